This design comes from an exercise in tuning for small area on the open sky130 flow, not from production work.
RTL that was checked went through simulation tests only; none was proved equivalent to the original.
Runs are listed by start time; runs that overlapped did not see each other's results, and the first one shown may already differ from the original design.
Some runs may be left out. An edit can pass the tests and still lose a function that they never use.
The RTL of runs 5, 6, 9 to 11 and 19 was laid out without a check of its function.
In runs 16 to 21 the design's own scripts or RTL, not TritonCTS, make the clock network.
The clock port is modelled as an ideal driver, which makes a skipped or thinned clock tree look cheaper than it is; a real chip needs a root buffer or a tree.
Power is estimated from default activity; no workload was simulated.

[flow/design.v]
module i2s (
	input master_enable, 
	input sdin, 
	output reg [31:0] dout_l, dout_r, 
	output reg sdout, 
	input [31:0] din_l, din_r, 
	input bclk_i, lrclk_i, 
	output bclk_o, lrclk_o, 
	input [19:0] bdiv, 
	input [7:0] lrdiv, 
	output reg [2:0] cst, nst, 
	input rstn, clk
);
reg bclk;
reg [19:0] bcnt;
always @(negedge rstn or posedge clk) begin
	if(!rstn) begin
		bcnt <= 20'd0;
		bclk <= 1'b0;
	end
	else begin
		if(master_enable) begin
			if(bcnt == 20'd0) begin
				bcnt <= bdiv;
				bclk <= ~bclk;
			end
			else bcnt <= bcnt - 20'd1;
		end
		else bclk <= bclk_i;
	end
end
assign bclk_o = bclk;
reg bclk_d;
always @(negedge rstn or posedge clk) begin
	if(!rstn) bclk_d <= 1'b0;
	else bclk_d <= bclk;
end
wire bclk_01 = ~bclk_d & bclk;
wire bclk_10 = bclk_d & ~bclk;
reg lrclk;
reg [7:0] lrcnt;
always @(negedge rstn or posedge clk) begin
	if(!rstn) begin
		lrcnt <= 8'd0;
		lrclk <= 1'b0;
	end
	else begin
		if(master_enable) begin
			if(bclk_10) begin
				if(lrcnt == 8'd0) begin
					lrcnt <= lrdiv;
					lrclk <= ~lrclk;
				end
				else lrcnt <= lrcnt - 8'd1;
			end
		end
		else lrclk <= lrclk_i;
	end
end
assign lrclk_o = lrclk;
reg lrclk_d;
always @(negedge rstn or posedge clk) begin
	if(!rstn) lrclk_d <= 1'b0;
	else lrclk_d <= lrclk;
end
wire lrclk_01 = ~lrclk_d & lrclk;
wire lrclk_10 = lrclk_d & ~lrclk;
localparam
	start_l = 3'd5, channel_l = 3'd4, idle_l = 3'd3, 
	start_r = 3'd2, channel_r = 3'd1, idle_r = 3'd0;
reg [4:0] channel_cnt;
always @(negedge rstn or posedge clk) begin
	if(!rstn) cst <= idle_r;
	else cst <= nst;
end
always @(*) begin
	case(cst)
		idle_l: nst = lrclk_01 ? start_r : cst;
		start_r: nst = bclk_10 ? channel_r : cst;
		channel_r: nst = bclk_10 & (channel_cnt == 5'd0) ? idle_r : cst;
		idle_r: nst = lrclk_10 ? start_l : cst;
		start_l: nst = bclk_10 ? channel_l : cst;
		channel_l: nst = bclk_10 & (channel_cnt == 5'd0) ? idle_l : cst;
		default: nst = cst;
	endcase
end
always @(negedge rstn or posedge clk) begin
	if(!rstn) channel_cnt <= 5'd0;
	else if(bclk_10) 
		channel_cnt <= ((cst == channel_l) | (cst == channel_r)) ? channel_cnt - 5'd1 : 5'd31;
end
reg [31:0] bin_l, bin_r;
always @(negedge rstn or posedge clk) begin
	if(!rstn) begin
		bin_l <= 32'd0;
		bin_r <= 32'd0;
	end
	else begin
		case(cst) 
			idle_l: bin_l <= din_l;
			idle_r: bin_r <= din_r;
			default: {bin_l, bin_r} <= {bin_l, bin_r};
		endcase
	end
end
always @(negedge rstn or posedge clk) begin
	if(!rstn) sdout <= 1'b0;
	else begin
		case(cst)
			channel_l: sdout <= bin_l[channel_cnt];
			channel_r: sdout <= bin_r[channel_cnt];
			default: sdout <= sdout;
		endcase
	end
end
reg [31:0] bout_l, bout_r;
always @(negedge rstn or posedge clk) begin
	if(!rstn) begin
		bout_l <= 32'd0;
		bout_r <= 32'd0;
	end
	else begin
		case(nst)
			channel_l: bout_l[channel_cnt] <= sdin;
			channel_r: bout_r[channel_cnt] <= sdin;
			default: {bout_l, bout_r} <= {bout_l, bout_r};
		endcase
	end
end
always @(negedge rstn or posedge clk) begin
	if(!rstn) begin
		dout_l <= 32'd0;
		dout_r <= 32'd0;
	end
	else begin
		case(cst) 
			idle_l: dout_l <= bout_l;
			idle_r: dout_r <= bout_r;
			default: {dout_l, dout_r} <= {dout_l, dout_r};
		endcase
	end
end
endmodule
[flow/run.sh]
#!/bin/bash
# synth_recipe.tcl (not shown) runs the flow's synth.tcl, then flattens the netlist and writes it again
# the make line also repeats each setting of config.mk as NAME=value (left out here)
make -C /OpenROAD-flow-scripts/flow DESIGN_CONFIG=/design/flow/config.mk WORK_HOME=/design/flow/orfs CLKGATE_MAP_FILE= SYNTH_SCRIPT=/design/flow/synth_recipe.tcl finish
[flow/config.mk]
export PLATFORM = sky130hd
export DESIGN_NAME = i2s
export DESIGN_NICKNAME = i2s
export VERILOG_FILES = /design/flow/design.v
export SDC_FILE = /design/flow/constraint.sdc
export NUM_CORES = 4
export LEC_CHECK = 0
export CAP_MARGIN = 20
export CORE_MARGIN = 2
export CORE_UTILIZATION = 40
export SLEW_MARGIN = 20
[flow/constraint.sdc]
create_clock -name core_clock -period 6.0 [get_ports {clk}]
set_input_delay 1.2000 -clock core_clock [delete_from_list [all_inputs] [get_ports {clk}]]
set_output_delay 1.2000 -clock core_clock [all_outputs]
set_load 0.01 [all_outputs]
==> impl_results.md, run 1 <==
* Hold Path Stages at 2
* CTS max path bufs at 3
* Pwr dens at 490.0 mW/mm2
* Clock sink total at 233
* Post-Syn Nets at 1,111
* DR vias/cell at 5.261
* Post-synthesis mux area share at 12.38%
* Post-synthesis register bit count at 233
* Xor-xnor portion of the synthesized cell area at 0.5054%
* Slew @ Worst Pin at 0.9672 ns
* CP Cell Sequence: buf_4, inv_1, ha_1, and2_1, ha_1, mux4_2, mux2_2, nand2_1, clkdlybuf4s50_1
* Path depth of the worst reg2reg path at 10
* Async SR Flop Fraction at 100.0%
* Top delay family on crit path: buffers and inverters
* Vias in the first global route at 7,585
* Initial Utilization at 40.36%
* Hold Path Class: reg2reg
* P&R area growth vs syn at 27.23%
* Final wirelength at 25,270 um
* First-pass GRT wire length at 40,660 um
* Final #Nets at 1,260
* Ys Warns at 1
* Minimum clock period at 4.749 ns
* TritonCTS clock tree: yes
* R2R Path End: bout_r[4]
* Number of synthesized flops with an enable pin at 0
* Startpoint types: flip-flop
* Largest family of logic cells by synthesized area: simple AND/OR/NAND/NOR gates
* Count of cell types in the netlist at 50
* Compound-cell area share of the yosys netlist at 12.14%
* Kind of critical path: reg2out
* Setup Buffers After CTS at 0
* Die area at 0.02730 mm2
* PostCTS Resize Cnt at 0
* H-tree depth at 1
* Drt first pass iters at 5
* Commonest non-fill, non-tap cell in the layout: nand2_1
* Hold-fix buffers, CTS at 0
* Proportion of layout cells with a drive suffix above 1 at 13.04%
* FMAX at 210.6 MHz
* Remaining DRCs at 0
* Clock transition at path regs at 0.06 ns
* Detailed placement HPWL at 17,140 um
* Fin. Hold Viols at 0
* VDD IR max at 0.2205 mV
* Max-slew headroom at 35.52%
* Top-level I/O count at 171
* CP max stage delay at 0.60 ns
* Most frequent cells in the layout: 235 x nand2_1, 233 x dfrtp_1, 169 x clkdlybuf4s50_1, 108 x o21ai_0, 85 x mux2_2
* GRT Util Overall at 18.79%
* R2R setup slack at 2.48 ns
* DR vias at 7,897
* Simple-Gate Fraction of Synth Area at 14.74%
* Later-pin clock latency in the skew report at 0.52 ns
* Crit path buffers/inverters at 3
* Crit path top cell by count: ha_1
* Leakage at 5.610 nW
* GP Congestion at 0.8263
* Crit path max-delay cell type: clkdlybuf4s50_1
* RSZ-0062 raised after global routing: false
* Critical path endpoint category: output port
* TNS Setup at 0 ns
* Mapped Cells at 1,003
* Cell area after synthesis at 0.01040 mm2
* Sequential share of the synthesized area at 56.08%
* Worst EP required at 4.80 ns
* Worst Path Arrival at 3.55 ns
* Setup violators final at 0
* Clk root buf: clkbuf_16
* Initial DRC count at 573
* Initial antenna violation count at 1
* Hold Slack at 0.4599 ns
* WL/cell at 16.84 um
* R2r startpoint: channel_cnt[0]
* Num CTS Buffers at 26
* Port bufs at 170
* Final Skew at 0.01282 ns
* Total congestion overflow at 0
* Min-delay src: bout_r[29]
* Syn Area/Cell at 10.37 um2
* Die H at 165.2 um
* Crit path max fanout at 27
* Site Rows at 59
* Adder-cell share of the synthesized area at 1.203%
* Die width at 165.2 um
* Synth Flop Type: dfrtp_1
* Tcrit/Tclk final at 79.15%
* Largest net degree at the start of global routing at 123
* Max Cap Viol at 0
* Core Box Area at 0.02576 mm2
* Worst Hold Endpoint: dout_r[29]
* Outcome: timing/DRC/antenna clean
* Ant diodes at 0
* Antenna Nets Post-Route at 0
* Max-slew violation count at 0
[kinds of logic after synthesis]
logic type	Yosys count
DFF	233
buffers and inverters	73
adders and majority gates	10
xor gates and xnor gates	6
AOI/OAI and AO/OA	220
and+or+nand+nor	358
muxes	103
[sequential cells by signal, indices dropped and copies added (netlist names), 3 cells and up]
register	cells
cst	3
lrcnt	8
bcnt	20
bin_l	32
dout_l	32
bout_l	32
channel_cnt	5
bin_r	32
dout_r	32
bout_r	32
[power by group]
group / switching (W) / internal (W) / total, W
combinational: 0.00116 / 0.00107 / 0.00223
sequential: 0.000431 / 0.00223 / 0.00266
clock: 0.000603 / 0.000990 / 0.00159
total: 0.00219 / 0.00429 / 0.00648
[layer usage]
metal | vias up | track usage (%) | wire [um]
met5 | - | 0 | 12
met4 | 2 | 4.545 | 514
met3 | 44 | 4.046 | 1660
met2 | 214 | 28.45 | 11210
met1 | 3814 | 27.61 | 11870
li1 | 3823 | - | -
[synth_stat cells (12+ instances only)]
| cell | count | area share [%] |
|---|---|---|
| mux2_2 | 85 | 9.2 |
| nor3_1 | 19 | 0.91 |
| o21ai_0 | 108 | 5.2 |
| nand3_1 | 20 | 0.96 |
| o31ai_1 | 28 | 2.0 |
| nor2_1 | 35 | 1.3 |
| inv_1 | 17 | 0.61 |
| a21oi_1 | 45 | 2.2 |
| clkbuf_1 | 42 | 1.5 |
| dfrtp_1 | 233 | 56 |
| mux4_2 | 12 | 2.6 |
| nand2_1 | 235 | 8.5 |
[per-stage QoR]
step	std cells	area, um2	setup slack, ns	util, %	total power (W)
detailed placement	1459	12370	1.786	48.01	0.004934
global placement	1459	12370	1.813	48.01	0.004879
floorplan	1003	10400	2.547	-	0.003935
finish	1501	13230	1.251	51.35	0.006482
CTS	1501	13220	1.244	51.32	0.006552
global route	1501	13230	1.103	51.35	0.006957
[area by class of cell]
cell class | count | area (um2)
fillers | 2320 | 12530
multi-input cells | 697 | 4290
repair buffers | 177 | 1772
well taps | 335 | 419.2
flip-flops and latches | 233 | 5831
clock inverters | 5 | 100.1
inverters | 17 | 63.81
clock buffers | 37 | 753.2
[worst max-delay path by stage]
stage               slack (ns)      startpoint     end  cells after the start
floorplan                 2.55  channel_cnt[0]  nst[0]                      8
global placement          1.81  channel_cnt[0]  nst[0]                      9
detailed placement        1.79  channel_cnt[0]  nst[0]                      9
CTS                       1.24  channel_cnt[0]  nst[0]                      9
global route              1.10  channel_cnt[0]  nst[0]                      9
finish                    1.25  channel_cnt[0]  nst[0]                      9
[worst min-delay path: cells and delay by family, from the launching register on]
family	cells	cell delay [ns]
DFF	1	0.33
and+or+nand+nor	2	0.10
==> run 2: changes to the inputs <==
==> flow/design.v (replaced) <==
module i2s (
	input master_enable, 
	input sdin, 
	output reg [31:0] dout_l, dout_r, 
	output reg sdout, 
	input [31:0] din_l, din_r, 
	input bclk_i, lrclk_i, 
	output bclk_o, lrclk_o, 
	input [19:0] bdiv, 
	input [7:0] lrdiv, 
	output reg [2:0] cst, nst, 
	input rstn, clk
);
reg bclk;
reg [19:0] bcnt;
wire [20:0] bb;
assign bb[0] = master_enable;
genvar gi;
generate for (gi = 0; gi < 20; gi = gi + 1) begin : g_bb
	assign bb[gi+1] = bb[gi] & ~bcnt[gi];
end endgenerate
wire bload = bb[20];
wire [19:0] bcnt_nx = (bcnt ^ bb[19:0]) & (bdiv | {20{~bload}});
always @(negedge rstn or posedge clk) begin
	if(!rstn) begin
		bcnt <= 20'd0;
		bclk <= 1'b0;
	end
	else begin
		bcnt <= bcnt_nx;
		bclk <= master_enable ? (bclk ^ bload) : bclk_i;
	end
end
assign bclk_o = bclk;
reg bclk_d;
always @(negedge rstn or posedge clk) begin
	if(!rstn) bclk_d <= 1'b0;
	else bclk_d <= bclk;
end
wire bclk_10 = bclk_d & ~bclk;
reg lrclk;
reg [7:0] lrcnt;
wire [8:0] lb;
assign lb[0] = master_enable & bclk_10;
generate for (gi = 0; gi < 8; gi = gi + 1) begin : g_lb
	assign lb[gi+1] = lb[gi] & ~lrcnt[gi];
end endgenerate
wire lload = lb[8];
wire [7:0] lrcnt_nx = (lrcnt ^ lb[7:0]) & (lrdiv | {8{~lload}});
always @(negedge rstn or posedge clk) begin
	if(!rstn) begin
		lrcnt <= 8'd0;
		lrclk <= 1'b0;
	end
	else begin
		lrcnt <= lrcnt_nx;
		lrclk <= master_enable ? (lrclk ^ lload) : lrclk_i;
	end
end
assign lrclk_o = lrclk;
reg lrclk_d;
always @(negedge rstn or posedge clk) begin
	if(!rstn) lrclk_d <= 1'b0;
	else lrclk_d <= lrclk;
end
wire lrclk_01 = ~lrclk_d & lrclk;
wire lrclk_10 = lrclk_d & ~lrclk;
localparam
	start_l = 3'd5, channel_l = 3'd4, idle_l = 3'd3, 
	start_r = 3'd2, channel_r = 3'd1, idle_r = 3'd0;
reg [4:0] ncnt;
wire in_chan = (cst == channel_l) | (cst == channel_r);
wire last = &ncnt;
always @(negedge rstn or posedge clk) begin
	if(!rstn) cst <= idle_r;
	else cst <= nst;
end
always @(*) begin
	case(cst)
		idle_l: nst = lrclk_01 ? start_r : cst;
		start_r: nst = bclk_10 ? channel_r : cst;
		channel_r: nst = bclk_10 & last ? idle_r : cst;
		idle_r: nst = lrclk_10 ? start_l : cst;
		start_l: nst = bclk_10 ? channel_l : cst;
		channel_l: nst = bclk_10 & last ? idle_l : cst;
		default: nst = cst;
	endcase
end
always @(negedge rstn or posedge clk) begin
	if(!rstn) ncnt <= 5'd0;
	else if(bclk_10 & in_chan) ncnt <= ncnt + 5'd1;
end
reg [31:0] bin_l, bin_r;
reg bin_l_v;
always @(posedge clk) begin
	if(cst == idle_l) bin_l <= din_l;
	if(cst == idle_r) bin_r <= din_r;
end
always @(negedge rstn or posedge clk) begin
	if(!rstn) bin_l_v <= 1'b0;
	else if(cst == idle_l) bin_l_v <= 1'b1;
end
wire [4:0] idx = ~ncnt;
always @(negedge rstn or posedge clk) begin
	if(!rstn) sdout <= 1'b0;
	else begin
		case(cst)
			channel_l: sdout <= bin_l[idx] & bin_l_v;
			channel_r: sdout <= bin_r[idx];
			default: sdout <= sdout;
		endcase
	end
end
reg [30:0] sr;
reg sr0;
always @(posedge clk) begin
	if(bclk_10 & in_chan & ~last) sr <= {sr[29:0], sdin};
	if(last & ~bclk_10) sr0 <= sdin;
end
always @(negedge rstn or posedge clk) begin
	if(!rstn) begin
		dout_l <= 32'd0;
		dout_r <= 32'd0;
	end
	else begin
		if(cst == idle_l) dout_l <= {sr, sr0};
		if((cst == idle_r) & bin_l_v) dout_r <= {sr, sr0};
	end
end
endmodule
==> impl_results.md, run 2 <==
* Outcome: timing/DRC/antenna clean
* Leakage at 4.642 nW (-17%)
* Kind of critical path: in2reg
* TritonCTS clock tree: yes
* Mapped Cells at 548 (-45%)
* Commonest non-fill, non-tap cell in the layout: clkdlybuf4s50_1
* Slew @ Worst Pin at 0.8027 ns (-0.1646 ns)
* Number of synthesized flops with an enable pin at 96 (+96)
* R2r startpoint: bcnt[0]
* Cell area after synthesis at 0.007921 mm2 (-24%)
* PostCTS Resize Cnt at 0 (unchanged)
* DR vias/cell at 4.687 (-11%)
* VDD IR max at 0.2012 mV (-8.8%)
* Vias in the first global route at 4,911 (-35%)
* Site Rows at 51 (-14%)
* Most frequent cells after synthesis: 106 x dfrtp_1, 100 x nand2_1, 96 x edfxtp_1, 60 x nor2_1, 34 x mux2_2
* GRT Util Overall at 15.31% (-3.5 points)
* Count of cell types in the netlist at 41 (-18%)
* Synth area leaders: edfxtp_1 36%, dfrtp_1 33%, mux2_2 4.8%
* P&R area growth vs syn at 33.80%
* Initial antenna violation count at 0 (-1)
* GP Congestion at 0.7829 (-5.3%)
* Num CTS Buffers at 22 (-15%)
* Post-Syn Nets at 674 (-39%)
* Tcrit/Tclk final at 86.81% (+7.7 points)
* TNS Setup at 0 ns (unchanged)
* Final Skew at 0.01868 ns (+0.005857 ns)
* Async SR Flop Fraction at 52.48% (-48 points)
* Max-slew headroom at 46.49% (+11 points)
* Cell with the most instances after synthesis: dfrtp_1
* Remaining DRCs at 0 (unchanged)
* Worst Slack Setup Final at 0.7914 ns (-0.4598 ns)
* H-tree depth at 1 (unchanged)
* Fin. Hold Viols at 0 (unchanged)
* WL/cell at 15.66 um (-7.0%)
* Clk root buf: clkbuf_16
* Largest net degree at the start of global routing at 65 (-47%)
* Die width at 144.7 um (-12%)
* Critical path startpoint: master_enable
* Max-slew violation count at 0 (unchanged)
* Max Cap Viol at 0 (unchanged)
* Antenna Nets Post-Route at 0 (unchanged)
* Critical path endpoint category: flip-flop
* Hold-fix buffers, CTS at 0 (unchanged)
* Sequential share of the synthesized area at 69.88% (+14 points)
* Proportion of layout cells with a drive suffix above 1 at 11.26% (-1.8 points)
* FMAX at 192.0 MHz (-8.8%)
* Clock transition at path regs at 0.06 ns (about the same)
* Startpoint types: input port
* Ant diodes at 0 (unchanged)
* Post-synth top area share at 36.39% (-20 points)
* Fillcell total at 1,634 (-30%)
* CTS max path bufs at 3 (unchanged)
* DR vias at 4,739 (-40%)
* Pre-CTS WS at 0.2524 ns (-1.534 ns)
* Die area at 0.02095 mm2 (-23%)
* Clock sink total at 202 (-13%)
* Post-synthesis register bit count at 202 (-13%)
* Minimum clock period at 5.209 ns (+0.4598 ns)
* Syn Area/Cell at 14.46 um2 (+39%)
* Later-pin clock latency in the skew report at 0.50 ns (-0.02 ns)
* Core Box Area at 0.01946 mm2 (-24%)
* Hold Path Class: reg2reg
* Port bufs at 170 (unchanged)
* Initial DRC count at 180 (-69%)
* First-pass GRT wire length at 25,050 um (-38%)
* Final wirelength at 15,840 um (-37%)
* Min-delay src: dout_l[29]
* Total congestion overflow at 0 (unchanged)
* Setup violators final at 0 (unchanged)
* Synth Flop Type: dfrtp_1
* Drt first pass iters at 4 (-1)
* Worst Path Arrival at 5.62 ns (+2.07 ns)
* Most frequent cells in the layout: 169 x clkdlybuf4s50_1, 106 x dfrtp_1, 100 x nand2_1, 96 x edfxtp_1, 60 x nor2_1
* Die H at 144.7 um (-12%)
* Pwr dens at 334.2 mW/mm2 (-32%)
* Ys Warns at 1 (unchanged)
* RSZ-0062 raised after global routing: false
* Final #Nets at 856 (-32%)
* Setup Buffers After CTS at 0 (unchanged)
* Area leader, netlist: edfxtp_1
* Initial Utilization at 40.70% (+0.34 points)
* Detailed placement HPWL at 10,870 um (-37%)
* Crit path max fanout at 11 (-59%)
* Worst EP required at 6.41 ns (+1.61 ns)
* Top-level I/O count at 171 (unchanged)
==> run 2: area by class of cell <==
class	instances	area, um2	area share (%)
inverter	31	116.4	1.098
clock inverter	10	86.33	0.8145
timing repair buffer	180	1774	16.74
tap	265	331.6	3.128
clock buffer	30	600.6	5.666
multi-input combinational	293	2155	20.33
sequential	202	5535	52.23
==> run 2: power breakdown <==
group / switching, W / internal, W
Clock: 0.000521 / 0.000746
Sequential: 0.000122 / 0.00162
Combinational: 0.000238 / 0.000290
Total: 0.000881 / 0.00266
==> run 2: final timing paths <==
path                               to  slack, ns  depth (start not counted)
hold reg to reg            dout_l[29]       0.47                          2
max in group asynchronous  dout_r[11]       4.14                          2
setup reg to reg              bcnt[3]       1.63                         24
min in group asynchronous    lrcnt[7]       0.78                          1
hold / removal             dout_l[29]       0.47                          2
setup / recovery              bcnt[3]       0.79                         24
==> run 2: kinds of logic after synthesis <==
logic type | Yosys count | share of synthesized area (%)
AO/OA/AOI/OAI | 18 | 1.469
XOR/XNOR | 6 | 0.6634
adder cells (fa/ha/maj) | 28 | 4.423
buffers and inverters | 53 | 3.064
flip-flops | 202 | 69.88
multiplexers | 58 | 11.03
AND/OR/NAND/NOR | 183 | 9.477
==> run 2: per-stage QoR <==
step | hold slack, ns | util (%) | std cells | instance area (um2) | power, W
after floorplan | 0.4346 | - | 548 | 7921 | 0.002103
final | 0.4721 | 54.46 | 1011 | 10600 | 0.003542
after global placement | 0.4394 | 50.93 | 971 | 9912 | 0.002301
after CTS | 0.4689 | 54.46 | 1011 | 10600 | 0.003601
after detailed placement | 0.4383 | 50.93 | 971 | 9912 | 0.002320
after global routing | 0.4847 | 54.46 | 1011 | 10600 | 0.003726
==> run 2: worst max-delay path, cell delays in order <==
cell and delay, ns:
clkdlybuf4s50_1 0.44, ha_1 0.22, ha_1 0.18, ha_1 0.19, ha_1 0.19, ha_1 0.18, ha_1 0.18, ha_1 0.18
ha_1 0.18, ha_1 0.18, ha_1 0.18, ha_1 0.18, ha_1 0.19, ha_1 0.19, ha_1 0.19, ha_1 0.19
ha_1 0.18, ha_1 0.18, ha_1 0.18, ha_1 0.18, nand2b_1 0.12, buf_4 0.19, nor2_1 0.05, nor2_1 0.09
==> run 2: metal layers <==
layer	up-vias	track usage, %	share of wire, %
li1	2260	-	-
met2	144	25.92	49
met5	-	0	0
met1	2313	20.72	44
met4	0	3.577	1.6
met3	22	2.797	5.5
==> run 3: changes to the inputs <==
==> flow/flow/run.sh (new file) <==
#!/bin/bash
# Standard ORFS layout with smaller port buffers and a clock tree of small
# clock buffers without dummy loads.
set -euo pipefail
export BUFFER_PORTS_ARGS="-buffer_cell sky130_fd_sc_hd__buf_1"
export CTS_ARGS="-sink_clustering_enable -repair_clock_nets -dont_use_dummy_load -buf_list {sky130_fd_sc_hd__clkbuf_2 sky130_fd_sc_hd__clkbuf_4}"
bash standard.sh > flow_standard.log 2>&1
==> flow/standard.sh (new file) <==
#!/bin/bash
# synth_recipe.tcl (not shown) runs the flow's synth.tcl, then flattens the netlist and writes it again
# the make line also repeats each setting of config.mk as NAME=value (left out here)
make -C /OpenROAD-flow-scripts/flow DESIGN_CONFIG=/design/flow/config.mk WORK_HOME=/design/flow/orfs CLKGATE_MAP_FILE= SYNTH_SCRIPT=/design/flow/synth_recipe.tcl "${@:-finish}"
--- a/flow/config.mk
+++ b/flow/config.mk
@@ -6,6 +6,7 @@
 export NUM_CORES = 4
 export LEC_CHECK = 0
+export ABC_AREA = 1
 export CAP_MARGIN = 20
 export CORE_MARGIN = 2
-export CORE_UTILIZATION = 40
+export CORE_UTILIZATION = 55
 export SLEW_MARGIN = 20
removed: flow/run.sh
==> impl_results.md, run 3 <==
* Outcome: timing/DRC/antenna clean
* TNS Setup at 0 ns (unchanged)
* Sequential share of the synthesized area at 67.25% (-2.6 points)
* Proportion of layout cells with a drive suffix above 1 at 9.934% (-1.3 points)
* Area leader, netlist: edfxtp_1
* Crit path buffers/inverters at 4 (+2)
* Core Box Area at 0.01459 mm2 (-25%)
* Die area at 0.01596 mm2 (-24%)
* R2r startpoint: bcnt[0]
* Max Cap Viol at 0 (unchanged)
* Most frequent cells after synthesis: 166 x nand2_1, 106 x dfrtp_1, 104 x inv_1, 96 x edfxtp_1, 43 x nand3_1
* WL/cell at 14.69 um (-6.2%)
* Site Rows at 44 (-14%)
* Worst EP required at 6.54 ns (+0.13 ns)
* Ys Warns at 1 (unchanged)
* Hold-fix buffers, CTS at 0 (unchanged)
* Clock sink total at 202 (unchanged)
* Synth Flop Type: dfrtp_1
* Top-level I/O count at 171 (unchanged)
* First-pass GRT wire length at 26,630 um (+6.3%)
* Min-delay src: sr[11]
* Initial DRC count at 307 (+71%)
* DR vias at 5,563 (+17%)
* Total congestion overflow at 0 (unchanged)
* Initial Utilization at 56.42% (+16 points)
* Critical path endpoint category: flip-flop
* Die width at 126.3 um (-13%)
* DR vias/cell at 5.057 (+7.9%)
* Number of synthesized flops with an enable pin at 96 (unchanged)
* Max Used Layer: met4
* Async SR Flop Fraction at 52.48% (unchanged)
* Clock transition at path regs at 0.06 ns (about the same)
* PostCTS Resize Cnt at 0 (unchanged)
* Vias in the first global route at 5,661 (+15%)
* Top delay family on crit path: adder cells
* Critical path startpoint: master_enable
* Post-Syn Nets at 841 (+25%)
* Max-slew violation count at 0 (unchanged)
* RSZ-0062 raised after global routing: false
* Clk root buf: clkbuf_4
* Post-DP Area at 0.008932 mm2 (-9.9%)
* Final #Nets at 1,044 (+22%)
* Hold Slack at 0.4326 ns (-0.03950 ns)
* H-tree depth at 2 (+1)
* Worst Path Arrival at 5.37 ns (-0.25 ns)
* Final Skew at 0.03478 ns (+0.01610 ns)
* Post-synth top area share at 35.03% (-1.4 points)
* Setup Buffers After CTS at 0 (unchanged)
* TritonCTS clock tree: yes
* CTS max path bufs at 3 (unchanged)
* GRT Util Overall at 20.92% (+5.6 points)
* Crit path top cell by count: ha_1
* Die H at 126.3 um (-13%)
* Synth area leaders: edfxtp_1 35%, dfrtp_1 32%, nand2_1 7.6%
* Met2 routed WL at 7172 um (-7.7%)
* Leakage at 4.208 nW (-9.3%)
* Crit path max-delay cell type: or2_2
* Crit path max fanout at 12 (+1)
* GP Congestion at 0.7833 (about the same)
* Slew @ Worst Pin at 1.030 ns (+0.2277 ns)
* Power Total at 0.003261 W (-7.9%)
* Detailed placement HPWL at 10,710 um (-1.5%)
* Cell with the most instances after synthesis: nand2_1
* Later-pin clock latency in the skew report at 0.63 ns (+0.13 ns)
* Drt first pass iters at 5 (+1)
* Most frequent cells in the layout: 169 x buf_1, 166 x nand2_1, 106 x dfrtp_1, 104 x inv_1, 96 x edfxtp_1
* Port bufs at 170 (unchanged)
* Mapped Cells at 715 (+30%)
* Fin. Hold Viols at 0 (unchanged)
* Fillcell total at 1,221 (-25%)
* Startpoint types: input port
* Post-route cell area at 0.009335 mm2 (-12%)
* Antenna Nets Post-Route at 0 (unchanged)
* Ant diodes at 0 (unchanged)
* Num CTS Buffers at 53 (+140%)
* Largest net degree at the start of global routing at 66 (+1.5%)
* CP max stage delay at 0.22 ns (-0.22 ns)
* Final wirelength at 16,160 um (+2.1%)
* Kind of critical path: in2reg
* Syn Area/Cell at 11.51 um2 (-20%)
* Minimum clock period at 4.829 ns (-0.3798 ns)
* Count of cell types in the netlist at 28 (-32%)
* Initial antenna violation count at 0 (unchanged)
* Met3 wire len at 1389 um (+59%)
* Post-synthesis register bit count at 202 (unchanged)
* Tcrit/Tclk final at 80.48% (-6.3 points)
* Max-slew headroom at 31.14% (-15 points)
* VDD IR max at 0.1933 mV (-3.9%)
* Setup violators final at 0 (unchanged)
* Pwr dens at 349.3 mW/mm2 (+4.5%)
* FMAX at 207.1 MHz (+7.9%)
* Hold Path Class: reg2reg
* Met1 WL at 7274 um (+5.0%)
* Cell area after synthesis at 0.008230 mm2 (+3.9%)
* P&R area growth vs syn at 13.42%
* Remaining DRCs at 0 (unchanged)
* Commonest non-fill, non-tap cell in the layout: buf_1
## run 3: changes by cell type in the layout (fill, tap and decap cells not counted), sizes merged, moves of 35 or more
cell / delta
clkdlybuf4s50: -169
buf: +164
inv: +78
o21ai: +69
nand2: +67
nor2: -42
nand3: +40
mux2: -35
## run 3: path summary, 6_finish.rpt
path	endpoint	cells after the start	slack [ns]
max	bcnt[1]	25	1.17
min in group asynchronous	ncnt[4]	1	0.59
min reg2reg	sr[12]	0	0.43
min	sr[12]	0	0.43
max in group asynchronous	dout_r[11]	2	4.17
max reg2reg	bcnt[1]	25	1.52
## run 3: metal layers
| metal | up-vias | global-route usage [%] |
|---|---|---|
| met4 | 0 | 7.822 |
| met1 | 2579 | 29.06 |
| li1 | 2742 | - |
| met5 | - | 0 |
| met3 | 29 | 6.622 |
| met2 | 213 | 31.34 |
## run 3: cell families (layout without fill, tap and decap cells)
| family | count (synthesis) | count (layout) | share of synthesized area (%) |
|---|---|---|---|
| simple gates | 236 | 236 | 12.12 |
| xor+xnor | 5 | 5 | 0.5321 |
| flops | 202 | 202 | 67.25 |
| buf+inv | 137 | 338 | 7.677 |
| compound gates | 107 | 107 | 8.164 |
| fa+ha+maj | 28 | 28 | 4.257 |
## run 3: per-stage QoR
step	setup WS [ns]	instances	util [%]
floorplan	0.8783	715	-
global placement	0.6213	1047	61.23
detailed placement	0.5314	1047	61.23
CTS	1.184	1100	63.95
global route	0.9837	1100	63.99
finish	1.171	1100	63.99
## run 3: worst reg2reg max path: stages, from the launching register on
cell	delay [ns]
dfrtp_1	0.32
inv_1	0.04
ha_1	0.17
ha_1	0.18
ha_1	0.18
ha_1	0.18
ha_1	0.18
ha_1	0.18
ha_1	0.18
ha_1	0.18
ha_1	0.18
ha_1	0.18
ha_1	0.19
ha_1	0.18
ha_1	0.18
ha_1	0.18
ha_1	0.18
ha_1	0.18
ha_1	0.18
ha_1	0.18
ha_1	0.18
inv_1	0.06
or2_2	0.22
buf_4	0.22
o21bai_1	0.08
inv_1	0.05
## run 3: report_power, final
group          internal, W  switching (W)  total [W]
registers          0.00165      0.0000935    0.00174
clock network     0.000398       0.000461   0.000859
logic             0.000206       0.000454   0.000659
## run 3: layout make-up
class	count	area, um2	share of cell area, %
tap	184	230.2	2.466
timing repair buffer	176	686.9	7.358
inverter	109	411.6	4.410
multi-input combinational	376	2073	22.21
clock buffer	53	397.9	4.262
sequential	202	5535	59.30
==> run 4: changes to the inputs <==
--- a/flow/config.mk
+++ b/flow/config.mk
@@ -6,7 +6,6 @@
 export NUM_CORES = 4
 export LEC_CHECK = 0
-export ABC_AREA = 1
 export CAP_MARGIN = 20
 export CORE_MARGIN = 2
-export CORE_UTILIZATION = 55
+export CORE_UTILIZATION = 60
 export SLEW_MARGIN = 20
==> impl_results.md, run 4 <==
* H-tree depth at 2 (unchanged)
* Count of cell types in the netlist at 41 (+46%)
* Sequential share of the synthesized area at 69.88% (+2.6 points)
* Setup Buffers After CTS at 0 (unchanged)
* GP Congestion at 0.7654 (-2.3%)
* RSZ-0062 raised after global routing: false
* DR vias/cell at 5.175 (+2.3%)
* P&R area growth vs syn at 14.77%
* Later-pin clock latency in the skew report at 0.63 ns (about the same)
* Area leader, netlist: edfxtp_1
* Mapped Cells at 548 (-23%)
* Hold Path Class: reg2reg
* Slew @ Worst Pin at 0.9720 ns (-0.05839 ns)
* Top-level I/O count at 171 (unchanged)
* Initial Utilization at 62.01% (+5.6 points)
* Crit path max fanout at 9 (-3)
* Drt first pass iters at 5 (unchanged)
* Fillcell total at 940 (-23%)
* Clk root buf: clkbuf_4
* Proportion of layout cells with a drive suffix above 1 at 13.15% (+3.2 points)
* Num CTS Buffers at 49 (-7.5%)
* Startpoint types: input port
* CTS max path bufs at 3 (unchanged)
* Antenna Nets Post-Route at 0 (unchanged)
* Port bufs at 170 (unchanged)
* Total congestion overflow at 0 (unchanged)
* Ys Warns at 1 (unchanged)
* Most frequent cells after synthesis: 106 x dfrtp_1, 100 x nand2_1, 96 x edfxtp_1, 60 x nor2_1, 34 x mux2_2
* Initial antenna violation count at 0 (unchanged)
* Cell area after synthesis at 0.007921 mm2 (-3.8%)
* TritonCTS clock tree: yes
* Number of synthesized flops with an enable pin at 96 (unchanged)
* Most frequent cells in the layout: 169 x buf_1, 106 x dfrtp_1, 100 x nand2_1, 96 x edfxtp_1, 60 x nor2_1
* Tcrit/Tclk final at 81.28% (+0.80 points)
* WL/cell at 15.69 um (+6.8%)
* Worst EP required at 6.49 ns (-0.05 ns)
* PostCTS Resize Cnt at 0 (unchanged)
* Critical path endpoint category: flip-flop
* Sequential cell area at 0.005535 mm2 (unchanged)
* Core Box Area at 0.01277 mm2 (-12%)
* Worst Slack Setup Final at 1.123 ns (-0.04784 ns)
* Remaining DRCs at 0 (unchanged)
* Clock transition at path regs at 0.06 ns (about the same)
* Area of the multi-input gates at 0.002155 mm2 (+3.9%)
* Syn Area/Cell at 14.46 um2 (+26%)
* GRT Util Overall at 21.62% (+0.70 points)
* Final #Nets at 881 (-16%)
* Synth Flop Type: dfrtp_1
* FMAX at 205.1 MHz (-0.98%)
* Largest net degree at the start of global routing at 65 (-1.5%)
* First-pass GRT wire length at 24,010 um (-9.8%)
* Vias in the first global route at 5,098 (-9.9%)
* Setup violators final at 0 (unchanged)
* Ant diodes at 0 (unchanged)
* Max-slew headroom at 35.20% (+4.1 points)
* Post-Syn Nets at 674 (-20%)
* Max Cap Viol at 0 (unchanged)
* TNS Setup at 0 ns (unchanged)
* Worst Path Arrival at 5.37 ns (about the same)
* Die width at 118.9 um (-5.9%)
* Commonest non-fill, non-tap cell in the layout: buf_1
* Site Rows at 41 (-6.8%)
* Die H at 118.9 um (-5.9%)
* Hold-fix buffers, CTS at 0 (unchanged)
* VDD IR max at 0.2210 mV (+14%)
* Synth area leaders: edfxtp_1 36%, dfrtp_1 33%, mux2_2 4.8%
* Kind of critical path: in2reg
* Post-synth top area share at 36.39% (+1.4 points)
* Die area at 0.01414 mm2 (-11%)
* Detailed placement HPWL at 9729 um (-9.1%)
* Final wirelength at 14,510 um (-10%)
* Max-slew violation count at 0 (unchanged)
* Async SR Flop Fraction at 52.48% (unchanged)
* Pwr dens at 332.0 mW/mm2 (-5.0%)
* Initial DRC count at 275 (-10%)
* Cell with the most instances after synthesis: dfrtp_1
* Minimum clock period at 4.877 ns (+0.04784 ns)
* Outcome: timing/DRC/antenna clean
* Clock sink total at 202 (unchanged)
* Final Skew at 0.04478 ns (+0.009999 ns)
* Pre-CTS WS at 0.4816 ns (-0.04978 ns)
* Leakage at 4.094 nW (-2.7%)
* Post-synthesis register bit count at 202 (unchanged)
* DR vias at 4,787 (-14%)
* Fin. Hold Viols at 0 (unchanged)
## run 4: changes by cell type in the layout (fill, tap and decap cells not counted), moves of 34 or more
cell / delta
nand2_1: -66
nor2_1: +45
o21ai_0: -36
inv_1: -74
mux2_2: +34
nand3_1: -40
## run 4: kinds of logic after synthesis
kind of cell             share of synthesized area, %
flip-flops                                      69.88
AND/OR/NAND/NOR                                 9.477
multiplexers                                    11.03
buffers and inverters                           3.064
adder cells (fa/ha/maj)                         4.423
AO/OA/AOI/OAI                                   1.469
XOR/XNOR                                       0.6634
## run 4: metrics by stage
stage	instance area (um2)	cells	utilization [%]	power [W]	hold WS, ns
after floorplan	7921	548	-	0.002103	0.4346
after global placement	8723	876	68.29	0.002222	0.4439
after detailed placement	8723	876	68.29	0.002247	0.4461
after CTS	9091	925	71.17	0.003068	0.4407
after global routing	9091	925	71.17	0.003205	0.4781
final	9091	925	71.17	0.003018	0.4580
## run 4: worst max-delay path: stages
cell and delay [ns]:
buf_1 0.13, ha_1 0.22, ha_1 0.18, ha_1 0.18
ha_1 0.18, ha_1 0.19, ha_1 0.19, ha_1 0.19
ha_1 0.19, ha_1 0.19, ha_1 0.19, ha_1 0.19
ha_1 0.19, ha_1 0.18, ha_1 0.19, ha_1 0.18
ha_1 0.18, ha_1 0.18, ha_1 0.18, ha_1 0.19
nand2b_1 0.10, buf_4 0.16, xor2_1 0.15, a21oi_1 0.08
## run 4: final cells by class
cell class	instances	share of cell area [%]
Sequential cell	202	60.89
Multi-Input combinational cell	293	23.70
Timing Repair Buffer	178	7.721
Inverter	31	1.280
Tap cell	172	2.367
Clock buffer	49	4.046
## run 4: final timing paths
| check | startpoint | to | slack, ns | depth (start not counted) |
|---|---|---|---|---|
| worst min-delay path | sr[5] | sr[6] | 0.46 | 0 |
| worst max register to register | bcnt[0] | bclk | 1.53 | 24 |
| worst min register to register | sr[5] | sr[6] | 0.46 | 0 |
| max in group asynchronous | rstn | dout_l[26] | 4.14 | 2 |
| min in group asynchronous | rstn | ncnt[1] | 0.62 | 1 |
| worst max-delay path | master_enable | bclk | 1.12 | 24 |
## run 4: routing by layer
metal | vias up | share of wire (%) | wire length (um) | track usage, %
met3 | 24 | 6.0 | 874 | 5.316
li1 | 2306 | - | - | -
met4 | 0 | 2.2 | 313 | 8.705
met5 | - | 0 | 0 | 0
met1 | 2290 | 43 | 6216 | 27.80
met2 | 167 | 49 | 7106 | 35.63
## run 4: power by group
group	leakage, nW	internal, W	switching [W]
sequential	2.22	0.00162	0.000155
combinational	1.65	0.000224	0.000204
clock	0.225	0.000370	0.000441
total	4.09	0.00222	0.000800
==> run 5: changes to the inputs <==
--- a/flow/design.v
+++ b/flow/design.v
@@ -101,11 +101,15 @@
 	else if(cst == idle_l) bin_l_v <= 1'b1;
 end
-wire [4:0] idx = ~ncnt;
+wire [31:0] bin_l_rev, bin_r_rev;
+generate for (gi = 0; gi < 32; gi = gi + 1) begin : g_rev
+	assign bin_l_rev[gi] = bin_l[31-gi];
+	assign bin_r_rev[gi] = bin_r[31-gi];
+end endgenerate
 always @(negedge rstn or posedge clk) begin
 	if(!rstn) sdout <= 1'b0;
 	else begin
 		case(cst)
-			channel_l: sdout <= bin_l[idx] & bin_l_v;
-			channel_r: sdout <= bin_r[idx];
+			channel_l: sdout <= bin_l_rev[ncnt] & bin_l_v;
+			channel_r: sdout <= bin_r_rev[ncnt];
 			default: sdout <= sdout;
 		endcase
==> impl_results.md, run 5 <==
* Hold-fix buffers, CTS at 0 (unchanged)
* Ant diodes at 0 (unchanged)
* Initial DRC count at 190 (-31%)
* GP Congestion at 0.7788 (+1.8%)
* Die area at 0.01414 mm2 (about the same)
* Setup Buffers After CTS at 0 (unchanged)
* Crit path buffers/inverters at 2 (unchanged)
* Hold Path Class: reg2reg
* Setup violators final at 0 (unchanged)
* Count of cell types in the netlist at 37 (-9.8%)
* Post-Syn Nets at 677 (+0.45%)
* Clock sink total at 202 (unchanged)
* Antenna Nets Post-Route at 0 (unchanged)
* Sequential share of the synthesized area at 69.85% (about the same)
* CP Cell Sequence: buf_1, ha_1, ha_1, ha_1, ha_1, ha_1, ha_1, ha_1, ha_1, ha_1, ha_1, ha_1, ha_1, ha_1, ha_1, ha_1, ha_1, ha_1, ha_1, ha_1, nand2b_1, buf_4, nor2_1, nor2_1
* Die width at 118.9 um (about the same)
* Async SR Flop Fraction at 52.48% (unchanged)
* Post-synth top area share at 36.38% (about the same)
* Startpoint types: input port
* Total congestion overflow at 0 (unchanged)
* Crit path max-delay cell type: nand2b_1
* VDD IR max at 0.2336 mV (+5.7%)
* Max-slew violation count at 0 (unchanged)
* Cell area after synthesis at 0.007925 mm2 (about the same)
* Leakage at 4.098 nW (about the same)
* Ys Warns at 1 (unchanged)
* Top-level I/O count at 171 (unchanged)
* CP max stage delay at 0.39 ns (+0.17 ns)
* Detailed placement HPWL at 9661 um (-0.70%)
* DR vias at 4,872 (+1.8%)
* DR vias/cell at 5.244 (+1.3%)
* Initial antenna violation count at 0 (unchanged)
* Crit path max fanout at 14 (+5)
* Mapped Cells at 551 (+0.55%)
* Kind of critical path: in2reg
* H-tree depth at 2 (unchanged)
* TNS Setup at 0 ns (unchanged)
* Synth Flop Type: dfrtp_1
* Fin. Hold Viols at 0 (unchanged)
* Die H at 118.9 um (about the same)
* First-pass GRT wire length at 23,740 um (-1.1%)
* Clock transition at path regs at 0.06 ns (about the same)
* Proportion of layout cells with a drive suffix above 1 at 13.21% (+0.063 points)
* Area leader, netlist: edfxtp_1
* Crit path top cell by count: ha_1
* Util after Layout at 71.30% (+0.13 points)
* Number of synthesized flops with an enable pin at 96 (unchanged)
* Critical path endpoint category: flip-flop
* Tcrit/Tclk final at 84.04% (+2.8 points)
* Vias in the first global route at 5,034 (-1.3%)
* Pwr dens at 330.2 mW/mm2 (-0.53%)
* Post-synthesis register bit count at 202 (unchanged)
* Slew @ Worst Pin at 1.019 ns (+0.04736 ns)
* Most frequent cells in the layout: 169 x buf_1, 106 x dfrtp_1, 103 x nand2_1, 96 x edfxtp_1, 61 x nor2_1
* Port bufs at 170 (unchanged)
* RSZ-0062 raised after global routing: false
* Clk root buf: clkbuf_4
* WL/cell at 15.28 um (-2.6%)
* Final wirelength at 14,200 um (-2.1%)
* Num CTS Buffers at 51 (+4.1%)
* Largest net degree at the start of global routing at 58 (-11%)
* Most frequent cells after synthesis: 106 x dfrtp_1, 103 x nand2_1, 96 x edfxtp_1, 61 x nor2_1, 36 x mux2_2
* Worst EP required at 6.55 ns (+0.06 ns)
* Syn Area/Cell at 14.38 um2 (-0.50%)
* Commonest non-fill, non-tap cell in the layout: buf_1
* Max Cap Viol at 0 (unchanged)
* Drt first pass iters at 4 (-1)
* Max-slew headroom at 32.04% (-3.2 points)
* Final #Nets at 885 (+0.45%)
* Site Rows at 41 (unchanged)
* Area of the multi-input gates at 0.002163 mm2 (+0.41%)
* Cell with the most instances after synthesis: dfrtp_1
* Remaining DRCs at 0 (unchanged)
* P&R area growth vs syn at 14.92%
* GRT Util Overall at 21.51% (-0.11 points)
* Initial Utilization at 62.04% (about the same)
* TritonCTS clock tree: yes
* FMAX at 198.3 MHz (-3.3%)
* Worst Path Arrival at 5.59 ns (+0.22 ns)
* PostCTS Resize Cnt at 0 (unchanged)
* Minimum clock period at 5.042 ns (+0.1654 ns)
* Outcome: timing/DRC/antenna clean
* Synth area leaders: edfxtp_1 36%, dfrtp_1 33%, mux2_2 5.1%
* Later-pin clock latency in the skew report at 0.61 ns (-0.02 ns)
* Top delay family on crit path: adder cells
* Final Skew at 0.02347 ns (-0.02131 ns)
* Core Box Area at 0.01277 mm2 (unchanged)
* CTS max path bufs at 3 (unchanged)
* Fillcell total at 928 (-1.3%)
* Sequential cell area at 0.005535 mm2 (unchanged)
[run 5: cell count changes after synthesis, moves of 2 or more]
cell     before  now
nand2_1     100  103
o21ai_0       2    4
buf_4         3    0
buf_1         0    4
buf_6         1    3
nand3_1       3    0
buf_2         6    4
nor3_1        1    3
mux2_2       34   36
[run 5: where the power goes]
group	internal [W]	leakage, nW	switching, W
Sequential	0.00161	2.22	0.000141
Combinational	0.000228	1.64	0.000192
Clock	0.000384	0.235	0.000448
[run 5: area by class of cell]
cell class,instances,area share (%)
Multi-Input combinational cell,296,23.75
Inverter,31,1.278
Timing Repair Buffer,177,7.625
Sequential cell,202,60.78
Clock buffer,51,4.204
Tap cell,172,2.363
[run 5: final timing paths]
path                       slack [ns]         end           from  cells past startpoint
min in group asynchronous        0.66    bcnt[14]           rstn                      1
hold reg to reg                  0.47       sr[9]          sr[8]                      0
hold / removal                   0.47       sr[9]          sr[8]                      0
setup / recovery                 0.96    bcnt[14]  master_enable                     24
setup reg to reg                 1.38    bcnt[14]        bcnt[0]                     24
max in group asynchronous        4.13  dout_r[24]           rstn                      2
[run 5: logic make-up (layout without fill, tap and decap cells)]
kind of cell               Yosys count  after routing  share of synthesized area, %
AOI/OAI and AO/OA                   18             18                         1.405
xor gates and xnor gates             5              5                        0.5525
adders and majority gates           28             28                         4.421
buffers and inverters               53            259                         2.984
DFF                                202            202                         69.85
muxes                               59             59                         11.23
and+or+nand+nor                    186            186                         9.567
[run 5: per-stage QoR]
stage | setup slack (ns) | power [W] | hold slack [ns] | instance area [um2] | instances
floorplan | 0.9163 | 0.002077 | 0.4346 | 7925 | 551
global route | 0.7034 | 0.003195 | 0.4859 | 9107 | 929
finish | 0.9579 | 0.003007 | 0.4659 | 9107 | 929
global placement | 0.4192 | 0.002197 | 0.4429 | 8725 | 878
CTS | 0.9598 | 0.003067 | 0.4680 | 9107 | 929
detailed placement | 0.2775 | 0.002216 | 0.4583 | 8725 | 878
[run 5: metal layers]
layer / GRT usage [%] / up-vias / part of all wire, %
met3: 5.699 / 25 / 5.5
li1: - / 2321 / -
met1: 26.02 / 2367 / 41
met4: 9.524 / 0 / 2.1
met5: 0 / - / 0
met2: 36.46 / 159 / 51
[run 5: worst register-to-register path: stages (launching register included)]
cell	delay, ns
dfrtp_1	0.32
inv_1	0.04
ha_1	0.18
ha_1	0.18
ha_1	0.18
ha_1	0.17
ha_1	0.17
ha_1	0.18
ha_1	0.18
ha_1	0.17
ha_1	0.18
ha_1	0.18
ha_1	0.18
ha_1	0.18
ha_1	0.18
ha_1	0.18
ha_1	0.18
ha_1	0.18
ha_1	0.18
ha_1	0.19
ha_1	0.19
nand2b_1	0.39
buf_4	0.25
nor2_1	0.05
nor2_1	0.08
==> run 6: changes to the inputs <==
==> flow/flow/run.sh (replaced) <==
#!/bin/bash
set -euo pipefail
export BUFFER_PORTS_ARGS="-buffer_cell sky130_fd_sc_hd__buf_1"
export CTS_ARGS="-sink_clustering_enable -repair_clock_nets -dont_use_dummy_load -sink_clustering_size 16 -sink_clustering_max_diameter 50 -buf_list {sky130_fd_sc_hd__clkbuf_4 sky130_fd_sc_hd__clkbuf_8}"
bash standard.sh > flow_standard.log 2>&1
==> impl_results.md, run 6 <==
* Clock sink total at 202 (unchanged)
* Top-level I/O count at 171 (unchanged)
* Final #Nets at 852 (-3.7%)
* Pwr dens at 316.6 mW/mm2 (-4.1%)
* Critical path startpoint: master_enable
* Post-synthesis mux area share at 11.23% (unchanged)
* Outcome: timing/DRC/antenna clean
* Kind of critical path: in2reg
* Top delay family on crit path: adder cells
* Clk root buf: clkbuf_8
* Xor-xnor portion of the synthesized cell area at 0.5526% (unchanged)
* Num CTS Buffers at 18 (-65%)
* Worst EP required at 6.42 ns (-0.13 ns)
* Synth Flop Type: dfrtp_1
* Critical path endpoint category: flip-flop
* Max-slew headroom at 32.39% (+0.35 points)
* Post-synth top area share at 36.38% (unchanged)
* Initial antenna violation count at 0 (unchanged)
* Sequential share of the synthesized area at 69.85% (unchanged)
* Vias in the first global route at 4,715 (-6.3%)
* Adder-cell share of the synthesized area at 4.421% (unchanged)
* Die area at 0.01414 mm2 (unchanged)
* Remaining DRCs at 0 (unchanged)
* Die H at 118.9 um (unchanged)
* WL/cell at 15.53 um (+1.6%)
* Power Total at 0.002841 W (-5.5%)
* Site Rows at 41 (unchanged)
* CTS max path bufs at 3 (unchanged)
* P&R area growth vs syn at 13.21%
* Max-slew violation count at 0 (unchanged)
* Compound-cell area share of the yosys netlist at 1.405% (unchanged)
* TNS Setup at 0 ns (unchanged)
* Area of the multi-input gates at 0.002163 mm2 (unchanged)
* Post-route cell area at 0.008972 mm2 (-1.5%)
* Cell with the most instances after synthesis: dfrtp_1
* Largest net degree at the start of global routing at 58 (unchanged)
* Most frequent cells in the layout: 169 x buf_1, 106 x dfrtp_1, 103 x nand2_1, 96 x edfxtp_1, 61 x nor2_1
* Detailed placement HPWL at 9661 um (unchanged)
* Clock transition at path regs at 0.09 ns (+0.03 ns)
* Port bufs at 170 (unchanged)
* DR vias/cell at 5.198 (-0.89%)
* H-tree depth at 1 (-1)
* Path depth of the worst reg2reg path at 24 (unchanged)
* DR vias at 4,657 (-4.4%)
* Hold Path Class: reg2reg
* TritonCTS clock tree: yes
* Most frequent cells after synthesis: 106 x dfrtp_1, 103 x nand2_1, 96 x edfxtp_1, 61 x nor2_1, 36 x mux2_2
* Synth area leaders: edfxtp_1 36%, dfrtp_1 33%, mux2_2 5.1%
* R2R setup slack at 1.38 ns (about the same)
* R2r startpoint: bcnt[0]
* Post-Syn Nets at 677 (unchanged)
* GP Congestion at 0.7788 (unchanged)
* Mapped Cells at 551 (unchanged)
* Fin. Hold Viols at 0 (unchanged)
* Largest family of logic cells by synthesized area: multiplexers
* Tcrit/Tclk final at 86.15% (+2.1 points)
* Crit path max fanout at 14 (unchanged)
* GRT Util Overall at 20.56% (-0.95 points)
* Minimum clock period at 5.169 ns (+0.1271 ns)
* Initial DRC count at 229 (+21%)
* Sequential cell area at 0.005535 mm2 (unchanged)
* Hold Path Stages at 2 (+2)
* Drt first pass iters at 4 (unchanged)
* Simple-Gate Fraction of Synth Area at 9.567% (unchanged)
* Crit path buffers/inverters at 2 (unchanged)
* Worst Path Arrival at 5.59 ns (about the same)
* PostCTS Resize Cnt at 0 (unchanged)
* Syn Area/Cell at 14.38 um2 (unchanged)
* Crit path max-delay cell type: nand2b_1
* Count of cell types in the netlist at 37 (unchanged)
* R2R Path End: bcnt[14]
* Die width at 118.9 um (unchanged)
* First-pass GRT wire length at 23,170 um (-2.4%)
* Final Skew at 0.04109 ns (+0.01762 ns)
* RSZ-0062 raised after global routing: false
* VDD IR max at 0.2419 mV (+3.6%)
* Min-delay src: sr[30]
* CP max stage delay at 0.39 ns (about the same)
* Ys Warns at 1 (unchanged)
* Core Box Area at 0.01277 mm2 (unchanged)
* Initial Utilization at 62.04% (unchanged)
* CP Cell Sequence: buf_1, ha_1, ha_1, ha_1, ha_1, ha_1, ha_1, ha_1, ha_1, ha_1, ha_1, ha_1, ha_1, ha_1, ha_1, ha_1, ha_1, ha_1, ha_1, ha_1, nand2b_1, buf_4, nor2_1, nor2_1
* Total congestion overflow at 0 (unchanged)
* Leakage at 3.992 nW (-2.6%)
* Area leader, netlist: edfxtp_1
* Final wirelength at 13,920 um (-2.0%)
* Proportion of layout cells with a drive suffix above 1 at 9.254% (-4.0 points)
* Worst Hold Endpoint: dout_l[31]
* Cell area after synthesis at 0.007925 mm2 (unchanged)
* Crit path top cell by count: ha_1
* Slew @ Worst Pin at 1.014 ns (-0.005234 ns)
* Setup violators final at 0 (unchanged)
* Ant diodes at 0 (unchanged)
* Antenna Nets Post-Route at 0 (unchanged)
* Post-synthesis register bit count at 202 (unchanged)
* Number of synthesized flops with an enable pin at 96 (unchanged)
* Max Cap Viol at 0 (unchanged)
* Startpoint types: input port
* Async SR Flop Fraction at 52.48% (unchanged)
* Fillcell total at 933 (+0.54%)
* Later-pin clock latency in the skew report at 0.50 ns (-0.11 ns)
* Post-DP Area at 0.008725 mm2 (unchanged)
* FMAX at 193.5 MHz (-2.5%)
* Hold-fix buffers, CTS at 0 (unchanged)
* Setup Buffers After CTS at 0 (unchanged)
* Commonest non-fill, non-tap cell in the layout: buf_1
## run 6: cell counts after synthesis
No cell type changed its count.
## run 6: tightest hold or removal path: stages, from the launching register on
cell      delay (ns)
edfxtp_1        0.34
nand2_1         0.05
nand2_1         0.05
## run 6: stage by stage
| stage | instances | setup WS (ns) | hold WS (ns) | util [%] |
|---|---|---|---|---|
| 6_report | 896 | 0.8308 | 0.4603 | 70.24 |
| 5_1_grt | 896 | 0.5570 | 0.4721 | 70.24 |
| 4_1_cts | 896 | 0.7882 | 0.4621 | 70.24 |
| 3_5_place_dp | 878 | 0.2775 | 0.4583 | 68.30 |
| 3_3_place_gp | 878 | 0.4192 | 0.4429 | 68.30 |
| 2_1_floorplan | 551 | 0.9163 | 0.4346 | - |
## run 6: cell type report
class | instances | area share [%]
clock buffers | 18 | 2.761
multi-input cells | 296 | 24.11
flip-flops and latches | 202 | 61.69
repair buffers | 177 | 7.740
inverters | 31 | 1.297
well taps | 172 | 2.399
## run 6: how the worst max path moves through the flow
stage                     slack, ns  cells past startpoint       end
after floorplan                0.92                     22  bcnt[19]
after global placement         0.42                     24  bcnt[17]
after detailed placement       0.28                     24  bcnt[14]
after CTS                      0.79                     24  bcnt[14]
after global routing           0.56                     24  bcnt[14]
final                          0.83                     24  bcnt[14]
## run 6: power by group
group	internal (W)	switching (W)	total, W
Combinational	0.000228	0.000191	0.000419
Clock	0.000269	0.000400	0.000670
Sequential	0.00161	0.000142	0.00175
Total	0.00211	0.000733	0.00284
## run 6: layer usage
layer	part of all wire [%]	GRT usage [%]
met3	5.1	3.544
met1	42	27.20
met2	51	35.70
met5	0	0
met4	1.9	5.134
## run 6: cell families (layout without fill, tap and decap cells)
logic type / count (synthesis) / after routing
simple gates: 186 / 186
mux: 59 / 59
fa+ha+maj: 28 / 28
xor+xnor: 5 / 5
compound gates: 18 / 18
flops: 202 / 202
buf+inv: 53 / 226
==> run 7: changes to the inputs <==
--- a/flow/design.v
+++ b/flow/design.v
@@ -13,20 +13,20 @@
 );
 reg bclk;
-reg [19:0] bcnt;
+reg [19:0] nbc;
 wire [20:0] bb;
 assign bb[0] = master_enable;
 genvar gi;
 generate for (gi = 0; gi < 20; gi = gi + 1) begin : g_bb
-	assign bb[gi+1] = bb[gi] & ~bcnt[gi];
+	assign bb[gi+1] = bb[gi] & nbc[gi];
 end endgenerate
 wire bload = bb[20];
-wire [19:0] bcnt_nx = (bcnt ^ bb[19:0]) & (bdiv | {20{~bload}});
+wire [19:0] nbc_nx = (nbc ^ bb[19:0]) | (~bdiv & {20{bload}});
 always @(negedge rstn or posedge clk) begin
 	if(!rstn) begin
-		bcnt <= 20'd0;
+		nbc <= 20'hfffff;
 		bclk <= 1'b0;
 	end
 	else begin
-		bcnt <= bcnt_nx;
+		nbc <= nbc_nx;
 		bclk <= master_enable ? (bclk ^ bload) : bclk_i;
 	end
@@ -40,19 +40,19 @@
 wire bclk_10 = bclk_d & ~bclk;
 reg lrclk;
-reg [7:0] lrcnt;
+reg [7:0] nlc;
 wire [8:0] lb;
 assign lb[0] = master_enable & bclk_10;
 generate for (gi = 0; gi < 8; gi = gi + 1) begin : g_lb
-	assign lb[gi+1] = lb[gi] & ~lrcnt[gi];
+	assign lb[gi+1] = lb[gi] & nlc[gi];
 end endgenerate
 wire lload = lb[8];
-wire [7:0] lrcnt_nx = (lrcnt ^ lb[7:0]) & (lrdiv | {8{~lload}});
+wire [7:0] nlc_nx = (nlc ^ lb[7:0]) | (~lrdiv & {8{lload}});
 always @(negedge rstn or posedge clk) begin
 	if(!rstn) begin
-		lrcnt <= 8'd0;
+		nlc <= 8'hff;
 		lrclk <= 1'b0;
 	end
 	else begin
-		lrcnt <= lrcnt_nx;
+		nlc <= nlc_nx;
 		lrclk <= master_enable ? (lrclk ^ lload) : lrclk_i;
 	end
@@ -91,34 +91,35 @@
 	else if(bclk_10 & in_chan) ncnt <= ncnt + 5'd1;
 end
-reg [31:0] bin_l, bin_r;
-reg bin_l_v;
+reg [31:0] tl, tr;
+reg tl_v;
+reg sdin_d;
+wire rx_bit = last ? sdin_d : sdin;
+wire sh_l = bclk_10 & (cst == channel_l);
+wire sh_r = bclk_10 & (cst == channel_r);
 always @(posedge clk) begin
-	if(cst == idle_l) bin_l <= din_l;
-	if(cst == idle_r) bin_r <= din_r;
+	sdin_d <= sdin;
+	if(cst == idle_l) tl <= din_l;
+	else if(sh_l) tl <= {tl[30:0], rx_bit};
+	if(cst == idle_r) tr <= din_r;
+	else if(sh_r) tr <= {tr[30:0], rx_bit};
 end
 always @(negedge rstn or posedge clk) begin
-	if(!rstn) bin_l_v <= 1'b0;
-	else if(cst == idle_l) bin_l_v <= 1'b1;
+	if(!rstn) tl_v <= 1'b0;
+	else if(cst == idle_l) tl_v <= 1'b1;
 end
-wire [31:0] bin_l_rev, bin_r_rev;
-generate for (gi = 0; gi < 32; gi = gi + 1) begin : g_rev
-	assign bin_l_rev[gi] = bin_l[31-gi];
-	assign bin_r_rev[gi] = bin_r[31-gi];
-end endgenerate
 always @(negedge rstn or posedge clk) begin
 	if(!rstn) sdout <= 1'b0;
 	else begin
 		case(cst)
-			channel_l: sdout <= bin_l_rev[ncnt] & bin_l_v;
-			channel_r: sdout <= bin_r_rev[ncnt];
+			channel_l: sdout <= tl[31] & tl_v;
+			channel_r: sdout <= tr[31];
 			default: sdout <= sdout;
 		endcase
 	end
 end
-reg [30:0] sr;
-reg sr0;
-always @(posedge clk) begin
-	if(bclk_10 & in_chan & ~last) sr <= {sr[29:0], sdin};
-	if(last & ~bclk_10) sr0 <= sdin;
+reg fin;
+always @(negedge rstn or posedge clk) begin
+	if(!rstn) fin <= 1'b0;
+	else fin <= bclk_10 & in_chan & last;
 end
 always @(negedge rstn or posedge clk) begin
@@ -128,6 +129,6 @@
 	end
 	else begin
-		if(cst == idle_l) dout_l <= {sr, sr0};
-		if((cst == idle_r) & bin_l_v) dout_r <= {sr, sr0};
+		if(fin & (cst == idle_l)) dout_l <= tl;
+		if(fin & (cst == idle_r)) dout_r <= tr;
 	end
 end
==> impl_results.md, run 7 <==
* Initial antenna violation count at 0 (unchanged)
* Initial DRC count at 206 (-10%)
* H-tree depth at 4 (+3)
* GRT Util Overall at 21.10% (+0.54 points)
* Post-Syn Nets at 593 (-12%)
* PostCTS Resize Cnt at 0 (unchanged)
* Max-slew headroom at 37.29% (+4.9 points)
* Crit path max fanout at 21 (+7)
* Clock transition at path regs at 0.09 ns (about the same)
* Ys Warns at 1 (unchanged)
* Cell area after synthesis at 0.007312 mm2 (-7.7%)
* Die H at 114.4 um (-3.8%)
* Die area at 0.01309 mm2 (-7.5%)
* Number of synthesized flops with an enable pin at 64 (-33%)
* Mapped Cells at 465 (-16%)
* Path depth of the worst reg2reg path at 22 (-8.3%)
* Clk root buf: clkbuf_8
* Startpoint types: input port
* Critical path endpoint category: flip-flop
* Num CTS Buffers at 17 (-1)
* Port bufs at 170 (unchanged)
* Outcome: timing/DRC/antenna clean
* Sequential share of the synthesized area at 63.66% (-6.2 points)
* P&R area growth vs syn at 13.64%
* R2R Path End: bclk
* Hold Slack at 0.4732 ns (+0.01293 ns)
* Most frequent cells in the layout: 169 x buf_1, 124 x mux2_2, 79 x dfrtp_1, 64 x edfxtp_1, 32 x inv_1
* RSZ-0062 raised after global routing: false
* Max Cap Viol at 0 (unchanged)
* CP max stage delay at 0.43 ns (+0.04 ns)
* Synth area leaders: dfrtp_1 27%, edfxtp_1 26%, mux2_2 19%
* Cell with the most instances after synthesis: mux2_2
* Worst Path Arrival at 5.61 ns (+0.02 ns)
* Die width at 114.4 um (-3.8%)
* Crit path buffers/inverters at 1 (-1)
* Worst Hold Endpoint: ncnt[3]
* Syn Area/Cell at 15.72 um2 (+9.3%)
* Total congestion overflow at 0 (unchanged)
* Leakage at 3.835 nW (-3.9%)
* Detailed placement HPWL at 8786 um (-9.1%)
* Slew @ Worst Pin at 0.9357 ns (-0.07843 ns)
* Most frequent cells after synthesis: 124 x mux2_2, 79 x dfrtp_1, 64 x edfxtp_1, 32 x inv_1, 30 x ha_1
* Proportion of layout cells with a drive suffix above 1 at 28.93% (+20 points)
* Post-synthesis register bit count at 172 (-15%)
* Tcrit/Tclk final at 87.32% (+1.2 points)
* Minimum clock period at 5.239 ns (+0.06988 ns)
* CP Cell Sequence: buf_1, ha_1, ha_1, ha_1, ha_1, ha_1, ha_1, ha_1, ha_1, ha_1, ha_1, ha_1, ha_1, ha_1, ha_1, ha_1, ha_1, ha_1, ha_1, ha_1, ha_1, xnor2_1, a21oi_1
* Top-level I/O count at 171 (unchanged)
* Worst EP required at 6.37 ns (-0.05 ns)
* Later-pin clock latency in the skew report at 0.46 ns (-0.04 ns)
* Vias in the first global route at 4,326 (-8.3%)
* Core Box Area at 0.01196 mm2 (-6.4%)
* Ant diodes at 0 (unchanged)
* Clock sink total at 172 (-15%)
* Fin. Hold Viols at 0 (unchanged)
* Initial Utilization at 61.13% (-0.91 points)
* R2r startpoint: nbc[0]
* Min-delay src: ncnt[3]
* Remaining DRCs at 0 (unchanged)
* Count of cell types in the netlist at 44 (+19%)
* Crit path top cell by count: ha_1
* Commonest non-fill, non-tap cell in the layout: buf_1
* Setup violators final at 0 (unchanged)
* Kind of critical path: in2reg
* FMAX at 190.9 MHz (-1.3%)
* Crit path max-delay cell type: ha_1
* Hold Path Stages at 1 (-1)
* Pwr dens at 322.8 mW/mm2 (+2.0%)
* Max-slew violation count at 0 (unchanged)
* Hold-fix buffers, CTS at 0 (unchanged)
* TritonCTS clock tree: yes
* Site Rows at 40 (-2.4%)
* CTS max path bufs at 2 (-1)
* TNS Setup at 0 ns (unchanged)
* GP Congestion at 0.7339 (-5.8%)
* Antenna Nets Post-Route at 0 (unchanged)
* Util after Layout at 69.47% (-0.78 points)
* Largest net degree at the start of global routing at 56 (-3.4%)
* Setup Buffers After CTS at 0 (unchanged)
* Drt first pass iters at 4 (unchanged)
* Top delay family on crit path: adder cells
* R2R setup slack at 1.34 ns (-0.04 ns)
* Final #Nets at 766 (-10%)
* Post-synth top area share at 27.04% (-9.3 points)
* Final wirelength at 12,920 um (-7.2%)
* Final Skew at 0.02052 ns (-0.02057 ns)
* VDD IR max at 0.2839 mV (+17%)
* WL/cell at 16.50 um (+6.2%)
* DR vias/cell at 5.345 (+2.8%)
* Async SR Flop Fraction at 62.21% (+9.7 points)
* DR vias at 4,185 (-10%)
* First-pass GRT wire length at 20,990 um (-9.4%)
* Synth Flop Type: dfrtp_1
* Hold Path Class: reg2reg
* Area leader, netlist: dfrtp_1
[run 7: changes by cell type in the layout (fill, tap and decap cells not counted), moves of 14 or more]
cell / before / now
dfstp_2: 0 / 28
a21o_1: 1 / 28
mux2_2: 36 / 124
dfrtp_1: 106 / 79
nand2_1: 103 / 2
nor2_1: 61 / 7
mux4_1: 14 / 0
edfxtp_1: 96 / 64
[run 7: layout make-up]
type,instances,area (um2)
Multi-Input combinational cell,239,2430
Sequential cell,172,4654
Tap cell,147,183.9
Fill cell,908,3652
Inverter,32,120.1
Timing Repair Buffer,176,686.9
Clock buffer,17,234.0
[run 7: worst max-delay path by stage]
stage                  start      end  slack (ns)  cells after the start
3_5_place_dp   master_enable     bclk        0.25                     23
4_1_cts        master_enable     bclk        0.74                     23
2_1_floorplan  master_enable  nbc[18]        0.87                     22
5_1_grt        master_enable     bclk        0.42                     23
6_report       master_enable     bclk        0.76                     23
3_3_place_gp   master_enable     bclk        0.31                     23
[run 7: power by group]
part / total [W] / switching, W / internal, W / leakage (nW)
clock network: 0.000595 / 0.000345 / 0.000250 / 0.122
logic: 0.000493 / 0.000240 / 0.000253 / 1.74
registers: 0.00159 / 0.000111 / 0.00148 / 1.97
[run 7: metrics by stage]
step           setup slack, ns  cell area [um2]  total power [W]  instances
2_1_floorplan           0.8708             7312         0.001969        465
5_1_grt                 0.4181             8309         0.002829        783
3_5_place_dp            0.2517             8075         0.002116        766
6_report                0.7609             8309         0.002682        783
3_3_place_gp            0.3117             8075         0.002089        766
4_1_cts                 0.7371             8309         0.002712        783
[run 7: logic make-up (layout without fill, tap and decap cells)]
kind of cell               count (synthesis)  count (layout)  share of synthesized area, %
AOI/OAI and AO/OA                         42              42                         4.278
xor gates and xnor gates                   6               6                        0.7187
adders and majority gates                 30              30                         5.133
buffers and inverters                     54             225                         3.371
DFF                                      172             172                         63.66
muxes                                    130             130                         20.09
and+or+nand+nor                           31              31                         2.755
[run 7: per-layer routing]
layer | share of wire (%) | GRT usage (%)
met4 | 1.8 | 7.886
met2 | 50 | 34.99
met3 | 4.8 | 5.876
met5 | 0 | 0
met1 | 43 | 26.62
==> run 8: changes to the inputs <==
==> flow/flow/run.sh (replaced) <==
#!/bin/bash
set -euo pipefail
export BUFFER_PORTS_ARGS="-buffer_cell sky130_fd_sc_hd__buf_1"
export CTS_ARGS="-sink_clustering_enable -repair_clock_nets -dont_use_dummy_load -sink_clustering_size 20 -sink_clustering_max_diameter 60 -buf_list {sky130_fd_sc_hd__clkbuf_4 sky130_fd_sc_hd__clkbuf_8}"
bash standard.sh > flow_standard.log 2>&1
==> impl_results.md, run 8 <==
* DR vias at 4,185 (unchanged)
* R2R Path End: bclk
* Kind of critical path: in2reg
* Largest net degree at the start of global routing at 56 (unchanged)
* Worst Path Arrival at 5.61 ns (about the same)
* DR vias/cell at 5.345 (unchanged)
* Hold Path Class: reg2reg
* Cell with the most instances after synthesis: mux2_2
* Ys Warns at 1 (unchanged)
* Most Crowded Layer GR: met2
* Sequential share of the synthesized area at 63.66% (unchanged)
* Post-Syn Nets at 593 (unchanged)
* Max Cap Viol at 0 (unchanged)
* TritonCTS clock tree: yes
* Mapped Cells at 465 (unchanged)
* Max-slew violation count at 0 (unchanged)
* H-tree depth at 4 (unchanged)
* Worst EP required at 6.37 ns (about the same)
* WL/cell at 16.50 um (unchanged)
* GRT Util Overall at 21.10% (unchanged)
* Pre-CTS WS at 0.2517 ns (unchanged)
* CTS max path bufs at 2 (unchanged)
* Fin. Hold Viols at 0 (unchanged)
* FMAX at 190.9 MHz (unchanged)
* PostCTS Resize Cnt at 0 (unchanged)
* Hold Path Stages at 1 (unchanged)
* VDD IR max at 0.2839 mV (unchanged)
* Num CTS Buffers at 17 (unchanged)
* Setup violators final at 0 (unchanged)
* Worst Slack Setup Final at 0.7609 ns (unchanged)
* Fillcell total at 908 (unchanged)
* Setup Buffers After CTS at 0 (unchanged)
* Leakage at 3.835 nW (unchanged)
* Most frequent cells in the layout: 169 x buf_1, 124 x mux2_2, 79 x dfrtp_1, 64 x edfxtp_1, 32 x inv_1
* Initial DRC count at 206 (unchanged)
* Initial Utilization at 61.13% (unchanged)
* Hold-fix buffers, CTS at 0 (unchanged)
* Detailed placement HPWL at 8786 um (unchanged)
* Proportion of layout cells with a drive suffix above 1 at 28.93% (unchanged)
* Path depth of the worst reg2reg path at 22 (unchanged)
* Slew @ Worst Pin at 0.9357 ns (unchanged)
* Syn Area/Cell at 15.72 um2 (unchanged)
* Initial antenna violation count at 0 (unchanged)
* Critical path endpoint category: flip-flop
* Area leader, netlist: dfrtp_1
* Count of cell types in the netlist at 44 (unchanged)
* Drt first pass iters at 4 (unchanged)
* First-pass GRT wire length at 20,990 um (unchanged)
* Max-slew headroom at 37.29% (unchanged)
* Tcrit/Tclk final at 87.32% (unchanged)
* Later-pin clock latency in the skew report at 0.46 ns (about the same)
* Number of synthesized flops with an enable pin at 64 (unchanged)
* Worst Hold Endpoint: ncnt[3]
* Async SR Flop Fraction at 62.21% (unchanged)
* GP Congestion at 0.7339 (unchanged)
* Met1 Track Usage GR at 26.62% (unchanged)
* Startpoint types: input port
* Ant diodes at 0 (unchanged)
* Post-synthesis register bit count at 172 (unchanged)
* Die area at 0.01309 mm2 (unchanged)
* Crit path max fanout at 21 (unchanged)
* Total congestion overflow at 0 (unchanged)
* Final #Nets at 766 (unchanged)
* Minimum clock period at 5.239 ns (unchanged)
* Core Box Area at 0.01196 mm2 (unchanged)
* R2r startpoint: nbc[0]
* Post-synth top area share at 27.04% (unchanged)
* Final wirelength at 12,920 um (unchanged)
* Clock sink total at 172 (unchanged)
* Post-DP Area at 0.008075 mm2 (unchanged)
* R2R setup slack at 1.34 ns (about the same)
* GR Util met2 at 34.99% (unchanged)
* Die H at 114.4 um (unchanged)
* Antenna Nets Post-Route at 0 (unchanged)
* Port bufs at 170 (unchanged)
* Most frequent cells after synthesis: 124 x mux2_2, 79 x dfrtp_1, 64 x edfxtp_1, 32 x inv_1, 30 x ha_1
* P&R area growth vs syn at 13.64% (unchanged)
* RSZ-0062 raised after global routing: false
* Clk root buf: clkbuf_8
* Synth area leaders: dfrtp_1 27%, edfxtp_1 26%, mux2_2 19%
* Die width at 114.4 um (unchanged)
* GRT met3 Usage at 5.876% (unchanged)
* Synth Flop Type: dfrtp_1
* Site Rows at 40 (unchanged)
* Min-delay src: ncnt[3]
* Pwr dens at 322.8 mW/mm2 (unchanged)
* Clock transition at path regs at 0.09 ns (about the same)
* Top-level I/O count at 171 (unchanged)
* Commonest non-fill, non-tap cell in the layout: buf_1
* Post-route cell area at 0.008309 mm2 (unchanged)
* Final Skew at 0.02052 ns (unchanged)
* TNS Setup at 0 ns (unchanged)
* Outcome: timing/DRC/antenna clean
* Vias in the first global route at 4,326 (unchanged)
* Remaining DRCs at 0 (unchanged)
* Cell area after synthesis at 0.007312 mm2 (unchanged)
run 8: cell counts after synthesis:
No cell type changed its count.
run 8: critical path, cell delays in order:
cell,delay (ns)
buf_1,0.13
ha_1,0.22
ha_1,0.18
ha_1,0.18
ha_1,0.18
ha_1,0.18
ha_1,0.18
ha_1,0.18
ha_1,0.18
ha_1,0.18
ha_1,0.18
ha_1,0.18
ha_1,0.18
ha_1,0.18
ha_1,0.18
ha_1,0.19
ha_1,0.18
ha_1,0.18
ha_1,0.18
ha_1,0.18
ha_1,0.43
xnor2_1,0.22
a21oi_1,0.16
run 8: metrics by stage:
step                utilization (%)  hold WS [ns]  std cells  power [W]
floorplan                         -        0.4350        465   0.001969
global placement              67.51        0.4496        766   0.002089
detailed placement            67.51        0.4547        766   0.002116
CTS                           69.47        0.4751        783   0.002712
global route                  69.47        0.4944        783   0.002829
finish                        69.47        0.4732        783   0.002682
run 8: worst max path at each step:
stage / start / end / slack (ns)
detailed placement: master_enable / bclk / 0.25
global placement: master_enable / bclk / 0.31
global route: master_enable / bclk / 0.42
floorplan: master_enable / nbc[18] / 0.87
CTS: master_enable / bclk / 0.74
finish: master_enable / bclk / 0.76
run 8: cell type report:
class,instances,area (um2),area share [%]
well taps,147,183.9,2.214
clock buffers,17,234.0,2.816
repair buffers,176,686.9,8.267
inverters,32,120.1,1.446
multi-input cells,239,2430,29.24
flip-flops and latches,172,4654,56.02
run 8: report_power, final:
part / switching, W / internal, W
Combinational: 0.000240 / 0.000253
Sequential: 0.000111 / 0.00148
Clock: 0.000345 / 0.000250
run 8: logic make-up (layout without fill, tap and decap cells):
logic type | count (synthesis) | count (layout) | synth area share, %
compound gates | 42 | 42 | 4.278
xor+xnor | 6 | 6 | 0.7187
fa+ha+maj | 30 | 30 | 5.133
buf+inv | 54 | 225 | 3.371
flops | 172 | 172 | 63.66
mux | 130 | 130 | 20.09
simple gates | 31 | 31 | 2.755
run 8: metal layers:
layer  wire [um]  vias up
li1            -     2003
met1        5604     2059
met2        6461      106
met3         622       17
met4         228        0
met5           0        -
==> run 9: changes to the inputs <==
--- a/flow/design.v
+++ b/flow/design.v
@@ -13,20 +13,20 @@
 );
 reg bclk;
-reg [19:0] nbc;
-wire [20:0] bb;
-assign bb[0] = master_enable;
+reg [19:0] bcnt;
+wire [20:0] nb;
+assign nb[0] = ~master_enable;
 genvar gi;
-generate for (gi = 0; gi < 20; gi = gi + 1) begin : g_bb
-	assign bb[gi+1] = bb[gi] & nbc[gi];
+generate for (gi = 0; gi < 20; gi = gi + 1) begin : g_nb
+	assign nb[gi+1] = nb[gi] | bcnt[gi];
 end endgenerate
-wire bload = bb[20];
-wire [19:0] nbc_nx = (nbc ^ bb[19:0]) | (~bdiv & {20{bload}});
+wire bload = ~nb[20];
+wire [19:0] bcnt_nx = ~(bcnt ^ nb[19:0]) & (bdiv | {20{~bload}});
 always @(negedge rstn or posedge clk) begin
 	if(!rstn) begin
-		nbc <= 20'hfffff;
+		bcnt <= 20'd0;
 		bclk <= 1'b0;
 	end
 	else begin
-		nbc <= nbc_nx;
+		bcnt <= bcnt_nx;
 		bclk <= master_enable ? (bclk ^ bload) : bclk_i;
 	end
@@ -40,19 +40,19 @@
 wire bclk_10 = bclk_d & ~bclk;
 reg lrclk;
-reg [7:0] nlc;
-wire [8:0] lb;
-assign lb[0] = master_enable & bclk_10;
-generate for (gi = 0; gi < 8; gi = gi + 1) begin : g_lb
-	assign lb[gi+1] = lb[gi] & nlc[gi];
+reg [7:0] lrcnt;
+wire [8:0] nl;
+assign nl[0] = ~(master_enable & bclk_10);
+generate for (gi = 0; gi < 8; gi = gi + 1) begin : g_nl
+	assign nl[gi+1] = nl[gi] | lrcnt[gi];
 end endgenerate
-wire lload = lb[8];
-wire [7:0] nlc_nx = (nlc ^ lb[7:0]) | (~lrdiv & {8{lload}});
+wire lload = ~nl[8];
+wire [7:0] lrcnt_nx = ~(lrcnt ^ nl[7:0]) & (lrdiv | {8{~lload}});
 always @(negedge rstn or posedge clk) begin
 	if(!rstn) begin
-		nlc <= 8'hff;
+		lrcnt <= 8'd0;
 		lrclk <= 1'b0;
 	end
 	else begin
-		nlc <= nlc_nx;
+		lrcnt <= lrcnt_nx;
 		lrclk <= master_enable ? (lrclk ^ lload) : lrclk_i;
 	end
==> flow/flow/run.sh (replaced) <==
#!/bin/bash
# Standard ORFS layout (standard.sh) with these changes:
#  - synthesis: no half-adder extraction, and abc maps the logic for area
#    (flow/area.abc) instead of with ORFS's speed script;
#  - ports get the smallest buffer (buf_1);
#  - the clock tree uses small clock buffers in clusters of up to 16
#    flip-flops, without dummy loads.
set -euo pipefail
here=$(pwd)
export AREA_ABC_SCRIPT=$here/flow/area.abc
export BUFFER_PORTS_ARGS="-buffer_cell sky130_fd_sc_hd__buf_1"
export CTS_ARGS="-sink_clustering_enable -repair_clock_nets -dont_use_dummy_load -sink_clustering_size 16 -sink_clustering_max_diameter 50 -buf_list {sky130_fd_sc_hd__clkbuf_4 sky130_fd_sc_hd__clkbuf_8}"
sed "s|SYNTH_SCRIPT=[^ ]*|SYNTH_SCRIPT=$here/flow/synth.tcl|" standard.sh > own_standard.sh
grep -q "SYNTH_SCRIPT=$here/flow/synth.tcl" own_standard.sh
bash own_standard.sh ADDER_MAP_FILE= finish > flow_standard.log 2>&1
==> flow/flow/area.abc (new file) <==
strash
&get -n
&deepsyn -T 30
&put
dch -f
amap
topo
stime -c
==> flow/flow/synth.tcl (new file) <==
# The standard flow's synthesis script (synth_recipe.tcl) with one change: abc maps the
# logic with the script in $::env(AREA_ABC_SCRIPT) (area-oriented) instead of
# ORFS's. Registers are mapped before abc exactly as in the standard script.
proc synth {args} { yosys synth -nofsm -noshare {*}$args }
proc abc {args} {
  set i [lsearch -exact $args -script]
  if { $i >= 0 } { lset args [expr {$i+1}] $::env(AREA_ABC_SCRIPT) }
  yosys abc {*}$args
}
source $::env(SCRIPTS_DIR)/synth.tcl
# left out here: clear keep_hierarchy, flatten, clean up, hide names made inside functions, write 1_2_yosys.v
--- a/flow/config.mk
+++ b/flow/config.mk
@@ -6,4 +6,5 @@
 export NUM_CORES = 4
 export LEC_CHECK = 0
+export ABC_AREA = 1
 export CAP_MARGIN = 20
 export CORE_MARGIN = 2
==> impl_results.md, run 9 <==
* Outcome: timing/DRC/antenna clean
* Hold Path Class: reg2reg
* Synth Flop Type: dfrtp_1
* Commonest non-fill, non-tap cell in the layout: buf_1
* DR vias/cell at 5.661 (+5.9%)
* Most frequent cells in the layout: 169 x buf_1, 127 x o22a_1, 107 x dfrtp_1, 64 x edfxtp_1, 42 x nor2_1
* Ant diodes at 0 (unchanged)
* Die area at 0.01179 mm2 (-9.9%)
* Most frequent cells after synthesis: 127 x o22a_1, 107 x dfrtp_1, 64 x edfxtp_1, 48 x nor2_1, 32 x nand2_1
* Die width at 108.6 um (-5.1%)
* Minimum clock period at 5.704 ns (+0.4648 ns)
* Synth area leaders: dfrtp_1 41%, edfxtp_1 29%, o22a_1 17%
* Critical path startpoint: master_enable
* Kind of critical path: in2reg
* Vias in the first global route at 4,679 (+8.2%)
* Cell Count, Final, Fillers Out at 823 (+5.1%)
* P&R area growth vs syn at 19.09%
* Crit path max-delay cell type: or3_4
* Min-delay src: bclk
* Setup violators final at 0 (unchanged)
* VDD IR max at 0.1601 mV (-44%)
* Drt first pass iters at 5 (+1)
* Max-slew violation count at 0 (unchanged)
* Clk root buf: clkbuf_8
* Ys Warns at 1 (unchanged)
* Fin. Hold Viols at 0 (unchanged)
* Site Rows at 38 (-5.0%)
* Crit path max fanout at 5 (-76%)
* WL/cell at 16.68 um (+1.1%)
* Area leader, netlist: dfrtp_1
* Port bufs at 170 (unchanged)
* Post-Syn Nets at 573 (-3.4%)
* Total congestion overflow at 0 (unchanged)
* Count of cell types in the netlist at 23 (-48%)
* Placed cell count at 804 (+5.0%)
* Core Box Area at 0.01075 mm2 (-10%)
* GP Congestion at 0.7630 (+4.0%)
* Met2 routed WL at 6775 um (+4.9%)
* Num CTS Buffers at 17 (unchanged)
* RSZ-0062 raised after global routing: false
* FMAX at 175.3 MHz (-8.1%)
* CTS max path bufs at 2 (unchanged)
* Post-route cell area at 0.007812 mm2 (-6.0%)
* Die H at 108.6 um (-5.1%)
* Cell area after synthesis at 0.006560 mm2 (-10%)
* TritonCTS clock tree: yes
* Tcrit/Tclk final at 95.07% (+7.7 points)
* Later-pin clock latency in the skew report at 0.43 ns (-0.03 ns)
* CP Cell Sequence: buf_1, clkinv_1, or3_4, or2_1, or2_1, or2_1, or2_1, or2_1, or2_1, or2_0, or2_0, or2_1, or2_0, or2_0, or2_0, or2_0, or3_4, nor2_4, nand2_2, nor2_4, clkinv_4, o22ai_1, a21oi_1
* DR vias at 4,659 (+11%)
* Worst EP required at 6.29 ns (-0.08 ns)
* Pwr dens at 328.0 mW/mm2 (+1.6%)
* Crit path top cell by count: or2_1
* Setup Buffers After CTS at 0 (unchanged)
* Max-slew headroom at 33.62% (-3.7 points)
* Clock sink total at 172 (unchanged)
* First-pass GRT wire length at 22,350 um (+6.5%)
* R2r startpoint: bcnt[0]
* Max Cap Viol at 0 (unchanged)
* Mapped Cells at 475 (+2.2%)
* H-tree depth at 4 (unchanged)
* Final wirelength at 13,730 um (+6.3%)
* Final #Nets at 783 (+2.2%)
* CP max stage delay at 0.40 ns (-0.03 ns)
* Slew @ Worst Pin at 0.9895 ns (+0.05384 ns)
* Post-synthesis register bit count at 172 (unchanged)
* Leakage at 3.093 nW (-19%)
* Post-synth top area share at 40.82% (+14 points)
* Max Used Layer: met4
* Proportion of layout cells with a drive suffix above 1 at 7.174% (-22 points)
* Syn Area/Cell at 13.81 um2 (-12%)
* Met1 WL at 5794 um (+3.4%)
* Cell with the most instances after synthesis: o22a_1
* Final Skew at 0.02942 ns (+0.008900 ns)
* Critical path endpoint category: flip-flop
* Worst Path Arrival at 5.99 ns (+0.38 ns)
* Async SR Flop Fraction at 62.21% (unchanged)
* Post-DP Area at 0.007547 mm2 (-6.5%)
* Top delay family on crit path: simple AND/OR/NAND/NOR gates
* Initial DRC count at 233 (+13%)
* Met3 wire len at 931 um (+50%)
* Detailed placement HPWL at 9118 um (+3.8%)
* Initial antenna violation count at 0 (unchanged)
* Top-level I/O count at 171 (unchanged)
* Startpoint types: input port
* Antenna Nets Post-Route at 0 (unchanged)
* Remaining DRCs at 0 (unchanged)
* Clock transition at path regs at 0.06 ns (-0.03 ns)
* Sequential share of the synthesized area at 70.42% (+6.8 points)
* Number of synthesized flops with an enable pin at 64 (unchanged)
* Initial Utilization at 61.05% (-0.079 points)
* Crit path buffers/inverters at 3 (+2)
* Largest net degree at the start of global routing at 56 (unchanged)
* GRT Util Overall at 24.60% (+3.5 points)
[run 9: changes by cell type in the layout (fill, tap and decap cells not counted), sizes merged, moves of 30 or more]
| cell | before | now |
|---|---|---|
| o22a | 0 | 127 |
| nand2 | 2 | 32 |
| ha | 30 | 0 |
| inv | 32 | 1 |
| nor2 | 7 | 48 |
| mux2 | 128 | 0 |
[run 9: cells by family (layout without fill, tap and decap cells)]
group	after synthesis	after routing	synth area share, %
buf+inv	22	230	1.259
simple gates	107	107	7.114
compound gates	174	174	21.21
flops	172	172	70.42
[run 9: cell type report]
class / instances / area, um2
Sequential cell: 172 / 4619
Fill cell: 787 / 2933
Multi-Input combinational cell: 281 / 1901
Timing Repair Buffer: 189 / 784.5
Clock buffer: 17 / 234.0
Tap cell: 140 / 175.2
Inverter: 22 / 87.58
Timing Repair inverter: 2 / 11.26
[run 9: metal layers]
layer  track usage [%]  vias up
li1                  -     2238
met2             40.49      142
met5                 0        -
met3             6.269       16
met4             8.242        0
met1             32.12     2263
[run 9: what timing repair did]
action | in CTS | in global routing
hold buffers | 0 | 0
setup endpoints to repair | 0 | 19
gates resized for setup | 0 | 13
[run 9: stage by stage]
stage | setup TNS, ns | setup WS, ns | hold slack [ns] | power [W] | util, %
2_1_floorplan | 0 | 0.02511 | 0.4345 | 0.001836 | -
3_3_place_gp | -0.06757 | -0.06614 | 0.4256 | 0.001976 | 70.24
3_5_place_dp | -1.173 | -0.1391 | 0.4302 | 0.001998 | 70.24
4_1_cts | 0 | 0.2540 | 0.4464 | 0.002582 | 72.41
5_1_grt | 0 | 0.02332 | 0.4626 | 0.002701 | 72.71
6_report | 0 | 0.2961 | 0.4438 | 0.002562 | 72.71
[run 9: path summary, 6_finish.rpt]
path / cells after the start / to / slack (ns)
setup reg to reg: 21 / bclk / 0.90
hold / removal: 0 / bclk_d / 0.44
min in group asynchronous: 1 / dout_r[10] / 0.88
setup / recovery: 23 / bclk / 0.30
hold reg to reg: 0 / bclk_d / 0.44
max in group asynchronous: 2 / lrcnt[0] / 3.92
[run 9: worst reg2reg max path, stage by stage (launching register included)]
cell      delay [ns]
dfrtp_1         0.39
or3_4           0.38
or2_1           0.25
or2_1           0.24
or2_1           0.24
or2_1           0.24
or2_1           0.25
or2_1           0.24
or2_0           0.22
or2_0           0.22
or2_1           0.25
or2_0           0.23
or2_0           0.22
or2_0           0.22
or2_0           0.23
or3_4           0.39
nor2_4          0.12
nand2_2         0.08
nor2_4          0.22
clkinv_4        0.11
o22ai_1         0.16
a21oi_1         0.08
[run 9: where the power goes]
part	switching (W)	internal, W
clock	0.000341	0.000251
combinational	0.000247	0.000195
sequential	0.0000869	0.00144
==> run 10: changes to the inputs <==
--- a/flow/config.mk
+++ b/flow/config.mk
@@ -7,6 +7,6 @@
 export LEC_CHECK = 0
 export ABC_AREA = 1
-export CAP_MARGIN = 20
+export CAP_MARGIN = 0
 export CORE_MARGIN = 2
 export CORE_UTILIZATION = 60
-export SLEW_MARGIN = 20
+export SLEW_MARGIN = 0
==> impl_results.md, run 10 <==
* Vias in the first global route at 4,679 (unchanged)
* Sequential share of the synthesized area at 70.42% (unchanged)
* Critical path startpoint: master_enable
* Hold-fix buffers, CTS at 0 (unchanged)
* Setup violators final at 0 (unchanged)
* Drt first pass iters at 5 (unchanged)
* Clock transition at path regs at 0.06 ns (about the same)
* Min-delay src: bclk
* Worst Slack Setup Final at 0.2961 ns (unchanged)
* Placed cell count at 804 (unchanged)
* Clock share of power at 23.1% (about the same)
* Crit path max-delay cell type: or3_4
* Max Cap Viol at 0 (unchanged)
* CP max stage delay at 0.40 ns (about the same)
* Worst EP required at 6.29 ns (about the same)
* Clock sink total at 172 (unchanged)
* Max-slew violation count at 0 (unchanged)
* Die area at 0.01179 mm2 (unchanged)
* Worst Path Arrival at 5.99 ns (about the same)
* Later-pin clock latency in the skew report at 0.43 ns (about the same)
* Commonest non-fill, non-tap cell in the layout: buf_1
* Post-synth top area share at 40.82% (unchanged)
* Remaining DRCs at 0 (unchanged)
* Cell Count, Final, Fillers Out at 823 (unchanged)
* Crit path top cell by count: or2_1
* Synth area leaders: dfrtp_1 41%, edfxtp_1 29%, o22a_1 17%
* CTS max path bufs at 2 (unchanged)
* First-pass GRT wire length at 22,350 um (unchanged)
* GRT Util Overall at 24.60% (unchanged)
* Clk root buf: clkbuf_8
* Post-Syn Nets at 573 (unchanged)
* PostCTS Resize Cnt at 0 (unchanged)
* Num CTS Buffers at 17 (unchanged)
* Syn Area/Cell at 13.81 um2 (unchanged)
* Initial DRC count at 233 (unchanged)
* Crit path buffers/inverters at 3 (unchanged)
* Top-level I/O count at 171 (unchanged)
* FMAX at 175.3 MHz (unchanged)
* Sw frac at 26.32% (unchanged)
* Detailed placement HPWL at 9118 um (unchanged)
* WL/cell at 16.68 um (unchanged)
* Cell internal pwr at 0.001888 W (unchanged)
* RSZ-0062 raised after global routing: false
* CP Cell Sequence: buf_1, clkinv_1, or3_4, or2_1, or2_1, or2_1, or2_1, or2_1, or2_1, or2_0, or2_0, or2_1, or2_0, or2_0, or2_0, or2_0, or3_4, nor2_4, nand2_2, nor2_4, clkinv_4, o22ai_1, a21oi_1
* Fillcell total at 787 (unchanged)
* Setup Buffers After CTS at 0 (unchanged)
* Most frequent cells after synthesis: 127 x o22a_1, 107 x dfrtp_1, 64 x edfxtp_1, 48 x nor2_1, 32 x nand2_1
* H-tree depth at 4 (unchanged)
* Leakage at 3.093 nW (unchanged)
* DR vias/cell at 5.661 (unchanged)
* Tcrit/Tclk final at 95.07% (unchanged)
* Final #Nets at 783 (unchanged)
* R2r startpoint: bcnt[0]
* GP Congestion at 0.7630 (unchanged)
* Post-route cell area at 0.007812 mm2 (unchanged)
* Pwr dens at 328.0 mW/mm2 (unchanged)
* Post-synthesis register bit count at 172 (unchanged)
* Cell area after synthesis at 0.006560 mm2 (unchanged)
* Antenna Nets Post-Route at 0 (unchanged)
* Post-DP Area at 0.007547 mm2 (unchanged)
* Die width at 108.6 um (unchanged)
* Max-slew headroom at 33.62% (unchanged)
* Crit path max fanout at 5 (unchanged)
* Critical path endpoint category: flip-flop
* TritonCTS clock tree: yes
* Fin. Hold Viols at 0 (unchanged)
* Kind of critical path: in2reg
* Port bufs at 170 (unchanged)
* Area of the multi-input gates at 0.001901 mm2 (unchanged)
* Ys Warns at 1 (unchanged)
* Count of cell types in the netlist at 23 (unchanged)
* Seq pwr share at 59.7% (about the same)
* Async SR Flop Fraction at 62.21% (unchanged)
* Pre-CTS WS at -0.1391 ns (unchanged)
* Comb power frac at 17.3% (about the same)
* Site Rows at 38 (unchanged)
* VDD IR max at 0.1601 mV (unchanged)
* Ant diodes at 0 (unchanged)
* Total congestion overflow at 0 (unchanged)
* Core Box Area at 0.01075 mm2 (unchanged)
* Final wirelength at 13,730 um (unchanged)
* Outcome: timing/DRC/antenna clean
* Startpoint types: input port
* Minimum clock period at 5.704 ns (unchanged)
* Sw power at 0.0006744 W (unchanged)
* Hold Path Class: reg2reg
* Top delay family on crit path: simple AND/OR/NAND/NOR gates
* Number of synthesized flops with an enable pin at 64 (unchanged)
* Final Skew at 0.02942 ns (unchanged)
* Area leader, netlist: dfrtp_1
* Initial Utilization at 61.05% (unchanged)
* Slew @ Worst Pin at 0.9895 ns (unchanged)
* Mapped Cells at 475 (unchanged)
* Sequential cell area at 0.004619 mm2 (unchanged)
* Most frequent cells in the layout: 169 x buf_1, 127 x o22a_1, 107 x dfrtp_1, 64 x edfxtp_1, 42 x nor2_1
* Initial antenna violation count at 0 (unchanged)
* Largest net degree at the start of global routing at 56 (unchanged)
* Proportion of layout cells with a drive suffix above 1 at 7.174% (unchanged)
* Synth Flop Type: dfrtp_1
* Die H at 108.6 um (unchanged)
* P&R area growth vs syn at 19.09% (unchanged)
* DR vias at 4,659 (unchanged)
* Cell with the most instances after synthesis: o22a_1
[run 10: routing by layer]
| metal | GRT usage, % | up-vias | part of all wire, % |
|---|---|---|---|
| met5 | 0 | - | 0 |
| met3 | 6.269 | 16 | 6.8 |
| li1 | - | 2238 | - |
| met4 | 8.242 | 0 | 1.7 |
| met1 | 32.12 | 2263 | 42 |
| met2 | 40.49 | 142 | 49 |
[run 10: cell type report]
type	instances	share of cell area (%)
clock buffers	17	2.995
inverters	22	1.121
multi-input cells	281	24.33
flip-flops and latches	172	59.13
well taps	140	2.242
repair buffers	189	10.04
repair inverters	2	0.1441
[run 10: final timing paths]
kind                            depth (start not counted)          to  slack [ns]
worst max-delay path                                   23        bclk        0.30
worst min-delay path                                    0      bclk_d        0.44
worst max register to register                         21        bclk        0.90
worst min register to register                          0      bclk_d        0.44
max in group asynchronous                               2    lrcnt[0]        3.92
min in group asynchronous                               1  dout_r[10]        0.88
[run 10: cell families (layout without fill, tap and decap cells)]
| group | after synthesis | in the layout | synth area share, % |
|---|---|---|---|
| simple gates | 107 | 107 | 7.114 |
| flops | 172 | 172 | 70.42 |
| buf+inv | 22 | 230 | 1.259 |
| compound gates | 174 | 174 | 21.21 |
[run 10: power by group through the flow]
stage                     clock network [W]  registers (W)  logic (W)
final                              0.000592        0.00153   0.000442
after CTS                          0.000607        0.00153   0.000448
after global placement                    0        0.00154   0.000434
after global routing               0.000653        0.00155   0.000500
after detailed placement                  0        0.00155   0.000446
after floorplan                           0        0.00153   0.000303
[run 10: metrics by stage]
stage / power [W] / setup TNS (ns) / utilization (%) / hold slack, ns
floorplan: 0.001836 / 0 / - / 0.4345
global placement: 0.001976 / -0.06757 / 70.24 / 0.4256
detailed placement: 0.001998 / -1.173 / 70.24 / 0.4302
CTS: 0.002582 / 0 / 72.41 / 0.4464
global route: 0.002701 / 0 / 72.71 / 0.4626
finish: 0.002562 / 0 / 72.71 / 0.4438
[run 10: worst register-to-register path: stages, from the launching register on]
cell,delay [ns]
dfrtp_1,0.39
or3_4,0.38
or2_1,0.25
or2_1,0.24
or2_1,0.24
or2_1,0.24
or2_1,0.25
or2_1,0.24
or2_0,0.22
or2_0,0.22
or2_1,0.25
or2_0,0.23
or2_0,0.22
or2_0,0.22
or2_0,0.23
or3_4,0.39
nor2_4,0.12
nand2_2,0.08
nor2_4,0.22
clkinv_4,0.11
o22ai_1,0.16
a21oi_1,0.08
==> run 11: changes to the inputs <==
--- a/flow/flow/run.sh
+++ b/flow/flow/run.sh
@@ -10,5 +10,5 @@
 export AREA_ABC_SCRIPT=$here/flow/area.abc
 export BUFFER_PORTS_ARGS="-buffer_cell sky130_fd_sc_hd__buf_1"
-export CTS_ARGS="-sink_clustering_enable -repair_clock_nets -dont_use_dummy_load -sink_clustering_size 16 -sink_clustering_max_diameter 50 -buf_list {sky130_fd_sc_hd__clkbuf_4 sky130_fd_sc_hd__clkbuf_8}"
+export CTS_ARGS="-sink_clustering_enable -repair_clock_nets -dont_use_dummy_load -sink_clustering_size 22 -sink_clustering_max_diameter 60 -buf_list {sky130_fd_sc_hd__clkbuf_8}"
 sed "s|SYNTH_SCRIPT=[^ ]*|SYNTH_SCRIPT=$here/flow/synth.tcl|" standard.sh > own_standard.sh
 grep -q "SYNTH_SCRIPT=$here/flow/synth.tcl" own_standard.sh
--- a/flow/config.mk
+++ b/flow/config.mk
@@ -7,6 +7,6 @@
 export LEC_CHECK = 0
 export ABC_AREA = 1
-export CAP_MARGIN = 0
+export CAP_MARGIN = 20
 export CORE_MARGIN = 2
 export CORE_UTILIZATION = 60
-export SLEW_MARGIN = 0
+export SLEW_MARGIN = 20
==> impl_results.md, run 11 <==
* Outcome: timing/DRC/antenna clean
* Die width at 108.6 um (unchanged)
* Hold-fix buffers, CTS at 0 (unchanged)
* WL/cell at 16.68 um (unchanged)
* Clock transition at path regs at 0.06 ns (about the same)
* DR vias at 4,659 (unchanged)
* CTS max path bufs at 2 (unchanged)
* Initial Utilization at 61.05% (unchanged)
* Ant diodes at 0 (unchanged)
* Max Cap Viol at 0 (unchanged)
* Synth Flop Type: dfrtp_1
* GP Congestion at 0.7630 (unchanged)
* Largest net degree at the start of global routing at 56 (unchanged)
* Kind of critical path: in2reg
* Later-pin clock latency in the skew report at 0.43 ns (about the same)
* Post-synth top area share at 40.82% (unchanged)
* Slew @ Worst Pin at 0.9895 ns (unchanged)
* Clk root buf: clkbuf_8
* Most frequent cells in the layout: 169 x buf_1, 127 x o22a_1, 107 x dfrtp_1, 64 x edfxtp_1, 42 x nor2_1
* Sequential share of the synthesized area at 70.42% (unchanged)
* Num CTS Buffers at 17 (unchanged)
* VDD IR max at 0.1601 mV (unchanged)
* Hold Path Class: reg2reg
* FMAX at 175.3 MHz (unchanged)
* Post-synthesis register bit count at 172 (unchanged)
* Post-route cell area at 0.007812 mm2 (unchanged)
* Site Rows at 38 (unchanged)
* Final #Nets at 783 (unchanged)
* First-pass GRT wire length at 22,350 um (unchanged)
* Max-slew violation count at 0 (unchanged)
* Tcrit/Tclk final at 95.07% (unchanged)
* Area leader, netlist: dfrtp_1
* H-tree depth at 4 (unchanged)
* Initial DRC count at 233 (unchanged)
* Ys Warns at 1 (unchanged)
* Path depth of the worst reg2reg path at 21 (unchanged)
* Die area at 0.01179 mm2 (unchanged)
* Worst Path Arrival at 5.99 ns (about the same)
* GRT Util Overall at 24.60% (unchanged)
* Fillcell total at 787 (unchanged)
* Drt first pass iters at 5 (unchanged)
* Clock sink total at 172 (unchanged)
* Antenna Nets Post-Route at 0 (unchanged)
* Final Skew at 0.02942 ns (unchanged)
* Setup violators final at 0 (unchanged)
* Proportion of layout cells with a drive suffix above 1 at 7.174% (unchanged)
* Cell with the most instances after synthesis: o22a_1
* TNS Setup at 0 ns (unchanged)
* Leakage at 3.093 nW (unchanged)
* Mapped Cells at 475 (unchanged)
* Syn Area/Cell at 13.81 um2 (unchanged)
* Crit path max fanout at 5 (unchanged)
* Top-level I/O count at 171 (unchanged)
* CP max stage delay at 0.40 ns (about the same)
* P&R area growth vs syn at 19.09% (unchanged)
* Commonest non-fill, non-tap cell in the layout: buf_1
* Pwr dens at 328.0 mW/mm2 (unchanged)
* Crit path top cell by count: or2_1
* RSZ-0062 raised after global routing: false
* Critical path endpoint category: flip-flop
* Count of cell types in the netlist at 23 (unchanged)
* Detailed placement HPWL at 9118 um (unchanged)
* Hold Path Stages at 0 (unchanged)
* Cell area after synthesis at 0.006560 mm2 (unchanged)
* Post-Syn Nets at 573 (unchanged)
* Number of synthesized flops with an enable pin at 64 (unchanged)
* Vias in the first global route at 4,679 (unchanged)
* Async SR Flop Fraction at 62.21% (unchanged)
* Placed cell count at 804 (unchanged)
* Final wirelength at 13,730 um (unchanged)
* Synth area leaders: dfrtp_1 41%, edfxtp_1 29%, o22a_1 17%
* Cell Count, Final, Fillers Out at 823 (unchanged)
* Most frequent cells after synthesis: 127 x o22a_1, 107 x dfrtp_1, 64 x edfxtp_1, 48 x nor2_1, 32 x nand2_1
* Remaining DRCs at 0 (unchanged)
* Worst EP required at 6.29 ns (about the same)
* Crit path max-delay cell type: or3_4
* Core Box Area at 0.01075 mm2 (unchanged)
* CP Cell Sequence: buf_1, clkinv_1, or3_4, or2_1, or2_1, or2_1, or2_1, or2_1, or2_1, or2_0, or2_0, or2_1, or2_0, or2_0, or2_0, or2_0, or3_4, nor2_4, nand2_2, nor2_4, clkinv_4, o22ai_1, a21oi_1
* TritonCTS clock tree: yes
* Startpoint types: input port
* Minimum clock period at 5.704 ns (unchanged)
* Initial antenna violation count at 0 (unchanged)
* Total congestion overflow at 0 (unchanged)
* Post-DP Area at 0.007547 mm2 (unchanged)
* Die H at 108.6 um (unchanged)
* Port bufs at 170 (unchanged)
* DR vias/cell at 5.661 (unchanged)
* Max-slew headroom at 33.62% (unchanged)
* Fin. Hold Viols at 0 (unchanged)
==> run 11: area by class of cell <==
type	instances	area, um2	area share (%)
Clock buffer	17	234.0	2.995
Inverter	22	87.58	1.121
Multi-Input combinational cell	281	1901	24.33
Sequential cell	172	4619	59.13
Tap cell	140	175.2	2.242
Timing Repair Buffer	189	784.5	10.04
Timing Repair inverter	2	11.26	0.1441
==> run 11: worst max-delay path, delay by kind of cell <==
family / cells / cell delay, ns
AND/OR/NAND/NOR: 18 / 4.26
AO/OA/AOI/OAI: 2 / 0.24
buffers and inverters: 3 / 0.29
==> run 11: path summary, 6_finish.rpt <==
check / start / endpoint / slack [ns]
min in group asynchronous: rstn / dout_r[10] / 0.88
hold / removal: bclk / bclk_d / 0.44
hold reg to reg: bclk / bclk_d / 0.44
setup / recovery: master_enable / bclk / 0.30
max in group asynchronous: rstn / lrcnt[0] / 3.92
setup reg to reg: bcnt[0] / bclk / 0.90
==> run 11: cell families (layout without fill, tap and decap cells) <==
family                 Yosys count  after routing  synth area share (%)
buffers and inverters           22            230                 1.259
AOI/OAI and AO/OA              174            174                 21.21
and+or+nand+nor                107            107                 7.114
DFF                            172            172                 70.42
==> run 11: layer usage <==
layer	global-route usage [%]	up-vias	wire, um
li1	-	2238	-
met1	32.12	2263	5794
met2	40.49	142	6775
met3	6.269	16	931
met4	8.242	0	227
met5	0	-	0
==> run 11: power breakdown <==
part           leakage (nW)  switching (W)  internal, W
registers              2.01      0.0000869      0.00144
logic                 0.959       0.000247     0.000195
clock network         0.122       0.000341     0.000251
total                  3.09       0.000674      0.00189
==> run 11: repair_timing <==
action	CTS	global route
setup buffers	0	0
gates resized for setup	0	13
endpoints found under the setup margin	0	19
==> run 11: per-stage QoR <==
| stage | worst slack, ns | power [W] | util (%) | hold WS (ns) |
|---|---|---|---|---|
| 2_1_floorplan | 0.02511 | 0.001836 | - | 0.4345 |
| 3_3_place_gp | -0.06614 | 0.001976 | 70.24 | 0.4256 |
| 3_5_place_dp | -0.1391 | 0.001998 | 70.24 | 0.4302 |
| 4_1_cts | 0.2540 | 0.002582 | 72.41 | 0.4464 |
| 5_1_grt | 0.02332 | 0.002701 | 72.71 | 0.4626 |
| 6_report | 0.2961 | 0.002562 | 72.71 | 0.4438 |
==> run 12: changes to the inputs <==
--- a/flow/design.v
+++ b/flow/design.v
@@ -87,7 +87,7 @@
 	endcase
 end
-always @(negedge rstn or posedge clk) begin
-	if(!rstn) ncnt <= 5'd0;
-	else if(bclk_10 & in_chan) ncnt <= ncnt + 5'd1;
+always @(posedge clk) begin
+	if(!in_chan) ncnt <= 5'd0;
+	else if(bclk_10) ncnt <= ncnt + 5'd1;
 end
 reg [31:0] tl, tr;
--- a/flow/flow/run.sh
+++ b/flow/flow/run.sh
@@ -10,5 +10,5 @@
 export AREA_ABC_SCRIPT=$here/flow/area.abc
 export BUFFER_PORTS_ARGS="-buffer_cell sky130_fd_sc_hd__buf_1"
-export CTS_ARGS="-sink_clustering_enable -repair_clock_nets -dont_use_dummy_load -sink_clustering_size 22 -sink_clustering_max_diameter 60 -buf_list {sky130_fd_sc_hd__clkbuf_8}"
+export CTS_ARGS="-sink_clustering_enable -repair_clock_nets -dont_use_dummy_load -sink_clustering_size 16 -sink_clustering_max_diameter 50 -buf_list {sky130_fd_sc_hd__clkbuf_4 sky130_fd_sc_hd__clkbuf_8}"
 sed "s|SYNTH_SCRIPT=[^ ]*|SYNTH_SCRIPT=$here/flow/synth.tcl|" standard.sh > own_standard.sh
 grep -q "SYNTH_SCRIPT=$here/flow/synth.tcl" own_standard.sh
==> flow/flow/area.abc (replaced) <==
strash
&get -n
&deepsyn -J 100 -T 120
&put
dch -f
amap
topo
stime -c
==> impl_results.md, run 12 <==
* Xor-xnor portion of the synthesized cell area at 0% (unchanged)
* Fin. Hold Viols at 0 (unchanged)
* Final #Nets at 783 (unchanged)
* Worst Slack Setup Final at 0.3615 ns (+0.06538 ns)
* Num CTS Buffers at 17 (unchanged)
* Worst EP required at 6.30 ns (about the same)
* Hold Path Class: reg2reg
* Path depth of the worst reg2reg path at 22 (+4.8%)
* GR Util met2 at 41.16% (+0.67 points)
* Clock sink total at 172 (unchanged)
* Max Cap Viol at 0 (unchanged)
* Die width at 108.4 um (-0.12%)
* Kind of critical path: in2reg
* Final wirelength at 13,730 um (about the same)
* Mapped Cells at 472 (-0.63%)
* Worst Hold Endpoint: lrclk_d
* Post-synthesis register bit count at 172 (unchanged)
* Crit path max fanout at 8 (+3)
* H-tree depth at 4 (unchanged)
* Synth area leaders: dfrtp_1 39%, edfxtp_1 29%, o22a_1 17%
* Syn Area/Cell at 13.86 um2 (+0.39%)
* Largest family of logic cells by synthesized area: compound AO/OA/AOI/OAI gates
* RSZ-0062 raised after global routing: false
* Die area at 0.01176 mm2 (-0.23%)
* First-pass GRT wire length at 21,940 um (-1.8%)
* Initial antenna violation count at 0 (unchanged)
* Total congestion overflow at 0 (unchanged)
* Largest net degree at the start of global routing at 64 (+14%)
* Slew @ Worst Pin at 1.004 ns (+0.01428 ns)
* Adder-cell share of the synthesized area at 0% (unchanged)
* Later-pin clock latency in the skew report at 0.44 ns (about the same)
* Top-level I/O count at 171 (unchanged)
* TNS Setup at 0 ns (unchanged)
* Vias in the first global route at 4,661 (-0.38%)
* Met1 Track Usage GR at 29.62% (-2.5 points)
* Hold Slack at 0.4514 ns (+0.007679 ns)
* Antenna Nets Post-Route at 0 (unchanged)
* Placed cell count at 806 (+0.25%)
* Setup violators final at 0 (unchanged)
* Commonest non-fill, non-tap cell in the layout: buf_1
* R2r startpoint: bcnt[0]
* CTS max path bufs at 2 (unchanged)
* Die H at 108.4 um (-0.12%)
* DR vias at 4,675 (+0.34%)
* Minimum clock period at 5.639 ns (-0.06538 ns)
* FMAX at 177.4 MHz (+1.2%)
* R2R Path End: bcnt[1]
* R2R setup slack at 0.99 ns (+0.09 ns)
* Ys Warns at 1 (unchanged)
* Post-synth top area share at 39.01% (-1.8 points)
* Synth Flop Type: dfrtp_1
* VDD IR max at 0.1710 mV (+6.8%)
* Most frequent cells in the layout: 169 x buf_1, 129 x o22a_1, 102 x dfrtp_1, 64 x edfxtp_1, 39 x nor2_1
* Setup Buffers After CTS at 0 (unchanged)
* Initial DRC count at 288 (+24%)
* Worst Path Arrival at 5.94 ns (-0.05 ns)
* TritonCTS clock tree: yes
* Pwr dens at 332.9 mW/mm2 (+1.5%)
* Compound-cell area share of the yosys netlist at 21.45% (+0.24 points)
* Pre-CTS WS at -0.1029 ns (+0.03620 ns)
* Proportion of layout cells with a drive suffix above 1 at 7.467% (+0.29 points)
* Async SR Flop Fraction at 59.30% (-2.9 points)
* Sequential share of the synthesized area at 70.21% (-0.21 points)
* DR vias/cell at 5.680 (+0.34%)
* Outcome: timing/DRC/antenna clean
* Core Box Area at 0.01075 mm2 (unchanged)
* Max-slew headroom at 32.83% (-0.80 points)
* Leakage at 3.087 nW (-0.20%)
* WL/cell at 16.68 um (about the same)
* Tcrit/Tclk final at 93.98% (-1.1 points)
* Hold-fix buffers, CTS at 0 (unchanged)
* Final Skew at 0.02645 ns (-0.002965 ns)
* Count of cell types in the netlist at 25 (+8.7%)
* Hold Path Stages at 0 (unchanged)
* Post-Syn Nets at 570 (-0.52%)
* Port bufs at 170 (unchanged)
* Critical path startpoint: master_enable
* P&R area growth vs syn at 19.54%
* Cell Count, Final, Fillers Out at 823 (unchanged)
* Startpoint types: input port
* Area leader, netlist: dfrtp_1
* Remaining DRCs at 0 (unchanged)
* Max-slew violation count at 0 (unchanged)
* Clk root buf: clkbuf_8
* Cell area after synthesis at 0.006544 mm2 (-0.25%)
* Clock transition at path regs at 0.06 ns (about the same)
* Number of synthesized flops with an enable pin at 64 (unchanged)
* GRT Util Overall at 24.40% (-0.19 points)
* Critical path endpoint category: flip-flop
* Simple-Gate Fraction of Synth Area at 7.132% (+0.018 points)
* GRT met3 Usage at 8.559% (+2.3 points)
* Ant diodes at 0 (unchanged)
* Cell with the most instances after synthesis: o22a_1
* Post-synthesis mux area share at 0% (unchanged)
* Power Total at 0.002604 W (+1.6%)
* Most Crowded Layer GR: met2
* Most frequent cells after synthesis: 129 x o22a_1, 102 x dfrtp_1, 64 x edfxtp_1, 44 x nor2_1, 30 x nand2_1
* Detailed placement HPWL at 9298 um (+2.0%)
* Initial Utilization at 60.90% (-0.15 points)
* Site Rows at 38 (unchanged)
* GP Congestion at 0.8196 (+7.4%)
* Min-delay src: lrclk
* Drt first pass iters at 4 (-1)
[run 12: cell types whose count changed in the layout (fill, tap and decap cells not counted), moves of 3 or more]
cell / delta
or2_0: +7
buf_4: +5
or2_1: -7
nor2_1: -3
dfxtp_1: +5
dfrtp_1: -5
[run 12: critical path, stage by stage]
cell and delay (ns):
buf_1 0.11, clkinv_1 0.09, or3_1 0.41, or2_0 0.26, or2_0 0.23, or2_0 0.24
or2_0 0.25, or2_0 0.25, or2_0 0.23, or2_0 0.24, or2_0 0.23, or2_0 0.22
or2_0 0.22, or2_0 0.22, or2_0 0.22, or2_0 0.24, or3_1 0.39, nor2_2 0.13
nand2_2 0.09, nor2_4 0.12, clkinv_4 0.07, buf_4 0.16, nor2_1 0.09, a21oi_1 0.05
[run 12: cells by family (layout without fill, tap and decap cells)]
group / Yosys count / in the layout
AO/OA/AOI/OAI: 174 / 174
flip-flops: 172 / 172
AND/OR/NAND/NOR: 105 / 105
buffers and inverters: 21 / 232
[run 12: cell type report]
cell class / instances / area, um2
Sequential cell: 172 / 4594
Fill cell: 800 / 2923
Tap cell: 140 / 175.2
Inverter: 21 / 83.83
Multi-Input combinational cell: 279 / 1913
Clock buffer: 17 / 234.0
Timing Repair Buffer: 194 / 822.0
[run 12: timing repair]
item,CTS,global route
gates resized for setup,0,3
endpoints found under the hold margin,0,0
endpoints found under the setup margin,0,9
[run 12: worst max-delay path by stage]
stage,slack (ns),depth (start not counted),endpoint
global placement,-0.002,24,bcnt[8]
detailed placement,-0.10,24,bcnt[13]
global route,0.03,24,bcnt[2]
finish,0.36,24,bcnt[1]
floorplan,0.004,22,bclk
CTS,0.30,24,bcnt[2]
[run 12: routing by layer]
layer	part of all wire [%]	routed length [um]	up-vias
met3	7.2	990	21
met1	41	5648	2267
met5	0	0	-
li1	-	-	2251
met4	1.6	217	0
met2	50	6874	136
[run 12: power by group]
| part | leakage, nW | internal (W) | switching (W) |
|---|---|---|---|
| logic | 0.975 | 0.000204 | 0.000259 |
| clock network | 0.122 | 0.000250 | 0.000338 |
| registers | 1.99 | 0.00146 | 0.0000960 |
[run 12: stage by stage]
stage	instance area (um2)	util [%]
3_5_place_dp	7579	70.53
3_3_place_gp	7579	70.53
4_1_cts	7812	72.71
2_1_floorplan	6556	-
5_1_grt	7823	72.80
6_report	7823	72.80
==> run 13: changes to the inputs <==
--- a/flow/config.mk
+++ b/flow/config.mk
@@ -10,3 +10,4 @@
 export CORE_MARGIN = 2
 export CORE_UTILIZATION = 60
+export GPL_TIMING_DRIVEN = 0
 export SLEW_MARGIN = 20
==> impl_results.md, run 13 <==
* Outcome: timing/DRC/antenna clean
* Ys Warns at 1 (unchanged)
* Cell area after synthesis at 0.006544 mm2 (unchanged)
* Ant diodes at 0 (unchanged)
* Clock share of power at 22.3% (-0.3 points)
* DR vias at 4,659 (-0.34%)
* Detailed placement HPWL at 9535 um (+2.5%)
* Post-Syn Nets at 570 (unchanged)
* Crit path max fanout at 11 (+3)
* Fin. Hold Viols at 0 (unchanged)
* Largest net degree at the start of global routing at 35 (-45%)
* Die H at 108.4 um (unchanged)
* Port bufs at 170 (unchanged)
* Startpoint types: input port
* Mapped Cells at 472 (unchanged)
* Max-slew violation count at 0 (unchanged)
* Kind of critical path: in2reg
* Post-route cell area at 0.007981 mm2 (+2.0%)
* Final Skew at 0.02576 ns (-0.0006920 ns)
* Die width at 108.4 um (unchanged)
* Area leader, netlist: dfrtp_1
* Crit path buffers/inverters at 4 (unchanged)
* Power Total at 0.002665 W (+2.3%)
* Sw power at 0.0007161 W (+3.3%)
* First-pass GRT wire length at 22,250 um (+1.4%)
* GRT Util Overall at 25.07% (+0.67 points)
* Die area at 0.01176 mm2 (unchanged)
* Hold Slack at 0.4329 ns (-0.01851 ns)
* Core Box Area at 0.01075 mm2 (unchanged)
* P&R area growth vs syn at 21.97%
* Post-DP Area at 0.007599 mm2 (+0.26%)
* Later-pin clock latency in the skew report at 0.44 ns (about the same)
* CP Cell Sequence: clkbuf_4, inv_4, or3_4, or2_1, or2_1, or2_1, or2_4, or2_1, or2_1, or2_1, or2_1, or2_1, or2_1, or2_1, or2_4, or2_4, or3_4, nor2_4, nand2_2, nor2_4, clkinv_4, buf_12, nor2_1, a21oi_1
* Proportion of layout cells with a drive suffix above 1 at 7.281% (-0.19 points)
* Commonest non-fill, non-tap cell in the layout: buf_1
* Setup violators final at 0 (unchanged)
* H-tree depth at 4 (unchanged)
* Pwr dens at 333.9 mW/mm2 (+0.30%)
* Final wirelength at 14,020 um (+2.1%)
* Remaining DRCs at 0 (unchanged)
* Initial Utilization at 60.90% (unchanged)
* Comb power frac at 19.5% (+1.7 points)
* Cell Count, Final, Fillers Out at 813 (-1.2%)
* WL/cell at 17.25 um (+3.4%)
* Critical path endpoint category: flip-flop
* Synth Flop Type: dfrtp_1
* Minimum clock period at 5.833 ns (+0.1947 ns)
* Initial antenna violation count at 0 (unchanged)
* DR vias/cell at 5.731 (+0.88%)
* Drt first pass iters at 4 (unchanged)
* Worst EP required at 6.32 ns (+0.02 ns)
* Fillcell total at 763 (-4.6%)
* Post-synthesis register bit count at 172 (unchanged)
* Synth area leaders: dfrtp_1 39%, edfxtp_1 29%, o22a_1 17%
* Clock transition at path regs at 0.07 ns (about the same)
* Count of cell types in the netlist at 25 (unchanged)
* VDD IR max at 0.1488 mV (-13%)
* Leakage at 3.128 nW (+1.4%)
* Max-slew headroom at 35.42% (+2.6 points)
* Vias in the first global route at 4,585 (-1.6%)
* Slew @ Worst Pin at 0.9627 ns (-0.04113 ns)
* Crit path top cell by count: or2_1
* Placed cell count at 790 (-2.0%)
* Post-synth top area share at 39.01% (unchanged)
* CTS max path bufs at 2 (unchanged)
* Sw frac at 26.87% (+0.25 points)
* CP max stage delay at 0.40 ns (about the same)
* GP Congestion at 0.8308 (+1.4%)
* TritonCTS clock tree: yes
* Tcrit/Tclk final at 97.22% (+3.2 points)
* Cell with the most instances after synthesis: o22a_1
* Most frequent cells after synthesis: 129 x o22a_1, 102 x dfrtp_1, 64 x edfxtp_1, 44 x nor2_1, 30 x nand2_1
* Antenna Nets Post-Route at 0 (unchanged)
* Cell internal pwr at 0.001949 W (+2.0%)
* Crit path max-delay cell type: or3_4
* FMAX at 171.4 MHz (-3.3%)
* Seq pwr share at 58.2% (-1.4 points)
* Top-level I/O count at 171 (unchanged)
* Initial DRC count at 290 (+0.69%)
* Number of synthesized flops with an enable pin at 64 (unchanged)
* Worst Path Arrival at 6.15 ns (+0.21 ns)
* Hold Path Class: reg2reg
* Num CTS Buffers at 17 (unchanged)
* Async SR Flop Fraction at 59.30% (unchanged)
* Final #Nets at 773 (-1.3%)
* Max Cap Viol at 0 (unchanged)
* Top delay family on crit path: simple AND/OR/NAND/NOR gates
* Clock sink total at 172 (unchanged)
* Most frequent cells in the layout: 168 x buf_1, 129 x o22a_1, 102 x dfrtp_1, 64 x edfxtp_1, 39 x nor2_1
* Hold-fix buffers, CTS at 0 (unchanged)
* Syn Area/Cell at 13.86 um2 (unchanged)
* Total congestion overflow at 0 (unchanged)
* Sequential share of the synthesized area at 70.21% (unchanged)
* Site Rows at 38 (unchanged)
* Clk root buf: clkbuf_8
==> run 13: changes by cell type in the layout (fill, tap and decap cells not counted), moves of 2 or more <==
cell,change
buf_12,+5
buf_16,+6
buf_4,-22
nor2_2,-4
nor2_4,+4
or2_0,-13
or2_1,+10
or2_4,+3
or3_1,-2
or3_4,+2
==> run 13: cell type report <==
type                    instances  area, um2  area share [%]
flip-flops and latches        172       4594           57.56
multi-input cells             279       1953           24.47
repair buffers                184      938.4           11.76
clock buffers                  17      234.0           2.931
well taps                     140      175.2           2.195
inverters                      21      86.33           1.082
==> run 13: power by group through the flow <==
stage               sequential (W)  clock, W  combinational [W]
finish                     0.00155  0.000594           0.000518
global route               0.00157  0.000655           0.000575
CTS                        0.00155  0.000609           0.000511
detailed placement         0.00157         0           0.000508
global placement           0.00157         0           0.000441
floorplan                  0.00156         0           0.000318
==> run 13: through the flow <==
stage / setup WS (ns) / TNS (ns) / util, %
after floorplan: 0.004099 / 0 / -
after global placement: -2.273 / -240.61 / 68.58
after detailed placement: -0.7784 / -13.48 / 70.71
after CTS: 0.01114 / 0 / 73.40
after global routing: -0.02228 / -0.1419 / 74.28
final: 0.1668 / 0 / 74.28
==> run 13: kinds of logic after synthesis <==
group | Yosys count | synth area share [%]
AO/OA/AOI/OAI | 174 | 21.45
AND/OR/NAND/NOR | 105 | 7.132
flip-flops | 172 | 70.21
buffers and inverters | 21 | 1.205
==> run 13: layer usage <==
| layer | global-route usage [%] | up-vias | wire length [um] |
|---|---|---|---|
| li1 | - | 2222 | - |
| met1 | 32.96 | 2270 | 5913 |
| met2 | 39.91 | 152 | 6851 |
| met3 | 8.017 | 15 | 1078 |
| met4 | 8.333 | 0 | 178 |
| met5 | 0 | - | 0 |
==> run 13: path summary, 6_finish.rpt <==
kind | depth (start not counted) | to | slack (ns) | from
setup / recovery | 24 | bcnt[6] | 0.17 | master_enable
hold / removal | 0 | bclk_d | 0.43 | bclk
setup reg to reg | 22 | bcnt[6] | 0.76 | bcnt[0]
hold reg to reg | 0 | bclk_d | 0.43 | bclk
max in group asynchronous | 3 | dout_l[4] | 4.56 | rstn
min in group asynchronous | 1 | dout_r[19] | 0.72 | rstn
==> run 13: repair_timing <==
action / in CTS / in global routing
resized for setup: 5 / 21
endpoints found under the setup margin: 19 / 20
setup buffers: 2 / 2
pin swaps: 0 / 3
endpoints found under the hold margin: 0 / 0
==> run 14: changes to the inputs <==
--- a/flow/config.mk
+++ b/flow/config.mk
@@ -9,5 +9,4 @@
 export CAP_MARGIN = 20
 export CORE_MARGIN = 2
-export CORE_UTILIZATION = 60
-export GPL_TIMING_DRIVEN = 0
+export CORE_UTILIZATION = 70
 export SLEW_MARGIN = 20
==> impl_results.md, run 14 <==
* Outcome: timing/DRC/antenna clean
* WL/cell at 17.85 um (+3.5%)
* CTS max path bufs at 2 (unchanged)
* Later-pin clock latency in the skew report at 0.43 ns (about the same)
* Top-level I/O count at 171 (unchanged)
* Minimum clock period at 5.747 ns (-0.08619 ns)
* Slew @ Worst Pin at 0.9385 ns (-0.02415 ns)
* Vias in the first global route at 4,788 (+4.4%)
* Post-synth top area share at 39.01% (unchanged)
* Commonest non-fill, non-tap cell in the layout: buf_1
* Ys Warns at 1 (unchanged)
* Cell area after synthesis at 0.006544 mm2 (unchanged)
* Pwr dens at 335.4 mW/mm2 (+0.44%)
* Cell internal pwr at 0.001916 W (-1.7%)
* Fin. Hold Viols at 0 (unchanged)
* Core Box Area at 0.009153 mm2 (-15%)
* Worst Slack Setup Final at 0.2530 ns (+0.08619 ns)
* Syn Area/Cell at 13.86 um2 (unchanged)
* Ant diodes at 0 (unchanged)
* Clock transition at path regs at 0.07 ns (about the same)
* Die area at 0.01014 mm2 (-14%)
* DR vias at 4,772 (+2.4%)
* Post-Syn Nets at 570 (unchanged)
* Sw power at 0.0007093 W (-0.96%)
* Post-synthesis register bit count at 172 (unchanged)
* Hold Slack at 0.4564 ns (+0.02349 ns)
* Synth area leaders: dfrtp_1 39%, edfxtp_1 29%, o22a_1 17%
* Cell with the most instances after synthesis: o22a_1
* Worst EP required at 6.30 ns (-0.02 ns)
* Total congestion overflow at 0 (unchanged)
* TNS Setup at 0 ns (unchanged)
* Worst Path Arrival at 6.05 ns (-0.10 ns)
* Startpoint types: input port
* Site Rows at 35 (-7.9%)
* Initial DRC count at 204 (-30%)
* Min-delay src: bclk
* Die H at 100.7 um (-7.1%)
* Antenna Nets Post-Route at 0 (unchanged)
* P&R area growth vs syn at 19.64%
* Comb power frac at 18.3% (-1.2 points)
* Critical path endpoint category: flip-flop
* R2r startpoint: bcnt[0]
* Initial Utilization at 71.50% (+11 points)
* DR vias/cell at 6.010 (+4.9%)
* Sw frac at 27.01% (+0.14 points)
* Port bufs at 170 (unchanged)
* Synth Flop Type: dfrtp_1
* Kind of critical path: in2reg
* Hold-fix buffers, CTS at 0 (unchanged)
* Number of synthesized flops with an enable pin at 64 (unchanged)
* Final #Nets at 783 (+1.3%)
* RSZ-0062 raised after global routing: false
* Max Cap Viol at 0 (unchanged)
* Clk root buf: clkbuf_8
* VDD IR max at 0.2073 mV (+39%)
* Most frequent cells after synthesis: 129 x o22a_1, 102 x dfrtp_1, 64 x edfxtp_1, 44 x nor2_1, 30 x nand2_1
* Max-slew headroom at 37.04% (+1.6 points)
* Area leader, netlist: dfrtp_1
* H-tree depth at 4 (unchanged)
* GP Congestion at 0.8366 (+0.70%)
* Setup Buffers After CTS at 0 (-2)
* Drt first pass iters at 4 (unchanged)
* Detailed placement HPWL at 9508 um (-0.28%)
* Initial antenna violation count at 0 (unchanged)
* Final wirelength at 14,170 um (+1.1%)
* Crit path max fanout at 17 (+6)
* Async SR Flop Fraction at 59.30% (unchanged)
* First-pass GRT wire length at 22,180 um (-0.28%)
* Clock share of power at 22.4% (about the same)
* Tcrit/Tclk final at 95.78% (-1.4 points)
* TritonCTS clock tree: yes
* Proportion of layout cells with a drive suffix above 1 at 7.613% (+0.33 points)
* Clock sink total at 172 (unchanged)
* Critical path startpoint: master_enable
* Max-slew violation count at 0 (unchanged)
* Die width at 100.7 um (-7.1%)
* Remaining DRCs at 0 (unchanged)
* Largest net degree at the start of global routing at 61 (+74%)
* Hold Path Class: reg2reg
* FMAX at 174.0 MHz (+1.5%)
* Setup violators final at 0 (unchanged)
* GRT Util Overall at 28.14% (+3.1 points)
* Mapped Cells at 472 (unchanged)
* Seq pwr share at 59.3% (+1.1 points)
* Leakage at 3.107 nW (-0.68%)
* Sequential share of the synthesized area at 70.21% (unchanged)
* Count of cell types in the netlist at 25 (unchanged)
* Num CTS Buffers at 17 (unchanged)
* Pre-CTS WS at -0.2654 ns (+0.5130 ns)
* Final Skew at 0.03592 ns (+0.01016 ns)
* Most frequent cells in the layout: 169 x buf_1, 129 x o22a_1, 102 x dfrtp_1, 64 x edfxtp_1, 39 x nor2_1
run 14: cell types whose count changed in the layout (fill, tap and decap cells not counted), sizes merged:
cell / change
buf: +10
clkinv: +1
inv: -1
run 14: metal layers:
metal  up-vias  global-route usage [%]  wire, um
met3        32                   7.559       932
met1      2336                   36.22      5841
li1       2230                       -         -
met2       174                   45.59      7044
met5         -                       0         0
met4         0                   12.12       352
run 14: power groups by stage:
stage | clock network (W) | registers [W] | logic, W
after floorplan | 0 | 0.00156 | 0.000318
after global placement | 0 | 0.00156 | 0.000452
after detailed placement | 0 | 0.00158 | 0.000472
after CTS | 0.000596 | 0.00156 | 0.000475
after global routing | 0.000642 | 0.00157 | 0.000526
final | 0.000588 | 0.00156 | 0.000480
run 14: path summary, 6_finish.rpt:
check | to | slack [ns] | cells past startpoint
max in group asynchronous | dout_l[27] | 4.01 | 2
min in group asynchronous | dout_r[8] | 0.77 | 1
max | bcnt[3] | 0.25 | 24
min | bclk_d | 0.46 | 0
max reg2reg | bcnt[3] | 0.90 | 22
min reg2reg | bclk_d | 0.46 | 0
run 14: per-stage QoR:
stage	power (W)	area (um2)	utilization [%]	std cells
final	0.002626	7829	85.54	794
after global routing	0.002743	7829	85.54	794
after CTS	0.002627	7766	84.85	792
after detailed placement	0.002050	7532	82.30	775
after global placement	0.002013	7532	82.30	775
after floorplan	0.001873	6556	-	472
run 14: cell families after synthesis:
logic type	count (synthesis)	share of synthesized area [%]
DFF	172	70.21
buffers and inverters	21	1.205
and+or+nand+nor	105	7.132
AOI/OAI and AO/OA	174	21.45
run 14: cell type report:
class	count	area (um2)
Inverter	21	83.83
Clock buffer	17	234.0
Multi-Input combinational cell	279	1916
Timing Repair Buffer	194	862.1
Fill cell	496	1324
Sequential cell	172	4594
Tap cell	111	138.9
run 14: critical path, stage by stage:
cell	delay, ns
buf_1	0.13
clkinv_1	0.09
or3_1	0.39
or2_0	0.25
or2_1	0.25
or2_1	0.25
or2_1	0.25
or2_1	0.25
or2_0	0.25
or2_0	0.24
or2_0	0.23
or2_1	0.25
or2_0	0.22
or2_0	0.22
or2_0	0.22
or2_0	0.23
or3_4	0.39
nor2_4	0.10
nand2_2	0.08
nor2_4	0.15
clkinv_4	0.08
buf_12	0.15
nor2_1	0.10
a21oi_1	0.05
run 14: repair_timing:
| item | CTS | global route |
|---|---|---|
| gates resized for setup | 0 | 10 |
| endpoints found under the setup margin | 0 | 18 |
| hold endpoints to repair | 0 | 0 |
==> run 15: changes to the inputs <==
--- a/flow/config.mk
+++ b/flow/config.mk
@@ -9,4 +9,4 @@
 export CAP_MARGIN = 20
 export CORE_MARGIN = 2
-export CORE_UTILIZATION = 70
+export CORE_UTILIZATION = 50
 export SLEW_MARGIN = 20
==> impl_results.md, run 15 <==
* Post-route cell area at 0.007873 mm2 (+0.56%)
* Tcrit/Tclk final at 93.11% (-2.7 points)
* Initial Utilization at 51.44% (-20 points)
* Max-slew headroom at 29.53% (-7.5 points)
* Commonest non-fill, non-tap cell in the layout: buf_1
* Number of synthesized flops with an enable pin at 64 (unchanged)
* Pwr dens at 331.6 mW/mm2 (-1.1%)
* GRT Util Overall at 21.15% (-7.0 points)
* Count of cell types in the netlist at 25 (unchanged)
* Startpoint types: input port
* Syn Area/Cell at 13.86 um2 (unchanged)
* Leakage at 3.093 nW (-0.45%)
* Vias in the first global route at 4,773 (-0.31%)
* Final #Nets at 783 (unchanged)
* P&R area growth vs syn at 20.31%
* First-pass GRT wire length at 23,310 um (+5.1%)
* FMAX at 179.0 MHz (+2.9%)
* Most frequent cells in the layout: 169 x buf_1, 129 x o22a_1, 102 x dfrtp_1, 64 x edfxtp_1, 39 x nor2_1
* Hold Path Class: reg2reg
* Initial antenna violation count at 0 (unchanged)
* Critical path endpoint category: flip-flop
* CTS max path bufs at 2 (unchanged)
* Hold-fix buffers, CTS at 0 (unchanged)
* Cell with the most instances after synthesis: o22a_1
* Final wirelength at 14,010 um (-1.2%)
* DR vias/cell at 5.414 (-9.9%)
* Fillcell total at 1,103 (+120%)
* Clock transition at path regs at 0.07 ns (about the same)
* Hold Path Stages at 0 (unchanged)
* Area leader, netlist: dfrtp_1
* Worst EP required at 6.31 ns (about the same)
* Ant diodes at 0 (unchanged)
* Fin. Hold Viols at 0 (unchanged)
* CP Cell Sequence: buf_1, clkinv_1, or3_1, or2_1, or2_0, or2_1, or2_1, or2_1, or2_0, or2_0, or2_0, or2_0, or2_0, or2_0, or2_0, or2_0, or3_1, nor2_2, nand2_1, nor2_4, clkinv_4, buf_12, nor2_1, a21oi_1
* Remaining DRCs at 0 (unchanged)
* Final Skew at 0.02826 ns (-0.007664 ns)
* H-tree depth at 4 (unchanged)
* Worst Path Arrival at 5.90 ns (-0.15 ns)
* Clock sink total at 172 (unchanged)
* Async SR Flop Fraction at 59.30% (unchanged)
* Setup violators final at 0 (unchanged)
* Die H at 118.4 um (+18%)
* Crit path depth at 24 (unchanged)
* Slew @ Worst Pin at 1.053 ns (+0.1146 ns)
* Initial DRC count at 373 (+83%)
* Kind of critical path: in2reg
* CP max stage delay at 0.40 ns (about the same)
* Sequential share of the synthesized area at 70.21% (unchanged)
* Post-synthesis register bit count at 172 (unchanged)
* Crit path buffers/inverters at 4 (unchanged)
* Drt first pass iters at 4 (unchanged)
* Crit path max fanout at 17 (unchanged)
* Core Box Area at 0.01272 mm2 (+39%)
* Num CTS Buffers at 17 (unchanged)
* GP Congestion at 0.7405 (-11%)
* Detailed placement HPWL at 9236 um (-2.9%)
* Largest net degree at the start of global routing at 74 (+21%)
* Proportion of layout cells with a drive suffix above 1 at 7.321% (-0.29 points)
* Site Rows at 41 (+17%)
* Power Total at 0.002611 W (-0.57%)
* Path depth of the worst reg2reg path at 22 (unchanged)
* Die width at 118.4 um (+18%)
* Top-level I/O count at 171 (unchanged)
* Mapped Cells at 472 (unchanged)
* Minimum clock period at 5.586 ns (-0.1605 ns)
* WL/cell at 16.38 um (-8.2%)
* PostCTS Resize Cnt at 0 (unchanged)
* VDD IR max at 0.1651 mV (-20%)
* Clk root buf: clkbuf_8
* Top delay family on crit path: simple AND/OR/NAND/NOR gates
* Crit path top cell by count: or2_0
* Synth Flop Type: dfrtp_1
* Setup Buffers After CTS at 0 (unchanged)
* TritonCTS clock tree: yes
* Post-Syn Nets at 570 (unchanged)
* Port bufs at 170 (unchanged)
* Antenna Nets Post-Route at 0 (unchanged)
* Ys Warns at 1 (unchanged)
* Outcome: timing/DRC/antenna clean
* Max Cap Viol at 0 (unchanged)
* Post-synth top area share at 39.01% (unchanged)
* Cell area after synthesis at 0.006544 mm2 (unchanged)
* Synth area leaders: dfrtp_1 39%, edfxtp_1 29%, o22a_1 17%
* Post-DP Area at 0.007631 mm2 (+1.3%)
* Most frequent cells after synthesis: 129 x o22a_1, 102 x dfrtp_1, 64 x edfxtp_1, 44 x nor2_1, 30 x nand2_1
* Total congestion overflow at 0 (unchanged)
* DR vias at 4,629 (-3.0%)
* Crit path max-delay cell type: or3_1
* Die area at 0.01402 mm2 (+38%)
* Max-slew violation count at 0 (unchanged)
* Later-pin clock latency in the skew report at 0.44 ns (about the same)
## run 15: cell types whose count changed in the layout (fill, tap and decap cells not counted), sizes merged
cell    delta
buf        +1
clkbuf     -1
## run 15: per-layer routing
layer	vias to the layer above	routed length, um	global-route usage [%]
met5	-	0	0
met4	0	242	7.366
met3	17	759	6.129
met2	119	6937	35.33
met1	2259	6068	26.43
li1	2234	-	-
## run 15: through the flow
step           utilization, %  hold slack (ns)  setup slack [ns]  instances   TNS, ns
6_report                61.88           0.4316            0.4135        855         0
3_3_place_gp            59.98           0.4391          0.002461        838         0
4_1_cts                 61.82           0.4388            0.3321        855         0
3_5_place_dp            59.98           0.4458           -0.1248        838    -1.585
5_1_grt                 61.88           0.4362          -0.01560        855  -0.03694
2_1_floorplan               -           0.4328          0.004099        472         0
## run 15: layout make-up
type,instances,area [um2],share of cell area [%]
sequential,172,4594,58.36
multi-input combinational,279,1911,24.27
timing repair buffer,194,834.6,10.60
clock buffer,17,234.0,2.972
tap,172,215.2,2.734
inverter,21,83.83,1.065
## run 15: path summary, 6_finish.rpt
path | startpoint | end | slack, ns
max | master_enable | bcnt[2] | 0.41
min | lrclk | lrclk_d | 0.43
max reg2reg | bcnt[0] | bcnt[2] | 1.03
min reg2reg | lrclk | lrclk_d | 0.43
max in group asynchronous | rstn | lrcnt[2] | 4.08
min in group asynchronous | rstn | dout_r[30] | 0.92
## run 15: where the power goes
part	leakage, nW	internal, W	switching, W
Combinational	0.981	0.000206	0.000262
Clock	0.122	0.000251	0.000343
Sequential	1.99	0.00146	0.0000936
Total	3.09	0.00191	0.000699
## run 15: cells by family (layout without fill, tap and decap cells)
| logic type | after synthesis | in the layout | synth area share (%) |
|---|---|---|---|
| DFF | 172 | 172 | 70.21 |
| AOI/OAI and AO/OA | 174 | 174 | 21.45 |
| and+or+nand+nor | 105 | 105 | 7.132 |
| buffers and inverters | 21 | 232 | 1.205 |
==> run 16: changes to the inputs <==
==> flow/flow/run.sh (replaced) <==
#!/bin/bash
# Standard ORFS layout (standard.sh) with these changes:
#  - synthesis: no half-adder extraction, and abc maps the logic for area
#    (flow/area.abc) instead of with ORFS's speed script; the registers are
#    mapped before abc exactly as in the standard synthesis;
#  - ports get the smallest buffer (buf_1);
#  - the clock tree is a plain two-level tree (flow/cts_hook.tcl): a root
#    clkbuf_4 driving 12 clkbuf_8, each driving the registers around it.
# The tools' logs are in orfs/logs/ and the make output in flow_standard.log.
set -euo pipefail
here=$(pwd)
export AREA_ABC_SCRIPT=$here/flow/area.abc
export BUFFER_PORTS_ARGS="-buffer_cell sky130_fd_sc_hd__buf_1"
export PRE_CTS_TCL=$here/flow/cts_hook.tcl
export CLOCK_LEAVES=12
export CLOCK_LEAF_BUF=sky130_fd_sc_hd__clkbuf_8
export CLOCK_ROOT_BUF=sky130_fd_sc_hd__clkbuf_4
sed "s|SYNTH_SCRIPT=[^ ]*|SYNTH_SCRIPT=$here/flow/synth.tcl|" standard.sh > own_standard.sh
grep -q "SYNTH_SCRIPT=$here/flow/synth.tcl" own_standard.sh
bash own_standard.sh ADDER_MAP_FILE= finish > flow_standard.log 2>&1
==> flow/flow/cts_hook.tcl (new file) <==
# Sourced by ORFS's cts.tcl before it calls clock_tree_synthesis (PRE_CTS_TCL).
# Replaces that call with a plain two-level clock tree: the clock port drives
# one root buffer, which drives CLOCK_LEAVES leaf buffers; the registers are
# split into that many groups of similar size by position (k-means), and each leaf buffer
# sits at the centre of its group and drives it. Every register is two
# buffers from the clock port.
proc clock_tree_synthesis {args} {
  set K $::env(CLOCK_LEAVES)
  set block [ord::get_db_block]
  set db [ord::get_db]
  set clknet [$block findNet clk]
  set sinks {}
  foreach it [$clknet getITerms] {
    set loc [[$it getInst] getLocation]
    lappend sinks [list $it [lindex $loc 0] [lindex $loc 1]]
  }
  set n [llength $sinks]
  puts "clock tree: $n sinks, $K leaf buffers"
  # k-means on the register positions, started from the x order
  set sorted [lsort -integer -index 1 $sinks]
  set cent {}
  for {set k 0} {$k < $K} {incr k} {
    set s [lindex $sorted [expr {int(($k + 0.5) * $n / $K)}]]
    lappend cent [list [lindex $s 1] [lindex $s 2]]
  }
  # capacitated k-means: each group takes at most ceil(n/K)+1 registers;
  # registers are assigned nearest-first to the closest group with room
  set cap [expr {($n + $K - 1) / $K + 1}]
  for {set iter 0} {$iter < 30} {incr iter} {
    set pairs {}
    set i 0
    foreach s $sinks {
      for {set k 0} {$k < $K} {incr k} {
        set c [lindex $cent $k]
        lappend pairs [list [expr {abs([lindex $s 1] - [lindex $c 0]) + abs([lindex $s 2] - [lindex $c 1])}] $i $k]
      }
      incr i
    }
    set asg [lrepeat $n -1]
    set fill [lrepeat $K 0]
    foreach p [lsort -real -index 0 $pairs] {
      lassign $p d i k
      if {[lindex $asg $i] >= 0 || [lindex $fill $k] >= $cap} { continue }
      lset asg $i $k
      lset fill $k [expr {[lindex $fill $k] + 1}]
    }
    set newc {}
    for {set k 0} {$k < $K} {incr k} {
      set sx 0; set sy 0; set c 0
      foreach s $sinks a $asg {
        if {$a == $k} { set sx [expr {$sx + [lindex $s 1]}]; set sy [expr {$sy + [lindex $s 2]}]; incr c }
      }
      if {$c > 0} { lappend newc [list [expr {$sx / $c}] [expr {$sy / $c}]] } else { lappend newc [lindex $cent $k] }
    }
    set cent $newc
  }
  set lm [$db findMaster $::env(CLOCK_LEAF_BUF)]
  set rm [$db findMaster $::env(CLOCK_ROOT_BUF)]
  set rootnet [odb::dbNet_create $block clknet_root]
  $rootnet setSigType CLOCK
  set rinst [odb::dbInst_create $block $rm clkbuf_root]
  set sx 0; set sy 0
  foreach c $cent { set sx [expr {$sx + [lindex $c 0]}]; set sy [expr {$sy + [lindex $c 1]}] }
  $rinst setLocation [expr {int($sx / $K)}] [expr {int($sy / $K)}]
  $rinst setPlacementStatus PLACED
  for {set k 0} {$k < $K} {incr k} {
    set c [lindex $cent $k]
    set li [odb::dbInst_create $block $lm clkbuf_leaf_$k]
    $li setLocation [expr {int([lindex $c 0])}] [expr {int([lindex $c 1])}]
    $li setPlacementStatus PLACED
    set ln [odb::dbNet_create $block clknet_leaf_$k]
    $ln setSigType CLOCK
    [$li findITerm A] connect $rootnet
    [$li findITerm X] connect $ln
    set cnt 0
    foreach s $sinks a $asg {
      if {$a == $k} { set it [lindex $s 0]; $it disconnect; $it connect $ln; incr cnt }
    }
    puts "clock tree: leaf $k drives $cnt registers"
  }
  [$rinst findITerm A] connect $clknet
  [$rinst findITerm X] connect $rootnet
  set_propagated_clock [all_clocks]
}
--- a/flow/config.mk
+++ b/flow/config.mk
@@ -9,4 +9,4 @@
 export CAP_MARGIN = 20
 export CORE_MARGIN = 2
-export CORE_UTILIZATION = 50
+export CORE_UTILIZATION = 60
 export SLEW_MARGIN = 20
==> impl_results.md, run 16 <==
* Outcome: timing/DRC/antenna clean
* Crit path max-delay cell type: or3_1
* Cell area after synthesis at 0.006544 mm2 (unchanged)
* Mapped Cells at 472 (unchanged)
* Synth area leaders: dfrtp_1 39%, edfxtp_1 29%, o22a_1 17%
* Count of cell types in the netlist at 25 (unchanged)
* Initial Utilization at 60.90% (+9.5 points)
* Die H at 108.4 um (-8.4%)
* Synth Flop Type: dfrtp_1
* Kind of critical path: in2reg
* Antenna Nets Post-Route at 0 (unchanged)
* Commonest non-fill, non-tap cell in the layout: buf_1
* Final Skew at 0.02434 ns (-0.003922 ns)
* Hold Path Class: reg2reg
* Worst Hold Endpoint: lrclk_d
* Seq pwr share at 61.2% (+1.8 points)
* Comb power frac at 18.3% (+0.4 points)
* Total congestion overflow at 0 (unchanged)
* Cell with the most instances after synthesis: o22a_1
* Clock transition at path regs at 0.10 ns (+0.03 ns)
* GRT Util Overall at 23.11% (+2.0 points)
* Post-synth top area share at 39.01% (unchanged)
* CP Cell Sequence: buf_1, clkinv_1, or3_1, or2_0, or2_0, or2_0, or2_0, or2_0, or2_0, or2_0, or2_0, or2_0, or2_0, or2_0, or2_0, or2_0, or3_1, nor2_1, nand2_1, nor2_2, clkinv_4, buf_4, nor2_1, a21oi_1
* DR vias at 4,643 (+0.30%)
* Post-synthesis register bit count at 172 (unchanged)
* Minimum clock period at 5.545 ns (-0.04106 ns)
* RSZ-0062 raised after global routing: false
* Detailed placement HPWL at 9298 um (+0.67%)
* R2R setup slack at 0.91 ns (-0.12 ns)
* Tcrit/Tclk final at 92.42% (-0.68 points)
* Pwr dens at 326.6 mW/mm2 (-1.5%)
* GP Congestion at 0.8196 (+11%)
* WL/cell at 16.78 um (+2.4%)
* PostCTS Resize Cnt at 0 (unchanged)
* Setup violators final at 0 (unchanged)
* Final #Nets at 779 (-0.51%)
* FMAX at 180.3 MHz (+0.74%)
* Async SR Flop Fraction at 59.30% (unchanged)
* Crit path top cell by count: or2_0
* Max Cap Viol at 0 (unchanged)
* VDD IR max at 0.2411 mV (+46%)
* Syn Area/Cell at 13.86 um2 (unchanged)
* DR vias/cell at 5.669 (+4.7%)
* Worst Slack Setup Final at 0.4546 ns (+0.04106 ns)
* Remaining DRCs at 0 (unchanged)
* Setup Buffers After CTS at 0 (unchanged)
* Critical path endpoint category: flip-flop
* R2R Path End: bcnt[1]
* Pre-CTS WS at -0.1029 ns (+0.02193 ns)
* P&R area growth vs syn at 18.45%
* Fin. Hold Viols at 0 (unchanged)
* Core Box Area at 0.01075 mm2 (-16%)
* Port bufs at 170 (unchanged)
* Slew @ Worst Pin at 1.000 ns (-0.05283 ns)
* Hold Slack at 0.4602 ns (+0.02865 ns)
* Clock share of power at 20.5% (-2.2 points)
* First-pass GRT wire length at 21,890 um (-6.1%)
* Largest net degree at the start of global routing at 64 (-14%)
* Path depth of the worst reg2reg path at 22 (unchanged)
* Post-Syn Nets at 570 (unchanged)
* Max-slew headroom at 33.06% (+3.5 points)
* Cell internal pwr at 0.001843 W (-3.6%)
* Area leader, netlist: dfrtp_1
* Sw frac at 27.22% (+0.46 points)
* Crit path buffers/inverters at 4 (unchanged)
* Leakage at 3.054 nW (-1.2%)
* Site Rows at 38 (-7.3%)
* Vias in the first global route at 4,638 (-2.8%)
* Placed cell count at 806 (-3.8%)
* Later-pin clock latency in the skew report at 0.58 ns (+0.14 ns)
* R2r startpoint: bcnt[0]
* Sequential share of the synthesized area at 70.21% (unchanged)
* Cell Count, Final, Fillers Out at 819 (-4.2%)
* Most frequent cells after synthesis: 129 x o22a_1, 102 x dfrtp_1, 64 x edfxtp_1, 44 x nor2_1, 30 x nand2_1
* Hold-fix buffers, CTS at 0 (unchanged)
* Drt first pass iters at 4 (unchanged)
* Initial DRC count at 300 (-20%)
* Sw power at 0.0006891 W (-1.4%)
* Top delay family on crit path: simple AND/OR/NAND/NOR gates
* Number of synthesized flops with an enable pin at 64 (unchanged)
* Crit path max fanout at 8 (-9)
* Proportion of layout cells with a drive suffix above 1 at 6.627% (-0.69 points)
* Die width at 108.4 um (-8.4%)
* Min-delay src: lrclk
* Hold Path Stages at 0 (unchanged)
* Die area at 0.01176 mm2 (-16%)
* Ant diodes at 0 (unchanged)
* Startpoint types: input port
* Worst Path Arrival at 6.00 ns (+0.10 ns)
* Initial antenna violation count at 0 (unchanged)
* Max-slew violation count at 0 (unchanged)
* Ys Warns at 1 (unchanged)
* Top-level I/O count at 171 (unchanged)
* Most frequent cells in the layout: 169 x buf_1, 129 x o22a_1, 102 x dfrtp_1, 64 x edfxtp_1, 40 x nor2_1
* Worst EP required at 6.45 ns (+0.14 ns)
* Final wirelength at 13,750 um (-1.9%)
* CP max stage delay at 0.41 ns (about the same)
-- run 16: through the flow --
stage	setup TNS [ns]	area, um2	utilization (%)	total power [W]
after floorplan	0	6556	-	0.001873
after global placement	-0.002402	7579	70.53	0.002022
after detailed placement	-1.606	7579	70.53	0.002044
after CTS	0	7751	72.14	0.002555
after global routing	0	7751	72.14	0.002666
final	0	7751	72.14	0.002532
-- run 16: metal layers --
metal	part of all wire (%)	global-route usage, %
met3	7.6	5.244
met2	50	41.03
met4	1.9	4.396
met5	0	0
met1	41	29.34
-- run 16: kinds of logic (layout without fill, tap and decap cells) --
group,count (synthesis),count (layout),share of synthesized area [%]
AND/OR/NAND/NOR,105,105,7.132
buffers and inverters,21,228,1.205
AO/OA/AOI/OAI,174,174,21.45
flip-flops,172,172,70.21
-- run 16: area by class of cell --
class,count,area (um2)
Buffer,13,172.7
Multi-Input combinational cell,279,1903
Tap cell,140,175.2
Fill cell,795,2994
Timing Repair Buffer,194,822.0
Inverter,21,83.83
Sequential cell,172,4594
-- run 16: worst max-delay path by stage --
stage                  start  depth (start not counted)  endpoint
6_report       master_enable                         24   bcnt[1]
5_1_grt        master_enable                         24   bcnt[2]
4_1_cts        master_enable                         24   bcnt[2]
3_5_place_dp   master_enable                         24  bcnt[13]
3_3_place_gp   master_enable                         24   bcnt[8]
2_1_floorplan  master_enable                         22      bclk
-- run 16: power groups by stage --
| stage | Combinational, W | Clock, W | Sequential, W |
|---|---|---|---|
| 6_report | 0.000463 | 0.000519 | 0.00155 |
| 3_5_place_dp | 0.000469 | 0 | 0.00157 |
| 5_1_grt | 0.000517 | 0.000576 | 0.00157 |
| 3_3_place_gp | 0.000458 | 0 | 0.00156 |
| 2_1_floorplan | 0.000318 | 0 | 0.00156 |
| 4_1_cts | 0.000472 | 0.000533 | 0.00155 |
==> run 17: changes to the inputs <==
--- a/flow/design.v
+++ b/flow/design.v
@@ -13,5 +13,7 @@
 );
 reg bclk;
-reg [19:0] bcnt;
+localparam [19:0] BINV = 20'haaaaa;
+reg [19:0] bq;
+wire [19:0] bcnt = bq ^ BINV;
 wire [20:0] nb;
 assign nb[0] = ~master_enable;
@@ -24,9 +26,9 @@
 always @(negedge rstn or posedge clk) begin
 	if(!rstn) begin
-		bcnt <= 20'd0;
+		bq <= BINV;
 		bclk <= 1'b0;
 	end
 	else begin
-		bcnt <= bcnt_nx;
+		bq <= bcnt_nx ^ BINV;
 		bclk <= master_enable ? (bclk ^ bload) : bclk_i;
 	end
==> impl_results.md, run 17 <==
* Outcome: timing/DRC/antenna clean
* Max-slew headroom at 33.52% (+0.46 points)
* R2r startpoint: bq[0]
* Port bufs at 170 (unchanged)
* Crit path top cell by count: nor2_1
* Compound-cell area share of the yosys netlist at 22.89% (+1.4 points)
* Setup Buffers After CTS at 0 (unchanged)
* Clock transition at path regs at 0.09 ns (about the same)
* Startpoint types: input port
* Hold-fix buffers, CTS at 0 (unchanged)
* Kind of critical path: in2reg
* Max-slew violation count at 0 (unchanged)
* Post-synth top area share at 35.33% (-3.7 points)
* Sequential share of the synthesized area at 70.70% (+0.49 points)
* R2R setup slack at 1.82 ns (+0.91 ns)
* Critical path startpoint: master_enable
* Max Cap Viol at 0 (unchanged)
* Simple-Gate Fraction of Synth Area at 5.319% (-1.8 points)
* DR vias at 4,562 (-1.7%)
* GRT Util Overall at 22.90% (-0.22 points)
* P&R area growth vs syn at 16.47%
* Xor-xnor portion of the synthesized cell area at 0% (unchanged)
* Fin. Hold Viols at 0 (unchanged)
* VDD IR max at 0.2333 mV (-3.3%)
* Crit path buffers/inverters at 3 (-1)
* Remaining DRCs at 0 (unchanged)
* Drt first pass iters at 4 (unchanged)
* CP max stage delay at 0.43 ns (+0.02 ns)
* Commonest non-fill, non-tap cell in the layout: buf_1
* Final Skew at 0.02986 ns (+0.005525 ns)
* Top-level I/O count at 171 (unchanged)
* Initial antenna violation count at 0 (unchanged)
* Ys Warns at 1 (unchanged)
* Worst Path Arrival at 5.27 ns (-0.73 ns)
* Detailed placement HPWL at 8980 um (-3.4%)
* Crit path max-delay cell type: clkinv_1
* Die width at 108.2 um (-0.20%)
* Post-synthesis mux area share at 0% (unchanged)
* Die area at 0.01171 mm2 (-0.40%)
* Most frequent cells in the layout: 169 x buf_1, 126 x o22a_1, 92 x dfrtp_1, 64 x edfxtp_1, 39 x nor2_1
* Min-delay src: bclk
* Power Total at 0.002414 W (-4.6%)
* Post-synthesis register bit count at 172 (unchanged)
* FMAX at 208.1 MHz (+15%)
* Mapped Cells at 463 (-1.9%)
* Largest net degree at the start of global routing at 58 (-9.4%)
* RSZ-0062 raised after global routing: false
* Hold Path Stages at 0 (unchanged)
* Fillcell total at 808 (+1.6%)
* Final #Nets at 754 (-3.2%)
* Initial DRC count at 266 (-11%)
* Initial Utilization at 60.91% (about the same)
* Hold Slack at 0.4414 ns (-0.01881 ns)
* Slew @ Worst Pin at 0.9910 ns (-0.009257 ns)
* GP Congestion at 0.7708 (-6.0%)
* First-pass GRT wire length at 21,650 um (-1.1%)
* Max Used Layer: met4
* Met2 routed WL at 6621 um (-3.3%)
* PostCTS Resize Cnt at 0 (unchanged)
* Most frequent cells after synthesis: 126 x o22a_1, 92 x dfrtp_1, 64 x edfxtp_1, 42 x nor2_1
* Site Rows at 38 (unchanged)
* TNS Setup at 0 ns (unchanged)
* Final wirelength at 13,570 um (-1.3%)
* Area leader, netlist: dfrtp_1
* R2R Path End: bclk
* Worst Hold Endpoint: bclk_d
* Antenna Nets Post-Route at 0 (unchanged)
* Post-Syn Nets at 561 (-1.6%)
* DR vias/cell at 5.746 (+1.3%)
* Die H at 108.2 um (-0.20%)
* Count of cell types in the netlist at 23 (-8.0%)
* Met1 WL at 5871 um (+5.1%)
* Later-pin clock latency in the skew report at 0.57 ns (about the same)
* Largest family of logic cells by synthesized area: compound AO/OA/AOI/OAI gates
* Syn Area/Cell at 14.07 um2 (+1.5%)
* WL/cell at 17.09 um (+1.8%)
* Ant diodes at 0 (unchanged)
* Crit path max fanout at 19 (+11)
* Cell with the most instances after synthesis: o22a_1
* Setup violators final at 0 (unchanged)
* Core Box Area at 0.01070 mm2 (-0.44%)
* Adder-cell share of the synthesized area at 0% (unchanged)
* Worst EP required at 6.46 ns (about the same)
* Cell area after synthesis at 0.006516 mm2 (-0.42%)
* Top delay family on crit path: simple AND/OR/NAND/NOR gates
* Hold Path Class: reg2reg
* Post-route cell area at 0.007590 mm2 (-2.1%)
* Tcrit/Tclk final at 80.11% (-12 points)
* Pwr dens at 318.1 mW/mm2 (-2.6%)
* Vias in the first global route at 4,529 (-2.4%)
* Number of synthesized flops with an enable pin at 64 (unchanged)
* Total congestion overflow at 0 (unchanged)
* Critical path endpoint category: flip-flop
* Synth Flop Type: dfrtp_1
* Post-DP Area at 0.007417 mm2 (-2.1%)
* Async SR Flop Fraction at 59.30% (unchanged)
* Minimum clock period at 4.806 ns (-0.7389 ns)
* Met3 wire len at 914 um (-13%)
* Synth area leaders: dfrtp_1 35%, edfxtp_1 29%, o22a_1 17%
* Path depth of the worst reg2reg path at 23 (+4.5%)
* Leakage at 2.987 nW (-2.2%)
* Proportion of layout cells with a drive suffix above 1 at 5.657% (-0.97 points)
[run 17: cell types whose count changed in the layout (fill, tap and decap cells not counted), sizes merged, moves of 3 or more]
cell	before	now
a21o	2	10
a21oi	23	9
buf	193	177
dfrtp	102	92
dfstp	0	10
nand2	30	23
nor3	3	7
o21a	5	12
o21ai	3	23
o22a	129	126
or2	19	6
[run 17: cell families (layout without fill, tap and decap cells)]
group / after synthesis / count (layout)
simple gates: 83 / 83
flops: 172 / 172
compound gates: 189 / 189
buf+inv: 19 / 210
[run 17: cell type report]
cell class	count	area, um2	area share, %
multi-input combinational	272	1862	24.53
timing repair buffer	178	701.9	9.248
buffer	13	172.7	2.275
inverter	19	71.32	0.9397
sequential	172	4607	60.70
tap	140	175.2	2.308
[run 17: worst max-delay path by stage]
stage               slack [ns]  cells past startpoint         to
global placement          0.88                     25       bclk
floorplan                 0.22                      8  dout_l[0]
CTS                       1.17                     25       bclk
detailed placement        0.56                     25       bclk
finish                    1.19                     25       bclk
global route              0.36                     25       bclk
[run 17: metrics by stage]
stage               setup slack, ns  instances  utilization, %
finish                        1.194        794           70.95
global route                 0.3586        794           70.95
CTS                           1.173        794           70.95
detailed placement           0.5559        781           69.33
global placement             0.8758        781           69.33
floorplan                    0.2234        463               -
[run 17: power by group]
part / leakage [nW] / switching (W) / internal (W)
registers: 1.99 / 0.0000782 / 0.00141
clock network: 0.0909 / 0.000335 / 0.000184
logic: 0.911 / 0.000225 / 0.000177
[run 17: routing by layer]
metal | GRT usage, % | vias to the layer above
met5 | 0 | -
met4 | 3.114 | 0
met3 | 4.340 | 11
met2 | 38.86 | 129
met1 | 32.07 | 2240
li1 | - | 2182
==> run 18: changes to the inputs <==
--- a/flow/design.v
+++ b/flow/design.v
@@ -99,10 +99,14 @@
 wire sh_l = bclk_10 & (cst == channel_l);
 wire sh_r = bclk_10 & (cst == channel_r);
+wire ld_l = (cst == idle_l);
+wire ld_r = (cst == idle_r);
+wire hd_l = ~ld_l & ~sh_l;
+wire hd_r = ~ld_r & ~sh_r;
+wire [31:0] tl_nx = ({32{ld_l}} & din_l) | ({32{sh_l}} & {tl[30:0], rx_bit}) | ({32{hd_l}} & tl);
+wire [31:0] tr_nx = ({32{ld_r}} & din_r) | ({32{sh_r}} & {tr[30:0], rx_bit}) | ({32{hd_r}} & tr);
 always @(posedge clk) begin
 	sdin_d <= sdin;
-	if(cst == idle_l) tl <= din_l;
-	else if(sh_l) tl <= {tl[30:0], rx_bit};
-	if(cst == idle_r) tr <= din_r;
-	else if(sh_r) tr <= {tr[30:0], rx_bit};
+	tl <= tl_nx;
+	tr <= tr_nx;
 end
 always @(negedge rstn or posedge clk) begin
==> impl_results.md, run 18 <==
* Ys Warns at 1 (unchanged)
* Synth Flop Type: dfrtp_1
* Util after Layout at 71.60% (+0.65 points)
* Final Skew at 0.01878 ns (-0.01109 ns)
* Cell with the most instances after synthesis: dfrtp_1
* Core Box Area at 0.01018 mm2 (-4.8%)
* Kind of critical path: in2reg
* Startpoint types: input port
* Post-Syn Nets at 648 (+16%)
* Worst Path Arrival at 5.20 ns (-0.07 ns)
* Total congestion overflow at 0 (unchanged)
* Fillcell total at 822 (+1.7%)
* Detailed placement HPWL at 9735 um (+8.4%)
* Vias in the first global route at 4,905 (+8.3%)
* R2r startpoint: bq[0]
* Die area at 0.01117 mm2 (-4.6%)
* Worst Hold Endpoint: dout_r[24]
* Hold Path Class: reg2reg
* RSZ-0062 raised after global routing: false
* Syn Area/Cell at 11.28 um2 (-20%)
* GP Congestion at 0.8040 (+4.3%)
* Minimum clock period at 4.748 ns (-0.05896 ns)
* Area of the multi-input gates at 0.001991 mm2 (+6.9%)
* R2R setup slack at 1.86 ns (+0.04 ns)
* Hold-fix buffers, CTS at 0 (unchanged)
* Port bufs at 170 (unchanged)
* Pwr dens at 349.7 mW/mm2 (+9.9%)
* Min-delay src: tr[24]
* Post-synthesis register bit count at 172 (unchanged)
* Crit path max-delay cell type: clkinv_1
* Final wirelength at 14,310 um (+5.5%)
* Largest net degree at the start of global routing at 60 (+3.4%)
* Slew @ Worst Pin at 0.9564 ns (-0.03460 ns)
* First-pass GRT wire length at 23,780 um (+9.8%)
* Top-level I/O count at 171 (unchanged)
* Max-slew violation count at 0 (unchanged)
* Max Cap Viol at 0 (unchanged)
* CP max stage delay at 0.41 ns (-0.02 ns)
* WL/cell at 16.28 um (-4.7%)
* DR vias/cell at 5.765 (+0.33%)
* Path depth of the worst reg2reg path at 23 (unchanged)
* Final #Nets at 842 (+12%)
* Tcrit/Tclk final at 79.13% (-0.98 points)
* Initial DRC count at 559 (+110%)
* Sequential cell area at 0.003966 mm2 (-14%)
* Initial Utilization at 60.92% (about the same)
* Initial antenna violation count at 0 (unchanged)
* Area leader, netlist: dfrtp_1
* Fin. Hold Viols at 0 (unchanged)
* Sequential share of the synthesized area at 63.92% (-6.8 points)
* Proportion of layout cells with a drive suffix above 1 at 5.121% (-0.54 points)
* Post-DP Area at 0.007092 mm2 (-4.4%)
* Drt first pass iters at 8 (+4)
* GRT Util Overall at 25.62% (+2.7 points)
* PostCTS Resize Cnt at 0 (unchanged)
* Crit path buffers/inverters at 3 (unchanged)
* Setup violators final at 0 (unchanged)
* Die H at 105.7 um (-2.3%)
* Antenna Nets Post-Route at 0 (unchanged)
* Placed cell count at 864 (+11%)
* TNS Setup at 0 ns (unchanged)
* FMAX at 210.6 MHz (+1.2%)
* Count of cell types in the netlist at 26 (+13%)
* Most frequent cells in the layout: 169 x buf_1, 92 x dfrtp_1, 70 x dfxtp_1, 69 x clkinv_1, 61 x nor2_1
* Crit path top cell by count: nor2_1
* Crit path max fanout at 19 (unchanged)
* Critical path startpoint: master_enable
* Top delay family on crit path: simple AND/OR/NAND/NOR gates
* R2R Path End: bclk
* Post-route cell area at 0.007292 mm2 (-3.9%)
* Post-synth top area share at 37.10% (+1.8 points)
* VDD IR max at 0.2634 mV (+13%)
* Async SR Flop Fraction at 59.30% (unchanged)
* Later-pin clock latency in the skew report at 0.56 ns (about the same)
* DR vias at 5,067 (+11%)
* P&R area growth vs syn at 17.52%
* Leakage at 3.067 nW (+2.7%)
* Mapped Cells at 550 (+19%)
* Site Rows at 37 (-2.6%)
* Commonest non-fill, non-tap cell in the layout: buf_1
* Outcome: timing/DRC/antenna clean
* Synth area leaders: dfrtp_1 37%, dfxtp_1 23%, o22a_1 7.8%
* Hold Path Stages at 2 (+2)
* Number of synthesized flops with an enable pin at 0 (-100%)
* Worst EP required at 6.45 ns (about the same)
* Remaining DRCs at 0 (unchanged)
* Cell area after synthesis at 0.006205 mm2 (-4.8%)
* Most frequent cells after synthesis: 92 x dfrtp_1, 70 x clkinv_1, 70 x dfxtp_1, 63 x nor2_1, 55 x o22a_1
* Cell Count, Final, Fillers Out at 879 (+11%)
* Die width at 105.7 um (-2.3%)
* Clock transition at path regs at 0.09 ns (about the same)
* Max-slew headroom at 36.08% (+2.6 points)
* Pre-CTS WS at 0.6286 ns (+0.07278 ns)
* Worst Slack Setup Final at 1.252 ns (+0.05896 ns)
* Setup Buffers After CTS at 0 (unchanged)
* Critical path endpoint category: flip-flop
[run 18: cell types whose count changed after synthesis, moves of 17 or more]
cell	change
o22ai_1	+18
clkinv_1	+51
dfxtp_1	+64
edfxtp_1	-64
a21oi_1	+17
nor2_1	+21
a222oi_1	+40
o22a_1	-71
[run 18: how the worst max path moves through the flow]
stage	endpoint	slack, ns	cells past startpoint
3_5_place_dp	bclk	0.63	25
4_1_cts	bclk	1.27	25
3_3_place_gp	bclk	0.86	25
2_1_floorplan	bclk	1.55	24
6_report	bclk	1.25	25
5_1_grt	bclk	0.44	25
[run 18: worst reg2reg max path, delay by kind of cell (launching register included)]
family | cells | cell delay [ns]
AOI/OAI and AO/OA | 2 | 0.40
buffers and inverters | 1 | 0.41
DFF | 1 | 0.39
and+or+nand+nor | 20 | 2.83
[run 18: where the power goes]
group | leakage (nW) | switching [W] | internal, W | total, W
Clock | 0.0909 | 0.000327 | 0.000184 | 0.000511
Sequential | 1.93 | 0.000139 | 0.00137 | 0.00151
Combinational | 1.05 | 0.000295 | 0.000232 | 0.000527
Total | 3.07 | 0.000761 | 0.00179 | 0.00255
[run 18: metal layers]
metal	routed length (um)	GRT usage, %	part of all wire [%]	vias to the layer above
met5	0	0	0	-
met4	282	4.323	2.0	0
met3	1016	3.340	7.1	22
met2	6966	43.92	49	190
met1	6043	35.74	42	2430
li1	-	-	-	2425
[run 18: cell type report]
cell class,count,area share [%]
antenna,1,0.03432
buffer,13,2.368
inverter,70,3.603
multi-input combinational,308,27.30
sequential,172,54.39
tap,136,2.334
timing repair buffer,179,9.969
[run 18: logic make-up after synthesis]
family | after synthesis | synth area share (%)
compound gates | 206 | 25.07
buf+inv | 70 | 4.235
flops | 172 | 63.92
simple gates | 102 | 6.776
[run 18: through the flow]
stage | power, W | hold slack [ns]
after floorplan | 0.001871 | 0.4238
after global placement | 0.002023 | 0.4273
after detailed placement | 0.002062 | 0.4286
after CTS | 0.002567 | 0.4540
after global routing | 0.002718 | 0.4808
final | 0.002550 | 0.4497
==> run 19: changes to the inputs <==
--- a/flow/design.v
+++ b/flow/design.v
@@ -22,13 +22,15 @@
 	assign nb[gi+1] = nb[gi] | bcnt[gi];
 end endgenerate
-wire bload = ~nb[20];
-wire [19:0] bcnt_nx = ~(bcnt ^ nb[19:0]) & (bdiv | {20{~bload}});
+reg bcnt_v;
+wire bload = master_enable & (~nb[20] | ~bcnt_v);
+wire [19:0] bcnt_nx = (~(bcnt ^ nb[19:0]) | {20{~bcnt_v}}) & (bdiv | {20{~bload}});
+always @(posedge clk) bq <= bcnt_nx ^ BINV;
 always @(negedge rstn or posedge clk) begin
 	if(!rstn) begin
-		bq <= BINV;
+		bcnt_v <= 1'b0;
 		bclk <= 1'b0;
 	end
 	else begin
-		bq <= bcnt_nx ^ BINV;
+		if(master_enable) bcnt_v <= 1'b1;
 		bclk <= master_enable ? (bclk ^ bload) : bclk_i;
 	end
@@ -48,13 +50,15 @@
 	assign nl[gi+1] = nl[gi] | lrcnt[gi];
 end endgenerate
-wire lload = ~nl[8];
-wire [7:0] lrcnt_nx = ~(lrcnt ^ nl[7:0]) & (lrdiv | {8{~lload}});
+reg lrcnt_v;
+wire lload = master_enable & bclk_10 & (~nl[8] | ~lrcnt_v);
+wire [7:0] lrcnt_nx = (~(lrcnt ^ nl[7:0]) | {8{~lrcnt_v}}) & (lrdiv | {8{~lload}});
+always @(posedge clk) lrcnt <= lrcnt_nx;
 always @(negedge rstn or posedge clk) begin
 	if(!rstn) begin
-		lrcnt <= 8'd0;
+		lrcnt_v <= 1'b0;
 		lrclk <= 1'b0;
 	end
 	else begin
-		lrcnt <= lrcnt_nx;
+		if(master_enable & bclk_10) lrcnt_v <= 1'b1;
 		lrclk <= master_enable ? (lrclk ^ lload) : lrclk_i;
 	end
==> impl_results.md, run 19 <==
* Crit path max fanout at 19 (unchanged)
* Final wirelength at 13,900 um (-2.9%)
* GRT Util Overall at 24.16% (-1.5 points)
* Top-level I/O count at 171 (unchanged)
* Later-pin clock latency in the skew report at 0.55 ns (about the same)
* Crit path buffers/inverters at 3 (unchanged)
* Fin. Hold Viols at 0 (unchanged)
* DR vias/cell at 5.894 (+2.2%)
* Crit path max-delay cell type: nand2_1
* Outcome: timing/DRC/antenna clean
* Cell with the most instances after synthesis: dfxtp_1
* Initial antenna violation count at 0 (unchanged)
* Synth Flop Type: dfxtp_1
* Startpoint types: input port
* Minimum clock period at 5.024 ns (+0.2767 ns)
* Commonest non-fill, non-tap cell in the layout: buf_1
* Antenna Nets Post-Route at 0 (unchanged)
* Initial Utilization at 60.90% (about the same)
* Pwr dens at 343.8 mW/mm2 (-1.7%)
* GRT met3 Usage at 4.576% (+1.2 points)
* Max-slew violation count at 0 (unchanged)
* Drt first pass iters at 8 (unchanged)
* Top delay family on crit path: simple AND/OR/NAND/NOR gates
* TNS Setup at 0 ns (unchanged)
* Die width at 105.4 um (-0.23%)
* Core Box Area at 0.01014 mm2 (-0.45%)
* Cell area after synthesis at 0.006175 mm2 (-0.48%)
* Detailed placement HPWL at 9099 um (-6.5%)
* Count of cell types in the netlist at 25 (-3.8%)
* Kind of critical path: in2reg
* First-pass GRT wire length at 22,680 um (-4.6%)
* Mapped Cells at 550 (unchanged)
* Hold-fix buffers, CTS at 0 (unchanged)
* Total congestion overflow at 0 (unchanged)
* Largest net degree at the start of global routing at 77 (+28%)
* Most frequent cells in the layout: 169 x buf_1, 98 x dfxtp_1, 81 x clkinv_1, 76 x dfrtp_1, 64 x o22a_1
* WL/cell at 15.81 um (-2.9%)
* GP Congestion at 0.8562 (+6.5%)
* Fillcell total at 776 (-5.6%)
* Post-Syn Nets at 648 (unchanged)
* GR Util met2 at 41.52% (-2.4 points)
* Proportion of layout cells with a drive suffix above 1 at 4.038% (-1.1 points)
* DR vias at 5,181 (+2.2%)
* Max Cap Viol at 0 (unchanged)
* Async SR Flop Fraction at 43.68% (-16 points)
* Final Skew at 0.02015 ns (+0.001369 ns)
* Max-slew headroom at 33.71% (-2.4 points)
* Number of synthesized flops with an enable pin at 0 (unchanged)
* Crit path top cell by count: nand2_1
* Ys Warns at 1 (unchanged)
* Post-synth top area share at 31.77% (-5.3 points)
* Synth area leaders: dfxtp_1 32%, dfrtp_1 31%, a222oi_1 10%
* Post-route cell area at 0.007292 mm2 (unchanged)
* Setup Buffers After CTS at 0 (unchanged)
* Port bufs at 170 (unchanged)
* Post-DP Area at 0.007092 mm2 (unchanged)
* Slew @ Worst Pin at 0.9883 ns (+0.03184 ns)
* Most Crowded Layer GR: met2
* PostCTS Resize Cnt at 0 (unchanged)
* Worst EP required at 6.45 ns (about the same)
* Setup violators final at 0 (unchanged)
* Critical path endpoint category: flip-flop
* VDD IR max at 0.2784 mV (+5.7%)
* Hold Path Class: reg2reg
* Tcrit/Tclk final at 83.74% (+4.6 points)
* Site Rows at 37 (unchanged)
* Die H at 105.4 um (-0.23%)
* Worst Path Arrival at 5.48 ns (+0.28 ns)
* CP max stage delay at 0.32 ns (-0.09 ns)
* Initial DRC count at 666 (+19%)
* Sequential share of the synthesized area at 62.57% (-1.4 points)
* P&R area growth vs syn at 18.10%
* Clock transition at path regs at 0.09 ns (about the same)
* Syn Area/Cell at 11.23 um2 (-0.48%)
* FMAX at 199.0 MHz (-5.5%)
* Vias in the first global route at 4,937 (+0.65%)
* Post-synthesis register bit count at 174 (+1.2%)
* Final #Nets at 843 (+0.12%)
* Ant diodes at 0 (-1)
* Most frequent cells after synthesis: 98 x dfxtp_1, 81 x clkinv_1, 76 x dfrtp_1, 64 x o22a_1, 62 x a222oi_1
* RSZ-0062 raised after global routing: false
* Leakage at 2.928 nW (-4.5%)
* Area leader, netlist: dfxtp_1
* Remaining DRCs at 0 (unchanged)
* Die area at 0.01112 mm2 (-0.46%)
* Met1 Track Usage GR at 31.89% (-3.9 points)
run 19: final cells by class:
class	instances	area [um2]	area share (%)
flip-flops and latches	174	3864	52.99
multi-input cells	295	2024	27.76
repair buffers	180	757.0	10.38
inverters	81	304.0	4.170
plain buffers	13	172.7	2.368
well taps	136	170.2	2.334
run 19: cell families after synthesis:
logic type             synth area share, %
AOI/OAI and AO/OA                    25.23
DFF                                  62.57
and+or+nand+nor                      7.275
buffers and inverters                4.924
run 19: metrics by stage:
step	std cells	hold WS (ns)	power, W	worst slack [ns]	utilization, %
2_1_floorplan	550	0.4276	0.001834	1.408	-
3_3_place_gp	864	0.4146	0.001980	0.7174	69.68
3_5_place_dp	865	0.4149	0.002006	0.4618	69.95
4_1_cts	878	0.4289	0.002519	1.045	71.65
5_1_grt	879	0.4362	0.002650	0.1696	71.92
6_report	879	0.4238	0.002507	0.9757	71.92
run 19: final timing paths:
check                         startpoint    endpoint  cells after the start  slack, ns
setup / recovery           master_enable      bq[18]                     25       0.98
hold / removal                     lrclk     lrclk_d                      0       0.42
setup reg to reg                   bq[0]      bq[18]                     23       1.81
hold reg to reg                    lrclk     lrclk_d                      0       0.42
max in group asynchronous           rstn  dout_r[16]                      3       4.73
min in group asynchronous           rstn  dout_l[28]                      2       0.67
run 19: report_power, final:
group	total, W	switching [W]	internal, W
Combinational	0.000505	0.000276	0.000229
Sequential	0.00149	0.000134	0.00135
Clock	0.000517	0.000333	0.000184
Total	0.00251	0.000743	0.00176
run 19: metal layers:
| metal | wire, um | part of all wire [%] |
|---|---|---|
| met5 | 0 | 0 |
| met4 | 329 | 2.4 |
| met3 | 1127 | 8.1 |
| met2 | 6576 | 47 |
| met1 | 5864 | 42 |
==> run 20: changes to the inputs <==
--- a/flow/design.v
+++ b/flow/design.v
@@ -22,15 +22,13 @@
 	assign nb[gi+1] = nb[gi] | bcnt[gi];
 end endgenerate
-reg bcnt_v;
-wire bload = master_enable & (~nb[20] | ~bcnt_v);
-wire [19:0] bcnt_nx = (~(bcnt ^ nb[19:0]) | {20{~bcnt_v}}) & (bdiv | {20{~bload}});
-always @(posedge clk) bq <= bcnt_nx ^ BINV;
+wire bload = ~nb[20];
+wire [19:0] bcnt_nx = ~(bcnt ^ nb[19:0]) & (bdiv | {20{~bload}});
 always @(negedge rstn or posedge clk) begin
 	if(!rstn) begin
-		bcnt_v <= 1'b0;
+		bq <= BINV;
 		bclk <= 1'b0;
 	end
 	else begin
-		if(master_enable) bcnt_v <= 1'b1;
+		bq <= bcnt_nx ^ BINV;
 		bclk <= master_enable ? (bclk ^ bload) : bclk_i;
 	end
@@ -50,15 +48,13 @@
 	assign nl[gi+1] = nl[gi] | lrcnt[gi];
 end endgenerate
-reg lrcnt_v;
-wire lload = master_enable & bclk_10 & (~nl[8] | ~lrcnt_v);
-wire [7:0] lrcnt_nx = (~(lrcnt ^ nl[7:0]) | {8{~lrcnt_v}}) & (lrdiv | {8{~lload}});
-always @(posedge clk) lrcnt <= lrcnt_nx;
+wire lload = ~nl[8];
+wire [7:0] lrcnt_nx = ~(lrcnt ^ nl[7:0]) & (lrdiv | {8{~lload}});
 always @(negedge rstn or posedge clk) begin
 	if(!rstn) begin
-		lrcnt_v <= 1'b0;
+		lrcnt <= 8'd0;
 		lrclk <= 1'b0;
 	end
 	else begin
-		if(master_enable & bclk_10) lrcnt_v <= 1'b1;
+		lrcnt <= lrcnt_nx;
 		lrclk <= master_enable ? (lrclk ^ lload) : lrclk_i;
 	end
--- a/flow/flow/run.sh
+++ b/flow/flow/run.sh
@@ -6,5 +6,5 @@
 #  - ports get the smallest buffer (buf_1);
 #  - the clock tree is a plain two-level tree (flow/cts_hook.tcl): a root
-#    clkbuf_4 driving 12 clkbuf_8, each driving the registers around it.
+#    clkbuf_4 driving 10 clkbuf_8, each driving the registers around it.
 # The tools' logs are in orfs/logs/ and the make output in flow_standard.log.
 set -euo pipefail
@@ -13,5 +13,5 @@
 export BUFFER_PORTS_ARGS="-buffer_cell sky130_fd_sc_hd__buf_1"
 export PRE_CTS_TCL=$here/flow/cts_hook.tcl
-export CLOCK_LEAVES=12
+export CLOCK_LEAVES=10
 export CLOCK_LEAF_BUF=sky130_fd_sc_hd__clkbuf_8
 export CLOCK_ROOT_BUF=sky130_fd_sc_hd__clkbuf_4
==> impl_results.md, run 20 <==
* Slew @ Worst Pin at 0.9516 ns (-0.03664 ns)
* Cell with the most instances after synthesis: dfrtp_1
* R2R setup slack at 1.82 ns (about the same)
* Crit path max fanout at 19 (unchanged)
* Pwr dens at 346.7 mW/mm2 (+0.85%)
* Final Skew at 0.02214 ns (+0.001992 ns)
* DR vias at 5,089 (-1.8%)
* Post-synth top area share at 37.10% (+5.3 points)
* Die width at 105.7 um (+0.23%)
* Area of the multi-input gates at 0.001991 mm2 (-1.7%)
* PostCTS Resize Cnt at 0 (unchanged)
* Antenna Nets Post-Route at 0 (unchanged)
* Proportion of layout cells with a drive suffix above 1 at 4.865% (+0.83 points)
* VDD IR max at 0.2511 mV (-9.8%)
* Final #Nets at 840 (-0.36%)
* GP Congestion at 0.8040 (-6.1%)
* Post-synthesis mux area share at 0% (unchanged)
* R2R Path End: bclk
* Crit path max-delay cell type: clkinv_1
* Adder-cell share of the synthesized area at 0% (unchanged)
* Ant diodes at 0 (unchanged)
* TNS Setup at 0 ns (unchanged)
* Vias in the first global route at 4,893 (-0.89%)
* R2r startpoint: bq[0]
* Top-level I/O count at 171 (unchanged)
* Tcrit/Tclk final at 80.41% (-3.3 points)
* Async SR Flop Fraction at 59.30% (+16 points)
* Max-slew violation count at 0 (unchanged)
* Top delay family on crit path: simple AND/OR/NAND/NOR gates
* Synth Flop Type: dfrtp_1
* Fin. Hold Viols at 0 (unchanged)
* CP max stage delay at 0.41 ns (+0.09 ns)
* Final wirelength at 14,350 um (+3.2%)
* Number of synthesized flops with an enable pin at 0 (unchanged)
* Worst EP required at 6.39 ns (-0.06 ns)
* Worst Path Arrival at 5.22 ns (-0.26 ns)
* Hold Path Stages at 0 (unchanged)
* Commonest non-fill, non-tap cell in the layout: buf_1
* Initial Utilization at 60.92% (about the same)
* Hold Slack at 0.4405 ns (+0.01668 ns)
* Leakage at 3.053 nW (+4.2%)
* Largest family of logic cells by synthesized area: compound AO/OA/AOI/OAI gates
* RSZ-0062 raised after global routing: false
* Xor-xnor portion of the synthesized cell area at 0% (unchanged)
* Most frequent cells in the layout: 169 x buf_1, 92 x dfrtp_1, 70 x dfxtp_1, 69 x clkinv_1, 61 x nor2_1
* WL/cell at 16.38 um (+3.6%)
* Path depth of the worst reg2reg path at 23 (unchanged)
* Largest net degree at the start of global routing at 60 (-22%)
* Sequential share of the synthesized area at 63.92% (+1.4 points)
* Simple-Gate Fraction of Synth Area at 6.776% (-0.50 points)
* Initial DRC count at 503 (-24%)
* Hold Path Class: reg2reg
* Syn Area/Cell at 11.28 um2 (+0.49%)
* Crit path top cell by count: nor2_1
* Ys Warns at 1 (unchanged)
* Die area at 0.01117 mm2 (+0.47%)
* P&R area growth vs syn at 17.04%
* Drt first pass iters at 9 (+1)
* Setup Buffers After CTS at 0 (unchanged)
* FMAX at 207.3 MHz (+4.1%)
* Remaining DRCs at 0 (unchanged)
* Power Total at 0.002518 W (+0.43%)
* Area leader, netlist: dfrtp_1
* Fillcell total at 831 (+7.1%)
* Kind of critical path: in2reg
* Port bufs at 170 (unchanged)
* GRT Util Overall at 25.47% (+1.3 points)
* Most frequent cells after synthesis: 92 x dfrtp_1, 70 x clkinv_1, 70 x dfxtp_1, 63 x nor2_1, 55 x o22a_1
* Post-synthesis register bit count at 172 (-1.1%)
* Crit path buffers/inverters at 3 (unchanged)
* Initial antenna violation count at 0 (unchanged)
* First-pass GRT wire length at 23,560 um (+3.9%)
* Setup violators final at 0 (unchanged)
* Die H at 105.7 um (+0.23%)
* Post-Syn Nets at 648 (unchanged)
* Pre-CTS WS at 0.6286 ns (+0.1668 ns)
* Compound-cell area share of the yosys netlist at 25.07% (-0.16 points)
* Later-pin clock latency in the skew report at 0.53 ns (-0.02 ns)
* Mapped Cells at 550 (unchanged)
* Minimum clock period at 4.825 ns (-0.1994 ns)
* Synth area leaders: dfrtp_1 37%, dfxtp_1 23%, o22a_1 7.8%
* Hold-fix buffers, CTS at 0 (unchanged)
* Worst Hold Endpoint: lrclk_d
* Max-slew headroom at 36.40% (+2.7 points)
* Core Box Area at 0.01018 mm2 (+0.46%)
* Clock transition at path regs at 0.10 ns (about the same)
* DR vias/cell at 5.809 (-1.4%)
* Detailed placement HPWL at 9735 um (+7.0%)
* Site Rows at 37 (unchanged)
* Max Cap Viol at 0 (unchanged)
* Cell area after synthesis at 0.006205 mm2 (+0.49%)
* Critical path endpoint category: flip-flop
* Min-delay src: lrclk
* Total congestion overflow at 0 (unchanged)
* Outcome: timing/DRC/antenna clean
* Startpoint types: input port
* Sequential cell area at 0.003966 mm2 (+2.7%)
* Util after Layout at 71.30% (-0.62 points)
* Count of cell types in the netlist at 26 (+4.0%)
* Worst Slack Setup Final at 1.175 ns (+0.1994 ns)
## run 20: changes by cell type after synthesis, sizes merged, moves of 13 or more
cell,change
o22ai,+21
o21ai,+13
a222oi,-22
dfxtp,-28
nand2,-13
dfrtp,+16
## run 20: layout make-up
class | instances | area share (%)
buffer | 11 | 1.999
inverter | 70 | 3.618
multi-input combinational | 308 | 27.41
sequential | 172 | 54.62
tap | 136 | 2.343
timing repair buffer | 179 | 10.01
## run 20: worst max path at each step
stage / cells past startpoint / start / endpoint / slack [ns]
3_5_place_dp: 25 / master_enable / bclk / 0.63
2_1_floorplan: 24 / master_enable / bclk / 1.55
5_1_grt: 25 / master_enable / bclk / 0.38
4_1_cts: 25 / master_enable / bclk / 1.17
3_3_place_gp: 25 / master_enable / bclk / 0.86
6_report: 25 / master_enable / bclk / 1.18
## run 20: routing by layer
metal	wire (um)	part of all wire, %	vias to the layer above	track usage, %
met5	0	0	-	0
met4	204	1.4	0	4.041
met3	1014	7.1	14	3.092
met2	7123	50	199	44.38
met1	6004	42	2456	35.15
li1	-	-	2420	-
## run 20: metrics by stage
step / instance area [um2] / instances
6_report: 7262 / 876
5_1_grt: 7262 / 876
4_1_cts: 7237 / 875
3_5_place_dp: 7092 / 864
3_3_place_gp: 7092 / 864
2_1_floorplan: 6205 / 550
## run 20: worst reg2reg max path, cell delays in order, from the launching register on
cell and delay [ns]:
dfrtp_1 0.39, nor2_1 0.16, nand2_1 0.12, nor2_1 0.18
nand2_1 0.11, nor2_1 0.16, nand2_1 0.11, nor2_1 0.16
nand2_1 0.10, nor2_1 0.15, nand2_1 0.10, nor2_1 0.16
nand2_1 0.10, nor2_1 0.16, nand2_1 0.11, nor2_1 0.16
nand2_1 0.11, nor2_1 0.16, nand2_1 0.10, or2_0 0.25
nor2_1 0.20, clkinv_1 0.41, o22ai_1 0.31, a21oi_1 0.09
## run 20: cell families (layout without fill, tap and decap cells)
| kind of cell | count (synthesis) | after routing |
|---|---|---|
| compound gates | 206 | 206 |
| flops | 172 | 172 |
| simple gates | 102 | 102 |
| buf+inv | 70 | 260 |
## run 20: power by group
part           internal, W  switching [W]  total (W)
registers          0.00137       0.000140    0.00151
clock network     0.000156       0.000321   0.000477
logic             0.000232       0.000296   0.000528
==> run 21: changes to the inputs <==
--- a/flow/flow/run.sh
+++ b/flow/flow/run.sh
@@ -6,5 +6,5 @@
 #  - ports get the smallest buffer (buf_1);
 #  - the clock tree is a plain two-level tree (flow/cts_hook.tcl): a root
-#    clkbuf_4 driving 10 clkbuf_8, each driving the registers around it.
+#    clkbuf_4 driving 11 clkbuf_8, each driving the registers around it.
 # The tools' logs are in orfs/logs/ and the make output in flow_standard.log.
 set -euo pipefail
@@ -13,5 +13,5 @@
 export BUFFER_PORTS_ARGS="-buffer_cell sky130_fd_sc_hd__buf_1"
 export PRE_CTS_TCL=$here/flow/cts_hook.tcl
-export CLOCK_LEAVES=10
+export CLOCK_LEAVES=11
 export CLOCK_LEAF_BUF=sky130_fd_sc_hd__clkbuf_8
 export CLOCK_ROOT_BUF=sky130_fd_sc_hd__clkbuf_4
==> impl_results.md, run 21 <==
* Compound-cell area share of the yosys netlist at 25.07% (unchanged)
* R2R Path End: bclk
* Kind of critical path: in2reg
* Ys Warns at 1 (unchanged)
* Max Cap Viol at 0 (unchanged)
* Most frequent cells after synthesis: 92 x dfrtp_1, 70 x clkinv_1, 70 x dfxtp_1, 63 x nor2_1, 55 x o22a_1
* TNS Setup at 0 ns (unchanged)
* Syn Area/Cell at 11.28 um2 (unchanged)
* Commonest non-fill, non-tap cell in the layout: buf_1
* Cell with the most instances after synthesis: dfrtp_1
* Initial Utilization at 60.92% (unchanged)
* FMAX at 208.9 MHz (+0.81%)
* Hold-fix buffers, CTS at 0 (unchanged)
* Detailed placement HPWL at 9735 um (unchanged)
* R2R setup slack at 1.87 ns (+0.05 ns)
* Top-level I/O count at 171 (unchanged)
* Hold Path Class: reg2reg
* Crit path max fanout at 19 (unchanged)
* Mapped Cells at 550 (unchanged)
* Outcome: timing/DRC/antenna clean
* Clock transition at path regs at 0.10 ns (about the same)
* Cell Count, Final, Fillers Out at 877 (+0.11%)
* Placed cell count at 864 (unchanged)
* GP Congestion at 0.8040 (unchanged)
* Slew @ Worst Pin at 0.9440 ns (-0.007595 ns)
* CP max stage delay at 0.41 ns (about the same)
* Fin. Hold Viols at 0 (unchanged)
* P&R area growth vs syn at 17.30%
* Synth Flop Type: dfrtp_1
* Synth area leaders: dfrtp_1 37%, dfxtp_1 23%, o22a_1 7.8%
* Drt first pass iters at 8 (-1)
* Die width at 105.7 um (unchanged)
* PostCTS Resize Cnt at 0 (unchanged)
* Critical path endpoint category: flip-flop
* Hold Path Stages at 0 (unchanged)
* Proportion of layout cells with a drive suffix above 1 at 4.993% (+0.13 points)
* First-pass GRT wire length at 23,700 um (+0.62%)
* Power Total at 0.002531 W (+0.51%)
* Leakage at 3.061 nW (+0.27%)
* Post-Syn Nets at 648 (unchanged)
* WL/cell at 16.39 um (about the same)
* Crit path top cell by count: nor2_1
* Final Skew at 0.01519 ns (-0.006947 ns)
* Area leader, netlist: dfrtp_1
* VDD IR max at 0.2762 mV (+10%)
* GRT Util Overall at 25.62% (+0.15 points)
* Tcrit/Tclk final at 79.77% (-0.64 points)
* Path depth of the worst reg2reg path at 23 (unchanged)
* Vias in the first global route at 4,915 (+0.45%)
* Setup violators final at 0 (unchanged)
* Initial antenna violation count at 0 (unchanged)
* Post-DP Area at 0.007092 mm2 (unchanged)
* Ant diodes at 0 (unchanged)
* Final #Nets at 841 (+0.12%)
* Site Rows at 37 (unchanged)
* Min-delay src: lrclk
* Post-synthesis mux area share at 0% (unchanged)
* Later-pin clock latency in the skew report at 0.52 ns (about the same)
* DR vias/cell at 5.732 (-1.3%)
* Sequential share of the synthesized area at 63.92% (unchanged)
* Remaining DRCs at 0 (unchanged)
* Post-synthesis register bit count at 172 (unchanged)
* Largest net degree at the start of global routing at 60 (unchanged)
* R2r startpoint: bq[0]
* Number of synthesized flops with an enable pin at 0 (unchanged)
* Xor-xnor portion of the synthesized cell area at 0% (unchanged)
* Core Box Area at 0.01018 mm2 (unchanged)
* Max-slew headroom at 36.91% (+0.51 points)
* Die area at 0.01117 mm2 (unchanged)
* Count of cell types in the netlist at 26 (unchanged)
* Startpoint types: input port
* Largest family of logic cells by synthesized area: compound AO/OA/AOI/OAI gates
* Die H at 105.7 um (unchanged)
* Port bufs at 170 (unchanged)
* Worst Path Arrival at 5.19 ns (-0.03 ns)
* Initial DRC count at 646 (+28%)
* Most frequent cells in the layout: 169 x buf_1, 92 x dfrtp_1, 70 x dfxtp_1, 69 x clkinv_1, 61 x nor2_1
* RSZ-0062 raised after global routing: false
* Crit path max-delay cell type: clkinv_1
* Post-synth top area share at 37.10% (unchanged)
* Final wirelength at 14,380 um (+0.20%)
* Antenna Nets Post-Route at 0 (unchanged)
* Total congestion overflow at 0 (unchanged)
* Setup Buffers After CTS at 0 (unchanged)
* Post-route cell area at 0.007278 mm2 (+0.22%)
* Adder-cell share of the synthesized area at 0% (unchanged)
* Worst EP required at 6.40 ns (about the same)
* Max-slew violation count at 0 (unchanged)
* Simple-Gate Fraction of Synth Area at 6.776% (unchanged)
* Cell area after synthesis at 0.006205 mm2 (unchanged)
* Pwr dens at 347.7 mW/mm2 (+0.28%)
* Minimum clock period at 4.786 ns (-0.03856 ns)
* Async SR Flop Fraction at 59.30% (unchanged)
* Worst Hold Endpoint: lrclk_d
* DR vias at 5,027 (-1.2%)
==> run 21: cell counts after synthesis <==
Identical to the previous run, type by type.
==> run 21: worst max path at each step <==
| stage | from | cells after the start | to |
|---|---|---|---|
| 4_1_cts | master_enable | 25 | bclk |
| 3_5_place_dp | master_enable | 25 | bclk |
| 2_1_floorplan | master_enable | 24 | bclk |
| 3_3_place_gp | master_enable | 25 | bclk |
| 6_report | master_enable | 25 | bclk |
| 5_1_grt | master_enable | 25 | bclk |
==> run 21: through the flow <==
step	hold WS [ns]	setup WS, ns	utilization, %
5_1_grt	0.4717	0.3903	71.46
6_report	0.4410	1.214	71.46
2_1_floorplan	0.4238	1.546	-
4_1_cts	0.4371	1.220	71.19
3_3_place_gp	0.4273	0.8627	69.63
3_5_place_dp	0.4286	0.6286	69.63
==> run 21: cell families (layout without fill, tap and decap cells) <==
| logic type | Yosys count | after routing |
|---|---|---|
| compound gates | 206 | 206 |
| flops | 172 | 172 |
| buf+inv | 70 | 261 |
| simple gates | 102 | 102 |
==> run 21: layout make-up <==
type	instances	area, um2
Inverter	70	262.8
Fill cell	822	2907
Sequential cell	172	3966
Buffer	12	158.9
Multi-Input combinational cell	308	1991
Timing Repair Buffer	179	729.5
Tap cell	136	170.2
==> run 21: critical path, delay by kind of cell <==
family	cells	cell delay, ns
buffers and inverters	3	0.72
AO/OA/AOI/OAI	2	0.40
AND/OR/NAND/NOR	20	2.87
==> run 21: metal layers <==
layer	vias to the layer above	GRT usage, %	wire [um]
li1	2419	-	-
met3	18	3.340	946
met1	2410	35.08	6089
met2	180	45.07	7115
met5	-	0	0
met4	0	3.477	224
==> run 21: report_power, final <==
| part | total (W) | switching (W) | leakage (nW) | internal (W) |
|---|---|---|---|---|
| registers | 0.00151 | 0.000140 | 1.93 | 0.00137 |
| logic | 0.000530 | 0.000298 | 1.05 | 0.000232 |
| clock network | 0.000487 | 0.000318 | 0.0837 | 0.000170 |

## re-timing with driven ports
In the flow no input, the clock included, has a driving cell. The finished layouts below were timed again as built, in two steps.
Step 1: set_driving_cell puts a clkbuf_16 on clk and a buf_2 on each other input, an assumption about the parent block.
Step 2 moves the port delays by t, midway between the first and last clock arrival at a register: inputs arrive t later, outputs are due t later. That takes back most of the time a late clock gives input paths.
a / b / c = no drivers / after step 1 / after step 2; a / b = the first two.
run | t, ns | setup slack, ns | worst setup path after step 2 | worst data-port slew with drivers (ns) | pins driven straight from the clock port
run 1 | 0.559 | 1.251 / 1.205 / 1.764 | register to output | 0.06 | 1
run 2 | 0.530 | 0.791 / 0.809 / 0.278 | input to register | 0.07 | 1
run 3 | 0.647 | 1.171 / 1.186 / 0.540 | input to register | 0.06 | 1
run 4 | 0.637 | 1.123 / 1.134 / 0.497 | input to register | 0.06 | 1
run 5 | 0.637 | 0.958 / 0.969 / 0.332 | input to register | 0.05 | 1
run 6 | 0.512 | 0.831 / 0.844 / 0.332 | input to register | 0.05 | 1
run 7 | 0.479 | 0.761 / 0.775 / 0.295 | input to register | 0.06 | 1
run 8 | 0.479 | 0.761 / 0.775 / 0.295 | input to register | 0.06 | 1
run 9 | 0.450 | 0.296 / 0.298 / -0.152 | input to register | 0.06 | 1
run 10 | 0.450 | 0.296 / 0.298 / -0.152 | input to register | 0.06 | 1
run 11 | 0.450 | 0.296 / 0.298 / -0.152 | input to register | 0.06 | 1
run 12 | 0.461 | 0.361 / 0.371 / -0.089 | input to register | 0.06 | 1
run 13 | 0.468 | 0.167 / 0.178 / -0.290 | input to register | 0.05 | 1
run 14 | 0.450 | 0.253 / 0.263 / -0.187 | input to register | 0.06 | 1
run 15 | 0.466 | 0.414 / 0.428 / -0.038 | input to register | 0.05 | 1
run 16 | 0.599 | 0.455 / 0.466 / -0.134 | input to register | 0.06 | 1
run 17 | 0.592 | 1.194 / 1.206 / 0.614 | input to register | 0.06 | 1
run 18 | 0.587 | 1.252 / 1.265 / 0.679 | input to register | 0.05 | 1
run 19 | 0.577 | 0.976 / 0.987 / 0.410 | input to register | 0.07 | 1
run 20 | 0.546 | 1.175 / 1.185 / 0.639 | input to register | 0.05 | 1
run 21 | 0.550 | 1.214 / 1.225 / 0.675 | input to register | 0.05 | 1
With both steps, setup timing fails in 8 of these runs, where it was met with ideal ports. The setup slack of run 3, which loses most, moves by +0.015 ns with the drivers and by -0.631 ns with both steps.
